This is an optimization exercise on Yosys and OpenROAD, whose aim is small area, not a production implementation. At most, simulation tests tie the RTL to the original design; equivalence was not proved. The runs stand in the order in which they began. Some may have run side by side, so a run need not build on the results above it, and the first need not be the original design. Some runs may be left out. An edit can pass the tests and still lose a function that they never use. The RTL of runs 2, 3, 7, 8, 13, 18 and 19 was laid out without a check of its function. Power and IR drop assume default switching activity.

==> design/flow/design.v <==
module programmer (
	input 			sys_clk,
	input 			sys_nrst,
	input 			MISO,
	output			MOSI,
	output			SCK,
	output 			NSS,
	input [15:0] 	command,
	input 			out_fifo_empty,
	input [15:0]	out_fifo_rd_data,
	output			out_fifo_rd_en,
	output reg 		program_done,
	output reg 		verify_done,
	output reg 		program_error,
	output reg 		spi_violation_err,
	output reg 		spi_process_err
);
reg			tx;			 
reg			wt;			 
reg			done;
reg			nss_r;
reg			sck_r;
reg			mosi_r;
reg [5:0]	clk_cnt;
reg [3:0]	bit_cnt;
reg [7:0]	sh;			 
assign NSS  = nss_r;
assign SCK  = sck_r | nss_r;
assign MOSI = mosi_r;
reg			spi_enable;
reg			spi_wr_req;
reg [15:0]	mem [0:15];
reg [4:0]	wp, rp;
reg			fifo_sync_rst;
reg			fifo_rd_req;
reg			fifo_wr_req;
wire		fifo_empty = (wp == rp);
wire		fifo_full  = (wp[4] != rp[4]) && (wp[3:0] == rp[3:0]);
wire		fifo_rd_en = fifo_rd_req & !fifo_empty;
wire		fifo_wr_en = fifo_wr_req & !fifo_full;
reg [15:0]	fifo_q;		 
integer		ri;
always @(*) begin
	fifo_q = 16'b0;
	for (ri = 0; ri < 16; ri = ri + 1)
		fifo_q = fifo_q | (mem[ri] & {16{rp[3:0] == ri}});
end
reg [3:0]	cr;			 
reg [2:0]	fst;
reg [2:0]	hs;			 
reg [15:0]	fb;			 
reg [32:0]	rem;		 
reg			ones;		 
reg [15:0]	crc;
reg [3:0]	crc_cnt;
reg [4:0]	ncomp;
reg [2:0]	kq;			 
reg [21:0]	q0, q1, q2, q3;	 
reg			out_fifo_rd_req;
reg			start_program;
assign out_fifo_rd_en = out_fifo_rd_req & !out_fifo_empty;
wire [15:0]	fifo_wr_data = (cr[1:0] == 2'b10) ? fb : 16'b0;
localparam	F_IDLE = 3'd0, F_READ = 3'd1, F_LOAD = 3'd2, F_CRC = 3'd3, F_WRITE = 3'd4;
localparam	H_W1 = 3'd0, H_W2 = 3'd1, H_W3 = 3'd2, H_CLO = 3'd3, H_CHI = 3'd4, H_CRC = 3'd5, H_DATA = 3'd6;
wire		crc_ok   = (crc == fb);
wire		rem_more = !rem[32] && ((|rem[31:3]) || (rem[2:0] == 3'd7));	 
reg [4:0]	ps;			 
reg [1:0]	pre;		 
reg [7:0]	cnt;		 
reg [1:0]	dc;			 
reg [15:0]	pb;			 
reg [4:0]	mc;			 
localparam	P_IDLE = 5'd0, P_ISCEN = 5'd1, P_ISCST = 5'd2, P_FINIT = 5'd3,
			P_CINIT = 5'd4, P_CSEL = 5'd5, P_CCHK = 5'd6, P_CSTART = 5'd7,
			P_CRDF = 5'd8, P_CSEND = 5'd9, P_CSET = 5'd10,
			P_DINIT = 5'd11, P_DCHKW = 5'd12, P_DCHKR = 5'd13, P_DSTW = 5'd14,
			P_DSTR = 5'd15, P_DSCMD = 5'd16, P_DSDUM = 5'd17, P_DRDUM = 5'd18,
			P_DRDF = 5'd19, P_DRDIG = 5'd20, P_ISCDIS = 5'd21, P_REL = 5'd22;
localparam	R_STEP = 2'd0, R_W1 = 2'd1, R_HWS = 2'd2, R_W2 = 2'd3;
wire		spi_free  = !tx & !spi_wr_req;
wire		wait_end  = cnt[7] & cnt[6] & cnt[3];	 
wire [7:0]	pb_byte   = cnt[0] ? pb[15:8] : pb[7:0];
reg			qshift;		 
always @(posedge sys_clk) begin
	if (nss_r) begin
		sck_r <= 1'b1;
		clk_cnt <= 0;
		mosi_r <= 0;
		bit_cnt <= 0;
	end
	else begin
		if (bit_cnt[3])
			bit_cnt <= 0;
		if (clk_cnt == 6'd47) begin
			clk_cnt <= 0;
			if (tx) begin
				sck_r <= !sck_r;
				if (sck_r)
					mosi_r <= sh[7];
				else begin
					sh <= {sh[6:0], MISO};
					bit_cnt <= bit_cnt + 1'b1;
				end
			end
		end
		else
			clk_cnt <= clk_cnt + 1'b1;
	end
	qshift = 1'b0;
	if (!sys_nrst) begin
		tx <= 0;
		wt <= 0;
		done <= 0;
		nss_r <= 1'b1;
		wp <= 0;
		rp <= 0;
		fifo_rd_req <= 0;
		fifo_wr_req <= 0;
		fst <= F_IDLE;
		spi_enable <= 0;
		spi_wr_req <= 0;
		cr <= 0;
		spi_violation_err <= 0;
		spi_process_err <= 0;
		program_error <= 0;
		verify_done <= 0;
		cnt <= 0;
		ps <= P_IDLE;
		pre <= R_STEP;
		program_done <= 0;
		start_program <= 0;
		fifo_sync_rst <= 0;
		out_fifo_rd_req <= 0;
	end
	else begin
		done <= 0;
		if (tx) begin
			if (bit_cnt[3]) begin
				tx <= 0;
				done <= 1'b1;
				wt <= spi_enable;
			end
		end
		else if (wt) begin
			if (spi_enable & spi_wr_req) begin
				wt <= 0;
				tx <= 1'b1;
			end
			else if (!spi_enable)
				wt <= 0;
		end
		else begin
			if (spi_enable) begin
				nss_r <= 0;
				if (spi_wr_req)
					tx <= 1'b1;
				else
					wt <= 1'b1;
			end
			else
				nss_r <= 1'b1;
		end
		if (fifo_sync_rst) begin
			wp <= 0;
			rp <= 0;
		end
		else begin
			if (fifo_wr_en)
				wp <= wp + 1'b1;
			if (fifo_rd_en)
				rp <= rp + 1'b1;
		end
		fifo_rd_req <= 0;
		fifo_wr_req <= 0;
		spi_wr_req <= 0;
		start_program <= 0;
		fifo_sync_rst <= 0;
		out_fifo_rd_req <= 0;
		if ((hs == H_CRC || hs == H_DATA) && kq != 3'd4) begin
			qshift = 1'b1;
			kq <= kq + 1'b1;
		end
		case (fst)
			F_IDLE: begin
				if (cr[3:1] != 0) begin
					hs <= H_W1;
					kq <= 0;
					crc <= 16'hffff;
					crc_cnt <= 0;
					fifo_sync_rst <= 1'b1;
					verify_done <= 0;
					fst <= F_READ;
				end
				else
					cr <= command[3:0];
			end
			F_READ: begin
				if (out_fifo_rd_en) begin
					fb <= out_fifo_rd_data;
					fst <= F_LOAD;
				end
				else
					out_fifo_rd_req <= 1'b1;
			end
			F_LOAD: begin
				fst <= F_CRC;
				if (hs[2:1] != 2'b00)
					rem[32:1] <= rem[32:1] - 1'b1;
				case (hs)
					H_W1: begin
						rem[15:0] <= fb;
						ones <= &fb;
						hs <= H_W2;
					end
					H_W2: begin
						rem[32:16] <= {1'b0, fb};
						ones <= ones & (&fb);
						hs <= H_W3;
					end
					H_W3: begin
						ncomp <= fb[4:0];
						hs <= (fb[4:0] == 0) ? H_CRC : H_CLO;
					end
					H_CLO: begin
						if (ncomp > 5'd4) begin
							cr <= 0;
							fst <= F_IDLE;
						end
						else begin
							qshift = 1'b1;
							kq <= kq + 1'b1;
							hs <= H_CHI;
						end
					end
					H_CHI: begin
						hs <= (kq == ncomp[2:0]) ? H_CRC : H_CLO;
					end
					H_CRC: begin
						if (!crc_ok) begin
							cr <= 0;
							fst <= F_IDLE;
						end
						else begin
							if (cr[2])
								start_program <= 1'b1;
							hs <= H_DATA;
						end
					end
					default: begin
						if (rem_more) begin
							if (cr[3] | cr[2])
								fst <= F_WRITE;
						end
						else begin
							if (cr[1] & crc_ok & !ones)
								verify_done <= 1'b1;
							cr <= 0;
							fst <= F_IDLE;
						end
					end
				endcase
			end
			F_CRC: begin
				crc_cnt <= crc_cnt + 1'b1;
				if (crc_cnt == 4'd15)
					fst <= F_READ;
				crc <= {1'b0, crc[15:1]} ^ ((crc[0] ^ fb[crc_cnt]) ? 16'h8408 : 16'h0000);
			end
			F_WRITE: begin
				if (fifo_wr_en)
					fst <= F_READ;
				else
					fifo_wr_req <= 1'b1;
			end
			default: ;
		endcase
		case (pre)
			R_W1, R_W2: begin
				if (wait_end) begin
					cnt <= 0;
					pre <= (pre == R_W1) ? R_HWS : R_STEP;
				end
				else
					cnt <= cnt + 1'b1;
			end
			R_HWS: begin
				if (!spi_enable) begin
					if (!tx) begin
						spi_enable <= 1'b1;
						spi_wr_req <= 1'b1;
						sh <= 8'h00;
					end
				end
				else if (done) begin
					spi_enable <= 0;
					if (sh[2] | sh[3]) begin
						spi_violation_err <= sh[2];
						spi_process_err <= sh[3];
						program_error <= 1'b1;
						ps <= P_IDLE;
						pre <= R_STEP;
					end
					else if (sh[1] & !sh[0])
						pre <= R_W2;
					else begin
						cnt <= 0;
						pre <= R_W1;
					end
				end
			end
			default: begin
				case (ps)
					P_IDLE: begin
						if (start_program) begin
							program_done <= 0;
							program_error <= 0;
							cnt <= 0;
							ps <= P_ISCEN;
							pre <= R_HWS;
						end
						else
							spi_enable <= 0;
					end
					P_ISCEN: begin
						if (!spi_enable) begin
							if (!tx) begin
								spi_enable <= 1'b1;
								spi_wr_req <= 1'b1;
								sh <= 8'h0B;
								cnt <= 8'd4;
							end
						end
						else if (done) begin
							if (cnt[2:0] != 0) begin
								cnt <= cnt - 1'b1;
								spi_wr_req <= 1'b1;
								sh <= {2'b00, cnt[0] & !cnt[1], 1'b0, cnt[0] & !cnt[1], 2'b00, cnt[2] | (cnt[0] & !cnt[1])};	 
							end
							else begin
								spi_enable <= 0;
								cnt <= 0;
								ps <= P_ISCST;
								pre <= R_W1;
							end
						end
					end
					P_ISCST: begin
						if (!spi_enable) begin
							if (!tx) begin
								spi_enable <= 1'b1;
								spi_wr_req <= 1'b1;
								sh <= 8'h01;
							end
						end
						else if (done) begin
							spi_enable <= 0;
							if (sh[0]) begin
								program_error <= 1'b1;
								ps <= P_IDLE;
							end
							else begin
								cnt <= 0;
								ps <= P_FINIT;
								pre <= R_W1;
							end
						end
					end
					P_FINIT: begin
						if (!spi_enable) begin
							if (!tx) begin
								spi_enable <= 1'b1;
								spi_wr_req <= 1'b1;
								sh <= 8'hAE;
								cnt <= 8'd1;
							end
						end
						else if (done) begin
							if (cnt[0]) begin
								cnt <= 0;
								spi_wr_req <= 1'b1;
								sh <= {6'b0, cr[3:2]};
							end
							else begin
								spi_enable <= 0;
								ps <= P_CINIT;
							end
						end
					end
					P_CINIT: ps <= P_CCHK;
					P_CSEL: begin
						qshift = 1'b1;
						mc <= mc - 1'b1;
						cnt <= 0;
						if (mc == 5'd1) begin
							ps <= P_ISCDIS;
							pre <= R_W1;
						end
						else
							ps <= P_CCHK;
					end
					P_CCHK: begin
						cnt <= 0;
						ps <= P_CSTART;
						pre <= R_W1;
					end
					P_CSTART: begin
						spi_enable <= 1'b1;
						spi_wr_req <= 1'b1;
						sh <= 8'hEE;
						cnt <= 0;
						ps <= P_CRDF;
					end
					P_CRDF, P_DRDF: begin
						if (fifo_rd_en) begin
							pb <= fifo_q;
							ps <= (ps == P_CRDF) ? P_CSEND : P_DRDIG;
						end
						else
							fifo_rd_req <= 1'b1;
					end
					P_CSEND: begin
						if (spi_free) begin
							spi_wr_req <= 1'b1;
							cnt <= cnt + 1'b1;
							sh <= pb_byte;
							if (cnt[0])
								ps <= (cnt[3:0] == 4'd15) ? P_CSET : P_CRDF;
						end
					end
					P_CSET: begin
						if (spi_free) begin
							spi_enable <= 0;
							q0 <= q0 - 1'b1;
							if (q0 == 22'd1) begin
								dc <= 0;
								ps <= P_DINIT;
							end
							else
								ps <= P_CCHK;
						end
					end
					P_DINIT: begin
						cnt <= 0;
						dc <= dc + 1'b1;
						ps <= (dc == 2'd3) ? P_CSEL : P_DCHKW;
					end
					P_DCHKW, P_DCHKR: begin
						cnt <= 0;
						ps <= (ps == P_DCHKW) ? P_DSTW : P_DSTR;
						pre <= R_W1;
					end
					P_DSTW, P_DSTR: begin
						spi_enable <= 1'b1;
						spi_wr_req <= 1'b1;
						sh <= (ps == P_DSTW) ? 8'hF2 : 8'h01;
						cnt <= 0;
						ps <= (ps == P_DSTW) ? P_DSCMD : P_DRDUM;
					end
					P_DSCMD: begin
						if (spi_free) begin
							spi_wr_req <= 1'b1;
							sh <= {6'b0, dc};
							ps <= P_DSDUM;
						end
					end
					P_DSDUM: begin
						if (spi_free) begin
							cnt <= cnt + 1'b1;
							if (cnt[3:0] == 4'd15) begin
								spi_enable <= 0;
								ps <= P_DCHKR;
							end
							else begin
								spi_wr_req <= 1'b1;
								sh <= 8'h00;
							end
						end
					end
					P_DRDUM: begin
						if (spi_free) begin
							spi_wr_req <= 1'b1;
							sh <= 8'h00;
							cnt <= cnt + 1'b1;
							if (dc[1] ? (cnt[2:0] == 3'd0) : (cnt[2:0] == 3'd4)) begin
								cnt <= 0;
								ps <= P_DRDF;
							end
						end
					end
					P_DRDIG: begin
						if (spi_free) begin
							cnt <= cnt + 1'b1;
							if (sh != pb_byte) begin
								spi_enable <= 0;
								program_error <= 1'b1;
								ps <= P_IDLE;
							end
							else if (cnt[0] &&
								((dc == 2'd1 && cnt[3:0] == 4'd11) ||
								 (dc == 2'd2 && cnt[3:0] == 4'd15) ||
								 (dc == 2'd3 && cnt[3:0] == 4'd3))) begin
								spi_enable <= 0;
								ps <= P_DINIT;
							end
							else begin
								spi_wr_req <= 1'b1;
								sh <= 8'h00;
								if (cnt[0])
									ps <= P_DRDF;
							end
						end
					end
					P_ISCDIS, P_REL: begin
						if (!spi_enable) begin
							if (spi_free) begin
								spi_enable <= 1'b1;
								spi_wr_req <= 1'b1;
								sh <= (ps == P_ISCDIS) ? 8'h0C : 8'h23;
							end
						end
						else if (done) begin
							spi_enable <= 0;
							if (ps == P_ISCDIS) begin
								cnt <= 0;
								ps <= P_REL;
								pre <= R_W1;
							end
							else begin
								program_done <= 1'b1;
								ps <= P_IDLE;
							end
						end
					end
					default: ;
				endcase
			end
		endcase
	end
	if (sys_nrst && fst == F_LOAD && hs == H_W3)
		mc <= fb[4:0];
	if (sys_nrst && qshift) begin
		q0 <= q1;
		q1 <= q2;
		q2 <= q3;
		q3 <= {6'b0, (fst == F_LOAD && hs == H_CLO) ? fb : 16'b0};
	end
	if (sys_nrst && fst == F_LOAD && hs == H_CHI)
		q3[21:16] <= fb[5:0];
	if (sys_nrst && !fifo_sync_rst && fifo_wr_en)
		mem[wp[3:0]] <= fifo_wr_data;
end
endmodule
==> design/flow/run.sh <==
#!/bin/bash
# synth_recipe.tcl (not shown) runs the flow's synth.tcl, then flattens the netlist and writes it again
# the make line also repeats each setting of config.mk as NAME=value (left out here)
make -C /OpenROAD-flow-scripts/flow DESIGN_CONFIG=/design/flow/config.mk WORK_HOME=/design/flow/orfs CLKGATE_MAP_FILE= SYNTH_SCRIPT=/design/flow/synth_recipe.tcl finish
==> design/flow/config.mk <==
export PLATFORM = sky130hd
export DESIGN_NAME = programmer
export DESIGN_NICKNAME = programmer
export VERILOG_FILES = /design/flow/design.v
export SDC_FILE = /design/flow/constraint.sdc
export NUM_CORES = 4
export LEC_CHECK = 0
export CAP_MARGIN = 20
export CORE_MARGIN = 2
export CORE_UTILIZATION = 40
export SLEW_MARGIN = 20
==> design/flow/constraint.sdc <==
create_clock -name core_clock -period 8.0 [get_ports {sys_clk}]
set_input_delay 1.6000 -clock core_clock [delete_from_list [all_inputs] [get_ports {sys_clk}]]
set_output_delay 1.6000 -clock core_clock [all_outputs]
set_load 0.01 [all_outputs]
==> results of run 1 <==
[Yosys cell counts, types with 12 or more instances]
| cell | instances |
|---|---|
| edfxtp_1 | 448 |
| nand2_1 | 145 |
| nor2_1 | 135 |
| clkbuf_1 | 100 |
| o21ai_0 | 100 |
| dfxtp_1 | 68 |
| a21oi_1 | 67 |
| a221oi_1 | 67 |
| a22o_1 | 67 |
| xnor2_1 | 59 |
| and2_1 | 54 |
| nor3_1 | 48 |
| xor2_1 | 48 |
| nand3_1 | 47 |
| inv_1 | 37 |
| nand4_1 | 33 |
| ha_1 | 30 |
| or3_1 | 30 |
| nor2b_1 | 25 |
| nor4_1 | 24 |
| nand2b_1 | 16 |
| mux2i_1 | 15 |
| nor3b_1 | 13 |
| and3_1 | 12 |
[layer usage]
layer	up-vias	routed length, um	GRT usage	part of all wire
met3	119	4080	0.0292	0.066
met5	-	0	0	0
met4	0	1690	0.0651	0.028
li1	7276	-	-	-
met1	7898	27100	0.282	0.44
met2	608	28400	0.323	0.46
[report_power, final]
part / switching [uW] / internal, uW / leakage [uW]
Sequential: 103 / 3050 / 0.00461
Combinational: 557 / 281 / 0.00290
Clock: 1060 / 1470 / 0.000866
Total: 1720 / 4800 / 0.00838
[area by class of cell]
cell class / count / share of cell area
Sequential cell: 516 / 0.562
Inverter: 39 / 0.00560
Timing Repair Buffer: 73 / 0.0238
Clock inverter: 30 / 0.0148
Tap cell: 765 / 0.0363
Multi-Input combinational cell: 1226 / 0.304
Clock buffer: 65 / 0.0528
[worst max path at each step]
stage / startpoint / end / slack [ps] / cells after the start
6_report: out_fifo_empty / out_fifo_rd_en / 3440 / 4
3_3_place_gp: out_fifo_empty / out_fifo_rd_en / 3420 / 4
4_1_cts: out_fifo_empty / out_fifo_rd_en / 3430 / 4
2_1_floorplan: sys_nrst / q0[0] / 3620 / 4
3_5_place_dp: sys_nrst / mem[0][1] / 3380 / 6
5_1_grt: out_fifo_empty / out_fifo_rd_en / 3420 / 4
[worst max-delay path, delay by kind of cell]
family        cells  cell delay, ps
simple gates      1             200
buf+inv           3            1160
[state kept, by name, indices dropped and copies added (netlist names), 6 cells and up]
register and count:
crc 16, rem 33, sh 8, fb 16, q2 22, clk_cnt 6
cnt 8, q0 22, pb 16, q1 22, mem 256, q3 22
[metrics by stage]
stage / total power, uW / util
after floorplan: 3750 / -
after global placement: 4010 / 0.425
after detailed placement: 4030 / 0.425
after CTS: 6560 / 0.456
after global routing: 6760 / 0.457
final: 6530 / 0.457
[cell families (layout without fill, tap and decap cells)]
family,after synthesis,after routing,share of synthesized area
muxes,24,24,0.0132
and+or+nand+nor,629,629,0.139
xor gates and xnor gates,107,107,0.0402
AOI/OAI and AO/OA,436,436,0.132
adders and majority gates,30,30,0.0161
DFF,516,516,0.635
buffers and inverters,150,207,0.0245
==> flow_summary.yaml, run 1 <==
global_route:
  grt_pass1_wl_mm: 92.7
  overflow: 0
  antenna_found_initial: 0
  grt_pass1_vias: 15100
  grt_max_degree: 79
  grt_use_total: 0.202
drt:
  wl_per_cell_um: 22.6
  num_vias: 15900
  routed_via_density: 5.86
  wl_mm: 61.3
  postRouteAntennaNets: 0
  firstDrtPassIters: 7
  drtIter0Drc: 1524
  drc: 0
clock_tree:
  cts_root_buf: "clkbuf_16"
  cts-htree-levels: 2
  cts_buffers: 53
  cts_num_sinks: 516
  cts_tree: "done"
  cts_hold_buf: 0
  clk_pin_slew_ps: 60
  clock_latency_ps: 630
  clockBufferDepth: 3
  cts_setup_buffers: 0
  cts_resized: 0
synthesis:
  yosysSeqAreaShare: 0.635
  ys.flop_type: "edfxtp_1"
  ys_ff_latch: 516
  synth_edf_count: 448
  async_flop_share: 0
  synthCells: 1892
  syn-num-nets: 1958
  synth_top_area_share: 0.577
  syn_area_um2: 23300
  synth_area_leaders: "edfxtp_1 (58%), dfxtp_1 (5.8%), a221oi_1 (2.5%)"
  synth_area_per_cell_um2: 12.3
  yosysWarnings: 1
  synthDistinctLibCells: 80
  synth_area_leader_cell: "edfxtp_1"
sta:
  drv_slew: 0
  timing.hold.ws_ps: 416
  fin_crit_ps: 4560
  tns_ps: 0
  fin_crit_sh: 0.570
  max_freq_mhz: 219
  finalSetupViolCount: 0
  finClkSkew_ps: 48.9
  maxSlewHeadroom: 0.208
  tightestPinTransition_ps: 1190
  setup_slack_ps: 3440
  hold_viol_final: 0
  grt_setup_unrepaired: "false"
worst_setup_path:
  cp_slowest_cell: "clkdlybuf4s50_1"
  startpoint_type: "primary input"
  path_max_fanout: 3
  worstSetupPathType: "in2out"
  path_cells: "clkdlybuf4s50_1 > nand2b_1 > inv_1 > clkdlybuf4s50_1"
  r2r_cells: 8
  cpMostUsedCell: "clkdlybuf4s50_1"
  r2r-end: "sh[5]"
  crit_arrival_ps: 2960
  r2r_slack_ps: 4250
  timing.rr.start: "cnt[0]"
  slowest_delay_ps: 560
  critPathCaptureType: "output port"
  required_ps: 6400
worst_hold_path:
  hold_path.class: "reg2reg"
  worstHoldPathCells: 0
  whs_endpoint: "q2[16]"
  hp-start: "q3[16]"
cells_and_area:
  final_area_um2: 26300
  n_antenna_cell: 0
  drive_gt1_frac: 0.0877
  fin_cells: 2714
  final-seq-area_um2: 14800
  fin_nets: 1975
  area_delta_synth_final_pct: 13.0
  nFillCells: 5234
  final_cell_mix: "edfxtp_1 (448), nand2_1 (145), nor2_1 (126)"
  layout_commonest_cell: "edfxtp_1"
  multi_input_area_um2: 8020
power:
  leakagePower_uw: 0.00838
  ir_drop_uv: 193
  power_density_nw_per_um2: 248
die:
  start_util: 0.404
  core_um2: 57700
  io_pins: 45
  fp.dieArea_um2: 60200
  dieHeight_um: 245
  rows: 88
  die_x_um: 245
placement:
  gp_congestion: 0.930
  dp_hpwl_mm: 38.3
  place_ws_ps: 3380
  port_buffers: 32
  dp_cells: 2618
  placed_area_um2: 24500
status:
  status: "no timing/DRC/antenna violations"
run:
  maxCapViolations: 0
==> run 2, diff against run 1 <==
--- a/design/flow/design.v
+++ b/design/flow/design.v
@@ -31,7 +31,6 @@
 reg			spi_wr_req;
 reg [15:0]	mem [0:15];
 reg [4:0]	wp, rp;
-reg			fifo_sync_rst;
 reg			fifo_rd_req;
 reg			fifo_wr_req;
 wire		fifo_empty = (wp == rp);
@@ -53,15 +52,16 @@
 reg			ones;		 
 reg [15:0]	crc;
 reg [3:0]	crc_cnt;
-reg [4:0]	ncomp;
+reg [4:0]	ncomp;		 
 reg [2:0]	kq;			 
 reg [21:0]	q0, q1, q2, q3;	 
 reg			out_fifo_rd_req;
-reg			start_program;
 assign out_fifo_rd_en = out_fifo_rd_req & !out_fifo_empty;
 wire [15:0]	fifo_wr_data = (cr[1:0] == 2'b10) ? fb : 16'b0;
 localparam	F_IDLE = 3'd0, F_READ = 3'd1, F_LOAD = 3'd2, F_CRC = 3'd3, F_WRITE = 3'd4;
 localparam	H_W1 = 3'd0, H_W2 = 3'd1, H_W3 = 3'd2, H_CLO = 3'd3, H_CHI = 3'd4, H_CRC = 3'd5, H_DATA = 3'd6;
+wire		fifo_sync_rst = (fst == F_READ) && (hs == H_W1) && !out_fifo_rd_req;
+wire		start_program = (fst == F_CRC) && (hs == H_DATA) && (crc_cnt == 4'd0) && cr[2];
 wire		crc_ok   = (crc == fb);
 wire		rem_more = !rem[32] && ((|rem[31:3]) || (rem[2:0] == 3'd7));	 
 reg [4:0]	ps;			 
@@ -69,7 +69,6 @@
 reg [7:0]	cnt;		 
 reg [1:0]	dc;			 
 reg [15:0]	pb;			 
-reg [4:0]	mc;			 
 localparam	P_IDLE = 5'd0, P_ISCEN = 5'd1, P_ISCST = 5'd2, P_FINIT = 5'd3,
 			P_CINIT = 5'd4, P_CSEL = 5'd5, P_CCHK = 5'd6, P_CSTART = 5'd7,
 			P_CRDF = 5'd8, P_CSEND = 5'd9, P_CSET = 5'd10,
@@ -128,8 +127,6 @@
 		ps <= P_IDLE;
 		pre <= R_STEP;
 		program_done <= 0;
-		start_program <= 0;
-		fifo_sync_rst <= 0;
 		out_fifo_rd_req <= 0;
 	end
 	else begin
@@ -173,8 +170,6 @@
 		fifo_rd_req <= 0;
 		fifo_wr_req <= 0;
 		spi_wr_req <= 0;
-		start_program <= 0;
-		fifo_sync_rst <= 0;
 		out_fifo_rd_req <= 0;
 		if ((hs == H_CRC || hs == H_DATA) && kq != 3'd4) begin
 			qshift = 1'b1;
@@ -187,7 +182,6 @@
 					kq <= 0;
 					crc <= 16'hffff;
 					crc_cnt <= 0;
-					fifo_sync_rst <= 1'b1;
 					verify_done <= 0;
 					fst <= F_READ;
 				end
@@ -241,8 +235,6 @@
 							fst <= F_IDLE;
 						end
 						else begin
-							if (cr[2])
-								start_program <= 1'b1;
 							hs <= H_DATA;
 						end
 					end
@@ -389,9 +381,9 @@
 					P_CINIT: ps <= P_CCHK;
 					P_CSEL: begin
 						qshift = 1'b1;
-						mc <= mc - 1'b1;
+						ncomp <= ncomp - 1'b1;
 						cnt <= 0;
-						if (mc == 5'd1) begin
+						if (ncomp == 5'd1) begin
 							ps <= P_ISCDIS;
 							pre <= R_W1;
 						end
@@ -536,8 +528,6 @@
 			end
 		endcase
 	end
-	if (sys_nrst && fst == F_LOAD && hs == H_W3)
-		mc <= fb[4:0];
 	if (sys_nrst && qshift) begin
 		q0 <= q1;
 		q1 <= q2;
--- a/design/flow/config.mk
+++ b/design/flow/config.mk
@@ -8,4 +8,5 @@
 export CAP_MARGIN = 20
 export CORE_MARGIN = 2
 export CORE_UTILIZATION = 40
+export CTS_BUF_LIST = sky130_fd_sc_hd__clkbuf_8
 export SLEW_MARGIN = 20
==> run 2 against run 1 <==
Compared with the run above: still clean; final cell count grew 4.9%; sequential share of layout area fell by 0.93 points; via count grew 4.3%; final area increased by 0.38%; highest routed layer unchanged.
==> flow_summary.yaml, run 2 <==
worst_setup_path:
  cpMostUsedCell: "clkdlybuf4s50_1"
  startpoint_type: "primary input"
  crit_arrival_ps: 2920
  cp_slowest_cell: "clkdlybuf4s50_1"
  critPathCaptureType: "output port"
  path_max_fanout: 4
  crit_start: "out_fifo_empty"
  critPathBufInv: 2
  timing.rr.start: "rp[3]"
  path_cells: "clkdlybuf4s50_1 > nor2b_1 > clkdlybuf4s50_1"
  required_ps: 6400
  slowest_delay_ps: 610
  worstSetupPathType: "in2out"
  crit_family: "buffers and inverters"
sta:
  fin_crit_sh: 0.565
  finalSetupViolCount: 0
  tns_ps: 0
  grt_setup_unrepaired: "false"
  drv_slew: 0
  maxSlewHeadroom: 0.236
  max_freq_mhz: 221
  finClkSkew_ps: 56.5
  timing.hold.ws_ps: 417
  fin_crit_ps: 4520
  hold_viol_final: 0
  tightestPinTransition_ps: 1140
global_route:
  grt_pass1_wl_mm: 96.6
  grt_use_total: 0.206
  antenna_found_initial: 0
  grt_pass1_vias: 16000
  overflow: 0
  grt_max_degree: 105
drt:
  met2WireLength_mm: 29.2
  postRouteAntennaNets: 0
  wl_per_cell_um: 22.1
  wl_met3_mm: 4.43
  firstDrtPassIters: 6
  drc: 0
  drtIter0Drc: 1785
  num_vias: 16600
  wl_mm: 62.9
  wl_met1_mm: 27.6
  routed_via_density: 5.82
  highest_layer: "met4"
die:
  core_um2: 58700
  start_util: 0.402
  fp.dieArea_um2: 61000
  io_pins: 45
  dieHeight_um: 247
  die_x_um: 247
  rows: 89
cells_and_area:
  final_area_um2: 26400
  final_cell_mix: "edfxtp_1 (443), nand2_1 (161), nor2_1 (148)"
  fin_nets: 2085
  area_delta_synth_final_pct: 12.1
  drive_gt1_frac: 0.106
  layout_commonest_cell: "edfxtp_1"
  largest_register_ffs: 256
  fin_util: 0.451
  n_antenna_cell: 0
synthesis:
  synth_edf_count: 443
  yosysWarnings: 1
  synthDistinctLibCells: 89
  synth_common_cells: "edfxtp_1 (443), nand2_1 (161), nor2_1 (152)"
  syn-num-nets: 2038
  synth_area_per_cell_um2: 12.0
  synthCells: 1970
  ys.flop_type: "edfxtp_1"
  yosysMostFrequentCell: "edfxtp_1"
  async_flop_share: 0
  synth_area_leaders: "edfxtp_1 (56%), dfxtp_1 (5.6%), nand2_1 (2.6%)"
  yosysSeqAreaShare: 0.620
  synth_area_leader_cell: "edfxtp_1"
  synth_top_area_share: 0.564
  syn_area_um2: 23600
  ys_ff_latch: 509
placement:
  port_buffers: 32
  gp_congestion: 0.933
  dp_hpwl_mm: 40.2
  placed_area_um2: 24800
power:
  leakagePower_uw: 0.00862
  ir_drop_uv: 139
  power_density_nw_per_um2: 252
clock_tree:
  cts_buffers: 84
  cts_resized: 0
  cts_tree: "done"
  cts_root_buf: "clkbuf_8"
  cts_hold_buf: 0
  cts_setup_buffers: 0
  clock_latency_ps: 690
  cts_num_sinks: 509
  clockBufferDepth: 3
  clk_pin_slew_ps: 60
  cts-htree-levels: 3
worst_hold_path:
  hp-start: "q3[1]"
  hold_path.class: "reg2reg"
run:
  maxCapViolations: 0
status:
  status: "no timing/DRC/antenna violations"
==> run 2: changes by cell type after synthesis, moves of 16 or more <==
cell | previous run | this run
a21oi_1 | 67 | 84
a221oi_1 | 67 | 19
a22o_1 | 67 | 23
a22oi_1 | 7 | 56
nand2_1 | 145 | 161
nor2_1 | 135 | 152
==> run 2: layout make-up <==
class | instances | area, um2
Inverter | 44 | 165
Clock inverter | 52 | 365
Multi-Input combinational cell | 1306 | 8440
Tap cell | 773 | 967
Fill cell | 5339 | 32200
Sequential cell | 509 | 14600
Timing Repair Buffer | 72 | 619
Clock buffer | 92 | 1270
==> run 2: through the flow <==
step	cells	worst slack (ps)	power (uW)
CTS	2848	3470	6690
finish	2848	3480	6650
floorplan	1970	3620	4110
global placement	2703	3480	4410
detailed placement	2704	3480	4440
global route	2848	3410	6950
==> run 2: final timing paths <==
path / depth (start not counted) / slack (ps) / to
worst max register to register: 9 / 4500 / mem[3][5]
worst max-delay path: 3 / 3480 / out_fifo_rd_en
worst min register to register: 0 / 420 / q2[1]
worst min-delay path: 0 / 420 / q2[1]
==> run 2: cells by family (layout without fill, tap and decap cells) <==
kind of cell | after synthesis | in the layout | share of synthesized area
mux | 51 | 51 | 0.0256
simple gates | 678 | 678 | 0.145
flops | 509 | 509 | 0.620
buf+inv | 155 | 260 | 0.0261
fa+ha+maj | 33 | 33 | 0.0174
compound gates | 439 | 439 | 0.127
xor+xnor | 105 | 105 | 0.0390
==> run 2: layer usage <==
layer | global-route usage | vias to the layer above
met5 | 0 | -
met4 | 0.0703 | 0
met3 | 0.0354 | 132
met2 | 0.324 | 684
met1 | 0.289 | 8204
li1 | - | 7568
==> run 2: worst register-to-register path, cell delays in order, from the launching register on <==
cell,delay [ps]
dfxtp_1,300
buf_4,480
xor2_1,210
nor4_1,90
a21boi_1,530
inv_1,90
nor2_1,240
nand2_1,170
nor3_2,730
buf_4,380
==> run 2: power breakdown <==
group / switching (uW) / internal, uW / total [uW] / leakage (uW)
Sequential: 155 / 3150 / 3310 / 0.00457
Combinational: 723 / 373 / 1100 / 0.00311
Clock: 1060 / 1190 / 2250 / 0.000936
==> run 3, diff against run 2 <==
--- a/design/flow/config.mk
+++ b/design/flow/config.mk
@@ -8,5 +8,5 @@
 export CAP_MARGIN = 20
 export CORE_MARGIN = 2
 export CORE_UTILIZATION = 40
-export CTS_BUF_LIST = sky130_fd_sc_hd__clkbuf_8
+export CTS_BUF_LIST = sky130_fd_sc_hd__clkbuf_4
 export SLEW_MARGIN = 20
==> run 3 against run 2 <==
Compared with the run above: register-to-register slack lost 40 ps; sequential power hardly changed; utilization unchanged; clock power down 2%; final area is the same.
==> flow_summary.yaml, run 3 <==
global_route:
  overflow: 0
  grt_util_met3: 0.0463
  met1_usage: 0.287
  grt_util_met2: 0.324
  busiest_layer: "met2"
  grt_use_total: 0.210
  grt_max_degree: 105
  antenna_found_initial: 2
  grt_pass1_vias: 16400
  grt_pass1_wl_mm: 97.4
sta:
  finalSetupViolCount: 0
  fin_crit_ps: 4530
  tightestPinTransition_ps: 1130
  maxSlewHeadroom: 0.244
  fin_crit_sh: 0.566
  finClkSkew_ps: 70.3
  drv_slew: 0
  grt_setup_unrepaired: "false"
  max_freq_mhz: 221
  tns_ps: 0
  hold_viol_final: 0
drt:
  wl_per_cell_um: 21.6
  firstDrtPassIters: 6
  drc: 0
  num_vias: 16900
  routed_via_density: 5.77
  wl_mm: 63.2
  drtIter0Drc: 1791
  postRouteAntennaNets: 0
cells_and_area:
  nFillCells: 5390
  largest_register_ffs: 256
  final_cell_mix: "edfxtp_1 (443), clkbuf_4 (191), nand2_1 (161)"
  fin_nets: 2134
  drive_gt1_frac: 0.148
  fin_cells: 2930
  layout_commonest_cell: "edfxtp_1"
  area_delta_synth_final_pct: 12.1
synthesis:
  ys.flop_type: "edfxtp_1"
  syn-num-nets: 2038
  synth_area_leaders: "edfxtp_1 (56%), dfxtp_1 (5.6%), nand2_1 (2.6%)"
  syn_area_um2: 23600
  yosysWarnings: 1
  yosysMostFrequentCell: "edfxtp_1"
  ys_ff_latch: 509
  async_flop_share: 0
  yosysSeqAreaShare: 0.620
  synth_area_per_cell_um2: 12.0
  synth_area_leader_cell: "edfxtp_1"
  synth_top_area_share: 0.564
  synthCells: 1970
  synth_edf_count: 443
  synthDistinctLibCells: 89
  synth_common_cells: "edfxtp_1 (443), nand2_1 (161), nor2_1 (152)"
placement:
  dp_hpwl_mm: 40.2
  dp_cells: 2704
  port_buffers: 32
  gp_congestion: 0.933
worst_setup_path:
  r2r-end: "mem[3][14]"
  path_max_fanout: 4
  crit_start: "out_fifo_empty"
  path_cells: "clkdlybuf4s50_1 > nor2b_1 > clkdlybuf4s50_1"
  critPathCaptureType: "output port"
  crit_end: "out_fifo_rd_en"
  critPathBufInv: 2
  startpoint_type: "primary input"
  r2r_slack_ps: 4460
  cpMostUsedCell: "clkdlybuf4s50_1"
  crit_arrival_ps: 2930
  required_ps: 6400
  worstSetupPathType: "in2out"
  timing.rr.start: "rp[3]"
  r2r_cells: 9
  cp_num_cells: 3
  crit_family: "buffers and inverters"
  slowest_delay_ps: 610
  cp_slowest_cell: "clkdlybuf4s50_1"
die:
  io_pins: 45
  start_util: 0.402
  fp.dieArea_um2: 61000
  rows: 89
  core_um2: 58700
  die_x_um: 247
  dieHeight_um: 247
clock_tree:
  clk_pin_slew_ps: 60
  cts_setup_buffers: 0
  cts_buffers: 133
  cts_tree: "done"
  clockBufferDepth: 3
  cts_num_sinks: 509
  cts_hold_buf: 0
  cts_resized: 0
  clock_latency_ps: 970
  cts_root_buf: "clkbuf_4"
  cts-htree-levels: 4
power:
  switching_share: 0.295
  power_density_nw_per_um2: 249
  leakagePower_uw: 0.00865
  internal-power_uw: 4650
  combPwrFrac: 0.166
  ir_drop_uv: 144
  seqPwrFrac: 0.501
  clkPwrFrac: 0.334
  switchingPower_uw: 1940
run:
  maxCapViolations: 0
status:
  status: "no timing/DRC/antenna violations"
worst_hold_path:
  hold_path.class: "reg2reg"
==> run 3: cell counts after synthesis <==
No cell type changed its count.
==> run 3: per-layer routing <==
layer  wire length [um]  up-vias  part of all wire
met5                  0        -                 0
met4               1640        0             0.026
met3               5080      128             0.080
met2              29000      730              0.46
met1              27400     8310              0.43
li1                   -     7741                 -
==> run 3: through the flow <==
stage / cell area [um2] / util / worst slack [ps] / hold WS (ps) / power [uW]
finish: 26400 / 0.451 / 3470 / 387 / 6600
global route: 26400 / 0.451 / 3420 / 404 / 6940
CTS: 26400 / 0.450 / 3480 / 374 / 6650
detailed placement: 24800 / 0.423 / 3480 / 405 / 4440
global placement: 24800 / 0.422 / 3480 / 404 / 4410
floorplan: 23600 / - / 3620 / 400 / 4110
==> run 3: power groups by stage <==
stage | clock network (uW) | registers (uW) | logic [uW]
4_1_cts | 2270 | 3300 | 1080
6_report | 2200 | 3300 | 1090
2_1_floorplan | 0 | 3290 | 822
3_5_place_dp | 0 | 3360 | 1080
5_1_grt | 2400 | 3330 | 1210
3_3_place_gp | 0 | 3350 | 1060
==> run 3: cells by family (layout without fill, tap and decap cells) <==
logic type               Yosys count  in the layout  synth area share
buffers and inverters            155            338            0.0261
AO/OA/AOI/OAI                    439            439             0.127
other                              0              4                 0
flip-flops                       509            509             0.620
multiplexers                      51             51            0.0256
XOR/XNOR                         105            105            0.0390
AND/OR/NAND/NOR                  678            678             0.145
adder cells (fa/ha/maj)           33             33            0.0174
==> run 3: cell type report <==
cell class / instances / area (um2) / share of cell area
Inverter: 44 / 165 / 0.00624
Clock buffer: 191 / 1430 / 0.0542
Timing Repair Buffer: 72 / 619 / 0.0234
Tap cell: 773 / 967 / 0.0366
Clock inverter: 31 / 188 / 0.00710
Antenna cell: 4 / 10.0 / 0.000378
Multi-Input combinational cell: 1306 / 8440 / 0.319
Sequential cell: 509 / 14600 / 0.553
==> run 3: how the worst min path moves through the flow <==
stage	slack (ps)	end	startpoint	cells past startpoint
6_report	390	q1[0]	q2[0]	0
3_3_place_gp	400	q1[5]	q2[5]	0
4_1_cts	370	q1[0]	q2[0]	0
3_5_place_dp	400	q1[0]	q2[0]	0
5_1_grt	400	q1[0]	q2[0]	0
2_1_floorplan	400	q1[0]	q2[0]	0
==> run 4, diff against run 3 <==
--- a/design/flow/design.v
+++ b/design/flow/design.v
@@ -37,12 +37,13 @@
 wire		fifo_full  = (wp[4] != rp[4]) && (wp[3:0] == rp[3:0]);
 wire		fifo_rd_en = fifo_rd_req & !fifo_empty;
 wire		fifo_wr_en = fifo_wr_req & !fifo_full;
+reg			fifo_zero;	 
 reg [15:0]	fifo_q;		 
 integer		ri;
 always @(*) begin
 	fifo_q = 16'b0;
 	for (ri = 0; ri < 16; ri = ri + 1)
-		fifo_q = fifo_q | (mem[ri] & {16{rp[3:0] == ri}});
+		fifo_q = fifo_q | (mem[ri] & {16{!fifo_zero && rp[3:0] == ri}});
 end
 reg [3:0]	cr;			 
 reg [2:0]	fst;
@@ -57,7 +58,6 @@
 reg [21:0]	q0, q1, q2, q3;	 
 reg			out_fifo_rd_req;
 assign out_fifo_rd_en = out_fifo_rd_req & !out_fifo_empty;
-wire [15:0]	fifo_wr_data = (cr[1:0] == 2'b10) ? fb : 16'b0;
 localparam	F_IDLE = 3'd0, F_READ = 3'd1, F_LOAD = 3'd2, F_CRC = 3'd3, F_WRITE = 3'd4;
 localparam	H_W1 = 3'd0, H_W2 = 3'd1, H_W3 = 3'd2, H_CLO = 3'd3, H_CHI = 3'd4, H_CRC = 3'd5, H_DATA = 3'd6;
 wire		fifo_sync_rst = (fst == F_READ) && (hs == H_W1) && !out_fifo_rd_req;
@@ -180,6 +180,7 @@
 				if (cr[3:1] != 0) begin
 					hs <= H_W1;
 					kq <= 0;
+					fifo_zero <= (cr[1:0] != 2'b10);
 					crc <= 16'hffff;
 					crc_cnt <= 0;
 					verify_done <= 0;
@@ -319,14 +320,14 @@
 								spi_enable <= 1'b1;
 								spi_wr_req <= 1'b1;
 								sh <= 8'h0B;
-								cnt <= 8'd4;
+								cnt <= 0;
 							end
 						end
 						else if (done) begin
-							if (cnt[2:0] != 0) begin
-								cnt <= cnt - 1'b1;
+							if (!cnt[2]) begin
+								cnt <= cnt + 1'b1;
 								spi_wr_req <= 1'b1;
-								sh <= {2'b00, cnt[0] & !cnt[1], 1'b0, cnt[0] & !cnt[1], 2'b00, cnt[2] | (cnt[0] & !cnt[1])};	 
+								sh <= {2'b00, cnt[1] & cnt[0], 1'b0, cnt[1] & cnt[0], 2'b00, cnt[1] ~^ cnt[0]};	 
 							end
 							else begin
 								spi_enable <= 0;
@@ -363,12 +364,12 @@
 								spi_enable <= 1'b1;
 								spi_wr_req <= 1'b1;
 								sh <= 8'hAE;
-								cnt <= 8'd1;
+								cnt <= 0;
 							end
 						end
 						else if (done) begin
-							if (cnt[0]) begin
-								cnt <= 0;
+							if (!cnt[0]) begin
+								cnt <= cnt + 1'b1;
 								spi_wr_req <= 1'b1;
 								sh <= {6'b0, cr[3:2]};
 							end
@@ -537,6 +538,6 @@
 	if (sys_nrst && fst == F_LOAD && hs == H_CHI)
 		q3[21:16] <= fb[5:0];
 	if (sys_nrst && !fifo_sync_rst && fifo_wr_en)
-		mem[wp[3:0]] <= fifo_wr_data;
+		mem[wp[3:0]] <= fb;
 end
 endmodule
--- a/design/flow/config.mk
+++ b/design/flow/config.mk
@@ -8,5 +8,7 @@
 export CAP_MARGIN = 20
 export CORE_MARGIN = 2
 export CORE_UTILIZATION = 40
-export CTS_BUF_LIST = sky130_fd_sc_hd__clkbuf_4
+export CTS_BUF_LIST = sky130_fd_sc_hd__clkbuf_16
+export CTS_CLUSTER_DIAMETER = 150
+export CTS_CLUSTER_SIZE = 20
 export SLEW_MARGIN = 20
==> run 4 against run 3 <==
Compared with the run above: still clean on timing, DRC and antenna; global-route usage is 0.11 points lower; sequential power is 4% lower; wire length up 0.55%; total power down 18%; final area fell by 3.0%; fmax is 0.57% higher; clock power fell by about 30%; critical path type unchanged; critical endpoint unchanged; largest cell class unchanged.
==> flow_summary.yaml, run 4 <==
sta:
  fin_crit_sh: 0.562
  setup_slack_ps: 3500
  grt_setup_unrepaired: "false"
  drv_slew: 0
  fin_crit_ps: 4500
  maxSlewHeadroom: 0.221
  tightestPinTransition_ps: 1160
  max_freq_mhz: 222
  finalSetupViolCount: 0
  hold_viol_final: 0
  finClkSkew_ps: 28.5
  tns_ps: 0
worst_setup_path:
  startpoint_type: "primary input"
  path_cells: "clkdlybuf4s50_1 > nand2b_1 > inv_1 > clkdlybuf4s50_1"
  path_max_fanout: 4
  slowest_delay_ps: 540
  crit_arrival_ps: 2900
  cp_slowest_cell: "clkdlybuf4s50_1"
  r2r_slack_ps: 4560
  worstSetupPathType: "in2out"
  required_ps: 6400
  critPathCaptureType: "output port"
  cpMostUsedCell: "clkdlybuf4s50_1"
synthesis:
  syn_area_um2: 23400
  ys_ff_latch: 510
  synth_top_area_share: 0.569
  async_flop_share: 0
  synthDistinctLibCells: 101
  synth_common_cells: "edfxtp_1 (444), nor2_1 (179), nand2_1 (138)"
  synth_area_leaders: "edfxtp_1 (57%), dfxtp_1 (5.6%), nor2_1 (2.9%)"
  synth_area_per_cell_um2: 12.3
  ys.flop_type: "edfxtp_1"
  yosysWarnings: 1
  synth_area_leader_cell: "edfxtp_1"
  synthCells: 1901
  yosysSeqAreaShare: 0.626
  synth_edf_count: 444
  yosysMostFrequentCell: "edfxtp_1"
  syn-num-nets: 1969
drt:
  wl_mm: 63.5
  routed_via_density: 5.85
  wl_per_cell_um: 23.5
  drtIter0Drc: 1467
  firstDrtPassIters: 5
  num_vias: 15800
  drc: 0
  postRouteAntennaNets: 0
cells_and_area:
  drive_gt1_frac: 0.0907
  largest_register_ffs: 256
  final_area_um2: 25700
  fin_nets: 1986
  n_antenna_cell: 0
  fin_util: 0.444
  final_cell_mix: "edfxtp_1 (444), nor2_1 (167), nand2_1 (138)"
  layout_commonest_cell: "edfxtp_1"
  area_delta_synth_final_pct: 9.61
  fin_cells: 2706
placement:
  placed_area_um2: 24800
  gp_congestion: 0.941
  dp_hpwl_mm: 40.3
  port_buffers: 32
  place_ws_ps: 3070
  dp_cells: 2652
die:
  core_um2: 57800
  rows: 88
  fp.dieArea_um2: 60500
  die_x_um: 246
  io_pins: 45
  dieHeight_um: 246
  start_util: 0.405
worst_hold_path:
  hold_path.class: "reg2reg"
clock_tree:
  cts_tree: "done"
  cts-htree-levels: 1
  cts_num_sinks: 510
  cts_buffers: 29
  clk_pin_slew_ps: 80
  cts_setup_buffers: 0
  clockBufferDepth: 3
  clock_latency_ps: 620
  cts_resized: 0
  cts_root_buf: "clkbuf_16"
  cts_hold_buf: 0
power:
  leakagePower_uw: 0.00809
  power_density_nw_per_um2: 211
  ir_drop_uv: 201
global_route:
  grt_use_total: 0.209
  overflow: 0
  grt_pass1_wl_mm: 96.2
  grt_max_degree: 70
  antenna_found_initial: 2
  grt_pass1_vias: 15300
run:
  maxCapViolations: 0
status:
  status: "no timing/DRC/antenna violations"
## run 4: changes by cell type after synthesis, moves of 21 or more
cell and delta:
a22oi_1 -51, a221oi_1 +45, a22o_1 +43, nor2_1 +27
and2_1 -24, nand2_1 -23, clkbuf_1 -21
## run 4: stage by stage
stage	hold slack, ps	power [uW]
after floorplan	400	3700
after global placement	402	3910
after detailed placement	405	3930
after CTS	423	5460
after global routing	431	5650
final	422	5420
## run 4: power breakdown
group	switching [uW]	internal (uW)	leakage, uW
registers	128	3040	0.00452
logic	446	261	0.00307
clock network	857	697	0.000503
## run 4: cells by family after synthesis
group,count (synthesis),synth area share
AO/OA/AOI/OAI,441,0.135
XOR/XNOR,106,0.0400
adder cells (fa/ha/maj),32,0.0171
buffers and inverters,138,0.0245
flip-flops,510,0.626
multiplexers,30,0.0160
AND/OR/NAND/NOR,644,0.141
## run 4: path summary, 6_finish.rpt
kind	depth (start not counted)	to	start
max reg2reg	9	cnt[7]	pre[0]
min	0	q1[9]	q2[9]
min reg2reg	0	q1[9]	q2[9]
max	4	out_fifo_rd_en	out_fifo_empty
## run 4: worst max-delay path, delay by kind of cell
kind | cells | cell delay [ps]
buf+inv | 3 | 1060
simple gates | 1 | 230
## run 4: per-layer routing
metal | up-vias | global-route usage | wire length [um]
met4 | 0 | 0.0579 | 1860
li1 | 7283 | - | -
met5 | - | 0 | 0
met2 | 510 | 0.348 | 30300
met3 | 107 | 0.0288 | 3700
met1 | 7942 | 0.286 | 27600
## run 4: cell type report
class / instances / area [um2]
clock buffers: 29 / 726
repair buffers: 87 / 728
clock inverters: 25 / 141
well taps: 765 / 957
multi-input cells: 1253 / 8320
fillers: 5294 / 32100
flip-flops and latches: 510 / 14700
inverters: 37 / 139
==> run 5, diff against run 4 <==
--- a/design/flow/config.mk
+++ b/design/flow/config.mk
@@ -10,5 +10,5 @@
 export CORE_UTILIZATION = 40
 export CTS_BUF_LIST = sky130_fd_sc_hd__clkbuf_16
 export CTS_CLUSTER_DIAMETER = 150
-export CTS_CLUSTER_SIZE = 20
+export CTS_CLUSTER_SIZE = 25
 export SLEW_MARGIN = 20
==> run 5 against run 4 <==
Compared with the run above: still clean on timing, DRC and antenna; critical path depth stayed put; fmax about the same; sequential power is essentially flat; worst hold slack improved by 2.6 ps; via count about the same; wire length decreased by 0.11%; largest cell class unchanged.
==> flow_summary.yaml, run 5 <==
status:
  status: "no timing/DRC/antenna violations"
die:
  io_pins: 45
  rows: 88
  start_util: 0.405
  core_um2: 57800
  die_x_um: 246
  fp.dieArea_um2: 60500
  dieHeight_um: 246
drt:
  routed_via_density: 5.88
  wl_met3_mm: 3.86
  wl_mm: 63.4
  drtIter0Drc: 1556
  wl_met1_mm: 27.5
  highest_layer: "met4"
  drc: 0
  wl_per_cell_um: 23.5
  num_vias: 15900
  met2WireLength_mm: 30.5
  firstDrtPassIters: 6
  postRouteAntennaNets: 0
synthesis:
  synthDistinctLibCells: 101
  ys_ff_latch: 510
  synth_common_cells: "edfxtp_1 (444), nor2_1 (179), nand2_1 (138)"
  ys.flop_type: "edfxtp_1"
  synth_edf_count: 444
  synth_area_per_cell_um2: 12.3
  synth_area_leader_cell: "edfxtp_1"
  yosysMostFrequentCell: "edfxtp_1"
  yosysSeqAreaShare: 0.626
  synth_area_leaders: "edfxtp_1 (57%), dfxtp_1 (5.6%), nor2_1 (2.9%)"
  syn_area_um2: 23400
  syn-num-nets: 1969
  async_flop_share: 0
  yosysWarnings: 1
  synth_top_area_share: 0.569
  synthCells: 1901
clock_tree:
  clock_latency_ps: 610
  cts_hold_buf: 0
  cts_tree: "done"
  cts-htree-levels: 1
  cts_resized: 0
  cts_num_sinks: 510
  cts_root_buf: "clkbuf_16"
  cts_buffers: 24
  clockBufferDepth: 3
  cts_setup_buffers: 0
  clk_pin_slew_ps: 90
cells_and_area:
  drive_gt1_frac: 0.0886
  fin_util: 0.441
  final_area_um2: 25500
  largest_register_ffs: 256
  final_cell_mix: "edfxtp_1 (444), nor2_1 (167), nand2_1 (138)"
  fin_nets: 1981
  nFillCells: 5280
  area_delta_synth_final_pct: 8.96
  n_antenna_cell: 0
  layout_commonest_cell: "edfxtp_1"
global_route:
  overflow: 0
  grt_pass1_wl_mm: 95.9
  grt_use_total: 0.208
  grt_max_degree: 70
  grt_pass1_vias: 15300
  antenna_found_initial: 2
placement:
  port_buffers: 32
  gp_congestion: 0.941
  placed_area_um2: 24800
  dp_hpwl_mm: 40.3
worst_setup_path:
  worstSetupPathType: "in2out"
  crit_family: "buffers and inverters"
  crit_end: "out_fifo_rd_en"
  cpMostUsedCell: "clkdlybuf4s50_1"
  r2r_slack_ps: 4590
  critPathBufInv: 3
  cp_slowest_cell: "clkdlybuf4s50_1"
  required_ps: 6400
  crit_arrival_ps: 2900
  cp_num_cells: 4
  crit_start: "out_fifo_empty"
  critPathCaptureType: "output port"
  timing.rr.start: "pre[0]"
  slowest_delay_ps: 540
  r2r-end: "cnt[7]"
  path_cells: "clkdlybuf4s50_1 > nand2b_1 > inv_1 > clkdlybuf4s50_1"
  r2r_cells: 9
  path_max_fanout: 4
  startpoint_type: "primary input"
sta:
  grt_setup_unrepaired: "false"
  fin_crit_ps: 4500
  finClkSkew_ps: 39.2
  drv_slew: 0
  hold_viol_final: 0
  max_freq_mhz: 222
  finalSetupViolCount: 0
  timing.hold.ws_ps: 425
  tightestPinTransition_ps: 1160
  tns_ps: 0
  maxSlewHeadroom: 0.223
  fin_crit_sh: 0.563
power:
  combPwrFrac: 0.134
  switching_share: 0.267
  ir_drop_uv: 169
  internal-power_uw: 3860
  clkPwrFrac: 0.265
  finalPower_uw: 5260
  switchingPower_uw: 1400
  power_density_nw_per_um2: 206
  seqPwrFrac: 0.601
  leakagePower_uw: 0.00800
run:
  maxCapViolations: 0
worst_hold_path:
  hold_path.class: "reg2reg"
-- run 5: worst min-delay path by stage --
stage | to | slack [ps] | from | cells after the start
after global placement | q1[4] | 400 | q2[4] | 0
after floorplan | q1[0] | 400 | q2[0] | 0
after global routing | q1[4] | 430 | q2[4] | 0
final | q1[8] | 430 | q2[8] | 0
after detailed placement | q1[7] | 400 | q2[7] | 0
after CTS | q1[13] | 430 | q2[13] | 0
-- run 5: layout make-up --
type	count	area (um2)	share of cell area
Timing Repair Buffer	87	728	0.0285
Inverter	37	139	0.00544
Tap cell	765	957	0.0375
Multi-Input combinational cell	1253	8320	0.326
Sequential cell	510	14700	0.574
Clock buffer	24	601	0.0235
Clock inverter	20	114	0.00446
-- run 5: metal layers --
layer / vias to the layer above / GRT usage
met5: - / 0
met4: 0 / 0.0535
met3: 100 / 0.0294
met2: 527 / 0.348
met1: 7957 / 0.285
li1: 7271 / -
-- run 5: power by group through the flow --
stage	logic (uW)	clock network, uW	registers [uW]
after floorplan	538	0	3160
after global placement	688	0	3220
after detailed placement	702	0	3230
after CTS	705	1430	3160
after global routing	785	1520	3180
final	707	1390	3160
-- run 5: stage by stage --
| stage | std cells | worst slack, ps |
|---|---|---|
| 3_3_place_gp | 2652 | 3070 |
| 3_5_place_dp | 2652 | 3070 |
| 6_report | 2696 | 3500 |
| 2_1_floorplan | 1901 | 3430 |
| 5_1_grt | 2696 | 3430 |
| 4_1_cts | 2696 | 3530 |
-- run 5: cells by family (layout without fill, tap and decap cells) --
kind of cell	after synthesis	in the layout	synth area share
multiplexers	30	30	0.0160
AND/OR/NAND/NOR	644	644	0.141
AO/OA/AOI/OAI	441	441	0.135
buffers and inverters	138	168	0.0245
flip-flops	510	510	0.626
XOR/XNOR	106	106	0.0400
adder cells (fa/ha/maj)	32	32	0.0171
==> run 6, diff against run 5 <==
--- a/design/flow/config.mk
+++ b/design/flow/config.mk
@@ -11,4 +11,5 @@
 export CTS_BUF_LIST = sky130_fd_sc_hd__clkbuf_16
 export CTS_CLUSTER_DIAMETER = 150
 export CTS_CLUSTER_SIZE = 25
+export GPL_TIMING_DRIVEN = 0
 export SLEW_MARGIN = 20
==> run 6 against run 5 <==
Compared with the run above: flip-flop and latch count did not move; via count is 4.3% higher; final area grew 1.1%; total power up 1.3%; clock-buffer cell count did not move; combinational power increased by 12%; critical endpoint is now q0[15]; largest power group unchanged; highest routed layer unchanged.
==> flow_summary.yaml, run 6 <==
synthesis:
  syn_area_um2: 23400
  synth_top_area_share: 0.569
  synth_edf_count: 444
  async_flop_share: 0
  synth_area_leader_cell: "edfxtp_1"
  yosysMostFrequentCell: "edfxtp_1"
  synth_common_cells: "edfxtp_1 (444), nor2_1 (179), nand2_1 (138)"
  syn-num-nets: 1969
  synthDistinctLibCells: 101
  yosysSeqAreaShare: 0.626
  synth_area_leaders: "edfxtp_1 (57%), dfxtp_1 (5.6%), nor2_1 (2.9%)"
  synth_area_per_cell_um2: 12.3
  ys_ff_latch: 510
  synthCells: 1901
  ys.flop_type: "edfxtp_1"
  yosysWarnings: 1
cells_and_area:
  area_delta_synth_final_pct: 10.2
  layout_commonest_cell: "edfxtp_1"
  largest_register_ffs: 256
  final_cell_mix: "edfxtp_1 (444), nor2_1 (164), nand2_1 (138)"
  drive_gt1_frac: 0.0821
  fin_nets: 2047
  fin_cells: 2763
drt:
  wl_mm: 70.3
  wl_per_cell_um: 25.5
  drc: 0
  postRouteAntennaNets: 0
  drtIter0Drc: 1912
  routed_via_density: 5.98
  firstDrtPassIters: 5
  num_vias: 16500
die:
  start_util: 0.405
  rows: 88
  die_x_um: 246
  fp.dieArea_um2: 60500
  core_um2: 57800
  io_pins: 45
  dieHeight_um: 246
worst_setup_path:
  crit_arrival_ps: 5170
  critPathBufInv: 5
  crit_family: "buffers and inverters"
  slowest_delay_ps: 900
  critPathCaptureType: "flip-flop"
  path_cells: "clkdlybuf4s50_1 > clkinv_1 > a31oi_1 > clkbuf_1 > clkbuf_4 > buf_16 > nand2_1 > o21ai_0"
  cp_slowest_cell: "clkdlybuf4s50_1"
  path_max_fanout: 61
  worstSetupPathType: "in2reg"
  required_ps: 8430
  startpoint_type: "primary input"
sta:
  maxSlewHeadroom: 0.250
  max_freq_mhz: 211
  tightestPinTransition_ps: 1120
  tns_ps: 0
  drv_slew: 0
  finalSetupViolCount: 0
  hold_viol_final: 0
  fin_crit_sh: 0.591
  fin_crit_ps: 4730
  finClkSkew_ps: 42.7
  grt_setup_unrepaired: "false"
global_route:
  grt_use_total: 0.232
  antenna_found_initial: 2
  grt_pass1_vias: 16000
  grt_max_degree: 62
  overflow: 0
  grt_pass1_wl_mm: 105
clock_tree:
  cts-htree-levels: 1
  cts_hold_buf: 0
  cts_buffers: 24
  cts_num_sinks: 510
  cts_resized: 0
  clock_latency_ps: 630
  cts_tree: "done"
  cts_setup_buffers: 0
  cts_root_buf: "clkbuf_16"
  clk_pin_slew_ps: 100
  clockBufferDepth: 3
placement:
  port_buffers: 32
  gp_congestion: 0.989
  dp_hpwl_mm: 48.0
  dp_cells: 2718
status:
  status: "no timing/DRC/antenna violations"
power:
  power_density_nw_per_um2: 207
  ir_drop_uv: 183
  leakagePower_uw: 0.00809
run:
  maxCapViolations: 0
worst_hold_path:
  hold_path.class: "reg2reg"
==> run 6: cells by family after synthesis <==
logic type / Yosys count / synth area share
AO/OA/AOI/OAI: 441 / 0.135
AND/OR/NAND/NOR: 644 / 0.141
XOR/XNOR: 106 / 0.0400
buffers and inverters: 138 / 0.0245
adder cells (fa/ha/maj): 32 / 0.0171
flip-flops: 510 / 0.626
multiplexers: 30 / 0.0160
==> run 6: worst paths after layout <==
check	from	to	slack, ps	cells past startpoint
worst max-delay path	sys_nrst	q0[15]	3270	8
worst min-delay path	q3[19]	q2[19]	420	0
worst max register to register	ps[2]	q0[15]	4440	9
worst min register to register	q3[19]	q2[19]	420	0
==> run 6: stage by stage <==
step / instance area (um2) / hold slack (ps) / total power, uW / utilization / worst slack (ps)
floorplan: 23400 / 400 / 3700 / - / 3430
global placement: 24700 / 402 / 3950 / 0.427 / 674
detailed placement: 25100 / 405 / 3970 / 0.434 / 2630
CTS: 25800 / 422 / 5350 / 0.446 / 3230
global route: 25800 / 426 / 5550 / 0.446 / 3170
finish: 25800 / 424 / 5330 / 0.446 / 3270
==> run 6: cell type report <==
class | count | area (um2)
well taps | 765 | 957
inverters | 37 | 139
clock inverters | 20 | 111
multi-input cells | 1253 | 8340
fillers | 5244 | 32000
repair buffers | 52 | 561
clock buffers | 24 | 601
plain buffers | 101 | 439
flip-flops and latches | 510 | 14700
diodes | 1 | 2.50
==> run 6: where the power goes <==
| part | leakage, uW | total (uW) | internal [uW] | switching, uW |
|---|---|---|---|---|
| Sequential | 0.00452 | 3130 | 3040 | 95.5 |
| Combinational | 0.00317 | 795 | 282 | 512 |
| Clock | 0.000408 | 1410 | 561 | 846 |
==> run 6: per-layer routing <==
metal	wire, um	track usage	vias up
met5	0	0	-
met4	2260	0.0709	0
met3	4750	0.0327	136
met2	34400	0.396	686
met1	28900	0.306	8305
li1	-	-	7403
==> run 7, diff against run 6 <==
--- a/design/flow/design.v
+++ b/design/flow/design.v
@@ -21,7 +21,7 @@
 reg			nss_r;
 reg			sck_r;
 reg			mosi_r;
-reg [5:0]	clk_cnt;
+reg [7:0]	tm;			 
 reg [3:0]	bit_cnt;
 reg [7:0]	sh;			 
 assign NSS  = nss_r;
@@ -66,32 +66,33 @@
 wire		rem_more = !rem[32] && ((|rem[31:3]) || (rem[2:0] == 3'd7));	 
 reg [4:0]	ps;			 
 reg [1:0]	pre;		 
-reg [7:0]	cnt;		 
+reg [3:0]	cnt;		 
 reg [1:0]	dc;			 
 reg [15:0]	pb;			 
 localparam	P_IDLE = 5'd0, P_ISCEN = 5'd1, P_ISCST = 5'd2, P_FINIT = 5'd3,
 			P_CINIT = 5'd4, P_CSEL = 5'd5, P_CCHK = 5'd6, P_CSTART = 5'd7,
-			P_CRDF = 5'd8, P_CSEND = 5'd9, P_CSET = 5'd10,
-			P_DINIT = 5'd11, P_DCHKW = 5'd12, P_DCHKR = 5'd13, P_DSTW = 5'd14,
-			P_DSTR = 5'd15, P_DSCMD = 5'd16, P_DSDUM = 5'd17, P_DRDUM = 5'd18,
-			P_DRDF = 5'd19, P_DRDIG = 5'd20, P_ISCDIS = 5'd21, P_REL = 5'd22;
+			P_CRDF = 5'd8, P_DRDF = 5'd9, P_CSEND = 5'd10, P_CSET = 5'd11,
+			P_DINIT = 5'd12, P_DSCMD = 5'd13, P_DCHKW = 5'd14, P_DCHKR = 5'd15,
+			P_DSTW = 5'd16, P_DSTR = 5'd17, P_DSDUM = 5'd18, P_DRDUM = 5'd19,
+			P_DRDIG = 5'd20, P_ISCDIS = 5'd22, P_REL = 5'd23;
 localparam	R_STEP = 2'd0, R_W1 = 2'd1, R_HWS = 2'd2, R_W2 = 2'd3;
 wire		spi_free  = !tx & !spi_wr_req;
-wire		wait_end  = cnt[7] & cnt[6] & cnt[3];	 
+wire		wait_end  = tm[7] & tm[6] & tm[3];	 
+wire		tm_end    = tm[5] & tm[3] & tm[2] & tm[1] & tm[0];	 
 wire [7:0]	pb_byte   = cnt[0] ? pb[15:8] : pb[7:0];
 reg			qshift;		 
 always @(posedge sys_clk) begin
 	if (nss_r) begin
 		sck_r <= 1'b1;
-		clk_cnt <= 0;
+		tm <= 0;
 		mosi_r <= 0;
 		bit_cnt <= 0;
 	end
 	else begin
 		if (bit_cnt[3])
 			bit_cnt <= 0;
-		if (clk_cnt == 6'd47) begin
-			clk_cnt <= 0;
+		if (tm_end) begin
+			tm <= 0;
 			if (tx) begin
 				sck_r <= !sck_r;
 				if (sck_r)
@@ -103,7 +104,7 @@
 			end
 		end
 		else
-			clk_cnt <= clk_cnt + 1'b1;
+			tm <= tm + 1'b1;
 	end
 	qshift = 1'b0;
 	if (!sys_nrst) begin
@@ -123,7 +124,6 @@
 		spi_process_err <= 0;
 		program_error <= 0;
 		verify_done <= 0;
-		cnt <= 0;
 		ps <= P_IDLE;
 		pre <= R_STEP;
 		program_done <= 0;
@@ -270,11 +270,11 @@
 		case (pre)
 			R_W1, R_W2: begin
 				if (wait_end) begin
-					cnt <= 0;
+					tm <= 0;
 					pre <= (pre == R_W1) ? R_HWS : R_STEP;
 				end
 				else
-					cnt <= cnt + 1'b1;
+					tm <= tm + 1'b1;
 			end
 			R_HWS: begin
 				if (!spi_enable) begin
@@ -293,11 +293,9 @@
 						ps <= P_IDLE;
 						pre <= R_STEP;
 					end
-					else if (sh[1] & !sh[0])
-						pre <= R_W2;
 					else begin
-						cnt <= 0;
-						pre <= R_W1;
+						tm <= 0;
+						pre <= (sh[1] & !sh[0]) ? R_W2 : R_W1;
 					end
 				end
 			end
@@ -307,7 +305,6 @@
 						if (start_program) begin
 							program_done <= 0;
 							program_error <= 0;
-							cnt <= 0;
 							ps <= P_ISCEN;
 							pre <= R_HWS;
 						end
@@ -331,7 +328,7 @@
 							end
 							else begin
 								spi_enable <= 0;
-								cnt <= 0;
+								tm <= 0;
 								ps <= P_ISCST;
 								pre <= R_W1;
 							end
@@ -352,7 +349,7 @@
 								ps <= P_IDLE;
 							end
 							else begin
-								cnt <= 0;
+								tm <= 0;
 								ps <= P_FINIT;
 								pre <= R_W1;
 							end
@@ -383,8 +380,8 @@
 					P_CSEL: begin
 						qshift = 1'b1;
 						ncomp <= ncomp - 1'b1;
-						cnt <= 0;
 						if (ncomp == 5'd1) begin
+							tm <= 0;
 							ps <= P_ISCDIS;
 							pre <= R_W1;
 						end
@@ -392,7 +389,7 @@
 							ps <= P_CCHK;
 					end
 					P_CCHK: begin
-						cnt <= 0;
+						tm <= 0;
 						ps <= P_CSTART;
 						pre <= R_W1;
 					end
@@ -417,7 +414,7 @@
 							cnt <= cnt + 1'b1;
 							sh <= pb_byte;
 							if (cnt[0])
-								ps <= (cnt[3:0] == 4'd15) ? P_CSET : P_CRDF;
+								ps <= (cnt == 4'd15) ? P_CSET : P_CRDF;
 						end
 					end
 					P_CSET: begin
@@ -438,7 +435,7 @@
 						ps <= (dc == 2'd3) ? P_CSEL : P_DCHKW;
 					end
 					P_DCHKW, P_DCHKR: begin
-						cnt <= 0;
+						tm <= 0;
 						ps <= (ps == P_DCHKW) ? P_DSTW : P_DSTR;
 						pre <= R_W1;
 					end
@@ -459,7 +456,7 @@
 					P_DSDUM: begin
 						if (spi_free) begin
 							cnt <= cnt + 1'b1;
-							if (cnt[3:0] == 4'd15) begin
+							if (cnt == 4'd15) begin
 								spi_enable <= 0;
 								ps <= P_DCHKR;
 							end
@@ -489,9 +486,9 @@
 								ps <= P_IDLE;
 							end
 							else if (cnt[0] &&
-								((dc == 2'd1 && cnt[3:0] == 4'd11) ||
-								 (dc == 2'd2 && cnt[3:0] == 4'd15) ||
-								 (dc == 2'd3 && cnt[3:0] == 4'd3))) begin
+								((dc == 2'd1 && cnt == 4'd11) ||
+								 (dc == 2'd2 && cnt == 4'd15) ||
+								 (dc == 2'd3 && cnt == 4'd3))) begin
 								spi_enable <= 0;
 								ps <= P_DINIT;
 							end
@@ -514,7 +511,7 @@
 						else if (done) begin
 							spi_enable <= 0;
 							if (ps == P_ISCDIS) begin
-								cnt <= 0;
+								tm <= 0;
 								ps <= P_REL;
 								pre <= R_W1;
 							end
--- a/design/flow/config.mk
+++ b/design/flow/config.mk
@@ -7,9 +7,8 @@
 export LEC_CHECK = 0
 export CAP_MARGIN = 20
 export CORE_MARGIN = 2
-export CORE_UTILIZATION = 40
+export CORE_UTILIZATION = 60
 export CTS_BUF_LIST = sky130_fd_sc_hd__clkbuf_16
 export CTS_CLUSTER_DIAMETER = 150
 export CTS_CLUSTER_SIZE = 25
-export GPL_TIMING_DRIVEN = 0
 export SLEW_MARGIN = 20
==> run 7 against run 6 <==
Compared with the run above: largest power group unchanged; flip-flop and latch count down 2; critical endpoint is now out_fifo_rd_en; final cell count is 14% lower; clock-buffer cell count did not move; clock power is essentially flat; utilization is 21 points higher; clock skew up 8.0 ps; die area fell by 34%.
==> flow_summary.yaml, run 7 <==
synthesis:
  synth_mux_area_frac: 0.0197
  syn-num-nets: 1921
  synth_xor_area_frac: 0.0395
  synth_common_cells: "edfxtp_1 (448), nor2_1 (162), nand2_1 (131)"
  synth_area_leaders: "edfxtp_1 (58%), dfxtp_1 (5.2%), nor2_1 (2.6%)"
  synth_area_leader_cell: "edfxtp_1"
  synthDistinctLibCells: 86
  synth_simple_gate_area_share: 0.132
  synth_top_area_share: 0.584
  synth_compound_area_frac: 0.131
  yosysMostFrequentCell: "edfxtp_1"
  yosysWarnings: 1
  synth_area_per_cell_um2: 12.4
  synthCells: 1853
  yosysSeqAreaShare: 0.636
  ys_ff_latch: 508
  ys.flop_type: "edfxtp_1"
  synthAdderAreaFrac: 0.0174
  synth_edf_count: 448
  synth_top_family_by_area: "simple AND/OR/NAND/NOR gates"
  async_flop_share: 0
  syn_area_um2: 23000
clock_tree:
  clk_pin_slew_ps: 110
  cts_buffers: 24
  cts_hold_buf: 0
  cts_setup_buffers: 0
  cts-htree-levels: 1
  clockBufferDepth: 3
  clock_latency_ps: 610
  cts_tree: "done"
  cts_resized: 0
  cts_num_sinks: 508
  cts_root_buf: "clkbuf_16"
sta:
  tns_ps: 0
  fin_crit_sh: 0.549
  finalSetupViolCount: 0
  tightestPinTransition_ps: 1130
  fin_crit_ps: 4390
  hold_viol_final: 0
  finClkSkew_ps: 50.7
  drv_slew: 0
  max_freq_mhz: 228
  grt_setup_unrepaired: "false"
  timing.hold.ws_ps: 422
  maxSlewHeadroom: 0.248
status:
  status: "no timing/DRC/antenna violations"
run:
  maxCapViolations: 0
cells_and_area:
  layout_commonest_cell: "edfxtp_1"
  fin_nets: 1928
  final_cell_mix: "edfxtp_1 (448), nor2_1 (149), nand2_1 (131)"
  largest_register_ffs: 256
  n_antenna_cell: 0
  area_delta_synth_final_pct: 7.77
  final_area_um2: 24800
  drive_gt1_frac: 0.0698
global_route:
  grt_use_total: 0.300
  overflow: 0
  grt_pass1_wl_mm: 88.9
  grt_max_degree: 56
  antenna_found_initial: 0
  grt_pass1_vias: 14600
die:
  die_x_um: 200
  core_um2: 37800
  rows: 71
  io_pins: 45
  start_util: 0.610
  dieHeight_um: 200
  fp.dieArea_um2: 40000
power:
  seqPwrFrac: 0.606
  switching_share: 0.263
  ir_drop_uv: 230
  leakagePower_uw: 0.00800
  combPwrFrac: 0.135
  power_density_nw_per_um2: 214
  clkPwrFrac: 0.259
  internal-power_uw: 3910
  switchingPower_uw: 1400
drt:
  drc: 0
  firstDrtPassIters: 6
  wl_mm: 59.3
  routed_via_density: 6.55
  drtIter0Drc: 1627
  num_vias: 15700
  wl_per_cell_um: 24.8
  postRouteAntennaNets: 0
worst_hold_path:
  hold_path.class: "reg2reg"
worst_setup_path:
  crit_end: "out_fifo_rd_en"
  r2r_slack_ps: 4210
  cp_slowest_cell: "clkdlybuf4s50_1"
  startpoint_type: "primary input"
  crit_arrival_ps: 2790
  slowest_delay_ps: 540
  path_max_fanout: 3
  r2r-end: "q3[20]"
  cpMostUsedCell: "clkdlybuf4s50_1"
  path_cells: "clkdlybuf4s50_1 > nand2b_1 > inv_1 > clkdlybuf4s50_1"
  timing.rr.start: "ncomp[0]"
  r2r_cells: 11
  worstSetupPathType: "in2out"
  required_ps: 6400
  crit_start: "out_fifo_empty"
  critPathCaptureType: "output port"
placement:
  dp_hpwl_mm: 37.5
  gp_congestion: 0.985
  port_buffers: 32
  placed_area_um2: 24100
run 7: cell count changes in the layout (fill, tap and decap cells not counted), moves of 8 or more:
cell	change
nand2b_1	+11
inv_1	+8
buf_4	+24
buf_2	-17
a22o_1	-12
or2_2	-19
o21ai_0	-23
a221oi_1	-8
a22oi_1	+18
clkbuf_1	-69
or3_1	-9
a21oi_1	+26
nor2_1	-15
run 7: final cells by class:
class                   instances  area [um2]
flip-flops and latches        508       14700
fillers                      2876       12900
multi-input cells            1207        8010
well taps                     511         639
repair buffers                 74         634
clock buffers                  24         601
inverters                      45         169
clock inverters                20         118
run 7: cell families after synthesis:
group                      Yosys count
adders and majority gates           32
buffers and inverters              138
xor gates and xnor gates           104
DFF                                508
AOI/OAI and AO/OA                  433
and+or+nand+nor                    600
muxes                               38
run 7: power groups by stage:
stage	logic [uW]	clock network, uW	registers, uW
2_1_floorplan	552	0	3210
3_3_place_gp	689	0	3270
3_5_place_dp	706	0	3280
4_1_cts	709	1400	3220
5_1_grt	797	1490	3240
6_report	715	1380	3220
run 7: worst min path at each step:
stage                start      to  slack [ps]  cells after the start
finish              q2[12]  q1[12]         420                      0
detailed placement  q2[18]  q1[18]         400                      0
global route         q2[2]   q1[2]         440                      0
CTS                 q2[12]  q1[12]         430                      0
floorplan            q2[0]   q1[0]         400                      0
global placement     q3[5]   q2[5]         400                      0
run 7: routing by layer:
layer	up-vias	GRT usage	share of wire
met5	-	0.00370	0
met4	0	0.0908	0.027
met3	121	0.0420	0.082
met2	698	0.488	0.48
met1	7765	0.424	0.42
li1	7072	-	-
run 7: critical path, delay by kind of cell:
kind / cells / cell delay (ps)
simple gates: 1 / 180
buf+inv: 3 / 1020
run 7: stage by stage:
stage,std cells,setup WS (ps),power [uW],utilization
2_1_floorplan,1853,3590,3770,-
3_3_place_gp,2344,3550,3960,0.637
3_5_place_dp,2344,3510,3990,0.637
4_1_cts,2388,3610,5320,0.657
5_1_grt,2389,3520,5520,0.658
6_report,2389,3610,5310,0.658
==> run 8, diff against run 7 <==
--- a/design/flow/design.v
+++ b/design/flow/design.v
@@ -31,10 +31,10 @@
 reg			spi_wr_req;
 reg [15:0]	mem [0:15];
 reg [4:0]	wp, rp;
-reg			fifo_rd_req;
-reg			fifo_wr_req;
 wire		fifo_empty = (wp == rp);
 wire		fifo_full  = (wp[4] != rp[4]) && (wp[3:0] == rp[3:0]);
+wire		fifo_rd_req;
+wire		fifo_wr_req;
 wire		fifo_rd_en = fifo_rd_req & !fifo_empty;
 wire		fifo_wr_en = fifo_wr_req & !fifo_full;
 reg			fifo_zero;	 
@@ -56,11 +56,12 @@
 reg [4:0]	ncomp;		 
 reg [2:0]	kq;			 
 reg [21:0]	q0, q1, q2, q3;	 
-reg			out_fifo_rd_req;
-assign out_fifo_rd_en = out_fifo_rd_req & !out_fifo_empty;
-localparam	F_IDLE = 3'd0, F_READ = 3'd1, F_LOAD = 3'd2, F_CRC = 3'd3, F_WRITE = 3'd4;
+localparam	F_IDLE = 3'd0, F_LOAD = 3'd1, F_CRC = 3'd2, F_READ = 3'd4, F_READW = 3'd5, F_WRITE = 3'd6, F_WRITEW = 3'd7;
+wire		out_fifo_rd_req = (fst == F_READW);
+assign		out_fifo_rd_en  = out_fifo_rd_req & !out_fifo_empty;
+assign		fifo_wr_req     = (fst == F_WRITEW);
 localparam	H_W1 = 3'd0, H_W2 = 3'd1, H_W3 = 3'd2, H_CLO = 3'd3, H_CHI = 3'd4, H_CRC = 3'd5, H_DATA = 3'd6;
-wire		fifo_sync_rst = (fst == F_READ) && (hs == H_W1) && !out_fifo_rd_req;
+wire		fifo_sync_rst = (fst == F_READ) && (hs == H_W1);
 wire		start_program = (fst == F_CRC) && (hs == H_DATA) && (crc_cnt == 4'd0) && cr[2];
 wire		crc_ok   = (crc == fb);
 wire		rem_more = !rem[32] && ((|rem[31:3]) || (rem[2:0] == 3'd7));	 
@@ -74,7 +75,9 @@
 			P_CRDF = 5'd8, P_DRDF = 5'd9, P_CSEND = 5'd10, P_CSET = 5'd11,
 			P_DINIT = 5'd12, P_DSCMD = 5'd13, P_DCHKW = 5'd14, P_DCHKR = 5'd15,
 			P_DSTW = 5'd16, P_DSTR = 5'd17, P_DSDUM = 5'd18, P_DRDUM = 5'd19,
-			P_DRDIG = 5'd20, P_ISCDIS = 5'd22, P_REL = 5'd23;
+			P_DRDIG = 5'd20, P_ISCDIS = 5'd22, P_REL = 5'd23,
+			P_CRDFW = 5'd24, P_DRDFW = 5'd25;
+assign		fifo_rd_req = (ps == P_CRDFW) || (ps == P_DRDFW);
 localparam	R_STEP = 2'd0, R_W1 = 2'd1, R_HWS = 2'd2, R_W2 = 2'd3;
 wire		spi_free  = !tx & !spi_wr_req;
 wire		wait_end  = tm[7] & tm[6] & tm[3];	 
@@ -114,8 +117,6 @@
 		nss_r <= 1'b1;
 		wp <= 0;
 		rp <= 0;
-		fifo_rd_req <= 0;
-		fifo_wr_req <= 0;
 		fst <= F_IDLE;
 		spi_enable <= 0;
 		spi_wr_req <= 0;
@@ -127,7 +128,6 @@
 		ps <= P_IDLE;
 		pre <= R_STEP;
 		program_done <= 0;
-		out_fifo_rd_req <= 0;
 	end
 	else begin
 		done <= 0;
@@ -167,10 +167,7 @@
 			if (fifo_rd_en)
 				rp <= rp + 1'b1;
 		end
-		fifo_rd_req <= 0;
-		fifo_wr_req <= 0;
 		spi_wr_req <= 0;
-		out_fifo_rd_req <= 0;
 		if ((hs == H_CRC || hs == H_DATA) && kq != 3'd4) begin
 			qshift = 1'b1;
 			kq <= kq + 1'b1;
@@ -189,13 +186,13 @@
 				else
 					cr <= command[3:0];
 			end
-			F_READ: begin
+			F_READ, F_READW: begin
 				if (out_fifo_rd_en) begin
 					fb <= out_fifo_rd_data;
 					fst <= F_LOAD;
 				end
 				else
-					out_fifo_rd_req <= 1'b1;
+					fst <= F_READW;
 			end
 			F_LOAD: begin
 				fst <= F_CRC;
@@ -259,11 +256,11 @@
 					fst <= F_READ;
 				crc <= {1'b0, crc[15:1]} ^ ((crc[0] ^ fb[crc_cnt]) ? 16'h8408 : 16'h0000);
 			end
-			F_WRITE: begin
+			F_WRITE, F_WRITEW: begin
 				if (fifo_wr_en)
 					fst <= F_READ;
 				else
-					fifo_wr_req <= 1'b1;
+					fst <= F_WRITEW;
 			end
 			default: ;
 		endcase
@@ -400,13 +397,13 @@
 						cnt <= 0;
 						ps <= P_CRDF;
 					end
-					P_CRDF, P_DRDF: begin
+					P_CRDF, P_DRDF, P_CRDFW, P_DRDFW: begin
 						if (fifo_rd_en) begin
 							pb <= fifo_q;
-							ps <= (ps == P_CRDF) ? P_CSEND : P_DRDIG;
+							ps <= ps[0] ? P_DRDIG : P_CSEND;
 						end
 						else
-							fifo_rd_req <= 1'b1;
+							ps <= {2'b11, ps[2:0]};
 					end
 					P_CSEND: begin
 						if (spi_free) begin
==> design/flow/config.mk (replaced) <==
export PLATFORM = sky130hd
export DESIGN_NAME = programmer
export DESIGN_NICKNAME = programmer
export VERILOG_FILES = /design/flow/design.v
export SDC_FILE = /design/flow/constraint.sdc
export NUM_CORES = 4
export LEC_CHECK = 0
export CAP_MARGIN = 5
export CORE_MARGIN = 2
export CORE_UTILIZATION = 40
export CTS_BUF_LIST = sky130_fd_sc_hd__clkbuf_16
export CTS_CLUSTER_DIAMETER = 150
export CTS_CLUSTER_SIZE = 25
export SLEW_MARGIN = 5
==> run 8 against run 7 <==
Compared with the run above: total power is 2.8% higher; synthesized cell count rose by 0.11%; critical path depth decreased by 1; final cell count up 11%; first-iteration DRC count increased by 13%; clock power about the same; critical endpoint unchanged; highest routed layer unchanged.
==> flow_summary.yaml, run 8 <==
drt:
  routed_via_density: 5.85
  wl_per_cell_um: 23.1
  postRouteAntennaNets: 0
  drc: 0
  num_vias: 15500
  firstDrtPassIters: 5
  wl_mm: 61.3
  drtIter0Drc: 1846
cells_and_area:
  nFillCells: 5218
  drive_gt1_frac: 0.0809
  n_antenna_cell: 0
  final_cell_mix: "edfxtp_1 (448), nor2_1 (167), nand2_1 (134)"
  final_area_um2: 25000
  multi_input_area_um2: 7820
  fin_nets: 1937
  final-seq-area_um2: 14600
  layout_commonest_cell: "edfxtp_1"
  area_delta_synth_final_pct: 9.46
  largest_register_ffs: 256
worst_setup_path:
  critPathCaptureType: "output port"
  required_ps: 6400
  startpoint_type: "primary input"
  path_max_fanout: 2
  worstSetupPathType: "in2out"
  r2r_slack_ps: 4090
  crit_arrival_ps: 2910
  crit_family: "buffers and inverters"
  r2r-end: "q3[20]"
  slowest_delay_ps: 610
  path_cells: "clkdlybuf4s50_1 > nor4_1 > clkdlybuf4s50_1"
  cp_slowest_cell: "clkdlybuf4s50_1"
  cpMostUsedCell: "clkdlybuf4s50_1"
  timing.rr.start: "ps[0]"
  critPathBufInv: 2
  cp_num_cells: 3
  r2r_cells: 9
synthesis:
  syn-num-nets: 1918
  synthDistinctLibCells: 74
  synth_common_cells: "edfxtp_1 (448), nor2_1 (175), nand2_1 (134)"
  synth_area_leader_cell: "edfxtp_1"
  yosysWarnings: 1
  ys.flop_type: "edfxtp_1"
  synth_area_leaders: "edfxtp_1 (59%), dfxtp_1 (5.0%), nor2_1 (2.9%)"
  synth_edf_count: 448
  synth_area_per_cell_um2: 12.3
  yosysSeqAreaShare: 0.640
  yosysMostFrequentCell: "edfxtp_1"
  ys_ff_latch: 505
  async_flop_share: 0
  synthCells: 1855
  synth_top_area_share: 0.590
  syn_area_um2: 22800
sta:
  finClkSkew_ps: 39.0
  fin_crit_sh: 0.564
  drv_slew: 0
  finalSetupViolCount: 0
  grt_setup_unrepaired: "false"
  hold_viol_final: 0
  maxSlewHeadroom: 0.226
  max_freq_mhz: 222
  fin_crit_ps: 4510
  tightestPinTransition_ps: 1160
  tns_ps: 0
power:
  seqPwrFrac: 0.592
  internal-power_uw: 3950
  switchingPower_uw: 1510
  combPwrFrac: 0.155
  clkPwrFrac: 0.253
  ir_drop_uv: 154
  power_density_nw_per_um2: 219
  switching_share: 0.277
  leakagePower_uw: 0.00788
die:
  rows: 87
  fp.dieArea_um2: 59000
  core_um2: 56400
  die_x_um: 243
  start_util: 0.405
  io_pins: 45
  dieHeight_um: 243
global_route:
  overflow: 0
  grt_pass1_vias: 14900
  antenna_found_initial: 3
  grt_pass1_wl_mm: 92.5
  grt_max_degree: 49
  grt_use_total: 0.204
clock_tree:
  cts_root_buf: "clkbuf_16"
  clock_latency_ps: 610
  cts_num_sinks: 505
  cts_hold_buf: 0
  cts-htree-levels: 1
  cts_tree: "done"
  clk_pin_slew_ps: 100
  cts_buffers: 24
  cts_setup_buffers: 0
  cts_resized: 0
  clockBufferDepth: 3
placement:
  dp_hpwl_mm: 39.1
  placed_area_um2: 24300
  port_buffers: 32
  gp_congestion: 0.944
worst_hold_path:
  hold_path.class: "reg2reg"
  whs_endpoint: "q1[1]"
  hp-start: "q2[1]"
  worstHoldPathCells: 0
status:
  status: "no timing/DRC/antenna violations"
run:
  maxCapViolations: 0
run 8: changes by cell type in the layout (fill, tap and decap cells not counted), moves of 6 or more:
cell	previous run	this run
nand2b_1	45	24
and2_1	29	38
nor2_1	149	167
xor2_1	50	57
xnor2_1	54	44
buf_4	41	58
or2_2	2	26
or3_1	6	13
inv_1	61	53
a221oi_1	56	50
run 8: cell families after synthesis:
family                     share of synthesized area
xor gates and xnor gates                      0.0388
AOI/OAI and AO/OA                              0.127
DFF                                            0.640
muxes                                         0.0188
buffers and inverters                         0.0223
and+or+nand+nor                                0.139
adders and majority gates                     0.0148
run 8: worst max-delay path by stage:
stage                              start             end  slack, ps
after global routing      out_fifo_empty  out_fifo_rd_en       3460
final                     out_fifo_empty  out_fifo_rd_en       3490
after global placement          sys_nrst      mem[15][6]       3270
after CTS                 out_fifo_empty  out_fifo_rd_en       3490
after floorplan                 sys_nrst           q0[0]       3880
after detailed placement        sys_nrst      mem[15][6]       3230
run 8: area by class of cell:
type / count / share of cell area
Clock buffer: 24 / 0.0240
Clock inverter: 20 / 0.00466
Inverter: 38 / 0.00571
Multi-Input combinational cell: 1215 / 0.313
Sequential cell: 505 / 0.584
Tap cell: 756 / 0.0379
Timing Repair Buffer: 90 / 0.0303
run 8: metal layers:
layer | track usage | share of wire | vias to the layer above
li1 | - | - | 7088
met1 | 0.291 | 0.43 | 7675
met2 | 0.326 | 0.46 | 631
met3 | 0.0334 | 0.080 | 94
met4 | 0.0498 | 0.024 | 0
met5 | 0 | 0 | -
run 8: power groups by stage:
stage          combinational (uW)  clock (uW)  sequential [uW]
2_1_floorplan                 642           0             3210
3_3_place_gp                  822           0             3290
3_5_place_dp                  837           0             3290
4_1_cts                       841        1420             3230
5_1_grt                       942        1510             3250
6_report                      846        1380             3230
run 8: worst register-to-register path: stages, from the launching register on:
cell	delay (ps)
dfxtp_1	320
buf_4	300
nor2b_1	670
nand4_1	540
nand3_1	300
nand2_1	80
buf_4	290
inv_2	280
buf_4	530
or2_2	290
run 8: through the flow:
step,worst slack [ps],utilization,hold slack [ps],cells,total power [uW]
floorplan,3880,-,400,1855,3850
global placement,3270,0.430,404,2604,4110
detailed placement,3230,0.430,405,2604,4130
CTS,3490,0.443,416,2648,5490
global route,3460,0.443,421,2648,5710
finish,3490,0.443,413,2648,5460
==> run 9, diff against run 8 <==
--- a/design/flow/design.v
+++ b/design/flow/design.v
@@ -17,12 +17,12 @@
 );
 reg			tx;			 
 reg			wt;			 
-reg			done;
 reg			nss_r;
 reg			sck_r;
 reg			mosi_r;
 reg [7:0]	tm;			 
-reg [3:0]	bit_cnt;
+reg [3:0]	bit_cnt;	 
+wire		done = bit_cnt[3] & !tx;	 
 reg [7:0]	sh;			 
 assign NSS  = nss_r;
 assign SCK  = sck_r | nss_r;
@@ -92,7 +92,7 @@
 		bit_cnt <= 0;
 	end
 	else begin
-		if (bit_cnt[3])
+		if (bit_cnt[3] & !tx)
 			bit_cnt <= 0;
 		if (tm_end) begin
 			tm <= 0;
@@ -113,7 +113,6 @@
 	if (!sys_nrst) begin
 		tx <= 0;
 		wt <= 0;
-		done <= 0;
 		nss_r <= 1'b1;
 		wp <= 0;
 		rp <= 0;
@@ -130,11 +129,9 @@
 		program_done <= 0;
 	end
 	else begin
-		done <= 0;
 		if (tx) begin
 			if (bit_cnt[3]) begin
 				tx <= 0;
-				done <= 1'b1;
 				wt <= spi_enable;
 			end
 		end
==> design/flow/config.mk (replaced) <==
export PLATFORM = sky130hd
export DESIGN_NAME = programmer
export DESIGN_NICKNAME = programmer
export VERILOG_FILES = /design/flow/design.v
export SDC_FILE = /design/flow/constraint.sdc
export NUM_CORES = 4
export LEC_CHECK = 0
export CAP_MARGIN = 0
export CORE_MARGIN = 2
export CORE_UTILIZATION = 60
export CTS_BUF_LIST = sky130_fd_sc_hd__clkbuf_16
export CTS_CLUSTER_DIAMETER = 150
export CTS_CLUSTER_SIZE = 25
export SLEW_MARGIN = 0
==> run 9 against run 8 <==
Compared with the run above: still clean; sequential share of layout area up 1.2 points; synthesized cell count down 2.3%; synthesized area fell by 0.74%; final cell count shrank 11%; sequential power barely moved; die area shrank 33%; register-to-register slack lost 120 ps.
==> flow_summary.yaml, run 9 <==
synthesis:
  syn-num-nets: 1875
  yosysWarnings: 1
  async_flop_share: 0
  ys_ff_latch: 504
  ys.flop_type: "edfxtp_1"
  synth_area_per_cell_um2: 12.5
  synth_simple_gate_area_share: 0.137
  synthDistinctLibCells: 74
  synth_edf_count: 448
  synth_xor_area_frac: 0.0383
  synth_area_leader_cell: "edfxtp_1"
  yosysSeqAreaShare: 0.643
  synthCells: 1812
  synth_area_leaders: "edfxtp_1 (59%), dfxtp_1 (4.9%), nor2_1 (3.2%)"
  synth_top_family_by_area: "simple AND/OR/NAND/NOR gates"
  synth_common_cells: "edfxtp_1 (448), nor2_1 (196), nand2_1 (115)"
  synth_compound_area_frac: 0.128
  synth_mux_area_frac: 0.0157
  yosysMostFrequentCell: "edfxtp_1"
  synthAdderAreaFrac: 0.0149
  synth_top_area_share: 0.594
  syn_area_um2: 22700
clock_tree:
  cts_buffers: 24
  cts_num_sinks: 504
  clock_latency_ps: 600
  clk_pin_slew_ps: 120
  cts-htree-levels: 1
  cts_tree: "done"
  cts_root_buf: "clkbuf_16"
  cts_setup_buffers: 0
  cts_resized: 0
  cts_hold_buf: 0
  clockBufferDepth: 3
worst_setup_path:
  r2r_slack_ps: 3970
  critPathCaptureType: "output port"
  cpMostUsedCell: "clkdlybuf4s50_1"
  crit_family: "buffers and inverters"
  worstSetupPathType: "in2out"
  required_ps: 6400
  crit_arrival_ps: 2830
  critPathBufInv: 2
  slowest_delay_ps: 570
  path_max_fanout: 3
  path_cells: "clkdlybuf4s50_1 > nor3_1 > clkdlybuf4s50_1"
  startpoint_type: "primary input"
  cp_slowest_cell: "clkdlybuf4s50_1"
status:
  status: "no timing/DRC/antenna violations"
cells_and_area:
  fin_cells: 2355
  layout_commonest_cell: "edfxtp_1"
  final-seq-area_um2: 14600
  drive_gt1_frac: 0.0694
  n_antenna_cell: 0
  multi_input_area_um2: 7700
  final_cell_mix: "edfxtp_1 (448), nor2_1 (185), nand2_1 (115)"
  area_delta_synth_final_pct: 7.86
  nFillCells: 2833
  fin_nets: 1889
  largest_register_ffs: 256
power:
  power_density_nw_per_um2: 226
  leakagePower_uw: 0.00779
  internal-power_uw: 3950
  clkPwrFrac: 0.249
  seqPwrFrac: 0.585
  switching_share: 0.283
  switchingPower_uw: 1560
  ir_drop_uv: 238
  combPwrFrac: 0.166
sta:
  tns_ps: 0
  maxSlewHeadroom: 0.162
  finalSetupViolCount: 0
  drv_slew: 0
  grt_setup_unrepaired: "false"
  max_freq_mhz: 226
  tightestPinTransition_ps: 1260
  hold_viol_final: 0
  fin_crit_sh: 0.554
  fin_crit_ps: 4430
  finClkSkew_ps: 38.4
die:
  io_pins: 45
  core_um2: 37400
  dieHeight_um: 198
  fp.dieArea_um2: 39300
  die_x_um: 198
  rows: 71
  start_util: 0.606
placement:
  gp_congestion: 0.983
  dp_cells: 2311
  port_buffers: 32
  dp_hpwl_mm: 38.1
drt:
  routed_via_density: 6.59
  postRouteAntennaNets: 0
  num_vias: 15500
  drtIter0Drc: 1980
  drc: 0
  wl_per_cell_um: 24.9
  wl_mm: 58.7
  firstDrtPassIters: 8
global_route:
  grt_use_total: 0.304
  grt_max_degree: 47
  overflow: 0
  grt_pass1_vias: 14800
  antenna_found_initial: 0
  grt_pass1_wl_mm: 89.6
run:
  maxCapViolations: 0
worst_hold_path:
  hold_path.class: "reg2reg"
[run 9: final timing paths]
kind,cells past startpoint,end,startpoint
max,3,out_fifo_rd_en,out_fifo_empty
min,0,q2[7],q3[7]
max reg2reg,8,q3[3],fst[0]
min reg2reg,0,q2[7],q3[7]
[run 9: final cells by class]
class,instances,share of cell area
timing repair buffer,76,0.0266
multi-input combinational,1184,0.315
clock buffer,24,0.0246
tap,511,0.0262
inverter,36,0.00553
clock inverter,20,0.00522
sequential,504,0.597
[run 9: routing by layer]
metal | vias to the layer above | part of all wire | track usage
met5 | - | 0 | 0
met4 | 0 | 0.037 | 0.106
met3 | 136 | 0.078 | 0.0317
met2 | 744 | 0.47 | 0.490
met1 | 7658 | 0.41 | 0.436
li1 | 6973 | - | -
[run 9: power by group through the flow]
stage               Sequential [uW]  Combinational, uW  Clock [uW]
finish                         3220                916        1370
global route                   3240               1010        1470
CTS                            3220                900        1390
detailed placement             3280                896           0
global placement               3280                889           0
floorplan                      3190                701           0
[run 9: per-stage QoR]
step / worst slack, ps / hold WS (ps) / utilization / power, uW / area, um2
floorplan: 3740 / 400 / - / 3890 / 22700
global placement: 3320 / 405 / 0.634 / 4170 / 23700
detailed placement: 3290 / 405 / 0.634 / 4180 / 23700
CTS: 3590 / 405 / 0.653 / 5510 / 24400
global route: 3510 / 412 / 0.653 / 5730 / 24400
finish: 3570 / 409 / 0.653 / 5510 / 24400
[run 9: kinds of logic (layout without fill, tap and decap cells)]
kind of cell               count (synthesis)  after routing
AOI/OAI and AO/OA                        410            410
xor gates and xnor gates                  99             99
adders and majority gates                 27             27
buffers and inverters                    124            156
DFF                                      504            504
muxes                                     28             28
and+or+nand+nor                          620            620
==> run 10, diff against run 9 <==
==> design/flow/config.mk (replaced) <==
export PLATFORM = sky130hd
export DESIGN_NAME = programmer
export DESIGN_NICKNAME = programmer
export VERILOG_FILES = /design/flow/design.v
export SDC_FILE = /design/flow/constraint.sdc
export NUM_CORES = 4
export LEC_CHECK = 0
export CAP_MARGIN = 20
export CORE_MARGIN = 2
export CORE_UTILIZATION = 70
export CTS_BUF_LIST = sky130_fd_sc_hd__clkbuf_16
export CTS_CLUSTER_DIAMETER = 150
export CTS_CLUSTER_SIZE = 25
export PLACE_DENSITY = 0.8
export SLEW_MARGIN = 20
==> run 10 against run 9 <==
Compared with the run above: register-to-register slack lost 150 ps; clock-buffer cell count is the same; sequential power is essentially flat; via count grew 2.4%; critical endpoint unchanged; largest cell class unchanged; largest power group unchanged.
==> flow_summary.yaml, run 10 <==
status:
  status: "no timing/DRC/antenna violations"
synthesis:
  ys.flop_type: "edfxtp_1"
  synth_area_per_cell_um2: 12.5
  async_flop_share: 0
  synthCells: 1812
  synth_edf_count: 448
  ys_ff_latch: 504
  synth_common_cells: "edfxtp_1 (448), nor2_1 (196), nand2_1 (115)"
  syn_area_um2: 22700
  synth_top_area_share: 0.594
  synthDistinctLibCells: 74
  syn-num-nets: 1875
  yosysSeqAreaShare: 0.643
  yosysWarnings: 1
  yosysMostFrequentCell: "edfxtp_1"
  synth_area_leader_cell: "edfxtp_1"
  synth_area_leaders: "edfxtp_1 (59%), dfxtp_1 (4.9%), nor2_1 (3.2%)"
power:
  ir_drop_uv: 220
  internal-power_uw: 3950
  switching_share: 0.284
  leakagePower_uw: 0.00777
  combPwrFrac: 0.170
  seqPwrFrac: 0.586
  clkPwrFrac: 0.244
  power_density_nw_per_um2: 227
  switchingPower_uw: 1560
cells_and_area:
  final-seq-area_um2: 14600
  fin_util: 0.765
  multi_input_area_um2: 7670
  drive_gt1_frac: 0.0697
  area_delta_synth_final_pct: 7.11
  nFillCells: 1938
  n_antenna_cell: 0
  final_cell_mix: "edfxtp_1 (448), nor2_1 (190), nand2_1 (115)"
  layout_commonest_cell: "edfxtp_1"
  largest_register_ffs: 256
  fin_nets: 1893
global_route:
  overflow: 0
  grt_pass1_wl_mm: 89.6
  grt_use_total: 0.354
  grt_pass1_vias: 15200
  grt_max_degree: 47
  antenna_found_initial: 0
worst_setup_path:
  r2r_cells: 9
  required_ps: 6400
  crit_arrival_ps: 2800
  startpoint_type: "primary input"
  worstSetupPathType: "in2out"
  path_max_fanout: 3
  critPathCaptureType: "output port"
drt:
  drtIter0Drc: 2128
  drc: 0
  postRouteAntennaNets: 0
  wl_mm: 59.2
  firstDrtPassIters: 7
  routed_via_density: 7.10
  num_vias: 15900
  wl_per_cell_um: 26.5
clock_tree:
  clockBufferDepth: 3
  cts_tree: "done"
  cts_buffers: 24
  cts_hold_buf: 0
  cts-htree-levels: 1
  cts_resized: 0
  clk_pin_slew_ps: 90
  cts_setup_buffers: 0
  cts_root_buf: "clkbuf_16"
  cts_num_sinks: 504
  clock_latency_ps: 590
placement:
  gp_congestion: 0.995
  port_buffers: 32
  dp_hpwl_mm: 38.3
sta:
  max_freq_mhz: 227
  drv_slew: 0
  finalSetupViolCount: 0
  hold_viol_final: 0
  finClkSkew_ps: 22.0
  fin_crit_sh: 0.550
  tightestPinTransition_ps: 1120
  grt_setup_unrepaired: "false"
  tns_ps: 0
  maxSlewHeadroom: 0.253
  fin_crit_ps: 4400
  timing.hold.ws_ps: 416
die:
  io_pins: 45
  die_x_um: 184
  fp.dieArea_um2: 33800
  rows: 65
  core_um2: 31700
  start_util: 0.714
  dieHeight_um: 184
run:
  maxCapViolations: 0
worst_hold_path:
  hold_path.class: "reg2reg"
  worstHoldPathCells: 0
[run 10: cell counts after synthesis]
No cell type changed its count.
[run 10: logic make-up after synthesis]
kind of cell | Yosys count | share of synthesized area
compound gates | 410 | 0.128
flops | 504 | 0.643
mux | 28 | 0.0157
simple gates | 620 | 0.137
buf+inv | 124 | 0.0220
fa+ha+maj | 27 | 0.0149
xor+xnor | 99 | 0.0383
[run 10: metrics by stage]
step / std cells / setup slack, ps / total power (uW) / cell area, um2
floorplan: 1812 / 3740 / 3890 / 22700
global placement: 2205 / 3160 / 4150 / 23500
detailed placement: 2205 / 3200 / 4180 / 23600
CTS: 2238 / 3590 / 5490 / 24200
global route: 2239 / 3520 / 5690 / 24300
finish: 2239 / 3600 / 5510 / 24300
[run 10: worst paths after layout]
check                 start              to  slack, ps
max          out_fifo_empty  out_fifo_rd_en       3600
min                   q2[7]           q1[7]        420
max reg2reg          fst[0]          q3[17]       3820
min reg2reg           q2[7]           q1[7]        420
[run 10: area by class of cell]
type | instances | share of cell area
Sequential cell | 504 | 0.601
Multi-Input combinational cell | 1184 | 0.316
Timing Repair Buffer | 80 | 0.0284
Clock buffer | 24 | 0.0248
Tap cell | 402 | 0.0207
Inverter | 36 | 0.00557
Clock inverter | 9 | 0.00356
[run 10: layer usage]
metal,vias up,track usage,share of wire
met4,0,0.163,0.051
met2,1142,0.561,0.47
met3,213,0.0695,0.11
met5,-,0,0
met1,7575,0.480,0.37
li1,6960,-,-
[run 10: critical path, stage by stage]
cell,delay [ps]
clkdlybuf4s50_1,450
nor3_1,190
clkdlybuf4s50_1,560
[run 10: power by group through the flow]
| stage | Clock [uW] | Sequential [uW] | Combinational, uW |
|---|---|---|---|
| global placement | 0 | 3280 | 876 |
| detailed placement | 0 | 3280 | 904 |
| global route | 1430 | 3250 | 1020 |
| floorplan | 0 | 3190 | 701 |
| CTS | 1350 | 3220 | 912 |
| finish | 1350 | 3230 | 937 |
==> run 11, diff against run 10 <==
==> design/flow/flow/run.sh (new file) <==
#!/bin/bash
# The standard layout (standard.sh, unchanged synthesis) with two changes:
#  - the input and output port buffers are the smallest buffer (buf_1);
#  - clock tree synthesis adds no dummy loads.
# Each tool's full output goes to the ORFS logs under orfs/logs; make's own
# output goes to standard.log here.
export BUFFER_PORTS_ARGS="-buffer_cell sky130_fd_sc_hd__buf_1"
export CTS_ARGS="-sink_clustering_enable -repair_clock_nets -sink_clustering_size 25 -sink_clustering_max_diameter 150 -buf_list sky130_fd_sc_hd__clkbuf_16 -dont_use_dummy_load"
bash standard.sh > standard.log 2>&1
==> design/flow/standard.sh (new file) <==
#!/bin/bash
# synth_recipe.tcl (not shown) runs the flow's synth.tcl, then flattens the netlist and writes it again
# the make line also repeats each setting of config.mk as NAME=value (left out here)
make -C /OpenROAD-flow-scripts/flow DESIGN_CONFIG=/design/flow/config.mk WORK_HOME=/design/flow/orfs CLKGATE_MAP_FILE= SYNTH_SCRIPT=/design/flow/synth_recipe.tcl "${@:-finish}"
removed: design/flow/run.sh
==> run 11 against run 10 <==
Compared with the run above: via count rose by 1.2%; combinational power fell by 2%; critical path depth rose by 6; sequential share of layout area rose by 0.73 points; final cell count fell by 0.40%; largest power group unchanged; flip-flop and latch count did not move; die area did not move; register-to-register slack improved by 210 ps; worst setup slack improved by 430 ps; non-clock buffer count fell by 1; total power fell by 1.2%.
==> flow_summary.yaml, run 11 <==
clock_tree:
  cts_resized: 0
  clock_latency_ps: 580
  clk_pin_slew_ps: 100
  cts_hold_buf: 0
  clockBufferDepth: 3
  cts_root_buf: "clkbuf_16"
  cts_setup_buffers: 0
  cts_num_sinks: 504
  cts_buffers: 24
  cts_tree: "done"
  cts-htree-levels: 1
drt:
  postRouteAntennaNets: 0
  wl_per_cell_um: 27.1
  routed_via_density: 7.21
  firstDrtPassIters: 6
  wl_mm: 60.5
  drtIter0Drc: 2468
  num_vias: 16100
  drc: 0
synthesis:
  yosysWarnings: 1
  synth_area_per_cell_um2: 12.5
  synth_simple_gate_area_share: 0.137
  synth_compound_area_frac: 0.128
  yosysSeqAreaShare: 0.643
  ys_ff_latch: 504
  ys.flop_type: "edfxtp_1"
  synth_mux_area_frac: 0.0157
  yosysMostFrequentCell: "edfxtp_1"
  syn-num-nets: 1875
  synth_top_area_share: 0.594
  synthDistinctLibCells: 74
  synth_top_family_by_area: "simple AND/OR/NAND/NOR gates"
  synth_area_leader_cell: "edfxtp_1"
  synthCells: 1812
  synth_common_cells: "edfxtp_1 (448), nor2_1 (196), nand2_1 (115)"
  synth_edf_count: 448
  syn_area_um2: 22700
  synth_area_leaders: "edfxtp_1 (59%), dfxtp_1 (4.9%), nor2_1 (3.2%)"
  async_flop_share: 0
  synth_xor_area_frac: 0.0383
  synthAdderAreaFrac: 0.0149
sta:
  tightestPinTransition_ps: 1210
  fin_crit_sh: 0.496
  finClkSkew_ps: 52.6
  tns_ps: 0
  hold_viol_final: 0
  grt_setup_unrepaired: "false"
  drv_slew: 0
  fin_crit_ps: 3970
  maxSlewHeadroom: 0.193
  finalSetupViolCount: 0
  max_freq_mhz: 252
  setup_slack_ps: 4030
worst_hold_path:
  hold_path.class: "reg2reg"
  hp-start: "q2[18]"
  whs_endpoint: "q1[18]"
  worstHoldPathCells: 0
global_route:
  antenna_found_initial: 2
  overflow: 0
  grt_pass1_wl_mm: 91.2
  grt_max_degree: 62
  grt_pass1_vias: 15500
  grt_use_total: 0.362
cells_and_area:
  final_area_um2: 24000
  area_delta_synth_final_pct: 5.83
  final_cell_mix: "edfxtp_1 (448), nor2_1 (189), nand2_1 (115)"
  layout_commonest_cell: "edfxtp_1"
  nFillCells: 1969
  fin_nets: 1892
  drive_gt1_frac: 0.0690
  fin_util: 0.756
  largest_register_ffs: 256
worst_setup_path:
  r2r_cells: 9
  critPathCaptureType: "flip-flop"
  path_max_fanout: 61
  r2r-end: "q3[21]"
  startpoint_type: "flip-flop"
  timing.rr.start: "fst[0]"
  crit_arrival_ps: 4250
  worstSetupPathType: "reg2reg"
  required_ps: 8290
  r2r_slack_ps: 4030
die:
  io_pins: 45
  fp.dieArea_um2: 33800
  rows: 65
  die_x_um: 184
  start_util: 0.714
  dieHeight_um: 184
  core_um2: 31700
placement:
  port_buffers: 32
  dp_hpwl_mm: 39.1
  gp_congestion: 0.959
  placed_area_um2: 23400
  place_ws_ps: 3800
power:
  ir_drop_uv: 175
  leakagePower_uw: 0.00761
  power_density_nw_per_um2: 227
run:
  maxCapViolations: 0
status:
  status: "no timing/DRC/antenna violations"
[run 11: cell counts after synthesis]
Identical to the previous run, type by type.
[run 11: metrics by stage]
| step | cells | hold slack (ps) | power (uW) |
|---|---|---|---|
| final | 2230 | 426 | 5440 |
| after detailed placement | 2205 | 405 | 4170 |
| after global placement | 2205 | 402 | 4140 |
| after global routing | 2229 | 433 | 5620 |
| after floorplan | 1812 | 400 | 3890 |
| after CTS | 2229 | 423 | 5420 |
[run 11: critical path: stages, from the launching register on]
cell	delay, ps
dfxtp_1	680
nor3b_1	490
and3_1	670
nand2_1	270
nand3_1	160
nand2_1	80
buf_4	290
inv_2	100
buf_4	570
or2_2	310
[run 11: cells by family (layout without fill, tap and decap cells)]
group / count (synthesis) / count (layout)
muxes: 28 / 28
AOI/OAI and AO/OA: 410 / 410
buffers and inverters: 124 / 139
and+or+nand+nor: 620 / 620
adders and majority gates: 27 / 27
DFF: 504 / 504
other: 0 / 1
xor gates and xnor gates: 99 / 99
[run 11: where the power goes]
group	switching [uW]	internal (uW)	total, uW	leakage, uW
sequential	167	3060	3230	0.00449
combinational	598	322	920	0.00283
clock	760	537	1300	0.000296
total	1520	3920	5440	0.00761
[run 11: how the worst max path moves through the flow]
| stage | from | endpoint | slack (ps) | cells after the start |
|---|---|---|---|---|
| 3_5_place_dp | sys_nrst | mem[1][2] | 3800 | 7 |
| 6_report | fst[0] | q3[21] | 4030 | 9 |
| 5_1_grt | fst[0] | q3[21] | 3740 | 9 |
| 4_1_cts | hs[0] | mem[1][13] | 4060 | 6 |
| 2_1_floorplan | sys_nrst | q0[0] | 3740 | 3 |
| 3_3_place_gp | sys_nrst | mem[1][10] | 3850 | 7 |
[run 11: layout make-up]
type	instances	area, um2	share of cell area
inverters	36	135	0.00564
clock buffers	24	601	0.0251
flip-flops and latches	504	14600	0.608
diodes	1	2.50	0.000104
multi-input cells	1184	7680	0.320
repair buffers	79	473	0.0197
well taps	402	503	0.0210
[run 11: metal layers]
layer / vias up / routed length (um) / track usage
met4: 0 / 2770 / 0.155
met5: - / 0 / 0
met3: 227 / 7230 / 0.0697
met2: 1231 / 28700 / 0.587
li1: 6955 / - / -
met1: 7672 / 21800 / 0.483
==> run 12, diff against run 11 <==
--- a/design/flow/design.v
+++ b/design/flow/design.v
@@ -29,7 +29,6 @@
 assign MOSI = mosi_r;
 reg			spi_enable;
 reg			spi_wr_req;
-reg [15:0]	mem [0:15];
 reg [4:0]	wp, rp;
 wire		fifo_empty = (wp == rp);
 wire		fifo_full  = (wp[4] != rp[4]) && (wp[3:0] == rp[3:0]);
@@ -39,12 +38,6 @@
 wire		fifo_wr_en = fifo_wr_req & !fifo_full;
 reg			fifo_zero;	 
 reg [15:0]	fifo_q;		 
-integer		ri;
-always @(*) begin
-	fifo_q = 16'b0;
-	for (ri = 0; ri < 16; ri = ri + 1)
-		fifo_q = fifo_q | (mem[ri] & {16{!fifo_zero && rp[3:0] == ri}});
-end
 reg [3:0]	cr;			 
 reg [2:0]	fst;
 reg [2:0]	hs;			 
@@ -55,7 +48,11 @@
 reg [3:0]	crc_cnt;
 reg [4:0]	ncomp;		 
 reg [2:0]	kq;			 
-reg [21:0]	q0, q1, q2, q3;	 
+reg [21:0]	r0, r1, r2, r3;
+reg [1:0]	ph;
+reg [1:0]	cidx;		 
+reg			pend_dec;	 
+reg			is_one;		 
 localparam	F_IDLE = 3'd0, F_LOAD = 3'd1, F_CRC = 3'd2, F_READ = 3'd4, F_READW = 3'd5, F_WRITE = 3'd6, F_WRITEW = 3'd7;
 wire		out_fifo_rd_req = (fst == F_READW);
 assign		out_fifo_rd_en  = out_fifo_rd_req & !out_fifo_empty;
@@ -80,10 +77,44 @@
 assign		fifo_rd_req = (ps == P_CRDFW) || (ps == P_DRDFW);
 localparam	R_STEP = 2'd0, R_W1 = 2'd1, R_HWS = 2'd2, R_W2 = 2'd3;
 wire		spi_free  = !tx & !spi_wr_req;
+wire [1:0]	slot3   = 2'd3 - ph;			 
+wire		hit_c   = (slot3 == cidx);
+wire		hit_w   = (slot3 == kq[1:0] - 1'b1);	 
+wire		ring_clr = (hs == H_W1) || (hs == H_W2);	 
+wire		ring_wlo = (fst == F_CRC) && (hs == H_CHI) && hit_w;
+wire		ring_whi = (fst == F_CRC) && (hs == H_CLO || hs == H_CRC) && (kq != 0) && hit_w;
+wire		ring_dec = pend_dec && hit_c;
+wire [21:0]	r3_dec  = r3 - 1'b1;
+reg [21:0]	ring_in;
+always @(*) begin
+	ring_in = ring_dec ? r3_dec : r3;
+	if (ring_wlo)
+		ring_in[15:0] = fb;
+	if (ring_whi)
+		ring_in[21:16] = fb[5:0];
+	if (ring_clr)
+		ring_in = 22'b0;
+end
+reg [127:0]	sa, sb;
+reg			wpend;		 
+reg [3:0]	wslot;
+wire		mem_we  = sys_nrst && !fifo_sync_rst && fifo_wr_en;
+wire		we_now  = mem_we && (wp[0] ^ ph[0]);
+reg [7:0]	ring_we;
+integer		ri;
+always @(*) begin
+	for (ri = 0; ri < 8; ri = ri + 1)
+		ring_we[ri] = (we_now && wp[3:1] == ri) || (wpend && wslot[3:1] == ri);
+	fifo_q = 16'b0;
+	for (ri = 0; ri < 8; ri = ri + 1)
+		fifo_q = fifo_q | (sa[ri*16 +: 16] & {16{!fifo_zero && rp[3:1] == ri && !(rp[0] ^ ph[0])}})
+		                | (sb[ri*16 +: 16] & {16{!fifo_zero && rp[3:1] == ri &&  (rp[0] ^ ph[0])}});
+	if (wpend && rp[3:0] == wslot && !fifo_zero)
+		fifo_q = fb;
+end
 wire		wait_end  = tm[7] & tm[6] & tm[3];	 
 wire		tm_end    = tm[5] & tm[3] & tm[2] & tm[1] & tm[0];	 
 wire [7:0]	pb_byte   = cnt[0] ? pb[15:8] : pb[7:0];
-reg			qshift;		 
 always @(posedge sys_clk) begin
 	if (nss_r) begin
 		sck_r <= 1'b1;
@@ -109,7 +140,6 @@
 		else
 			tm <= tm + 1'b1;
 	end
-	qshift = 1'b0;
 	if (!sys_nrst) begin
 		tx <= 0;
 		wt <= 0;
@@ -165,10 +195,6 @@
 				rp <= rp + 1'b1;
 		end
 		spi_wr_req <= 0;
-		if ((hs == H_CRC || hs == H_DATA) && kq != 3'd4) begin
-			qshift = 1'b1;
-			kq <= kq + 1'b1;
-		end
 		case (fst)
 			F_IDLE: begin
 				if (cr[3:1] != 0) begin
@@ -216,7 +242,6 @@
 							fst <= F_IDLE;
 						end
 						else begin
-							qshift = 1'b1;
 							kq <= kq + 1'b1;
 							hs <= H_CHI;
 						end
@@ -370,9 +395,12 @@
 							end
 						end
 					end
-					P_CINIT: ps <= P_CCHK;
+					P_CINIT: begin
+						cidx <= 0;
+						ps <= P_CCHK;
+					end
 					P_CSEL: begin
-						qshift = 1'b1;
+						cidx <= cidx + 1'b1;
 						ncomp <= ncomp - 1'b1;
 						if (ncomp == 5'd1) begin
 							tm <= 0;
@@ -414,8 +442,8 @@
 					P_CSET: begin
 						if (spi_free) begin
 							spi_enable <= 0;
-							q0 <= q0 - 1'b1;
-							if (q0 == 22'd1) begin
+							pend_dec <= 1'b1;
+							if (is_one) begin
 								dc <= 0;
 								ps <= P_DINIT;
 							end
@@ -520,15 +548,22 @@
 			end
 		endcase
 	end
-	if (sys_nrst && qshift) begin
-		q0 <= q1;
-		q1 <= q2;
-		q2 <= q3;
-		q3 <= {6'b0, (fst == F_LOAD && hs == H_CLO) ? fb : 16'b0};
-	end
-	if (sys_nrst && fst == F_LOAD && hs == H_CHI)
-		q3[21:16] <= fb[5:0];
-	if (sys_nrst && !fifo_sync_rst && fifo_wr_en)
-		mem[wp[3:0]] <= fb;
+	r1 <= r0;
+	r2 <= r1;
+	r3 <= r2;
+	r0 <= ring_in;
+	if (hit_c)
+		is_one <= (ring_in == 22'd1);
+	if (!sys_nrst)
+		ph <= 0;
+	else
+		ph <= ph + 1'b1;
+	if (!sys_nrst || ring_dec)
+		pend_dec <= 0;
+	sb <= sa;
+	for (ri = 0; ri < 8; ri = ri + 1)
+		sa[ri*16 +: 16] <= ring_we[ri] ? fb : sb[ri*16 +: 16];
+	wpend <= sys_nrst && mem_we && !(wp[0] ^ ph[0]);
+	wslot <= wp[3:0];
 end
 endmodule
==> run 12 against run 11 <==
Compared with the run above: worst hold slack lost 110 ps; sequential power fell by 9.3%; clock power barely moved; critical path type unchanged.
==> flow_summary.yaml, run 12 <==
placement:
  dp_hpwl_mm: 36.4
  dp_cells: 2364
  gp_congestion: 0.977
  port_buffers: 32
sta:
  fin_crit_ps: 4230
  drv_slew: 0
  tns_ps: 0
  grt_setup_unrepaired: "false"
  max_freq_mhz: 236
  hold_viol_final: 0
  tightestPinTransition_ps: 1180
  finClkSkew_ps: 70.1
  finalSetupViolCount: 0
  maxSlewHeadroom: 0.212
  fin_crit_sh: 0.529
drt:
  num_vias: 16300
  firstDrtPassIters: 6
  wl_mm: 56.5
  wl_per_cell_um: 23.7
  drc: 0
  routed_via_density: 6.81
  drtIter0Drc: 2087
  postRouteAntennaNets: 0
clock_tree:
  clk_pin_slew_ps: 90
  cts_root_buf: "clkbuf_16"
  cts_setup_buffers: 0
  cts_num_sinks: 515
  cts_buffers: 24
  clockBufferDepth: 3
  cts_hold_buf: 0
  clock_latency_ps: 590
  cts_tree: "done"
  cts-htree-levels: 1
  cts_resized: 0
worst_setup_path:
  r2r-end: "sa[56]"
  timing.rr.start: "hs[1]"
  critPathCaptureType: "flip-flop"
  startpoint_type: "flip-flop"
  worstSetupPathType: "reg2reg"
  r2r_slack_ps: 3770
  r2r_cells: 7
  crit_arrival_ps: 4710
  required_ps: 8480
  path_max_fanout: 32
synthesis:
  synth_top_area_share: 0.381
  synth_area_leaders: "dfxtp_1 (38%), edfxtp_1 (15%), mux2_2 (7.6%)"
  synth_area_leader_cell: "dfxtp_1"
  yosysWarnings: 1
  synth_area_per_cell_um2: 10.6
  synth_edf_count: 107
  yosysSeqAreaShare: 0.531
  ys_ff_latch: 515
  syn-num-nets: 2087
  yosysMostFrequentCell: "dfxtp_1"
  synthCells: 2031
  synthDistinctLibCells: 86
  ys.flop_type: "dfxtp_1"
  syn_area_um2: 21500
  async_flop_share: 0
  synth_common_cells: "dfxtp_1 (408), nor2_1 (157), mux2_2 (144)"
cells_and_area:
  area_delta_synth_final_pct: 4.87
  layout_commonest_cell: "dfxtp_1"
  final_cell_mix: "dfxtp_1 (408), nor2_1 (151), mux2_2 (144)"
  n_antenna_cell: 0
  fin_cells: 2388
  drive_gt1_frac: 0.123
  fin_nets: 2050
die:
  fp.dieArea_um2: 32100
  io_pins: 45
  dieHeight_um: 179
  start_util: 0.707
  rows: 64
  core_um2: 30300
  die_x_um: 179
global_route:
  grt_max_degree: 40
  grt_pass1_vias: 15500
  overflow: 0
  antenna_found_initial: 0
  grt_pass1_wl_mm: 86.2
  grt_use_total: 0.349
status:
  status: "no timing/DRC/antenna violations"
worst_hold_path:
  whs_endpoint: "sb[72]"
  worstHoldPathCells: 0
  hold_path.class: "reg2reg"
  hp-start: "sa[72]"
power:
  leakagePower_uw: 0.00809
  ir_drop_uv: 205
  finalPower_uw: 5070
  power_density_nw_per_um2: 226
run:
  maxCapViolations: 0
-- run 12: cell count changes after synthesis, sizes merged, moves of 22 or more --
cell / before / now
nor2: 197 / 157
mux2: 4 / 144
dfxtp: 56 / 408
edfxtp: 448 / 107
clkbuf: 67 / 96
a22oi: 9 / 31
-- run 12: critical path, cell delays in order (launching register included) --
cell	delay (ps)
edfxtp_1	520
nor2_1	410
nand2_2	480
o41ai_2	1010
inv_1	120
nand4b_1	230
o32a_1	960
mux2_2	430
-- run 12: worst max path at each step --
stage / startpoint / endpoint / slack (ps)
2_1_floorplan: sys_nrst / fb[0] / 3790
3_3_place_gp: hs[2] / sa[12] / 3520
3_5_place_dp: hs[2] / sa[12] / 3370
4_1_cts: hs[2] / sa[12] / 3410
5_1_grt: hs[1] / sa[118] / 3470
6_report: hs[1] / sa[56] / 3770
-- run 12: per-stage QoR --
step | hold WS (ps) | utilization | cell area [um2] | worst slack (ps)
after floorplan | 310 | - | 21500 | 3790
after global placement | 310 | 0.721 | 21900 | 3520
after detailed placement | 312 | 0.721 | 21900 | 3370
after CTS | 321 | 0.741 | 22500 | 3410
after global routing | 334 | 0.741 | 22500 | 3470
final | 320 | 0.741 | 22500 | 3770
-- run 12: report_power, final --
part / total (uW) / leakage (uW) / internal, uW / switching (uW)
Combinational: 842 / 0.00360 / 299 / 542
Clock: 1310 / 0.000296 / 537 / 769
Sequential: 2930 / 0.00419 / 2780 / 145
-- run 12: cell families (layout without fill, tap and decap cells) --
group,after synthesis,after routing,share of synthesized area
AO/OA/AOI/OAI,451,451,0.149
XOR/XNOR,112,112,0.0457
adder cells (fa/ha/maj),20,20,0.0117
buffers and inverters,177,138,0.0328
flip-flops,515,515,0.531
multiplexers,171,171,0.0911
AND/OR/NAND/NOR,585,585,0.139
-- run 12: cell type report --
cell class,count,area (um2)
clock buffer,24,601
timing repair buffer,69,398
fill,2163,7850
tap,396,495
multi-input combinational,1339,9450
inverter,45,169
sequential,515,11400
-- run 12: per-layer routing --
metal / vias up / GRT usage / part of all wire
met4: 0 / 0.145 / 0.040
met3: 162 / 0.0553 / 0.089
li1: 7380 / - / -
met2: 860 / 0.552 / 0.46
met5: - / 0 / 0
met1: 7853 / 0.480 / 0.42
==> run 13, diff against run 12 <==
--- a/design/flow/design.v
+++ b/design/flow/design.v
@@ -44,6 +44,10 @@
 reg [15:0]	fb;			 
 reg [32:0]	rem;		 
 reg			ones;		 
+reg			rem_swp;	 
+reg			rem_brw;	 
+wire		rem_bin = !rem_swp | rem_brw;
+wire [16:0]	rem_dif = {1'b0, rem[16:1]} - rem_bin;
 reg [15:0]	crc;
 reg [3:0]	crc_cnt;
 reg [4:0]	ncomp;		 
@@ -147,6 +151,7 @@
 		wp <= 0;
 		rp <= 0;
 		fst <= F_IDLE;
+		rem_swp <= 0;
 		spi_enable <= 0;
 		spi_wr_req <= 0;
 		cr <= 0;
@@ -195,6 +200,12 @@
 				rp <= rp + 1'b1;
 		end
 		spi_wr_req <= 0;
+		if (rem_swp || (fst == F_LOAD && hs[2:1] != 2'b00)) begin
+			rem[32:17] <= rem_dif[15:0];
+			rem[16:1] <= rem[32:17];
+			rem_brw <= rem_dif[16];
+			rem_swp <= !rem_swp;
+		end
 		case (fst)
 			F_IDLE: begin
 				if (cr[3:1] != 0) begin
@@ -219,8 +230,6 @@
 			end
 			F_LOAD: begin
 				fst <= F_CRC;
-				if (hs[2:1] != 2'b00)
-					rem[32:1] <= rem[32:1] - 1'b1;
 				case (hs)
 					H_W1: begin
 						rem[15:0] <= fb;
==> run 13 against run 12 <==
Compared with the run above: fmax up 1.2%; synthesized cell count grew 0.89%; worst hold slack improved by 0.62 ps; die area increased by 1.6%; global-route usage shrank 0.56 points; worst setup slack better by 49 ps; clock skew rose by 3.2 ps; synthesized area grew 1.7%; clock-buffer cell count unchanged; sequential share of layout area down 0.59 points; utilization rose by 0.41 points; clock power about the same; critical path type is now in2reg; largest cell class unchanged.
==> flow_summary.yaml, run 13 <==
status:
  status: "no timing/DRC/antenna violations"
worst_setup_path:
  crit_arrival_ps: 4610
  r2r_slack_ps: 4600
  slowest_delay_ps: 990
  r2r-end: "is_one"
  path_max_fanout: 25
  cp_slowest_cell: "o22a_1"
  startpoint_type: "primary input"
  critPathCaptureType: "flip-flop"
  path_cells: "clkbuf_2 > buf_4 > inv_1 > buf_4 > a41o_1 > inv_1 > nand4_1 > o22a_1 > mux2_2"
  crit_family: "compound AO/OA/AOI/OAI gates"
  worstSetupPathType: "in2reg"
  critPathBufInv: 5
  cp_num_cells: 9
  timing.rr.start: "fst[1]"
  r2r_cells: 8
  required_ps: 8430
die:
  rows: 64
  fp.dieArea_um2: 32600
  dieHeight_um: 180
  io_pins: 45
  core_um2: 30700
  start_util: 0.711
  die_x_um: 180
global_route:
  busiest_layer: "met2"
  grt_pass1_wl_mm: 89.4
  grt_util_met2: 0.547
  grt_util_met3: 0.0430
  grt_max_degree: 45
  antenna_found_initial: 0
  grt_use_total: 0.344
  overflow: 0
  grt_pass1_vias: 15900
  met1_usage: 0.481
cells_and_area:
  area_delta_synth_final_pct: 4.84
  layout_commonest_cell: "dfxtp_1"
  final_cell_mix: "dfxtp_1 (409), nor2_1 (159), nand2_1 (133), mux2_2 (133), edfxtp_1 (108)"
  n_antenna_cell: 0
  fin_nets: 2078
  drive_gt1_frac: 0.131
power:
  ir_drop_uv: 220
  leakagePower_uw: 0.00829
  power_density_nw_per_um2: 235
placement:
  dp_hpwl_mm: 36.9
  gp_congestion: 0.973
  place_ws_ps: 3360
  port_buffers: 32
clock_tree:
  cts-htree-levels: 1
  cts_num_sinks: 517
  clockBufferDepth: 3
  cts_setup_buffers: 0
  cts_root_buf: "clkbuf_16"
  clk_pin_slew_ps: 110
  cts_tree: "done"
  cts_resized: 0
  clock_latency_ps: 590
  cts_hold_buf: 0
  cts_buffers: 24
drt:
  wl_mm: 57.0
  num_vias: 16400
  postRouteAntennaNets: 0
  drc: 0
  firstDrtPassIters: 6
  drtIter0Drc: 1958
  wl_per_cell_um: 23.6
  routed_via_density: 6.79
worst_hold_path:
  whs_endpoint: "r2[2]"
  worstHoldPathCells: 0
  hold_path.class: "reg2reg"
  hp-start: "r1[2]"
synthesis:
  yosysMostFrequentCell: "dfxtp_1"
  yosysSeqAreaShare: 0.524
  synthDistinctLibCells: 103
  synth_area_leader_cell: "dfxtp_1"
  syn_area_um2: 21800
  synth_edf_count: 108
  synthCells: 2049
  synth_area_per_cell_um2: 10.6
  async_flop_share: 0
  ys.flop_type: "dfxtp_1"
  syn-num-nets: 2106
  synth_area_leaders: "dfxtp_1 (38%), edfxtp_1 (15%), mux2_2 (6.9%)"
  synth_common_cells: "dfxtp_1 (409), nor2_1 (161), mux2_2 (133), nand2_1 (133), edfxtp_1 (108)"
  synth_top_area_share: 0.376
  yosysWarnings: 1
  ys_ff_latch: 517
sta:
  drv_slew: 0
  fin_crit_ps: 4180
  setup_slack_ps: 3820
  maxSlewHeadroom: 0.202
  grt_setup_unrepaired: "false"
  tightestPinTransition_ps: 1200
  tns_ps: 0
  hold_viol_final: 0
  fin_crit_sh: 0.523
  finClkSkew_ps: 73.3
  finalSetupViolCount: 0
  max_freq_mhz: 239
run:
  maxCapViolations: 0
==> run 13: worst max path at each step <==
stage,start,end,slack [ps]
floorplan,sys_nrst,fb[0],3720
global placement,sys_nrst,sa[84],3430
detailed placement,sys_nrst,sa[95],3360
CTS,sys_nrst,sa[85],3900
global route,sys_nrst,sa[85],3770
finish,sys_nrst,sa[85],3820
==> run 13: power breakdown <==
part | switching [uW] | leakage [uW] | total [uW] | internal, uW
Combinational | 644 | 0.00370 | 1040 | 395
Clock | 768 | 0.000296 | 1310 | 537
Sequential | 186 | 0.00430 | 3040 | 2850
==> run 13: logic make-up after synthesis <==
kind of cell / after synthesis / synth area share
xor+xnor: 99 / 0.0405
buf+inv: 170 / 0.0335
compound gates: 456 / 0.149
fa+ha+maj: 21 / 0.0121
flops: 517 / 0.524
simple gates: 602 / 0.145
mux: 184 / 0.0954
==> run 13: through the flow <==
stage	power [uW]	utilization	hold slack, ps	instance area [um2]	std cells
after floorplan	3810	-	310	21800	2049
after global placement	4070	0.725	310	22200	2390
after detailed placement	4100	0.725	312	22200	2390
after CTS	5360	0.745	327	22800	2414
after global routing	5600	0.745	333	22900	2415
final	5380	0.745	321	22900	2415
==> run 13: layout make-up <==
class | count | area [um2]
clock buffers | 24 | 601
well taps | 396 | 495
flip-flops and latches | 517 | 11400
inverters | 37 | 139
fillers | 2167 | 7810
repair buffers | 79 | 474
multi-input cells | 1362 | 9720
==> run 13: worst reg2reg max path: cells and delay by family (launching register included) <==
kind	cells	cell delay, ps
and+or+nand+nor	5	1830
DFF	1	640
AOI/OAI and AO/OA	2	450
buffers and inverters	1	280
==> run 13: per-layer routing <==
| layer | vias to the layer above | part of all wire |
|---|---|---|
| met4 | 0 | 0.040 |
| li1 | 7479 | - |
| met3 | 157 | 0.087 |
| met1 | 7892 | 0.41 |
| met5 | - | 0 |
| met2 | 868 | 0.46 |
==> run 14, diff against run 13 <==
--- a/design/flow/design.v
+++ b/design/flow/design.v
@@ -44,10 +44,6 @@
 reg [15:0]	fb;			 
 reg [32:0]	rem;		 
 reg			ones;		 
-reg			rem_swp;	 
-reg			rem_brw;	 
-wire		rem_bin = !rem_swp | rem_brw;
-wire [16:0]	rem_dif = {1'b0, rem[16:1]} - rem_bin;
 reg [15:0]	crc;
 reg [3:0]	crc_cnt;
 reg [4:0]	ncomp;		 
@@ -101,24 +97,26 @@
 end
 reg [127:0]	sa, sb;
 reg			wpend;		 
-reg [3:0]	wslot;
+reg			rd_late;	 
+wire [3:0]	wp_prev = wp[3:0] - 1'b1;
+wire [3:0]	rp_prev = rp[3:0] - 1'b1;
 wire		mem_we  = sys_nrst && !fifo_sync_rst && fifo_wr_en;
 wire		we_now  = mem_we && (wp[0] ^ ph[0]);
+wire		rd_now  = !(rp[0] ^ ph[0]);		 
+wire [2:0]	rd_ring = rd_late ? rp_prev[3:1] : rp[3:1];
 reg [7:0]	ring_we;
 integer		ri;
 always @(*) begin
 	for (ri = 0; ri < 8; ri = ri + 1)
-		ring_we[ri] = (we_now && wp[3:1] == ri) || (wpend && wslot[3:1] == ri);
+		ring_we[ri] = (we_now && wp[3:1] == ri) || (wpend && wp_prev[3:1] == ri);
 	fifo_q = 16'b0;
 	for (ri = 0; ri < 8; ri = ri + 1)
-		fifo_q = fifo_q | (sa[ri*16 +: 16] & {16{!fifo_zero && rp[3:1] == ri && !(rp[0] ^ ph[0])}})
-		                | (sb[ri*16 +: 16] & {16{!fifo_zero && rp[3:1] == ri &&  (rp[0] ^ ph[0])}});
-	if (wpend && rp[3:0] == wslot && !fifo_zero)
-		fifo_q = fb;
+		fifo_q = fifo_q | (sa[ri*16 +: 16] & {16{!fifo_zero && rd_ring == ri}});
 end
+wire [15:0]	pb_eff = rd_late ? fifo_q : pb;
 wire		wait_end  = tm[7] & tm[6] & tm[3];	 
 wire		tm_end    = tm[5] & tm[3] & tm[2] & tm[1] & tm[0];	 
-wire [7:0]	pb_byte   = cnt[0] ? pb[15:8] : pb[7:0];
+wire [7:0]	pb_byte   = cnt[0] ? pb_eff[15:8] : pb_eff[7:0];
 always @(posedge sys_clk) begin
 	if (nss_r) begin
 		sck_r <= 1'b1;
@@ -151,7 +149,6 @@
 		wp <= 0;
 		rp <= 0;
 		fst <= F_IDLE;
-		rem_swp <= 0;
 		spi_enable <= 0;
 		spi_wr_req <= 0;
 		cr <= 0;
@@ -200,12 +197,6 @@
 				rp <= rp + 1'b1;
 		end
 		spi_wr_req <= 0;
-		if (rem_swp || (fst == F_LOAD && hs[2:1] != 2'b00)) begin
-			rem[32:17] <= rem_dif[15:0];
-			rem[16:1] <= rem[32:17];
-			rem_brw <= rem_dif[16];
-			rem_swp <= !rem_swp;
-		end
 		case (fst)
 			F_IDLE: begin
 				if (cr[3:1] != 0) begin
@@ -230,6 +221,8 @@
 			end
 			F_LOAD: begin
 				fst <= F_CRC;
+				if (hs[2:1] != 2'b00)
+					rem[32:1] <= rem[32:1] - 1'b1;
 				case (hs)
 					H_W1: begin
 						rem[15:0] <= fb;
@@ -433,7 +426,8 @@
 					end
 					P_CRDF, P_DRDF, P_CRDFW, P_DRDFW: begin
 						if (fifo_rd_en) begin
-							pb <= fifo_q;
+							if (rd_now)
+								pb <= fifo_q;
 							ps <= ps[0] ? P_DRDIG : P_CSEND;
 						end
 						else
@@ -573,6 +567,8 @@
 	for (ri = 0; ri < 8; ri = ri + 1)
 		sa[ri*16 +: 16] <= ring_we[ri] ? fb : sb[ri*16 +: 16];
 	wpend <= sys_nrst && mem_we && !(wp[0] ^ ph[0]);
-	wslot <= wp[3:0];
+	rd_late <= sys_nrst && fifo_rd_en && !rd_now;
+	if (rd_late)
+		pb <= fifo_q;
 end
 endmodule
==> run 14 against run 13 <==
Compared with the run above: wire length down 4.1%; global-route usage down 1.1 points; first-iteration DRC count down 13%; still clean on timing, DRC and antenna; clock-buffer cell count unchanged; flip-flop and latch count down 5; register-to-register slack worse by 2000 ps; clock power about the same; utilization down 0.23 points; fmax down 22%.
==> flow_summary.yaml, run 14 <==
clock_tree:
  cts_num_sinks: 512
  clk_pin_slew_ps: 100
  cts_resized: 0
  cts_tree: "done"
  clockBufferDepth: 3
  clock_latency_ps: 590
  cts_setup_buffers: 0
  cts_root_buf: "clkbuf_16"
  cts_hold_buf: 0
  cts-htree-levels: 1
  cts_buffers: 24
drt:
  wl_per_cell_um: 22.4
  num_vias: 16100
  firstDrtPassIters: 5
  wl_mm: 54.7
  drc: 0
  postRouteAntennaNets: 0
  drtIter0Drc: 1694
  routed_via_density: 6.57
cells_and_area:
  final-seq-area_um2: 11300
  n_antenna_cell: 0
  multi_input_area_um2: 9750
  final_cell_mix: "dfxtp_1 (405), nor2_1 (188), nand2_1 (168)"
  nFillCells: 2182
  fin_nets: 2109
  area_delta_synth_final_pct: 4.55
  drive_gt1_frac: 0.121
  layout_commonest_cell: "dfxtp_1"
synthesis:
  ys.flop_type: "dfxtp_1"
  synth_common_cells: "dfxtp_1 (405), nor2_1 (190), nand2_1 (168)"
  ys_ff_latch: 512
  synth_area_leader_cell: "dfxtp_1"
  synth_top_area_share: 0.374
  synth_area_per_cell_um2: 10.4
  synthCells: 2088
  syn-num-nets: 2146
  yosysWarnings: 1
  synthDistinctLibCells: 77
  yosysSeqAreaShare: 0.522
  syn_area_um2: 21700
  synth_edf_count: 107
  yosysMostFrequentCell: "dfxtp_1"
  async_flop_share: 0
  synth_area_leaders: "dfxtp_1 (37%), edfxtp_1 (15%), mux2_2 (7.1%)"
sta:
  max_freq_mhz: 186
  finalSetupViolCount: 0
  tns_ps: 0
  fin_crit_ps: 5360
  tightestPinTransition_ps: 1100
  drv_slew: 0
  timing.hold.ws_ps: 320
  fin_crit_sh: 0.671
  finClkSkew_ps: 62.8
  hold_viol_final: 0
  maxSlewHeadroom: 0.265
  grt_setup_unrepaired: "false"
die:
  core_um2: 30500
  die_x_um: 180
  fp.dieArea_um2: 32400
  dieHeight_um: 180
  start_util: 0.711
  io_pins: 45
  rows: 64
global_route:
  grt_pass1_wl_mm: 86.4
  overflow: 0
  antenna_found_initial: 0
  grt_pass1_vias: 15600
  grt_max_degree: 46
  grt_use_total: 0.333
worst_setup_path:
  r2r_slack_ps: 2640
  critPathCaptureType: "flip-flop"
  worstSetupPathType: "reg2reg"
  cp_slowest_cell: "ha_1"
  crit_arrival_ps: 5800
  path_max_fanout: 16
  required_ps: 8440
  startpoint_type: "flip-flop"
  slowest_delay_ps: 630
  path_cells: "buf_4 > inv_1 > ha_1 > and2_1 > nor2_4 > mux4_2 > a22o_1 > or4_1 > a211oi_2 > nand4bb_1 > nor2b_1 > a21oi_1 > mux2i_1"
placement:
  gp_congestion: 0.985
  dp_hpwl_mm: 36.7
  port_buffers: 32
power:
  ir_drop_uv: 237
  power_density_nw_per_um2: 205
  leakagePower_uw: 0.00813
worst_hold_path:
  hold_path.class: "reg2reg"
status:
  status: "no timing/DRC/antenna violations"
run:
  maxCapViolations: 0
## run 14: area by class of cell
cell class,instances,share of cell area
Clock buffer,24,0.0265
Inverter,40,0.00662
Multi-Input combinational cell,1410,0.430
Sequential cell,512,0.499
Tap cell,396,0.0219
Timing Repair Buffer,63,0.0158
## run 14: worst max-delay path, delay by kind of cell, from the launching register on
kind / cells / cell delay (ps)
AND/OR/NAND/NOR: 5 / 2360
multiplexers: 2 / 760
AO/OA/AOI/OAI: 3 / 750
adder cells (fa/ha/maj): 1 / 630
buffers and inverters: 2 / 370
flip-flops: 1 / 320
## run 14: final timing paths
check | from | endpoint | depth (start not counted)
worst min-delay path | sa[97] | sb[97] | 0
worst max-delay path | rp[1] | spi_enable | 13
worst min register to register | sa[97] | sb[97] | 0
worst max register to register | rp[1] | spi_enable | 13
## run 14: cell families after synthesis
family / count (synthesis) / share of synthesized area
AO/OA/AOI/OAI: 408 / 0.122
multiplexers: 222 / 0.122
buffers and inverters: 166 / 0.0306
XOR/XNOR: 111 / 0.0452
AND/OR/NAND/NOR: 647 / 0.145
flip-flops: 512 / 0.522
adder cells (fa/ha/maj): 22 / 0.0127
## run 14: routing by layer
layer | vias up | track usage | part of all wire
met5 | - | 0 | 0
met4 | 0 | 0.138 | 0.045
met3 | 147 | 0.0423 | 0.084
met2 | 768 | 0.522 | 0.45
met1 | 7752 | 0.470 | 0.42
li1 | 7404 | - | -
## run 14: power by group
group	internal [uW]	switching, uW
Combinational	182	295
Sequential	2740	126
Clock	536	766
## run 14: metrics by stage
step	instance area, um2	worst slack (ps)	util	power [uW]	std cells
after floorplan	21700	3530	-	3230	2088
after global placement	22100	2710	0.723	3360	2420
after detailed placement	22100	2710	0.723	3390	2421
after CTS	22700	2630	0.743	4640	2445
after global routing	22700	2330	0.743	4790	2445
final	22700	2640	0.743	4650	2445
==> run 15, diff against run 14 <==
--- a/design/flow/config.mk
+++ b/design/flow/config.mk
@@ -5,6 +5,7 @@
 export SDC_FILE = /design/flow/constraint.sdc
 export NUM_CORES = 4
 export LEC_CHECK = 0
+export ABC_AREA = 1
 export CAP_MARGIN = 20
 export CORE_MARGIN = 2
 export CORE_UTILIZATION = 70
==> run 15 against run 14 <==
Compared with the run above: critical endpoint is now sa[38]; largest cell class unchanged; non-clock buffer count down 16; sequential power grew 4%; synthesized cell count increased by 20%.
==> flow_summary.yaml, run 15 <==
status:
  status: "no timing/DRC/antenna violations"
cells_and_area:
  n_antenna_cell: 0
  area_delta_synth_final_pct: 4.77
  drive_gt1_frac: 0.0495
  final_cell_mix: "nand2_1 (497), dfxtp_1 (405), nor2_1 (370)"
  nFillCells: 2186
  fin_nets: 2547
  layout_commonest_cell: "nand2_1"
worst_setup_path:
  startpoint_type: "primary input"
  crit_start: "sys_nrst"
  r2r-end: "ps[2]"
  required_ps: 8450
  crit_arrival_ps: 4860
  r2r_cells: 27
  crit_end: "sa[38]"
  worstSetupPathType: "in2reg"
  critPathCaptureType: "flip-flop"
  path_max_fanout: 29
  r2r_slack_ps: 3590
  timing.rr.start: "rd_late"
clock_tree:
  cts-htree-levels: 1
  clk_pin_slew_ps: 90
  cts_tree: "done"
  cts_num_sinks: 512
  cts_setup_buffers: 0
  cts_hold_buf: 0
  clock_latency_ps: 590
  cts_root_buf: "clkbuf_16"
  cts_resized: 0
  clockBufferDepth: 3
  cts_buffers: 24
sta:
  tightestPinTransition_ps: 1080
  fin_crit_sh: 0.552
  finalSetupViolCount: 0
  tns_ps: 0
  hold_viol_final: 0
  drv_slew: 0
  fin_crit_ps: 4410
  finClkSkew_ps: 65.7
  grt_setup_unrepaired: "false"
  timing.hold.ws_ps: 298
  max_freq_mhz: 227
  maxSlewHeadroom: 0.277
synthesis:
  syn_area_um2: 20900
  yosysWarnings: 1
  synth_area_leader_cell: "dfxtp_1"
  synthCells: 2496
  synth_common_cells: "nand2_1 (497), dfxtp_1 (405), nor2_1 (370)"
  yosysMostFrequentCell: "nand2_1"
  synth_area_per_cell_um2: 8.39
  async_flop_share: 0
  yosysSeqAreaShare: 0.541
  ys_ff_latch: 512
  synth_area_leaders: "dfxtp_1 (39%), edfxtp_1 (15%), nand2_1 (8.9%)"
  syn-num-nets: 2554
  synth_top_area_share: 0.387
  synth_edf_count: 107
  synthDistinctLibCells: 57
  ys.flop_type: "dfxtp_1"
die:
  rows: 63
  die_x_um: 177
  io_pins: 45
  start_util: 0.709
  dieHeight_um: 177
  fp.dieArea_um2: 31300
  core_um2: 29600
drt:
  drc: 0
  wl_per_cell_um: 18.6
  firstDrtPassIters: 6
  postRouteAntennaNets: 0
  wl_mm: 53.4
  routed_via_density: 5.97
  drtIter0Drc: 1900
  num_vias: 17200
worst_hold_path:
  hold_path.class: "reg2reg"
  worstHoldPathCells: 0
power:
  ir_drop_uv: 232
  finalPower_uw: 5450
  power_density_nw_per_um2: 249
  leakagePower_uw: 0.00928
global_route:
  antenna_found_initial: 0
  grt_pass1_vias: 16300
  grt_pass1_wl_mm: 85.2
  grt_max_degree: 30
  grt_use_total: 0.342
  overflow: 0
placement:
  gp_congestion: 0.957
  dp_hpwl_mm: 37.9
  port_buffers: 32
run:
  maxCapViolations: 0
==> run 15: kinds of logic (layout without fill, tap and decap cells) <==
| kind of cell | Yosys count | after routing | share of synthesized area |
|---|---|---|---|
| and+or+nand+nor | 1130 | 1130 | 0.230 |
| DFF | 512 | 512 | 0.541 |
| AOI/OAI and AO/OA | 420 | 420 | 0.113 |
| buffers and inverters | 316 | 307 | 0.0599 |
| xor gates and xnor gates | 72 | 72 | 0.0301 |
| muxes | 24 | 24 | 0.0129 |
| adders and majority gates | 22 | 22 | 0.0131 |
==> run 15: worst min-delay path by stage <==
stage / start / to / slack, ps
4_1_cts: sa[78] / sb[78] / 300
5_1_grt: sa[94] / sb[94] / 310
6_report: sa[78] / sb[78] / 300
3_5_place_dp: r0[4] / r1[4] / 310
2_1_floorplan: r0[0] / r1[0] / 310
3_3_place_gp: r1[9] / r2[9] / 310
==> run 15: critical path, cell delays in order <==
cell     delay (ps)
buf_1            80
buf_4           290
inv_1           100
a21oi_1         490
inv_1           250
nor3_1          650
nand3_1         300
o21ai_4         670
mux2_2          420
==> run 15: power by group <==
part / switching, uW / internal (uW)
Sequential: 155 / 2820
Combinational: 821 / 359
Clock: 759 / 537
Total: 1740 / 3720
==> run 15: cell type report <==
| class | instances | area, um2 | share of cell area |
|---|---|---|---|
| flip-flops and latches | 512 | 11300 | 0.516 |
| multi-input cells | 1668 | 8400 | 0.383 |
| inverters | 236 | 886 | 0.0404 |
| clock buffers | 24 | 601 | 0.0274 |
| well taps | 390 | 488 | 0.0222 |
| repair buffers | 47 | 253 | 0.0115 |
==> run 15: through the flow <==
stage               utilization  instances  setup slack [ps]  cell area, um2
detailed placement        0.721       2852              2860           21300
global placement          0.720       2851              3060           21300
finish                    0.742       2877              3590           21900
CTS                       0.741       2876              3410           21900
global route              0.742       2877              3140           21900
floorplan                     -       2496              4190           20900
==> run 15: metal layers <==
layer | GRT usage | wire, um | vias to the layer above
met2 | 0.560 | 24600 | 762
li1 | - | - | 8199
met4 | 0.134 | 2370 | 0
met3 | 0.0488 | 4180 | 168
met1 | 0.461 | 22300 | 8037
met5 | 0 | 0 | -
==> run 16, diff against run 15 <==
--- a/design/flow/config.mk
+++ b/design/flow/config.mk
@@ -8,9 +8,9 @@
 export ABC_AREA = 1
 export CAP_MARGIN = 20
 export CORE_MARGIN = 2
-export CORE_UTILIZATION = 70
+export CORE_UTILIZATION = 60
 export CTS_BUF_LIST = sky130_fd_sc_hd__clkbuf_16
 export CTS_CLUSTER_DIAMETER = 150
 export CTS_CLUSTER_SIZE = 25
-export PLACE_DENSITY = 0.8
+export PLACE_DENSITY = 0.7
 export SLEW_MARGIN = 20
==> run 16 against run 15 <==
Compared with the run above: largest cell class unchanged; synthesized cell count stayed put; sequential share of layout area is 0.15 points lower; clock power hardly changed; critical path depth is 16 higher; final cell count is 2.3% higher.
==> flow_summary.yaml, run 16 <==
drt:
  drtIter0Drc: 1356
  postRouteAntennaNets: 0
  firstDrtPassIters: 5
  routed_via_density: 5.65
  drc: 0
  num_vias: 16600
  wl_mm: 53.1
  wl_per_cell_um: 18.0
global_route:
  antenna_found_initial: 0
  grt_pass1_vias: 15400
  overflow: 0
  grt_pass1_wl_mm: 83.9
  grt_max_degree: 30
  grt_use_total: 0.293
sta:
  grt_setup_unrepaired: "false"
  tns_ps: 0
  maxSlewHeadroom: 0.359
  drv_slew: 0
  fin_crit_sh: 0.550
  hold_viol_final: 0
  finClkSkew_ps: 71.5
  fin_crit_ps: 4400
  finalSetupViolCount: 0
  max_freq_mhz: 227
  tightestPinTransition_ps: 959
synthesis:
  yosysMostFrequentCell: "nand2_1"
  yosysWarnings: 1
  ys_ff_latch: 512
  yosysSeqAreaShare: 0.541
  synth_area_leader_cell: "dfxtp_1"
  synth_top_area_share: 0.387
  async_flop_share: 0
  syn_area_um2: 20900
  synth_area_per_cell_um2: 8.39
  synthDistinctLibCells: 57
  synth_area_leaders: "dfxtp_1 (39%), edfxtp_1 (15%), nand2_1 (8.9%)"
  syn-num-nets: 2554
  ys.flop_type: "dfxtp_1"
  synthCells: 2496
  synth_edf_count: 107
  synth_common_cells: "nand2_1 (497), dfxtp_1 (405), nor2_1 (370)"
clock_tree:
  clk_pin_slew_ps: 100
  clockBufferDepth: 3
  cts_root_buf: "clkbuf_16"
  cts_buffers: 24
  clock_latency_ps: 590
  cts_tree: "done"
  cts_setup_buffers: 0
  cts-htree-levels: 1
  cts_num_sinks: 512
  cts_resized: 0
  cts_hold_buf: 0
cells_and_area:
  final_cell_mix: "nand2_1 (496), dfxtp_1 (405), nor2_1 (370)"
  area_delta_synth_final_pct: 5.07
  n_antenna_cell: 0
  layout_commonest_cell: "nand2_1"
  drive_gt1_frac: 0.0498
  fin_nets: 2548
  final_area_um2: 22000
worst_setup_path:
  r2r_slack_ps: 3600
  cpMostUsedCell: "nand2_1"
  critPathBufInv: 1
  required_ps: 8410
  timing.rr.start: "rd_late"
  startpoint_type: "flip-flop"
  crit_family: "simple AND/OR/NAND/NOR gates"
  critPathCaptureType: "flip-flop"
  path_max_fanout: 25
  r2r-end: "ps[2]"
  r2r_cells: 25
  crit_arrival_ps: 4820
  slowest_delay_ps: 790
  worstSetupPathType: "reg2reg"
  cp_slowest_cell: "dfxtp_1"
placement:
  port_buffers: 32
  gp_congestion: 0.968
  placed_area_um2: 21400
  dp_hpwl_mm: 37.8
die:
  fp.dieArea_um2: 36400
  rows: 68
  start_util: 0.608
  core_um2: 34500
  dieHeight_um: 191
  die_x_um: 191
  io_pins: 45
worst_hold_path:
  whs_endpoint: "r2[17]"
  hold_path.class: "reg2reg"
  worstHoldPathCells: 0
  hp-start: "r1[17]"
power:
  leakagePower_uw: 0.00927
  power_density_nw_per_um2: 248
  ir_drop_uv: 200
status:
  status: "no timing/DRC/antenna violations"
run:
  maxCapViolations: 0
-- run 16: cell count changes in the layout (fill, tap and decap cells not counted) --
cell     change
a32o_1       +1
a32o_2       -1
buf_16       -1
buf_4        +2
nand2_1      -1
nand2_2      +1
o21ai_2      +1
o21ai_4      -1
-- run 16: how the worst max path moves through the flow --
stage | from | endpoint | slack (ps) | cells past startpoint
finish | rd_late | ps[2] | 3600 | 25
global route | rd_late | ps[2] | 3260 | 25
CTS | sys_nrst | sa[22] | 3650 | 9
detailed placement | sys_nrst | sa[22] | 3030 | 9
global placement | sys_nrst | sa[26] | 3180 | 9
floorplan | sys_nrst | pb[0] | 4190 | 5
-- run 16: area by class of cell --
cell class                      instances  area (um2)
Multi-Input combinational cell       1668        8390
Timing Repair Buffer                   48         240
Fill cell                            3024       12500
Sequential cell                       512       11300
Clock buffer                           24         601
Tap cell                              455         569
Inverter                              236         886
-- run 16: logic make-up after synthesis --
kind of cell	share of synthesized area
fa+ha+maj	0.0131
simple gates	0.230
buf+inv	0.0599
mux	0.0129
compound gates	0.113
flops	0.541
xor+xnor	0.0301
-- run 16: per-stage QoR --
stage | setup slack [ps] | instances | hold slack (ps) | utilization | power (uW)
finish | 3600 | 2943 | 333 | 0.639 | 5460
global route | 3260 | 2943 | 340 | 0.639 | 5750
CTS | 3650 | 2943 | 334 | 0.639 | 5470
detailed placement | 3030 | 2919 | 312 | 0.621 | 4190
global placement | 3180 | 2919 | 310 | 0.621 | 4170
floorplan | 4190 | 2496 | 310 | - | 3840
-- run 16: layer usage --
| layer | global-route usage | share of wire | up-vias |
|---|---|---|---|
| met3 | 0.0407 | 0.069 | 100 |
| li1 | - | - | 8207 |
| met4 | 0.0969 | 0.035 | 0 |
| met5 | 0 | 0 | - |
| met1 | 0.408 | 0.44 | 7784 |
| met2 | 0.472 | 0.46 | 542 |
-- run 16: power breakdown --
group,switching (uW),internal (uW)
Combinational,826,359
Sequential,155,2820
Clock,762,536
==> run 17, diff against run 16 <==
==> design/flow/flow/run.sh (replaced) <==
#!/bin/bash
# The standard layout (standard.sh, unchanged synthesis) with two changes:
#  - the input and output port buffers are the smallest buffer (buf_1);
#  - clock tree synthesis adds no dummy loads.
# Each tool's full output goes to the ORFS logs under orfs/logs; make's own
# output goes to standard.log here.
export BUFFER_PORTS_ARGS="-buffer_cell sky130_fd_sc_hd__buf_1"
export CTS_ARGS="-sink_clustering_enable -repair_clock_nets -sink_clustering_size 28 -sink_clustering_max_diameter 120 -buf_list sky130_fd_sc_hd__clkbuf_16 -dont_use_dummy_load"
bash standard.sh > standard.log 2>&1
--- a/design/flow/config.mk
+++ b/design/flow/config.mk
@@ -8,9 +8,9 @@
 export ABC_AREA = 1
 export CAP_MARGIN = 20
 export CORE_MARGIN = 2
-export CORE_UTILIZATION = 60
+export CORE_UTILIZATION = 70
 export CTS_BUF_LIST = sky130_fd_sc_hd__clkbuf_16
 export CTS_CLUSTER_DIAMETER = 150
 export CTS_CLUSTER_SIZE = 25
-export PLACE_DENSITY = 0.7
+export PLACE_DENSITY = 0.8
 export SLEW_MARGIN = 20
==> run 17 against run 16 <==
Compared with the run above: still clean on timing, DRC and antenna; critical path depth down 16; combinational power hardly changed; synthesized area did not move; clock skew shrank 14 ps; critical endpoint is now sa[42]; largest cell class unchanged.
==> flow_summary.yaml, run 17 <==
status:
  status: "no timing/DRC/antenna violations"
die:
  dieHeight_um: 177
  die_x_um: 177
  io_pins: 45
  start_util: 0.709
  core_um2: 29600
  fp.dieArea_um2: 31300
  rows: 63
worst_setup_path:
  path_max_fanout: 29
  cpMostUsedCell: "inv_1"
  critPathBufInv: 4
  crit_arrival_ps: 4850
  critPathCaptureType: "flip-flop"
  path_cells: "buf_1 > buf_4 > inv_1 > a21oi_1 > inv_1 > nor3_1 > nand3_1 > o21ai_4 > mux2_2"
  cp_slowest_cell: "o21ai_4"
  worstSetupPathType: "in2reg"
  crit_family: "compound AO/OA/AOI/OAI gates"
  startpoint_type: "primary input"
  required_ps: 8450
  slowest_delay_ps: 670
cells_and_area:
  final_area_um2: 21900
  layout_commonest_cell: "nand2_1"
  drive_gt1_frac: 0.0487
  n_antenna_cell: 0
  area_delta_synth_final_pct: 4.53
  fin_nets: 2545
  fin_cells: 2875
  final_cell_mix: "nand2_1 (497), dfxtp_1 (405), nor2_1 (370)"
clock_tree:
  cts_hold_buf: 0
  cts_resized: 0
  cts_tree: "done"
  cts-htree-levels: 1
  clock_latency_ps: 570
  clockBufferDepth: 3
  cts_num_sinks: 512
  cts_buffers: 22
  cts_setup_buffers: 0
  clk_pin_slew_ps: 100
  cts_root_buf: "clkbuf_16"
sta:
  drv_slew: 0
  hold_viol_final: 0
  fin_crit_sh: 0.550
  finalSetupViolCount: 0
  maxSlewHeadroom: 0.286
  tightestPinTransition_ps: 1070
  tns_ps: 0
  fin_crit_ps: 4400
  max_freq_mhz: 227
  grt_setup_unrepaired: "false"
  setup_slack_ps: 3600
  finClkSkew_ps: 57.1
power:
  ir_drop_uv: 236
  power_density_nw_per_um2: 247
  leakagePower_uw: 0.00926
  finalPower_uw: 5400
synthesis:
  yosysMostFrequentCell: "nand2_1"
  synth_area_per_cell_um2: 8.39
  syn_area_um2: 20900
  synthCells: 2496
  yosysSeqAreaShare: 0.541
  syn-num-nets: 2554
  ys.flop_type: "dfxtp_1"
  synthDistinctLibCells: 57
  synth_top_area_share: 0.387
  synth_area_leader_cell: "dfxtp_1"
  yosysWarnings: 1
  synth_common_cells: "nand2_1 (497), dfxtp_1 (405), nor2_1 (370)"
  synth_edf_count: 107
  async_flop_share: 0
  synth_area_leaders: "dfxtp_1 (39%), edfxtp_1 (15%), nand2_1 (8.9%)"
  ys_ff_latch: 512
run:
  maxCapViolations: 0
placement:
  gp_congestion: 0.957
  dp_cells: 2852
  dp_hpwl_mm: 37.9
  place_ws_ps: 2860
  port_buffers: 32
  placed_area_um2: 21300
drt:
  postRouteAntennaNets: 0
  drc: 0
  num_vias: 17200
  firstDrtPassIters: 9
  drtIter0Drc: 1908
  wl_mm: 53.5
  wl_per_cell_um: 18.6
  routed_via_density: 5.97
global_route:
  grt_max_degree: 30
  grt_use_total: 0.343
  overflow: 0
  grt_pass1_wl_mm: 85.2
  antenna_found_initial: 0
  grt_pass1_vias: 16300
worst_hold_path:
  hold_path.class: "reg2reg"
run 17: cell counts after synthesis:
Identical to the previous run, type by type.
run 17: cell families after synthesis:
logic type / share of synthesized area
flops: 0.541
xor+xnor: 0.0301
mux: 0.0129
buf+inv: 0.0599
simple gates: 0.230
compound gates: 0.113
fa+ha+maj: 0.0131
run 17: layout make-up:
cell class	instances	area, um2
Timing Repair Buffer	47	253
Tap cell	390	488
Inverter	236	886
Fill cell	2193	7670
Multi-Input combinational cell	1668	8400
Clock buffer	22	551
Sequential cell	512	11300
run 17: power breakdown:
group | internal [uW] | total (uW) | switching [uW]
combinational | 359 | 1180 | 823
sequential | 2820 | 2980 | 157
clock | 496 | 1240 | 743
total | 3680 | 5400 | 1720
run 17: layer usage:
layer  share of wire  up-vias  wire length, um  global-route usage
met1            0.41     8043            22100               0.465
met3           0.081      145             4320              0.0464
met2            0.47      782            24900               0.561
li1                -     8190                -                   -
met5               0        -                0                   0
met4           0.041        0             2200               0.131
run 17: stage by stage:
step                      hold WS, ps   util
after detailed placement          312  0.721
after CTS                         335  0.739
after global placement            310  0.720
after floorplan                   310      -
final                             327  0.741
after global routing              340  0.741
run 17: worst paths after layout:
kind / to / slack (ps) / cells after the start / start
min: sb[92] / 330 / 0 / sa[92]
min reg2reg: sb[92] / 330 / 0 / sa[92]
max reg2reg: ps[2] / 3610 / 27 / rd_late
max: sa[42] / 3600 / 9 / sys_nrst
==> run 18, diff against run 17 <==
--- a/design/flow/design.v
+++ b/design/flow/design.v
@@ -299,7 +299,7 @@
 			end
 			R_HWS: begin
 				if (!spi_enable) begin
-					if (!tx) begin
+					begin	 
 						spi_enable <= 1'b1;
 						spi_wr_req <= 1'b1;
 						sh <= 8'h00;
@@ -329,12 +329,10 @@
 							ps <= P_ISCEN;
 							pre <= R_HWS;
 						end
-						else
-							spi_enable <= 0;
 					end
 					P_ISCEN: begin
 						if (!spi_enable) begin
-							if (!tx) begin
+							begin	 
 								spi_enable <= 1'b1;
 								spi_wr_req <= 1'b1;
 								sh <= 8'h0B;
@@ -357,7 +355,7 @@
 					end
 					P_ISCST: begin
 						if (!spi_enable) begin
-							if (!tx) begin
+							begin	 
 								spi_enable <= 1'b1;
 								spi_wr_req <= 1'b1;
 								sh <= 8'h01;
@@ -378,7 +376,7 @@
 					end
 					P_FINIT: begin
 						if (!spi_enable) begin
-							if (!tx) begin
+							begin	 
 								spi_enable <= 1'b1;
 								spi_wr_req <= 1'b1;
 								sh <= 8'hAE;
@@ -527,7 +525,7 @@
 					end
 					P_ISCDIS, P_REL: begin
 						if (!spi_enable) begin
-							if (spi_free) begin
+							begin	 
 								spi_enable <= 1'b1;
 								spi_wr_req <= 1'b1;
 								sh <= (ps == P_ISCDIS) ? 8'h0C : 8'h23;
==> design/flow/flow/run.sh (replaced) <==
#!/bin/bash
# The standard layout (standard.sh, unchanged synthesis) with two changes:
#  - the input and output port buffers are the smallest buffer (buf_1);
#  - clock tree synthesis adds no dummy loads.
# Each tool's full output goes to the ORFS logs under orfs/logs; make's own
# output goes to standard.log here.
export BUFFER_PORTS_ARGS="-buffer_cell sky130_fd_sc_hd__buf_1"
export CTS_ARGS="-sink_clustering_enable -repair_clock_nets -sink_clustering_size 25 -sink_clustering_max_diameter 150 -buf_list sky130_fd_sc_hd__clkbuf_16 -dont_use_dummy_load"
bash standard.sh > standard.log 2>&1
--- a/design/flow/config.mk
+++ b/design/flow/config.mk
@@ -5,7 +5,6 @@
 export SDC_FILE = /design/flow/constraint.sdc
 export NUM_CORES = 4
 export LEC_CHECK = 0
-export ABC_AREA = 1
 export CAP_MARGIN = 20
 export CORE_MARGIN = 2
 export CORE_UTILIZATION = 70
==> run 18 against run 17 <==
Compared with the run above: sequential power fell by 2%; sequential share of layout area down 0.16 points; flip-flop and latch count did not move; wire length is 1.8% lower; critical path type is now reg2reg; die area rose by 0.21%; synthesized cell count down 21%; via count fell by 11%; final cell count shrank 19%; fmax fell by 17%; worst hold slack got worse by 8.4 ps.
==> flow_summary.yaml, run 18 <==
status:
  status: "no timing/DRC/antenna violations"
clock_tree:
  clock_latency_ps: 560
  cts_hold_buf: 0
  cts_tree: "done"
  cts_buffers: 24
  clk_pin_slew_ps: 100
  cts_setup_buffers: 0
  cts-htree-levels: 1
  clockBufferDepth: 3
  cts_root_buf: "clkbuf_16"
  cts_num_sinks: 512
  cts_resized: 0
worst_setup_path:
  r2r-end: "ps[0]"
  crit_arrival_ps: 5740
  critPathBufInv: 2
  startpoint_type: "flip-flop"
  crit_family: "simple AND/OR/NAND/NOR gates"
  path_cells: "inv_1 > ha_1 > and2_1 > nor2_4 > buf_4 > mux4_2 > a22oi_1 > a21oi_1 > or4_1 > or4_4 > nor2_1 > a21oi_1 > o32ai_1"
  critPathCaptureType: "flip-flop"
  cp_slowest_cell: "dfxtp_1"
  worstSetupPathType: "reg2reg"
  required_ps: 8460
  slowest_delay_ps: 590
  r2r_cells: 13
  timing.rr.start: "rp[1]"
  cpMostUsedCell: "a21oi_1"
  path_max_fanout: 15
  r2r_slack_ps: 2720
sta:
  fin_crit_sh: 0.660
  finalSetupViolCount: 0
  maxSlewHeadroom: 0.283
  tightestPinTransition_ps: 1080
  fin_crit_ps: 5280
  hold_viol_final: 0
  drv_slew: 0
  tns_ps: 0
  grt_setup_unrepaired: "false"
  max_freq_mhz: 189
  finClkSkew_ps: 35.8
worst_hold_path:
  hold_path.class: "reg2reg"
  hp-start: "sa[55]"
  worstHoldPathCells: 0
  whs_endpoint: "sb[55]"
power:
  leakagePower_uw: 0.00795
  switching_share: 0.282
  seqPwrFrac: 0.581
  power_density_nw_per_um2: 228
  combPwrFrac: 0.163
  clkPwrFrac: 0.256
  internal-power_uw: 3590
  switchingPower_uw: 1410
  ir_drop_uv: 250
placement:
  port_buffers: 32
  dp_cells: 2306
  gp_congestion: 0.975
  dp_hpwl_mm: 35.2
cells_and_area:
  area_delta_synth_final_pct: 4.62
  drive_gt1_frac: 0.124
  final_cell_mix: "dfxtp_1 (405), nor2_1 (186), mux2_2 (132)"
  fin_nets: 2000
  layout_commonest_cell: "dfxtp_1"
  n_antenna_cell: 0
  fin_cells: 2330
  nFillCells: 1993
global_route:
  grt_pass1_vias: 14700
  grt_max_degree: 42
  grt_util_met3: 0.0498
  grt_util_met2: 0.536
  antenna_found_initial: 0
  overflow: 0
  met1_usage: 0.452
  grt_pass1_wl_mm: 81.7
  grt_use_total: 0.333
  busiest_layer: "met2"
drt:
  num_vias: 15300
  drtIter0Drc: 1655
  routed_via_density: 6.58
  drc: 0
  firstDrtPassIters: 6
  wl_per_cell_um: 22.6
  postRouteAntennaNets: 0
  wl_mm: 52.6
die:
  core_um2: 29600
  start_util: 0.710
  dieHeight_um: 177
  die_x_um: 177
  rows: 63
  io_pins: 45
  fp.dieArea_um2: 31400
synthesis:
  synthDistinctLibCells: 76
  yosysMostFrequentCell: "dfxtp_1"
  yosysWarnings: 1
  async_flop_share: 0
  yosysSeqAreaShare: 0.539
  synth_area_per_cell_um2: 10.6
  synthCells: 1981
  ys.flop_type: "dfxtp_1"
  syn-num-nets: 2039
  ys_ff_latch: 512
  synth_area_leaders: "dfxtp_1 (39%), edfxtp_1 (15%), mux2_2 (7.1%)"
  synth_top_area_share: 0.386
  synth_edf_count: 107
  synth_area_leader_cell: "dfxtp_1"
  syn_area_um2: 21000
  synth_common_cells: "dfxtp_1 (405), nor2_1 (188), mux2_2 (132)"
run:
  maxCapViolations: 0
==> run 18: power groups by stage <==
stage          Combinational (uW)  Clock, uW  Sequential (uW)
6_report                      813       1280             2910
5_1_grt                       892       1380             2920
4_1_cts                       792       1310             2900
3_5_place_dp                  787          0             2960
3_3_place_gp                  768          0             2960
2_1_floorplan                 629          0             2880
==> run 18: cells by family (layout without fill, tap and decap cells) <==
kind of cell               count (synthesis)  count (layout)  synth area share
adders and majority gates                 22              22            0.0131
DFF                                      512             512             0.539
buffers and inverters                    168             127            0.0315
AOI/OAI and AO/OA                        405             405             0.126
xor gates and xnor gates                 102             102            0.0426
muxes                                    184             184             0.112
and+or+nand+nor                          588             588             0.136
==> run 18: final cells by class <==
| class | count | area, um2 | area share |
|---|---|---|---|
| Sequential cell | 512 | 11300 | 0.516 |
| Inverter | 39 | 146 | 0.00667 |
| Tap cell | 390 | 488 | 0.0222 |
| Multi-Input combinational cell | 1301 | 9040 | 0.412 |
| Timing Repair Buffer | 64 | 360 | 0.0164 |
| Clock buffer | 24 | 601 | 0.0273 |
==> run 18: how the worst max path moves through the flow <==
stage               start  endpoint  depth (start not counted)
global route        rp[1]     ps[0]                         13
detailed placement  rp[0]     ps[0]                         13
CTS                 rp[1]     ps[0]                         13
finish              rp[1]     ps[0]                         13
floorplan           rp[0]     ps[1]                         16
global placement    rp[0]     ps[0]                         13
==> run 18: metal layers <==
layer	vias up	part of all wire
met4	0	0.044
met2	739	0.46
met5	-	0
met3	159	0.085
li1	7067	-
met1	7358	0.41
==> run 18: through the flow <==
step / worst slack [ps] / power, uW / util / area [um2] / hold slack (ps)
6_report: 2720 / 5000 / 0.743 / 22000 / 318
5_1_grt: 2480 / 5200 / 0.743 / 22000 / 315
4_1_cts: 2800 / 5000 / 0.743 / 22000 / 321
3_5_place_dp: 2840 / 3750 / 0.722 / 21400 / 312
3_3_place_gp: 2870 / 3720 / 0.722 / 21400 / 309
2_1_floorplan: 3610 / 3510 / - / 21000 / 310
==> run 19, diff against run 18 <==
--- a/design/flow/design.v
+++ b/design/flow/design.v
@@ -164,7 +164,7 @@
 		if (tx) begin
 			if (bit_cnt[3]) begin
 				tx <= 0;
-				wt <= spi_enable;
+				wt <= 1'b1;
 			end
 		end
 		else if (wt) begin
@@ -178,10 +178,7 @@
 		else begin
 			if (spi_enable) begin
 				nss_r <= 0;
-				if (spi_wr_req)
-					tx <= 1'b1;
-				else
-					wt <= 1'b1;
+				tx <= 1'b1;
 			end
 			else
 				nss_r <= 1'b1;
==> design/flow/flow/run.sh (replaced) <==
#!/bin/bash
# The standard layout (standard.sh, unchanged synthesis) with two changes:
#  - the input and output port buffers are the smallest buffer (buf_1);
#  - clock tree synthesis adds no dummy loads.
# Each tool's full output goes to the ORFS logs under orfs/logs; make's own
# output goes to standard.log here.
export BUFFER_PORTS_ARGS="-buffer_cell sky130_fd_sc_hd__buf_1"
export CTS_ARGS="-sink_clustering_enable -repair_clock_nets -sink_clustering_size 28 -sink_clustering_max_diameter 120 -buf_list sky130_fd_sc_hd__clkbuf_16 -dont_use_dummy_load"
bash standard.sh > standard.log 2>&1
--- a/design/flow/config.mk
+++ b/design/flow/config.mk
@@ -5,6 +5,7 @@
 export SDC_FILE = /design/flow/constraint.sdc
 export NUM_CORES = 4
 export LEC_CHECK = 0
+export ABC_AREA = 1
 export CAP_MARGIN = 20
 export CORE_MARGIN = 2
 export CORE_UTILIZATION = 70
==> run 19 against run 18 <==
Compared with the run above: register-to-register slack better by 920 ps; final area down 0.46%; first-iteration DRC count up 30%; fmax up 18%.
==> flow_summary.yaml, run 19 <==
status:
  status: "no timing/DRC/antenna violations"
global_route:
  grt_pass1_vias: 16600
  grt_max_degree: 31
  grt_use_total: 0.347
  antenna_found_initial: 0
  grt_pass1_wl_mm: 86.0
  overflow: 0
sta:
  finClkSkew_ps: 65.9
  timing.hold.ws_ps: 314
  fin_crit_ps: 4470
  hold_viol_final: 0
  max_freq_mhz: 224
  tightestPinTransition_ps: 1040
  grt_setup_unrepaired: "false"
  maxSlewHeadroom: 0.306
  finalSetupViolCount: 0
  tns_ps: 0
  fin_crit_sh: 0.559
  drv_slew: 0
synthesis:
  synth_top_area_share: 0.387
  synthDistinctLibCells: 63
  synth_area_per_cell_um2: 8.30
  synth_common_cells: "nand2_1 (505), dfxtp_1 (405), nor2_1 (384)"
  synth_edf_count: 107
  yosysMostFrequentCell: "nand2_1"
  yosysSeqAreaShare: 0.540
  syn_area_um2: 21000
  synth_area_leaders: "dfxtp_1 (39%), edfxtp_1 (15%), nand2_1 (9.0%)"
  syn-num-nets: 2583
  ys.flop_type: "dfxtp_1"
  async_flop_share: 0
  ys_ff_latch: 512
  yosysWarnings: 1
  synth_area_leader_cell: "dfxtp_1"
  synthCells: 2525
clock_tree:
  cts_root_buf: "clkbuf_16"
  clk_pin_slew_ps: 110
  cts_setup_buffers: 0
  cts-htree-levels: 1
  cts_num_sinks: 512
  clock_latency_ps: 580
  cts_buffers: 22
  cts_hold_buf: 0
  clockBufferDepth: 3
  cts_tree: "done"
  cts_resized: 0
worst_setup_path:
  slowest_delay_ps: 730
  worstSetupPathType: "in2reg"
  cp_slowest_cell: "o21ai_4"
  path_max_fanout: 30
  required_ps: 8480
  path_cells: "buf_1 > buf_4 > inv_2 > a21oi_1 > inv_1 > nor3_2 > nand3_1 > o21ai_4 > mux2_2"
  startpoint_type: "primary input"
  crit_arrival_ps: 4950
  critPathCaptureType: "flip-flop"
placement:
  dp_hpwl_mm: 38.6
  gp_congestion: 0.986
  dp_cells: 2875
  placed_area_um2: 21300
  port_buffers: 32
power:
  clkPwrFrac: 0.241
  ir_drop_uv: 232
  power_density_nw_per_um2: 237
  seqPwrFrac: 0.566
  combPwrFrac: 0.193
  internal-power_uw: 3590
  leakagePower_uw: 0.00930
  switching_share: 0.306
  switchingPower_uw: 1580
run:
  maxCapViolations: 0
drt:
  routed_via_density: 5.97
  postRouteAntennaNets: 0
  firstDrtPassIters: 8
  wl_per_cell_um: 18.7
  drc: 0
  wl_mm: 54.2
  num_vias: 17300
  drtIter0Drc: 2149
die:
  io_pins: 45
  fp.dieArea_um2: 31300
  rows: 63
  die_x_um: 177
  core_um2: 29600
  start_util: 0.709
  dieHeight_um: 177
cells_and_area:
  fin_cells: 2897
  fin_util: 0.739
  area_delta_synth_final_pct: 4.30
  final_cell_mix: "nand2_1 (504), dfxtp_1 (405), nor2_1 (383)"
  final_area_um2: 21900
  fin_nets: 2567
  drive_gt1_frac: 0.0467
  n_antenna_cell: 0
  layout_commonest_cell: "nand2_1"
worst_hold_path:
  hold_path.class: "reg2reg"
run 19: cell types whose count changed in the layout (fill, tap and decap cells not counted), moves of 29 or more:
cell      previous run  this run
nand3_1             52        81
a21oi_1             98       209
mux2_2             132        16
nand2_1            131       504
nor2_1             186       383
inv_1               37       239
nand2b_1            32         0
run 19: path summary, 6_finish.rpt:
kind,startpoint,end,slack [ps],depth (start not counted)
worst max-delay path,sys_nrst,sa[38],3530,9
worst min-delay path,sa[79],sb[79],310,0
worst max register to register,fst[2],is_one,3640,11
worst min register to register,sa[79],sb[79],310,0
run 19: cells by family after synthesis:
group,Yosys count,share of synthesized area
adders and majority gates,22,0.0131
AOI/OAI and AO/OA,415,0.111
xor gates and xnor gates,62,0.0259
muxes,16,0.00860
buffers and inverters,337,0.0639
and+or+nand+nor,1161,0.237
DFF,512,0.540
run 19: layout make-up:
type	instances	area, um2
clock buffers	22	551
inverters	252	946
flip-flops and latches	512	11300
repair buffers	45	218
fillers	2218	7700
well taps	390	488
multi-input cells	1676	8340
run 19: metal layers:
metal | up-vias | part of all wire | track usage | wire [um]
li1 | 8230 | - | - | -
met3 | 162 | 0.081 | 0.0460 | 4380
met1 | 8135 | 0.42 | 0.473 | 22700
met2 | 782 | 0.46 | 0.564 | 24900
met4 | 0 | 0.043 | 0.136 | 2310
met5 | - | 0 | 0 | 0
run 19: power groups by stage:
stage          combinational, uW  sequential, uW  clock [uW]
3_3_place_gp                 940            2970           0
5_1_grt                     1120            2940        1330
4_1_cts                      974            2920        1250
3_5_place_dp                 968            2980           0
6_report                     996            2930        1250
2_1_floorplan                738            2920           0
run 19: per-stage QoR:
stage | setup WS, ps | total power (uW)
after detailed placement | 2930 | 3950
after floorplan | 4250 | 3660
after global routing | 3310 | 5390
after CTS | 3540 | 5150
after global placement | 2910 | 3910
final | 3530 | 5170
run 19: worst max-delay path: cells and delay by family:
family / cells / cell delay, ps
AOI/OAI and AO/OA: 2 / 1230
and+or+nand+nor: 2 / 750
buffers and inverters: 4 / 940
muxes: 1 / 410
==> run 20, diff against run 19 <==
--- a/design/flow/design.v
+++ b/design/flow/design.v
@@ -45,7 +45,7 @@
 reg [32:0]	rem;		 
 reg			ones;		 
 reg [15:0]	crc;
-reg [3:0]	crc_cnt;
+reg [3:0]	cnt;		 
 reg [4:0]	ncomp;		 
 reg [2:0]	kq;			 
 reg [21:0]	r0, r1, r2, r3;
@@ -59,12 +59,11 @@
 assign		fifo_wr_req     = (fst == F_WRITEW);
 localparam	H_W1 = 3'd0, H_W2 = 3'd1, H_W3 = 3'd2, H_CLO = 3'd3, H_CHI = 3'd4, H_CRC = 3'd5, H_DATA = 3'd6;
 wire		fifo_sync_rst = (fst == F_READ) && (hs == H_W1);
-wire		start_program = (fst == F_CRC) && (hs == H_DATA) && (crc_cnt == 4'd0) && cr[2];
+wire		start_program = (fst == F_CRC) && (hs == H_DATA) && (cnt == 4'd0) && cr[2];
 wire		crc_ok   = (crc == fb);
 wire		rem_more = !rem[32] && ((|rem[31:3]) || (rem[2:0] == 3'd7));	 
 reg [4:0]	ps;			 
 reg [1:0]	pre;		 
-reg [3:0]	cnt;		 
 reg [1:0]	dc;			 
 reg [15:0]	pb;			 
 localparam	P_IDLE = 5'd0, P_ISCEN = 5'd1, P_ISCST = 5'd2, P_FINIT = 5'd3,
@@ -201,7 +200,7 @@
 					kq <= 0;
 					fifo_zero <= (cr[1:0] != 2'b10);
 					crc <= 16'hffff;
-					crc_cnt <= 0;
+					cnt <= 0;
 					verify_done <= 0;
 					fst <= F_READ;
 				end
@@ -272,10 +271,10 @@
 				endcase
 			end
 			F_CRC: begin
-				crc_cnt <= crc_cnt + 1'b1;
-				if (crc_cnt == 4'd15)
+				cnt <= cnt + 1'b1;
+				if (cnt == 4'd15)
 					fst <= F_READ;
-				crc <= {1'b0, crc[15:1]} ^ ((crc[0] ^ fb[crc_cnt]) ? 16'h8408 : 16'h0000);
+				crc <= {1'b0, crc[15:1]} ^ ((crc[0] ^ fb[cnt]) ? 16'h8408 : 16'h0000);
 			end
 			F_WRITE, F_WRITEW: begin
 				if (fifo_wr_en)
==> run 20 against run 19 <==
Compared with the run above: critical endpoint is now is_one; wire length up 1.3%; register-to-register slack improved by 90 ps; critical path type is now reg2reg; first-iteration DRC count decreased by 6.6%; global-route usage is 0.38 points higher; utilization is 0.26 points higher; worst hold slack worse by 19 ps; flip-flop and latch count fell by 4; combinational power rose by 48%; critical path depth grew 5; synthesized area fell by 0.35%.
==> flow_summary.yaml, run 20 <==
cells_and_area:
  final_cell_mix: "nand2_1 (490), nor2_1 (412), dfxtp_1 (405)"
  layout_commonest_cell: "nand2_1"
  drive_gt1_frac: 0.0402
  fin_cells: 2950
  nFillCells: 2224
  fin_nets: 2616
  fin_util: 0.742
  final_area_um2: 21900
  n_antenna_cell: 0
  multi_input_area_um2: 8320
  final-seq-area_um2: 11200
  area_delta_synth_final_pct: 4.76
worst_setup_path:
  required_ps: 8350
  worstSetupPathType: "reg2reg"
  r2r_cells: 14
  crit_arrival_ps: 4610
  startpoint_type: "flip-flop"
  r2r-end: "is_one"
  critPathCaptureType: "flip-flop"
  r2r_slack_ps: 3730
  timing.rr.start: "fst[2]"
  path_max_fanout: 12
drt:
  postRouteAntennaNets: 0
  drc: 0
  wl_mm: 54.9
  wl_per_cell_um: 18.6
  firstDrtPassIters: 8
  wl_met1_mm: 22.2
  met2WireLength_mm: 26.5
  highest_layer: "met4"
  num_vias: 17700
  wl_met3_mm: 4.30
  routed_via_density: 5.99
  drtIter0Drc: 2008
synthesis:
  synth_top_area_share: 0.388
  synth_common_cells: "nand2_1 (492), nor2_1 (412), dfxtp_1 (405)"
  synthDistinctLibCells: 59
  synth_area_leader_cell: "dfxtp_1"
  yosysSeqAreaShare: 0.536
  yosysWarnings: 1
  yosysMostFrequentCell: "nand2_1"
  synth_area_leaders: "dfxtp_1 (39%), edfxtp_1 (15%), nand2_1 (8.8%)"
  synth_area_per_cell_um2: 8.14
  ys.flop_type: "dfxtp_1"
  synthCells: 2565
  async_flop_share: 0
  syn-num-nets: 2619
  ys_ff_latch: 508
  syn_area_um2: 20900
  synth_edf_count: 103
worst_hold_path:
  hold_path.class: "reg2reg"
  whs_endpoint: "sb[103]"
  worstHoldPathCells: 0
  hp-start: "sa[103]"
placement:
  port_buffers: 32
  dp_cells: 2928
  placed_area_um2: 21300
  gp_congestion: 0.999
  dp_hpwl_mm: 39.6
clock_tree:
  cts_buffers: 22
  cts-htree-levels: 1
  clockBufferDepth: 3
  clk_pin_slew_ps: 110
  clock_latency_ps: 580
  cts_setup_buffers: 0
  cts_resized: 0
  cts_num_sinks: 508
  cts_hold_buf: 0
  cts_root_buf: "clkbuf_16"
  cts_tree: "done"
sta:
  fin_crit_ps: 4270
  tightestPinTransition_ps: 1040
  max_freq_mhz: 234
  drv_slew: 0
  fin_crit_sh: 0.533
  grt_setup_unrepaired: "false"
  maxSlewHeadroom: 0.304
  finalSetupViolCount: 0
  finClkSkew_ps: 65.0
  hold_viol_final: 0
  tns_ps: 0
die:
  io_pins: 45
  fp.dieArea_um2: 31200
  dieHeight_um: 177
  die_x_um: 177
  core_um2: 29500
  start_util: 0.708
  rows: 63
global_route:
  grt_use_total: 0.351
  grt_max_degree: 33
  grt_pass1_vias: 16800
  grt_pass1_wl_mm: 87.2
  antenna_found_initial: 0
  overflow: 0
power:
  power_density_nw_per_um2: 258
  ir_drop_uv: 232
  leakagePower_uw: 0.00933
run:
  maxCapViolations: 0
status:
  status: "no timing/DRC/antenna violations"
## run 20: cells by family after synthesis
family / synth area share
compound gates: 0.123
xor+xnor: 0.0285
fa+ha+maj: 0.0108
buf+inv: 0.0661
flops: 0.536
simple gates: 0.236
## run 20: final cells by class
| cell class | count | area share |
|---|---|---|
| multi-input combinational | 1702 | 0.380 |
| sequential | 508 | 0.512 |
| clock buffer | 22 | 0.0252 |
| tap | 390 | 0.0223 |
| timing repair buffer | 55 | 0.0134 |
| inverter | 273 | 0.0468 |
## run 20: worst max path at each step
stage	endpoint	cells past startpoint	start
2_1_floorplan	fb[0]	4	sys_nrst
3_3_place_gp	sa[16]	9	sys_nrst
3_5_place_dp	sa[18]	9	sys_nrst
4_1_cts	sa[31]	10	sys_nrst
5_1_grt	is_one	14	fst[2]
6_report	is_one	14	fst[2]
## run 20: per-layer routing
layer,vias to the layer above,GRT usage
met5,-,0
met2,810,0.595
met1,8324,0.461
li1,8399,-
met3,135,0.0447
met4,0,0.131
## run 20: power by group
part / switching [uW] / internal (uW)
Sequential: 150 / 2790
Clock: 739 / 495
Combinational: 1030 / 442
## run 20: through the flow
stage	total power, uW	setup slack [ps]	hold slack, ps
floorplan	4000	3800	310
global placement	4360	3350	310
detailed placement	4410	3150	312
CTS	5610	3720	300
global route	5920	3420	297
finish	5650	3730	295
## run 20: critical path: stages, from the launching register on
cell	delay (ps)
dfxtp_1	380
nor2_1	200
inv_1	100
nor2_1	790
nand3_1	210
nor2_1	540
inv_1	330
o21ai_0	280
o21ai_0	160
nor3_1	180
nor3b_1	250
nand4_1	170
nor2_1	160
nand4_1	100
nor2_1	230
==> run 21, diff against run 20 <==
==> design/flow/flow/run.sh (replaced) <==
#!/bin/bash
# The standard layout (standard.sh, unchanged synthesis) with two changes:
#  - the input and output port buffers are the smallest buffer (buf_1);
#  - clock tree synthesis adds no dummy loads.
# Each tool's full output goes to the ORFS logs under orfs/logs; make's own
# output goes to standard.log here.
export BUFFER_PORTS_ARGS="-buffer_cell sky130_fd_sc_hd__buf_1"
export CTS_ARGS="-sink_clustering_enable -repair_clock_nets -sink_clustering_size 25 -sink_clustering_max_diameter 150 -buf_list sky130_fd_sc_hd__clkbuf_16 -dont_use_dummy_load"
bash standard.sh > standard.log 2>&1
==> run 21 against run 20 <==
Compared with the run above: flip-flop and latch count unchanged; clock-buffer cell count increased by 2; worst hold slack better by 3.4 ps; worst setup slack got worse by 35 ps; global-route usage is 0.24 points lower; utilization up 0.17 points; critical endpoint unchanged.
==> flow_summary.yaml, run 21 <==
status:
  status: "no timing/DRC/antenna violations"
cells_and_area:
  nFillCells: 2205
  area_delta_synth_final_pct: 5.00
  drive_gt1_frac: 0.0410
  layout_commonest_cell: "nand2_1"
  n_antenna_cell: 0
  final_area_um2: 21900
  fin_util: 0.744
  final_cell_mix: "nand2_1 (490), nor2_1 (412), dfxtp_1 (405)"
  fin_nets: 2618
power:
  leakagePower_uw: 0.00936
  switching_share: 0.338
  switchingPower_uw: 1930
  power_density_nw_per_um2: 260
  combPwrFrac: 0.258
  clkPwrFrac: 0.226
  ir_drop_uv: 221
  internal-power_uw: 3770
  seqPwrFrac: 0.516
clock_tree:
  cts_tree: "done"
  cts_root_buf: "clkbuf_16"
  cts_num_sinks: 508
  cts_buffers: 24
  clockBufferDepth: 3
  cts_hold_buf: 0
  clk_pin_slew_ps: 100
  clock_latency_ps: 590
  cts-htree-levels: 1
  cts_setup_buffers: 0
  cts_resized: 0
drt:
  num_vias: 17700
  routed_via_density: 5.98
  firstDrtPassIters: 7
  drtIter0Drc: 1856
  wl_per_cell_um: 18.6
  postRouteAntennaNets: 0
  wl_mm: 54.8
  drc: 0
worst_setup_path:
  crit_end: "is_one"
  r2r_slack_ps: 3700
  critPathCaptureType: "flip-flop"
  worstSetupPathType: "reg2reg"
  timing.rr.start: "fst[0]"
  startpoint_type: "flip-flop"
  path_max_fanout: 16
  r2r-end: "is_one"
  crit_arrival_ps: 4650
  crit_start: "fst[0]"
  required_ps: 8350
  r2r_cells: 14
synthesis:
  syn_area_um2: 20900
  synth_area_per_cell_um2: 8.14
  synth_compound_area_frac: 0.123
  synthCells: 2565
  syn-num-nets: 2619
  yosysSeqAreaShare: 0.536
  synth_top_area_share: 0.388
  synth_mux_area_frac: 0
  ys.flop_type: "dfxtp_1"
  synth_top_family_by_area: "simple AND/OR/NAND/NOR gates"
  synth_common_cells: "nand2_1 (492), nor2_1 (412), dfxtp_1 (405)"
  yosysWarnings: 1
  ys_ff_latch: 508
  synth_area_leaders: "dfxtp_1 (39%), edfxtp_1 (15%), nand2_1 (8.8%)"
  yosysMostFrequentCell: "nand2_1"
  synth_edf_count: 103
  synth_area_leader_cell: "dfxtp_1"
  synthDistinctLibCells: 59
  synth_simple_gate_area_share: 0.236
  async_flop_share: 0
  synthAdderAreaFrac: 0.0108
  synth_xor_area_frac: 0.0285
sta:
  tns_ps: 0
  finClkSkew_ps: 74.5
  max_freq_mhz: 232
  drv_slew: 0
  grt_setup_unrepaired: "false"
  fin_crit_sh: 0.538
  hold_viol_final: 0
  tightestPinTransition_ps: 1070
  fin_crit_ps: 4300
  finalSetupViolCount: 0
  maxSlewHeadroom: 0.282
global_route:
  grt_max_degree: 33
  grt_use_total: 0.348
  grt_pass1_wl_mm: 86.6
  grt_pass1_vias: 16700
  antenna_found_initial: 0
  overflow: 0
worst_hold_path:
  hold_path.class: "reg2reg"
placement:
  gp_congestion: 0.999
  port_buffers: 32
  dp_hpwl_mm: 39.6
  placed_area_um2: 21300
die:
  die_x_um: 177
  start_util: 0.708
  rows: 63
  io_pins: 45
  core_um2: 29500
  fp.dieArea_um2: 31200
  dieHeight_um: 177
run:
  maxCapViolations: 0
[run 21: worst max-delay path, stage by stage (launching register included)]
cell	delay [ps]
dfxtp_1	370
nor2_1	190
inv_1	110
nor2_1	820
inv_1	510
nor3_1	360
inv_1	320
o211ai_1	330
nand2_1	80
nor3_1	170
nor3b_1	200
nand4_1	130
nor2_1	140
nand4_1	100
nor2_1	220
[run 21: cell families (layout without fill, tap and decap cells)]
| family | Yosys count | in the layout |
|---|---|---|
| simple gates | 1160 | 1160 |
| flops | 508 | 508 |
| compound gates | 456 | 456 |
| buf+inv | 355 | 352 |
| xor+xnor | 68 | 68 |
| fa+ha+maj | 18 | 18 |
[run 21: worst min path at each step]
stage | from | to | cells after the start
floorplan | r0[0] | r1[0] | 0
global placement | r2[14] | r3[14] | 0
detailed placement | r1[14] | r2[14] | 0
CTS | sa[90] | sb[90] | 0
global route | sa[90] | sb[90] | 0
finish | sa[119] | sb[119] | 0
[run 21: cell type report]
type / count / area (um2) / area share
well taps: 390 / 488 / 0.0223
multi-input cells: 1702 / 8320 / 0.379
repair buffers: 55 / 293 / 0.0134
inverters: 273 / 1020 / 0.0467
flip-flops and latches: 508 / 11200 / 0.511
clock buffers: 24 / 601 / 0.0274
[run 21: power groups by stage]
stage	clock network [uW]	logic (uW)	registers (uW)
floorplan	0	1070	2930
global placement	0	1380	2980
detailed placement	0	1420	2990
CTS	1290	1430	2930
global route	1370	1630	2950
finish	1290	1470	2940
[run 21: through the flow]
step / hold slack, ps / setup WS, ps / cells / total power [uW]
after global placement: 310 / 3350 / 2928 / 4360
final: 298 / 3700 / 2952 / 5700
after detailed placement: 312 / 3150 / 2928 / 4410
after floorplan: 310 / 3800 / 2565 / 4000
after CTS: 295 / 3690 / 2952 / 5660
after global routing: 307 / 3450 / 2952 / 5960
[run 21: routing by layer]
metal / share of wire / global-route usage
met1: 0.41 / 0.456
met2: 0.48 / 0.594
met3: 0.076 / 0.0460
met4: 0.037 / 0.125
met5: 0 / 0
==> run 22, diff against run 21 <==
--- a/design/flow/design.v
+++ b/design/flow/design.v
@@ -112,10 +112,9 @@
 	for (ri = 0; ri < 8; ri = ri + 1)
 		fifo_q = fifo_q | (sa[ri*16 +: 16] & {16{!fifo_zero && rd_ring == ri}});
 end
-wire [15:0]	pb_eff = rd_late ? fifo_q : pb;
 wire		wait_end  = tm[7] & tm[6] & tm[3];	 
 wire		tm_end    = tm[5] & tm[3] & tm[2] & tm[1] & tm[0];	 
-wire [7:0]	pb_byte   = cnt[0] ? pb_eff[15:8] : pb_eff[7:0];
+wire [7:0]	pb_byte   = rd_late ? fifo_q[7:0] : cnt[0] ? pb[15:8] : pb[7:0];
 always @(posedge sys_clk) begin
 	if (nss_r) begin
 		sck_r <= 1'b1;
==> run 22 against run 21 <==
Compared with the run above: synthesized area shrank 0.22%; combinational power is essentially flat; critical endpoint is now sa[41]; utilization shrank 0.41 points; non-clock buffer count shrank 5; clock skew shrank 18 ps; sequential share of layout area grew 0.28 points; clock power is essentially flat; sequential power is essentially flat; wire length is essentially flat.
==> flow_summary.yaml, run 22 <==
status:
  status: "no timing/DRC/antenna violations"
clock_tree:
  clock_latency_ps: 580
  clk_pin_slew_ps: 90
  cts_num_sinks: 508
  cts_root_buf: "clkbuf_16"
  cts-htree-levels: 1
  cts_resized: 0
  clockBufferDepth: 3
  cts_buffers: 24
  cts_tree: "done"
  cts_hold_buf: 0
  cts_setup_buffers: 0
power:
  ir_drop_uv: 218
  leakagePower_uw: 0.00922
  internal-power_uw: 3780
  finalPower_uw: 5710
  seqPwrFrac: 0.520
  clkPwrFrac: 0.226
  switching_share: 0.338
  switchingPower_uw: 1930
  combPwrFrac: 0.255
  power_density_nw_per_um2: 262
synthesis:
  ys.flop_type: "dfxtp_1"
  syn_area_um2: 20800
  synth_area_per_cell_um2: 8.41
  synth_simple_gate_area_share: 0.231
  synth_xor_area_frac: 0.0277
  ys_ff_latch: 508
  synth_mux_area_frac: 0.00216
  yosysSeqAreaShare: 0.538
  async_flop_share: 0
  synth_compound_area_frac: 0.125
  synthDistinctLibCells: 59
  synth_top_family_by_area: "simple AND/OR/NAND/NOR gates"
  synth_area_leaders: "dfxtp_1 (39%), edfxtp_1 (15%), nand2_1 (7.5%)"
  synth_edf_count: 103
  synthCells: 2478
  yosysMostFrequentCell: "nand2_1"
  synth_common_cells: "nand2_1 (419), dfxtp_1 (405), nor2_1 (377)"
  yosysWarnings: 1
  synth_top_area_share: 0.389
  synth_area_leader_cell: "dfxtp_1"
  synthAdderAreaFrac: 0.0108
  syn-num-nets: 2532
worst_setup_path:
  required_ps: 8470
  path_max_fanout: 28
  r2r_slack_ps: 4140
  critPathCaptureType: "flip-flop"
  crit_arrival_ps: 5280
  r2r_cells: 11
  worstSetupPathType: "in2reg"
  startpoint_type: "primary input"
drt:
  postRouteAntennaNets: 0
  wl_mm: 54.9
  num_vias: 17200
  wl_per_cell_um: 19.2
  drtIter0Drc: 1788
  firstDrtPassIters: 6
  routed_via_density: 6.02
  drc: 0
sta:
  fin_crit_ps: 4800
  max_freq_mhz: 208
  drv_slew: 0
  maxSlewHeadroom: 0.333
  finClkSkew_ps: 56.7
  tns_ps: 0
  fin_crit_sh: 0.600
  tightestPinTransition_ps: 997
  hold_viol_final: 0
  finalSetupViolCount: 0
  grt_setup_unrepaired: "false"
  timing.hold.ws_ps: 308
cells_and_area:
  nFillCells: 2210
  fin_nets: 2530
  area_delta_synth_final_pct: 4.65
  fin_cells: 2864
  final_cell_mix: "nand2_1 (419), dfxtp_1 (405), nor2_1 (376)"
  fin_util: 0.740
  drive_gt1_frac: 0.0546
  n_antenna_cell: 0
  layout_commonest_cell: "nand2_1"
placement:
  dp_cells: 2840
  port_buffers: 32
  dp_hpwl_mm: 38.7
  gp_congestion: 0.939
worst_hold_path:
  hold_path.class: "reg2reg"
  worstHoldPathCells: 0
run:
  maxCapViolations: 0
global_route:
  grt_pass1_vias: 16300
  overflow: 0
  antenna_found_initial: 0
  grt_pass1_wl_mm: 86.4
  grt_use_total: 0.350
  grt_max_degree: 33
die:
  rows: 63
  die_x_um: 177
  core_um2: 29500
  io_pins: 45
  dieHeight_um: 177
  fp.dieArea_um2: 31200
  start_util: 0.707
## run 22: cell count changes after synthesis, sizes merged, moves of 7 or more
cell / before / now
a22oi: 4 / 16
a21oi: 231 / 198
o21ai: 131 / 139
nor2: 426 / 402
nand4: 57 / 49
inv: 267 / 253
clkbuf: 56 / 45
nand3: 79 / 102
buf: 26 / 33
o2111ai: 3 / 11
a221oi: 4 / 13
nand2: 502 / 441
## run 22: through the flow
stage               area, um2  worst slack [ps]
CTS                     21800              3270
finish                  21800              3200
floorplan               20800              3820
detailed placement      21200              2690
global placement        21200              2840
global route            21800              3060
## run 22: path summary, 6_finish.rpt
| kind | endpoint | start |
|---|---|---|
| setup / recovery | sa[41] | sys_nrst |
| hold reg to reg | sb[109] | sa[109] |
| setup reg to reg | sa[41] | hs[1] |
| hold / removal | sb[109] | sa[109] |
## run 22: cell families (layout without fill, tap and decap cells)
| group | after synthesis | after routing |
|---|---|---|
| xor+xnor | 66 | 66 |
| mux | 4 | 4 |
| simple gates | 1092 | 1092 |
| compound gates | 449 | 449 |
| buf+inv | 341 | 337 |
| flops | 508 | 508 |
| fa+ha+maj | 18 | 18 |
## run 22: metal layers
metal | track usage | wire length (um) | part of all wire | vias up
met2 | 0.575 | 25500 | 0.46 | 809
li1 | - | - | - | 8180
met4 | 0.124 | 2000 | 0.036 | 0
met1 | 0.472 | 22900 | 0.42 | 8113
met5 | 0 | 0 | 0 | -
met3 | 0.0573 | 4470 | 0.081 | 136
## run 22: power by group through the flow
stage | Sequential (uW) | Combinational [uW] | Clock, uW
after detailed placement | 3020 | 1410 | 0
after global placement | 3010 | 1370 | 0
after CTS | 2960 | 1420 | 1300
after global routing | 2980 | 1620 | 1380
final | 2970 | 1450 | 1290
after floorplan | 2930 | 1090 | 0
## run 22: final cells by class
cell class | instances | area (um2) | share of cell area
Sequential cell | 508 | 11200 | 0.514
Multi-Input combinational cell | 1629 | 8280 | 0.379
Inverter | 263 | 987 | 0.0453
Timing Repair Buffer | 50 | 255 | 0.0117
Clock buffer | 24 | 601 | 0.0275
Tap cell | 390 | 488 | 0.0224
## run 22: critical path, stage by stage
cell     delay, ps
buf_1           70
buf_4          330
inv_1           70
buf_4          230
a21oi_1        680
inv_1          220
nor3_2         500
nand3_1        230
o21ai_2        590
buf_4          350
mux2_2         370
==> run 23, diff against run 22 <==
--- a/design/flow/design.v
+++ b/design/flow/design.v
@@ -104,7 +104,7 @@
 wire		rd_now  = !(rp[0] ^ ph[0]);		 
 wire [2:0]	rd_ring = rd_late ? rp_prev[3:1] : rp[3:1];
 reg [7:0]	ring_we;
-integer		ri;
+integer		ri, si;
 always @(*) begin
 	for (ri = 0; ri < 8; ri = ri + 1)
 		ring_we[ri] = (we_now && wp[3:1] == ri) || (wpend && wp_prev[3:1] == ri);
@@ -557,8 +557,8 @@
 	if (!sys_nrst || ring_dec)
 		pend_dec <= 0;
 	sb <= sa;
-	for (ri = 0; ri < 8; ri = ri + 1)
-		sa[ri*16 +: 16] <= ring_we[ri] ? fb : sb[ri*16 +: 16];
+	for (si = 0; si < 8; si = si + 1)
+		sa[si*16 +: 16] <= ring_we[si] ? fb : sb[si*16 +: 16];
 	wpend <= sys_nrst && mem_we && !(wp[0] ^ ph[0]);
 	rd_late <= sys_nrst && fifo_rd_en && !rd_now;
 	if (rd_late)
==> run 23 against run 22 <==
Compared with the run above: still clean; synthesized area unchanged; sequential power about the same; non-clock buffer count unchanged; clock-buffer cell count unchanged; sequential share of layout area unchanged; die area unchanged; critical path depth unchanged; worst hold slack unchanged; worst setup slack unchanged; first-iteration DRC count unchanged; final cell count unchanged; largest power group unchanged; highest routed layer unchanged.
==> flow_summary.yaml, run 23 <==
worst_setup_path:
  crit_arrival_ps: 5280
  timing.rr.start: "hs[1]"
  r2r_slack_ps: 4140
  critPathCaptureType: "flip-flop"
  worstSetupPathType: "in2reg"
  startpoint_type: "primary input"
  r2r-end: "sa[41]"
  required_ps: 8470
  r2r_cells: 11
  path_max_fanout: 28
clock_tree:
  clock_latency_ps: 580
  cts_hold_buf: 0
  cts_setup_buffers: 0
  cts_resized: 0
  clockBufferDepth: 3
  cts_num_sinks: 508
  cts_buffers: 24
  cts-htree-levels: 1
  clk_pin_slew_ps: 90
  cts_root_buf: "clkbuf_16"
  cts_tree: "done"
drt:
  routed_via_density: 6.02
  drc: 0
  drtIter0Drc: 1788
  num_vias: 17200
  wl_mm: 54.9
  wl_per_cell_um: 19.2
  postRouteAntennaNets: 0
  firstDrtPassIters: 6
synthesis:
  synth_common_cells: "nand2_1 (419), dfxtp_1 (405), nor2_1 (377)"
  ys.flop_type: "dfxtp_1"
  async_flop_share: 0
  yosysSeqAreaShare: 0.538
  synth_area_leader_cell: "dfxtp_1"
  syn-num-nets: 2532
  yosysWarnings: 1
  synth_area_leaders: "dfxtp_1 (39%), edfxtp_1 (15%), nand2_1 (7.5%)"
  yosysMostFrequentCell: "nand2_1"
  synthDistinctLibCells: 59
  syn_area_um2: 20800
  synth_top_area_share: 0.389
  synthCells: 2478
  synth_edf_count: 103
  synth_area_per_cell_um2: 8.41
  ys_ff_latch: 508
power:
  power_density_nw_per_um2: 262
  seqPwrFrac: 0.520
  switching_share: 0.338
  switchingPower_uw: 1930
  internal-power_uw: 3780
  clkPwrFrac: 0.226
  leakagePower_uw: 0.00922
  ir_drop_uv: 218
  combPwrFrac: 0.255
sta:
  finClkSkew_ps: 56.7
  finalSetupViolCount: 0
  tns_ps: 0
  tightestPinTransition_ps: 997
  fin_crit_ps: 4800
  fin_crit_sh: 0.600
  grt_setup_unrepaired: "false"
  max_freq_mhz: 208
  drv_slew: 0
  hold_viol_final: 0
  timing.hold.ws_ps: 308
  maxSlewHeadroom: 0.333
worst_hold_path:
  hp-start: "sa[109]"
  whs_endpoint: "sb[109]"
  hold_path.class: "reg2reg"
  worstHoldPathCells: 0
status:
  status: "no timing/DRC/antenna violations"
cells_and_area:
  fin_nets: 2530
  drive_gt1_frac: 0.0546
  final_cell_mix: "nand2_1 (419), dfxtp_1 (405), nor2_1 (376)"
  fin_cells: 2864
  area_delta_synth_final_pct: 4.65
  final_area_um2: 21800
  layout_commonest_cell: "nand2_1"
  n_antenna_cell: 0
  nFillCells: 2210
  fin_util: 0.740
placement:
  gp_congestion: 0.939
  dp_hpwl_mm: 38.7
  placed_area_um2: 21200
  dp_cells: 2840
  port_buffers: 32
die:
  fp.dieArea_um2: 31200
  dieHeight_um: 177
  io_pins: 45
  rows: 63
  start_util: 0.707
  die_x_um: 177
  core_um2: 29500
global_route:
  grt_max_degree: 33
  grt_pass1_vias: 16300
  overflow: 0
  grt_pass1_wl_mm: 86.4
  antenna_found_initial: 0
  grt_use_total: 0.350
run:
  maxCapViolations: 0
[run 23: area by class of cell]
cell class	instances	area (um2)	area share
Tap cell	390	488	0.0224
Timing Repair Buffer	50	255	0.0117
Clock buffer	24	601	0.0275
Multi-Input combinational cell	1629	8280	0.379
Inverter	263	987	0.0453
Sequential cell	508	11200	0.514
[run 23: per-layer routing]
metal  GRT usage  wire, um
met1       0.472     22900
met2       0.575     25500
met3      0.0573      4470
met4       0.124      2000
met5           0         0
[run 23: logic make-up after synthesis]
kind of cell	synth area share
muxes	0.00216
adders and majority gates	0.0108
AOI/OAI and AO/OA	0.125
DFF	0.538
and+or+nand+nor	0.231
xor gates and xnor gates	0.0277
buffers and inverters	0.0661
[run 23: worst max-delay path: stages]
cell     delay (ps)
buf_1            70
buf_4           330
inv_1            70
buf_4           230
a21oi_1         680
inv_1           220
nor3_2          500
nand3_1         230
o21ai_2         590
buf_4           350
mux2_2          370
[run 23: worst max-delay path by stage]
| stage | slack, ps | depth (start not counted) | startpoint | end |
|---|---|---|---|---|
| floorplan | 3820 | 4 | sys_nrst | fb[0] |
| global placement | 2840 | 11 | sys_nrst | sa[41] |
| finish | 3200 | 11 | sys_nrst | sa[41] |
| detailed placement | 2690 | 11 | sys_nrst | sa[41] |
| global route | 3060 | 11 | sys_nrst | sa[41] |
| CTS | 3270 | 11 | sys_nrst | sa[41] |
[run 23: power by group through the flow]
stage | Combinational (uW) | Sequential [uW] | Clock [uW]
after floorplan | 1090 | 2930 | 0
after global placement | 1370 | 3010 | 0
after detailed placement | 1410 | 3020 | 0
after CTS | 1420 | 2960 | 1300
after global routing | 1620 | 2980 | 1380
final | 1450 | 2970 | 1290
[run 23: per-stage QoR]
stage,total power [uW],setup WS [ps]
2_1_floorplan,4020,3820
5_1_grt,5980,3060
3_3_place_gp,4380,2840
4_1_cts,5670,3270
6_report,5710,3200
3_5_place_dp,4420,2690
==> run 24, diff against run 23 <==
==> design/flow/flow/run.sh (replaced) <==
#!/bin/bash
# The standard layout (standard.sh, with its standard synthesis) with
# these changes:
#  - after the standard synthesis, the logic between the registers is mapped
#    again for area by ABC (remap.ys / remap.abc); the registers are kept
#    as the standard synthesis made them (same instances, names, cell types);
#  - the input and output port buffers are the smallest buffer (buf_1);
#  - clock tree synthesis adds no dummy loads.
# Logs: standard_synth.log, remap.log, standard.log here; ORFS's own logs
# under orfs/logs.
set -euo pipefail
export BUFFER_PORTS_ARGS="-buffer_cell sky130_fd_sc_hd__buf_1"
export CTS_ARGS="-sink_clustering_enable -repair_clock_nets -sink_clustering_size 25 -sink_clustering_max_diameter 150 -buf_list sky130_fd_sc_hd__clkbuf_16 -dont_use_dummy_load"

bash standard.sh synth > standard_synth.log 2>&1

RES=orfs/results/${FLOW_PLATFORM}/programmer/base
LIB=${FLOW_HOME}/platforms/${FLOW_PLATFORM}/lib/sky130_fd_sc_hd__tt_025C_1v80.lib
YOSYS=yosys
if [ -x "${FLOW_HOME}/../tools/install/yosys/bin/yosys" ]; then
  YOSYS="${FLOW_HOME}/../tools/install/yosys/bin/yosys"
fi
DONTUSE=""
for c in $(sed -n '/^export DONT_USE_CELLS/,/^$/p' ${FLOW_HOME}/platforms/${FLOW_PLATFORM}/config.mk | tr -d '\\' | tr ' ' '\n' | grep '^sky130'); do
  DONTUSE="$DONTUSE -dont_use $c"
done
cp ${RES}/1_2_yosys.v standard_1_2_yosys.v
sed -e "s#LIBFILE#${LIB}#g" -e "s#NETLIST_IN#$(pwd)/standard_1_2_yosys.v#" \
    -e "s#NETLIST_OUT#$(pwd)/remapped_1_2_yosys.v#" -e "s#ABCSCRIPT#$(pwd)/flow/remap.abc#" \
    -e "s#DONTUSE#${DONTUSE}#" flow/remap.ys > remap_run.ys
"${YOSYS}" -s remap_run.ys > remap.log 2>&1
cp remapped_1_2_yosys.v ${RES}/1_2_yosys.v
touch ${RES}/1_2_yosys.v
rm -f ${RES}/1_synth.odb ${RES}/1_synth.sdc

bash standard.sh > standard.log 2>&1
==> design/flow/flow/remap.abc (new file) <==
strash
dch
map -a
topo
dnsize
==> design/flow/flow/remap.ys (new file) <==
# Re-map the standard synthesis's logic between its registers for area.
# The registers (dfxtp / edfxtp instances) are kept as they are, with their
# names and cell types; only the combinational cells are mapped again.
read_liberty -ignore_miss_func -ignore_miss_dir LIBFILE
read_verilog NETLIST_IN
hierarchy -top programmer
blackbox sky130_fd_sc_hd__dfxtp_1 sky130_fd_sc_hd__edfxtp_1
setattr -set keep 1 t:sky130_fd_sc_hd__dfxtp_1 t:sky130_fd_sc_hd__edfxtp_1
flatten
opt -purge
abc -liberty LIBFILE DONTUSE -script ABCSCRIPT
opt -purge
stat -liberty LIBFILE
write_verilog -noattr -nohex -nodec NETLIST_OUT
==> run 24 against run 23 <==
Compared with the run above: via count is 7.8% lower; synthesized area is 9.6% lower; total power is 2.6% lower; worst setup slack worse by 850 ps; clock power hardly changed; die area is 9.4% lower; largest cell class unchanged; non-clock buffer count is 2 higher; register-to-register slack worse by 1800 ps; clock-buffer cell count stayed put; first-iteration DRC count is 14% higher; still clean; worst hold slack better by 12 ps; utilization is 1.6 points higher.
==> flow_summary.yaml, run 24 <==
global_route:
  overflow: 0
  grt_pass1_wl_mm: 81.4
  antenna_found_initial: 0
  grt_pass1_vias: 15300
  grt_use_total: 0.363
  grt_max_degree: 33
drt:
  routed_via_density: 6.29
  num_vias: 15900
  wl_per_cell_um: 20.3
  postRouteAntennaNets: 0
  drc: 0
  firstDrtPassIters: 6
  drtIter0Drc: 2042
  wl_mm: 51.2
synthesis:
  synthCells: 2108
  synth_area_per_cell_um2: 8.93
  yosysWarnings: 1
  syn-num-nets: 2144
  syn_area_um2: 18800
clock_tree:
  cts_num_sinks: 508
  cts_buffers: 24
  clk_pin_slew_ps: 100
  clockBufferDepth: 3
  cts-htree-levels: 1
  cts_resized: 0
  cts_root_buf: "clkbuf_16"
  cts_tree: "done"
  cts_setup_buffers: 0
  clock_latency_ps: 590
  cts_hold_buf: 0
cells_and_area:
  layout_commonest_cell: "dfxtp_1"
  drive_gt1_frac: 0.0284
  final_cell_mix: "dfxtp_1 (405), nor2_1 (323), nand2_1 (291)"
  final-seq-area_um2: 11200
  fin_nets: 2222
  n_antenna_cell: 0
  area_delta_synth_final_pct: 6.99
  fin_util: 0.756
  nFillCells: 1912
  multi_input_area_um2: 6730
  final_area_um2: 20100
power:
  power_density_nw_per_um2: 276
  ir_drop_uv: 219
  leakagePower_uw: 0.00751
worst_setup_path:
  crit_arrival_ps: 6060
  r2r_cells: 23
  timing.rr.start: "rd_late"
  r2r-end: "ps[1]"
  required_ps: 8400
  critPathCaptureType: "flip-flop"
  worstSetupPathType: "reg2reg"
  r2r_slack_ps: 2340
  startpoint_type: "flip-flop"
  path_max_fanout: 19
die:
  io_pins: 45
  fp.dieArea_um2: 28200
  core_um2: 26700
  rows: 60
  start_util: 0.707
  dieHeight_um: 168
  die_x_um: 168
sta:
  drv_slew: 0
  fin_crit_ps: 5660
  finalSetupViolCount: 0
  timing.hold.ws_ps: 320
  maxSlewHeadroom: 0.306
  finClkSkew_ps: 66.3
  grt_setup_unrepaired: "false"
  tns_ps: 0
  max_freq_mhz: 177
  fin_crit_sh: 0.707
  hold_viol_final: 0
  tightestPinTransition_ps: 1040
run:
  maxCapViolations: 0
worst_hold_path:
  whs_endpoint: "sb[30]"
  hp-start: "sa[30]"
  hold_path.class: "reg2reg"
  worstHoldPathCells: 0
placement:
  gp_congestion: 0.971
  dp_hpwl_mm: 35.7
  placed_area_um2: 19500
  port_buffers: 32
status:
  status: "no timing/DRC/antenna violations"
[run 24: cell types whose count changed in the layout (fill, tap and decap cells not counted), sizes merged, moves of 10 or more]
| cell | previous run | this run |
|---|---|---|
| a21oi | 198 | 135 |
| ha | 18 | 0 |
| o21ai | 139 | 218 |
| nor2 | 402 | 324 |
| xor2 | 31 | 21 |
| nand3 | 102 | 33 |
| a22oi | 16 | 61 |
| clkinv | 10 | 246 |
| xnor2 | 35 | 11 |
| nand4 | 49 | 33 |
| a31oi | 8 | 43 |
| inv | 253 | 0 |
| nand2 | 441 | 292 |
[run 24: routing by layer]
layer | GRT usage | up-vias | wire [um]
li1 | - | 7417 | -
met1 | 0.500 | 7445 | 21000
met2 | 0.595 | 878 | 23300
met3 | 0.0517 | 152 | 5100
met4 | 0.121 | 0 | 1860
met5 | 0 | - | 0
[run 24: through the flow]
step	worst slack [ps]	power, uW	std cells
floorplan	3960	3860	2108
global placement	2710	4230	2501
detailed placement	2610	4260	2501
CTS	2530	5510	2525
global route	1910	5780	2525
finish	2340	5560	2525
[run 24: worst max path at each step]
stage | endpoint | cells after the start | slack, ps | startpoint
floorplan | fb[0] | 2 | 3960 | sys_nrst
global placement | sa[94] | 11 | 2710 | sys_nrst
detailed placement | sa[30] | 11 | 2610 | sys_nrst
CTS | ps[1] | 22 | 2530 | rd_late
global route | ps[2] | 23 | 1910 | rd_late
finish | ps[1] | 23 | 2340 | rd_late
[run 24: layout make-up]
cell class	instances	area share
Clock buffer	24	0.0298
Inverter	246	0.0458
Multi-Input combinational cell	1354	0.334
Sequential cell	508	0.556
Tap cell	341	0.0212
Timing Repair Buffer	52	0.0134
[run 24: worst max-delay path, cell delays in order (launching register included)]
cell and delay, ps:
dfxtp_1 350, clkinv_1 390, nor3_1 430, xor2_1 290
clkinv_1 100, nor2_1 200, clkinv_1 180, nor2_1 560
buf_4 360, a22oi_1 130, nand4_1 180, o21ai_0 250
xor2_1 230, nand4_1 130, nor4_1 580, nand2_1 220
clkinv_1 120, o21ai_0 70, nand2_1 130, clkinv_1 110
nand2_1 70, clkinv_1 130, o21ai_0 170, a311oi_1 60
[run 24: power by group]
part	switching, uW	total [uW]	internal, uW	leakage (uW)
combinational	906	1290	386	0.00292
sequential	166	2970	2810	0.00430
clock	760	1300	536	0.000296
total	1830	5560	3730	0.00751
==> run 25, diff against run 24 <==
==> design/flow/flow/remap.abc (replaced) <==
strash
dch -f
amap
strash
dch -f
amap
strash
dch -f
amap
strash
dch -f
amap
strash
dch -f
amap
strash
dch -f
amap
topo
dnsize
==> run 25 against run 24 <==
Compared with the run above: final area fell by 2.8%; non-clock buffer count up 7; total power shrank 4.0%; utilization rose by 1.7 points; combinational power shrank 15%; largest cell class unchanged; highest routed layer is now met5.
==> flow_summary.yaml, run 25 <==
cells_and_area:
  layout_commonest_cell: "dfxtp_1"
  fin_nets: 1974
  final_cell_mix: "dfxtp_1 (405), nor2_1 (333), a21oi_1 (186)"
  drive_gt1_frac: 0.0341
  area_delta_synth_final_pct: 7.80
  n_antenna_cell: 0
worst_setup_path:
  path_max_fanout: 16
  critPathCaptureType: "flip-flop"
  slowest_delay_ps: 830
  cp_slowest_cell: "nor3_4"
  cpMostUsedCell: "clkinv_1"
  worstSetupPathType: "reg2reg"
  required_ps: 8390
  startpoint_type: "flip-flop"
  crit_arrival_ps: 6910
  path_cells: "clkinv_1 > nor2_1 > clkinv_1 > o22ai_1 > clkinv_1 > nor3_4 > a22o_1 > a221oi_1 > nand2_1 > o32ai_1 > a221oi_1 > o21ai_0 > a2111oi_0 > nor4b_1 > buf_4 > nand2_1 > a21oi_1 > nor2b_1 > clkinv_1 > nor3_1 > o21a_1 > nor2_1 > a2111oi_0 > o22ai_1"
drt:
  highest_layer: "met5"
  wl_mm: 50.6
  routed_via_density: 6.71
  postRouteAntennaNets: 0
  wl_met3_mm: 4.55
  drtIter0Drc: 1903
  met2WireLength_mm: 24.2
  drc: 0
  firstDrtPassIters: 6
  num_vias: 15200
  wl_met1_mm: 19.4
  wl_per_cell_um: 22.3
synthesis:
  synth_area_per_cell_um2: 9.80
  syn_area_um2: 18200
  synthCells: 1853
  yosysWarnings: 1
  syn-num-nets: 1889
sta:
  drv_slew: 0
  setup_slack_ps: 1480
  hold_viol_final: 0
  finalSetupViolCount: 0
  tightestPinTransition_ps: 1010
  grt_setup_unrepaired: "false"
  maxSlewHeadroom: 0.327
  fin_crit_sh: 0.815
  max_freq_mhz: 153
  finClkSkew_ps: 71.1
  fin_crit_ps: 6520
  tns_ps: 0
die:
  io_pins: 45
  start_util: 0.717
  fp.dieArea_um2: 27200
  dieHeight_um: 165
  core_um2: 25300
  die_x_um: 165
  rows: 58
placement:
  port_buffers: 32
  dp_hpwl_mm: 34.3
  gp_congestion: 0.975
  place_ws_ps: 1770
clock_tree:
  clock_latency_ps: 590
  cts_num_sinks: 508
  cts_hold_buf: 0
  clk_pin_slew_ps: 100
  cts_root_buf: "clkbuf_16"
  cts_setup_buffers: 0
  clockBufferDepth: 3
  cts_resized: 0
  cts_tree: "done"
  cts_buffers: 24
  cts-htree-levels: 1
worst_hold_path:
  hold_path.class: "reg2reg"
power:
  power_density_nw_per_um2: 273
  ir_drop_uv: 285
  leakagePower_uw: 0.00696
global_route:
  antenna_found_initial: 1
  grt_pass1_vias: 14800
  overflow: 0
  grt_use_total: 0.370
  grt_pass1_wl_mm: 78.3
  grt_max_degree: 33
run:
  maxCapViolations: 0
status:
  status: "no timing/DRC/antenna violations"
==> run 25: cell count changes in the layout (fill, tap and decap cells not counted), sizes merged, moves of 32 or more <==
cell / delta
nand2: -183
o21ai: -154
clkinv: -86
o22ai: +56
a21oi: +51
a22oi: -42
nor2b: +32
==> run 25: path summary, 6_finish.rpt <==
path / startpoint / to / slack [ps] / cells after the start
max: rd_late / sh[5] / 1480 / 24
max reg2reg: rd_late / sh[5] / 1480 / 24
min reg2reg: sa[66] / sb[66] / 310 / 0
min: sa[66] / sb[66] / 310 / 0
==> run 25: per-layer routing <==
metal	global-route usage	vias up
li1	-	6895
met5	0	-
met1	0.477	7250
met2	0.624	881
met4	0.169	2
met3	0.0532	178
==> run 25: power breakdown <==
part	switching (uW)	internal, uW
logic	755	344
registers	138	2810
clock network	752	537
==> run 25: cell type report <==
type / instances / area [um2]
flip-flops and latches: 508 / 11200
multi-input cells: 1185 / 6440
fillers: 1635 / 5750
clock buffers: 24 / 601
inverters: 160 / 601
well taps: 330 / 413
repair buffers: 59 / 323
==> run 25: metrics by stage <==
step	hold WS [ps]	instance area [um2]	power [uW]	std cells	util
floorplan	310	18200	3700	1853	-
global placement	310	19000	4020	2242	0.749
detailed placement	312	19000	4050	2242	0.749
CTS	317	19600	5300	2266	0.773
global route	326	19600	5520	2266	0.773
finish	310	19600	5340	2266	0.773
==> run 25: critical path, delay by kind of cell (launching register included) <==
kind / cells / cell delay, ps
AND/OR/NAND/NOR: 8 / 2170
flip-flops: 1 / 520
buffers and inverters: 5 / 1130
AO/OA/AOI/OAI: 11 / 2530
==> run 26, diff against run 25 <==
--- a/design/flow/flow/remap.abc
+++ b/design/flow/flow/remap.abc
@@ -1,3 +1,15 @@
+strash
+dch -f
+amap
+strash
+dch -f
+amap
+strash
+dch -f
+amap
+strash
+dch -f
+amap
 strash
 dch -f
 amap
==> run 26 against run 25 <==
Compared with the run above: still clean on timing, DRC and antenna; die area is 0.71% lower; critical path depth is 1 higher; non-clock buffer count is 3 higher; utilization is 0.23 points lower; largest cell class unchanged; largest power group unchanged; highest routed layer is now met4.
==> flow_summary.yaml, run 26 <==
worst_hold_path:
  whs_endpoint: "r1[11]"
  worstHoldPathCells: 0
  hold_path.class: "reg2reg"
  hp-start: "r0[11]"
global_route:
  grt_pass1_vias: 14600
  grt_max_degree: 33
  grt_pass1_wl_mm: 78.3
  antenna_found_initial: 1
  overflow: 0
  grt_use_total: 0.373
sta:
  grt_setup_unrepaired: "false"
  finClkSkew_ps: 65.0
  finalSetupViolCount: 0
  fin_crit_sh: 0.798
  tightestPinTransition_ps: 1030
  hold_viol_final: 0
  tns_ps: 0
  drv_slew: 0
  fin_crit_ps: 6380
  max_freq_mhz: 157
  maxSlewHeadroom: 0.310
worst_setup_path:
  required_ps: 8420
  path_max_fanout: 16
  crit_arrival_ps: 6810
  worstSetupPathType: "reg2reg"
  critPathCaptureType: "flip-flop"
  startpoint_type: "flip-flop"
  r2r_cells: 25
  r2r_slack_ps: 1620
  r2r-end: "spi_process_err"
  timing.rr.start: "rd_late"
clock_tree:
  cts_tree: "done"
  cts_buffers: 24
  cts_hold_buf: 0
  cts_setup_buffers: 0
  cts-htree-levels: 1
  cts_num_sinks: 508
  clk_pin_slew_ps: 110
  cts_root_buf: "clkbuf_16"
  clock_latency_ps: 570
  clockBufferDepth: 3
  cts_resized: 0
status:
  status: "no timing/DRC/antenna violations"
die:
  io_pins: 45
  start_util: 0.714
  dieHeight_um: 164
  fp.dieArea_um2: 27100
  core_um2: 25300
  rows: 58
  die_x_um: 164
placement:
  gp_congestion: 0.978
  dp_hpwl_mm: 33.3
  dp_cells: 2215
  port_buffers: 32
drt:
  drc: 0
  drtIter0Drc: 1840
  num_vias: 15000
  wl_per_cell_um: 22.3
  wl_mm: 49.9
  postRouteAntennaNets: 0
  routed_via_density: 6.68
  firstDrtPassIters: 6
run:
  maxCapViolations: 0
synthesis:
  synth_area_per_cell_um2: 9.89
  synthCells: 1823
  syn-num-nets: 1859
  syn_area_um2: 18000
  yosysWarnings: 1
cells_and_area:
  fin_cells: 2240
  layout_commonest_cell: "dfxtp_1"
  final_cell_mix: "dfxtp_1 (405), nor2_1 (330), a21oi_1 (192)"
  area_delta_synth_final_pct: 7.95
  drive_gt1_frac: 0.0356
  fin_nets: 1947
  nFillCells: 1653
power:
  power_density_nw_per_um2: 276
  leakagePower_uw: 0.00689
  ir_drop_uv: 329
[run 26: worst max-delay path by stage]
stage / start / end / cells after the start
2_1_floorplan: kq[0] / is_one / 16
3_3_place_gp: rd_late / ps[1] / 22
3_5_place_dp: rd_late / spi_process_err / 22
4_1_cts: rd_late / spi_process_err / 25
5_1_grt: rem[1] / rem[31] / 36
6_report: rd_late / spi_process_err / 25
[run 26: routing by layer]
layer	track usage	up-vias	part of all wire
met5	0	-	0
met4	0.183	0	0.053
met3	0.0530	214	0.091
met2	0.607	870	0.46
met1	0.494	7057	0.39
li1	-	6826	-
[run 26: final cells by class]
class / count / area, um2 / area share
multi-input cells: 1160 / 6320 / 0.325
flip-flops and latches: 508 / 11200 / 0.576
clock buffers: 24 / 601 / 0.0309
diodes: 1 / 2.50 / 0.000129
well taps: 330 / 413 / 0.0212
repair buffers: 62 / 345 / 0.0177
inverters: 155 / 582 / 0.0299
[run 26: report_power, final]
part | internal, uW | total (uW) | switching, uW
registers | 2810 | 2960 | 149
clock network | 537 | 1290 | 750
logic | 364 | 1130 | 769
total | 3710 | 5380 | 1670
[run 26: metrics by stage]
| step | power (uW) | setup WS [ps] | instance area (um2) | hold slack [ps] | util |
|---|---|---|---|---|---|
| final | 5380 | 1620 | 19500 | 282 | 0.771 |
| after floorplan | 3750 | 2310 | 18000 | 310 | - |
| after CTS | 5340 | 1600 | 19500 | 284 | 0.770 |
| after global placement | 4070 | 1920 | 18900 | 310 | 0.747 |
| after global routing | 5590 | 695 | 19500 | 289 | 0.771 |
| after detailed placement | 4100 | 1730 | 18900 | 312 | 0.747 |
[run 26: worst max-delay path, cell delays in order (launching register included)]
cell and delay, ps:
dfxtp_1 520, clkinv_1 330, nor2_1 220, nand2_1 100, nor2_1 160, nor2_1 60
a21oi_1 150, or2_0 310, nor3_2 70, buf_4 260, a222oi_1 400, nand3_1 170
o32ai_1 330, o22ai_1 150, a221o_1 300, a211o_1 290, a2111oi_1 770, nand2_1 310
a21oi_1 220, nor4_1 80, o211ai_1 390, a31oi_1 160, clkinv_1 140, nor2_1 100
a22oi_1 210, nor2_1 60
==> run 27, diff against run 26 <==
--- a/design/flow/flow/remap.abc
+++ b/design/flow/flow/remap.abc
@@ -1,3 +1,7 @@
+strash
+&get -n
+&deepsyn -T 30
+&put
 strash
 dch -f
 amap
==> run 27 against run 26 <==
Compared with the run above: register-to-register slack lost 50 ps; still clean; wire length shrank 7.4%; final cell count shrank 4.8%; critical path type unchanged; sequential share of layout area grew 1.8 points; final area shrank 3.0%; worst setup slack lost 52 ps; largest power group unchanged; fmax shrank 0.81%; sequential power is essentially flat; highest routed layer unchanged.
==> flow_summary.yaml, run 27 <==
clock_tree:
  cts_resized: 0
  cts_setup_buffers: 0
  cts_root_buf: "clkbuf_16"
  cts_tree: "done"
  cts_hold_buf: 0
  cts_buffers: 24
  clockBufferDepth: 3
  clk_pin_slew_ps: 110
  clock_latency_ps: 580
  cts_num_sinks: 508
  cts-htree-levels: 1
worst_setup_path:
  crit_arrival_ps: 6710
  r2r_cells: 15
  path_max_fanout: 18
  startpoint_type: "flip-flop"
  slowest_delay_ps: 620
  r2r_slack_ps: 1560
  critPathBufInv: 0
  worstSetupPathType: "reg2reg"
  r2r-end: "is_one"
  path_cells: "nor2_1 > nand2_1 > a211oi_1 > o21ai_0 > or3_1 > nand2_1 > o22ai_1 > nor3_1 > nand2_1 > or4_1 > or4_1 > or4_1 > or4_1 > or4_1 > nor4_1"
  required_ps: 8270
  cpMostUsedCell: "or4_1"
  cp_slowest_cell: "or3_1"
  timing.rr.start: "fst[2]"
  critPathCaptureType: "flip-flop"
  crit_family: "simple AND/OR/NAND/NOR gates"
sta:
  fin_crit_ps: 6440
  fin_crit_sh: 0.805
  grt_setup_unrepaired: "false"
  finClkSkew_ps: 68.7
  finalSetupViolCount: 0
  drv_slew: 0
  tightestPinTransition_ps: 994
  timing.hold.ws_ps: 312
  max_freq_mhz: 155
  maxSlewHeadroom: 0.335
  hold_viol_final: 0
  tns_ps: 0
die:
  dieHeight_um: 162
  die_x_um: 162
  io_pins: 45
  core_um2: 24400
  start_util: 0.716
  rows: 57
  fp.dieArea_um2: 26200
placement:
  port_buffers: 32
  dp_cells: 2109
  dp_hpwl_mm: 30.6
  gp_congestion: 0.978
synthesis:
  yosysWarnings: 1
  synthCells: 1732
  syn-num-nets: 1768
  synth_area_per_cell_um2: 10.1
  syn_area_um2: 17500
drt:
  postRouteAntennaNets: 0
  routed_via_density: 6.58
  wl_per_cell_um: 21.7
  drtIter0Drc: 1806
  num_vias: 14000
  wl_mm: 46.2
  firstDrtPassIters: 8
  drc: 0
cells_and_area:
  nFillCells: 1648
  n_antenna_cell: 0
  fin_nets: 1847
  layout_commonest_cell: "dfxtp_1"
  fin_util: 0.774
  final_cell_mix: "dfxtp_1 (405), nor2_1 (314), a21oi_1 (193)"
  area_delta_synth_final_pct: 7.98
  drive_gt1_frac: 0.0332
  fin_cells: 2133
power:
  switchingPower_uw: 1350
  seqPwrFrac: 0.599
  finalPower_uw: 4940
  combPwrFrac: 0.141
  clkPwrFrac: 0.260
  internal-power_uw: 3580
  power_density_nw_per_um2: 262
  leakagePower_uw: 0.00664
  ir_drop_uv: 199
  switching_share: 0.274
global_route:
  antenna_found_initial: 0
  grt_pass1_wl_mm: 72.2
  grt_max_degree: 33
  overflow: 0
  grt_use_total: 0.351
  grt_pass1_vias: 13600
worst_hold_path:
  whs_endpoint: "sb[5]"
  worstHoldPathCells: 0
  hp-start: "sa[5]"
  hold_path.class: "reg2reg"
run:
  maxCapViolations: 0
status:
  status: "no timing/DRC/antenna violations"
-- run 27: layout make-up --
type | count | area [um2] | area share
flip-flops and latches | 508 | 11200 | 0.594
clock buffers | 24 | 601 | 0.0318
well taps | 324 | 405 | 0.0215
inverters | 164 | 616 | 0.0326
multi-input cells | 1060 | 5770 | 0.306
repair buffers | 53 | 278 | 0.0147
-- run 27: metrics by stage --
| stage | worst slack, ps | area, um2 |
|---|---|---|
| 2_1_floorplan | 2820 | 17500 |
| 3_3_place_gp | 1960 | 18300 |
| 3_5_place_dp | 1750 | 18300 |
| 4_1_cts | 1610 | 18900 |
| 5_1_grt | 829 | 18900 |
| 6_report | 1560 | 18900 |
-- run 27: metal layers --
layer	part of all wire	global-route usage
met3	0.091	0.0495
met5	0	0
met2	0.46	0.567
met1	0.40	0.472
met4	0.051	0.169
-- run 27: how the worst max path moves through the flow --
stage                         end  cells after the start  slack, ps   start
final                      is_one                     15       1560  fst[2]
after floorplan           rem[32]                     31       2820  rem[1]
after global placement     is_one                     15       1960  fst[2]
after global routing      rem[32]                     32        830  rem[1]
after CTS                  is_one                     15       1610  fst[2]
after detailed placement   is_one                     15       1750  fst[2]
-- run 27: worst register-to-register path: cells and delay by family, from the launching register on --
family	cells	cell delay (ps)
DFF	1	390
AOI/OAI and AO/OA	3	650
and+or+nand+nor	12	5150
-- run 27: power by group through the flow --
stage	clock (uW)	combinational (uW)	sequential (uW)
2_1_floorplan	0	478	2970
3_3_place_gp	0	646	3000
3_5_place_dp	0	671	3010
4_1_cts	1290	676	2950
5_1_grt	1360	761	2980
6_report	1280	695	2960
==> run 28, diff against run 27 <==
--- a/design/flow/flow/remap.abc
+++ b/design/flow/flow/remap.abc
@@ -1,6 +1,6 @@
 strash
 &get -n
-&deepsyn -T 30
+&deepsyn -T 90
 &put
 strash
 dch -f
==> run 28 against run 27 <==
Compared with the run above: still clean; critical endpoint unchanged; utilization is 0.22 points lower; highest routed layer is now met5; worst hold slack better by 7.8 ps; critical path depth is 23 higher; total power is 7.0% lower; via count is 2.5% lower; critical path type unchanged; final area is 0.57% lower; global-route usage hardly changed; largest power group unchanged.
==> flow_summary.yaml, run 28 <==
status:
  status: "no timing/DRC/antenna violations"
die:
  die_x_um: 162
  rows: 57
  core_um2: 24300
  fp.dieArea_um2: 26100
  start_util: 0.714
  dieHeight_um: 162
  io_pins: 45
sta:
  grt_setup_unrepaired: "false"
  drv_slew: 0
  tns_ps: 0
  finalSetupViolCount: 0
  tightestPinTransition_ps: 1070
  hold_viol_final: 0
  fin_crit_ps: 6390
  fin_crit_sh: 0.799
  finClkSkew_ps: 56.3
  maxSlewHeadroom: 0.285
  setup_slack_ps: 1610
  max_freq_mhz: 156
clock_tree:
  cts_tree: "done"
  cts_hold_buf: 0
  cts-htree-levels: 1
  clock_latency_ps: 580
  clockBufferDepth: 3
  clk_pin_slew_ps: 110
  cts_num_sinks: 508
  cts_root_buf: "clkbuf_16"
  cts_setup_buffers: 0
  cts_resized: 0
  cts_buffers: 24
global_route:
  met1_usage: 0.470
  grt_pass1_vias: 13500
  grt_pass1_wl_mm: 72.1
  overflow: 0
  grt_use_total: 0.351
  grt_util_met3: 0.0511
  grt_max_degree: 33
  antenna_found_initial: 1
  busiest_layer: "met2"
  grt_util_met2: 0.583
worst_hold_path:
  hp-start: "sa[1]"
  hold_path.class: "reg2reg"
  worstHoldPathCells: 0
  whs_endpoint: "sb[1]"
synthesis:
  synth_area_per_cell_um2: 10.2
  synthCells: 1711
  yosysWarnings: 1
  syn_area_um2: 17400
  syn-num-nets: 1747
cells_and_area:
  final_area_um2: 18800
  nFillCells: 1594
  fin_nets: 1825
  final_cell_mix: "dfxtp_1 (405), nor2_1 (295), a21oi_1 (192)"
  layout_commonest_cell: "dfxtp_1"
  fin_cells: 2111
  drive_gt1_frac: 0.0330
  area_delta_synth_final_pct: 8.00
  n_antenna_cell: 0
worst_setup_path:
  r2r_cells: 38
  cpMostUsedCell: "nor2_1"
  r2r_slack_ps: 1610
  timing.rr.start: "ph[1]"
  r2r-end: "is_one"
  startpoint_type: "flip-flop"
  cp_slowest_cell: "dfxtp_1"
  crit_arrival_ps: 6680
  slowest_delay_ps: 410
  worstSetupPathType: "reg2reg"
  path_max_fanout: 5
  required_ps: 8280
  critPathCaptureType: "flip-flop"
power:
  leakagePower_uw: 0.00655
  finalPower_uw: 4590
  ir_drop_uv: 233
  power_density_nw_per_um2: 245
placement:
  placed_area_um2: 18200
  place_ws_ps: 1750
  port_buffers: 32
  dp_cells: 2087
  gp_congestion: 0.963
  dp_hpwl_mm: 29.8
drt:
  wl_mm: 45.3
  num_vias: 13700
  drc: 0
  postRouteAntennaNets: 0
  drtIter0Drc: 1635
  wl_per_cell_um: 21.5
  routed_via_density: 6.48
  firstDrtPassIters: 6
run:
  maxCapViolations: 0
[run 28: layout make-up]
| class | count | area [um2] | share of cell area |
|---|---|---|---|
| multi-input cells | 1053 | 5720 | 0.305 |
| well taps | 324 | 405 | 0.0216 |
| clock buffers | 24 | 601 | 0.0320 |
| flip-flops and latches | 508 | 11200 | 0.597 |
| inverters | 150 | 563 | 0.0300 |
| repair buffers | 52 | 270 | 0.0144 |
[run 28: worst max-delay path by stage]
stage | start | endpoint | cells past startpoint
finish | ph[1] | is_one | 38
global route | ph[1] | is_one | 38
CTS | ph[1] | is_one | 38
detailed placement | fst[2] | is_one | 14
global placement | fst[1] | is_one | 13
floorplan | kq[0] | is_one | 17
[run 28: power breakdown]
part / total, uW / switching, uW / internal [uW]
Combinational: 479 / 331 / 148
Sequential: 2820 / 82.1 / 2740
Clock: 1290 / 751 / 537
[run 28: per-layer routing]
layer,up-vias,wire (um)
met5,-,13
met4,2,1920
met3,125,3770
met2,681,21500
met1,6529,18100
li1,6346,-
[run 28: worst max-delay path, delay by kind of cell, from the launching register on]
kind | cells | cell delay [ps]
DFF | 1 | 410
AOI/OAI and AO/OA | 3 | 690
and+or+nand+nor | 24 | 3840
buffers and inverters | 11 | 1200
[run 28: metrics by stage]
stage          utilization  hold WS [ps]
2_1_floorplan            -           310
3_3_place_gp         0.747           310
3_5_place_dp         0.747           312
4_1_cts              0.771           315
5_1_grt              0.771           327
6_report             0.771           319

[port drivers added, routing unchanged]
In the flow no input, the clock included, has a driving cell. The finished layouts below were timed again as built, in two steps. Step 1 (the two cells are an assumption about what drives the block):
set clk [get_ports {sys_clk}]
set_driving_cell -lib_cell sky130_fd_sc_hd__clkbuf_16 $clk
set_driving_cell -lib_cell sky130_fd_sc_hd__buf_2 [delete_from_list [all_inputs] $clk]
Step 2 also shifts input and output timing later by t, the mid clock arrival at the registers, as if the neighbouring blocks saw the same clock. Slacks: no drivers / after step 1 / after step 2; pairs: no drivers / after step 1.
run	t (ns)	setup WS [ns]	worst setup path at the end	worst register clock-pin slew, ns	worst data-port slew with drivers (ns)
run 1	0.660	3.437 / 3.417 / 3.417	input to output	0.07 / 0.07	0.06
run 2	0.718	3.478 / 3.455 / 3.455	input to output	0.06 / 0.06	0.05
run 3	0.993	3.474 / 3.451 / 3.451	input to output	0.07 / 0.07	0.04
run 4	0.668	3.500 / 3.477 / 3.308	input to register	0.10 / 0.10	0.04
run 5	0.657	3.498 / 3.475 / 3.289	input to register	0.10 / 0.10	0.04
run 6	0.667	3.269 / 3.302 / 2.635	input to register	0.11 / 0.11	0.04
run 7	0.643	3.611 / 3.584 / 3.584	input to output	0.11 / 0.11	0.04
run 8	0.646	3.489 / 3.465 / 3.228	input to register	0.11 / 0.11	0.04
run 9	0.643	3.570 / 3.547 / 3.288	input to register	0.12 / 0.12	0.04
run 10	0.633	3.600 / 3.572 / 3.106	input to register	0.12 / 0.12	0.05
run 11	0.609	4.033 / 4.033 / 3.734	input to register	0.12 / 0.12	0.04
run 12	0.607	3.770 / 3.770 / 3.770	register to register	0.11 / 0.11	0.04
run 13	0.608	3.819 / 3.840 / 3.232	input to register	0.11 / 0.11	0.04
run 14	0.619	2.636 / 2.636 / 2.636	register to register	0.10 / 0.10	0.03
run 15	0.603	3.585 / 3.586 / 3.003	input to register	0.11 / 0.11	0.04
run 16	0.614	3.596 / 3.596 / 3.179	input to register	0.10 / 0.10	0.03
run 17	0.595	3.600 / 3.612 / 3.031	input to register	0.11 / 0.11	0.04
run 18	0.596	2.721 / 2.721 / 2.721	register to register	0.10 / 0.10	0.04
run 19	0.599	3.530 / 3.560 / 2.961	input to register	0.12 / 0.12	0.05
run 20	0.599	3.733 / 3.733 / 3.377	input to register	0.11 / 0.11	0.04
run 21	0.608	3.698 / 3.698 / 3.407	input to register	0.10 / 0.10	0.03
run 22	0.609	3.197 / 3.226 / 2.617	input to register	0.10 / 0.10	0.04
run 23	0.609	3.197 / 3.226 / 2.617	input to register	0.10 / 0.10	0.04
run 24	0.607	2.344 / 2.344 / 2.344	register to register	0.10 / 0.10	0.04
run 25	0.603	1.480 / 1.480 / 1.480	register to register	0.11 / 0.11	0.04
run 26	0.597	1.616 / 1.616 / 1.616	register to register	0.11 / 0.11	0.04
run 27	0.600	1.564 / 1.564 / 1.564	register to register	0.11 / 0.11	0.03
run 28	0.599	1.608 / 1.608 / 1.608	register to register	0.11 / 0.11	0.04
After both steps setup and hold are still met in every run listed. The setup slack of run 6, which loses most, moves by +0.033 ns with the drivers and by -0.634 ns with both steps.
